This is an optimization exercise on Yosys and OpenROAD, whose aim is small area and a short achievable clock period, not a production implementation.
Function was checked by simulation only, so behaviour that the tests miss may differ from the original.
The runs stand in the order in which they began. Some may have run side by side, so a run need not build on the results above it, and the first need not be the original design.
The series may have gaps, and a smaller design here may also do less where the tests do not look.

==> flow/design.v <==
module EdgeGray(
	ig00,
	ig01,
	ig02,
	ig10,
	ig11,
	ig12,
	ig20,
	ig21,
	ig22,
	oEdgeGray
);
input		[7:0] ig00;
input		[7:0]	ig01; 
input		[7:0]	ig02; 
input		[7:0]	ig10; 
input		[7:0]	ig11;
input		[7:0]	ig12;
input		[7:0]	ig20;
input		[7:0]	ig21; 
input		[7:0]	ig22; 
output 	[7:0]	oEdgeGray;
wire 		[7:0]	t0,t1,t2,t3,t4,t5,t6,t7;
wire 		[10:0]	otmp;
assign t0 = (ig11>ig00) ? (ig11-ig00) : (ig00-ig11);
assign t1 = (ig11>ig01) ? (ig11-ig01) : (ig01-ig11);
assign t2 = (ig11>ig02) ? (ig11-ig02) : (ig02-ig11);
assign t3 = (ig11>ig10) ? (ig11-ig10) : (ig10-ig11);
assign t4 = (ig11>ig12) ? (ig11-ig12) : (ig12-ig11);
assign t5 = (ig11>ig20) ? (ig11-ig20) : (ig20-ig11);
assign t6 = (ig11>ig21) ? (ig11-ig21) : (ig21-ig11);
assign t7 = (ig11>ig22) ? (ig11-ig22) : (ig22-ig11);
assign otmp = (t0 + t1 + t2 + t3 + t4 + t5 + t6 + t7) >> 1 ;
assign oEdgeGray = (otmp > 90) ? 255 : (otmp < 27) ? 0 : (otmp[7:0]-27)*4;
endmodule 
module SobelEdgeGray(
	ig00,
	ig01,
	ig02,
	ig10,
	ig11,
	ig12,
	ig20,
	ig21,
	ig22,
	oEdgeGray
);
input		[7:0]	ig00;
input		[7:0]	ig01;
input		[7:0]	ig02;
input		[7:0]	ig10;
input		[7:0]	ig11;
input		[7:0]	ig12;
input		[7:0]	ig20;
input		[7:0]	ig21;
input		[7:0]	ig22;
output 	[7:0]	oEdgeGray;
wire 		[10:0]	t1;
wire		[10:0]	t2;
wire 		[10:0]	t3;
wire		[10:0]	t4;
wire 		[10:0]	Tx;
wire		[10:0]	Ty;
wire 		[10:0]	otmp;
assign t1 =  ig02 + 2 * ig12 + ig22;
assign t2 =  ig00 + 2 * ig10 + ig20;
assign Tx =  (t1 >= t2) ? t1 - t2 : t2 - t1;
assign t3 =  ig20 + 2 * ig21 + ig22;
assign t4 =  ig00 + 2 * ig01 + ig02;
assign Ty =  (t3 >= t4) ? t3 - t4 : t4 - t3;
assign otmp = ( Tx + Ty ) >> 1;
assign oEdgeGray =  ( otmp > 255 ) ? 255 : otmp[7:0];
endmodule
module GAUSSIAN(
	ig00,
	ig01,
	ig02,
	ig10,
	ig11,
	ig12,
	ig20,
	ig21,
	ig22,
	oGrey
);
input		[7:0]	ig00;
input		[7:0]	ig01;
input		[7:0]	ig02;
input		[7:0]	ig10;
input		[7:0]	ig11;
input		[7:0]	ig12;
input		[7:0]	ig20;
input		[7:0]	ig21;
input		[7:0]	ig22;
output      [7:0]   oGrey;
wire 		[11:0] 	sum;
assign sum = ig00 + (2*ig01) + ig02 + (2*ig10) + (4*ig11) + (2*ig12) + ig20 + (2*ig21) + ig22;
assign oGrey = sum[11:4];
endmodule 
module RGB2HSI(
	iR,
	iG,
	iB,
	Hue,
	Saturation,
	Intensity
);
input		[7:0]	iR;
input		[7:0]	iG;
input		[7:0]	iB;
output  reg    [8:0]   Hue;
output      [7:0]   Saturation;
output      [7:0]   Intensity;
reg [7:0] min;
wire [9:0] sum;
assign sum = iR + iG + iB;
assign Saturation = (sum==0) ? 0 : (255 - ((765*min)/sum));
assign Intensity = sum/3;
always @(*) begin 
	if (iR <= iG && iR <= iB) begin 
		min = iR;
	end 
	else if (iG < iR && iG <= iB) begin
		min = iG;
	end
	else begin
		min = iB;
	end 
	if (iR==iG && iR==iB) begin
		Hue = 0;
	end 
	else if (min==iB) begin
		Hue = 120*(iG-iB)/(iR+iG-iB-iB);
	end 
	else if (min==iR) begin 
		Hue = 120*(iB-iR)/(iB+iG-iR-iR)+120;
	end 
	else begin
		Hue = 120*(iR-iG)/(iB+iR-iG-iG)+240;
	end 
end 
endmodule  
module HSI2HSI_ALL(
	iH,
	iS,
	iI,
	sw_H,
	sw_H1,
	sw_H2,
	sw_H3,
	sw_S,
	sw_S1,
	sw_S2,
	sw_S3,
	sw_I,
	sw_I1,
	sw_I2,
	sw_I3,
	oH,
	oS,
	oI
);
input		[8:0]	iH;
input		[7:0]	iS;
input		[7:0]	iI;
input               sw_H;
input               sw_H1;
input               sw_H2;
input               sw_H3;
input               sw_S;
input               sw_S1;
input               sw_S2;
input               sw_S3;
input               sw_I;
input               sw_I1;
input               sw_I2;
input               sw_I3;
output      [8:0]   oH;
output      [7:0]   oS;
output      [7:0]   oI;
reg [9:0] oH_w;
reg [8:0] oS_w;
reg [8:0] oI_w;
localparam H_LEVEL1 = 10;
localparam H_LEVEL2 = 20;
localparam H_LEVEL3 = 30;
localparam H_LEVEL4 = 40;
assign oH = (oH_w > 360) ? 360 : oH_w[8:0]; 
assign oS = (oS_w > 255) ? 255 : oS_w[7:0];
assign oI = (oI_w > 255) ? 255 : oI_w[7:0];
always @(*) begin
	if(sw_H)begin
		if({sw_H1,sw_H2,sw_H3} == 3'b000)begin
			if(iH > 60 && iH <=240)begin
				oH_w = (iH>(240-H_LEVEL4)) ? 240 : (iH + H_LEVEL4);
			end  
			else begin
				oH_w = (iH < H_LEVEL4) ? (iH+360-H_LEVEL4) : (iH<(240+H_LEVEL4) && iH > 60) ? 240 : (iH - H_LEVEL4); 
			end  
		end  
		else if({sw_H1,sw_H2,sw_H3} == 3'b001)begin
			if(iH > 60 && iH <=240)begin
				oH_w = (iH>(240-H_LEVEL3)) ? 240 : (iH + H_LEVEL3);
			end  
			else begin
				oH_w = (iH < H_LEVEL3) ? (iH+360-H_LEVEL3) : (iH<(240+H_LEVEL3) && iH > 60) ? 240 : (iH - H_LEVEL3); 
			end  
		end  
		else if({sw_H1,sw_H2,sw_H3} == 3'b010)begin
			if(iH > 60 && iH <=240)begin
				oH_w = (iH>(240-H_LEVEL2)) ? 240 : (iH + H_LEVEL2);
			end  
			else begin
				oH_w = (iH < H_LEVEL2) ? (iH+360-H_LEVEL2) : (iH<(240+H_LEVEL2) && iH > 60) ? 240 : (iH - H_LEVEL2); 
			end  
		end 
		else if({sw_H1,sw_H2,sw_H3} == 3'b011)begin
			if(iH > 60 && iH <=240)begin
				oH_w = (iH>(240-H_LEVEL1)) ? 240 : (iH + H_LEVEL1);
			end  
			else begin
				oH_w = (iH < H_LEVEL1) ? (iH+360-H_LEVEL1) : (iH<(240+H_LEVEL1) && iH > 60) ? 240 : (iH - H_LEVEL1); 
			end  
		end 
		else if({sw_H1,sw_H2,sw_H3} == 3'b100)begin
			if(iH > 60 && iH <=240)begin
				oH_w = (iH<(60+H_LEVEL1))? 60 : (iH - H_LEVEL1) ;
			end  
			else begin
				oH_w = (iH>(360-H_LEVEL1)) ? (iH + H_LEVEL1 - 360) : (iH>(60-H_LEVEL1) && iH < 240) ? 60 : iH + H_LEVEL1; 
			end  
		end 
		else if({sw_H1,sw_H2,sw_H3} == 3'b101)begin
			if(iH > 60 && iH <=240)begin
				oH_w = (iH<(60+H_LEVEL2))? 60 : (iH - H_LEVEL2) ;
			end  
			else begin
				oH_w = (iH>(360-H_LEVEL2)) ? (iH + H_LEVEL2 - 360) : (iH>(60-H_LEVEL2) && iH < 240) ? 60 : iH + H_LEVEL2; 
			end  
		end 
		else if({sw_H1,sw_H2,sw_H3} == 3'b110)begin
			if(iH > 60 && iH <=240)begin
				oH_w = (iH<(60+H_LEVEL3))? 60 : (iH - H_LEVEL3) ;
			end  
			else begin
				oH_w = (iH>(360-H_LEVEL3)) ? (iH + H_LEVEL3 - 360) : (iH>(60-H_LEVEL3) && iH < 240) ? 60 : iH + H_LEVEL3; 
			end  
		end 
		else begin
			if(iH > 60 && iH <=240)begin
				oH_w = (iH<(60+H_LEVEL4))? 60 : (iH - H_LEVEL4) ;
			end  
			else begin
				oH_w = (iH>(360-H_LEVEL4)) ? (iH + H_LEVEL4 - 360) : (iH>(60-H_LEVEL4) && iH < 240) ? 60 : iH + H_LEVEL4; 
			end  
		end  
	end  
	else begin
		oH_w = iH;
	end  
	if(sw_S) begin
		if({sw_S1,sw_S2,sw_S3}==3'b000)begin
			oS_w = (iS<128) ? (iS >> 1) : (iS + (iS >> 1) - 128);
		end 
		else if({sw_S1,sw_S2,sw_S3}==3'b001)begin
			oS_w = (iS<128) ? (iS - (iS>>2) - (iS>>3)) : (iS + (iS >> 2) + (iS >> 3) - 96);
		end  
		else if({sw_S1,sw_S2,sw_S3}==3'b010)begin
			oS_w = (iS<128) ? (iS - (iS >> 2)) : (iS + (iS >> 2) - 64);
		end
		else if({sw_S1,sw_S2,sw_S3}==3'b011)begin
			oS_w = (iS<128) ? (iS - (iS >> 3)) : (iS + (iS >> 3) - 32);
		end  
		else if({sw_S1,sw_S2,sw_S3}==3'b100)begin
			oS_w = (iS>32 && iS<=128)?(iS + (iS >> 3) - 4) : (iS>128 && iS<224) ? (iS - (iS >> 3) + 28) : iS;
		end  
		else if({sw_S1,sw_S2,sw_S3}==3'b101)begin
			oS_w = (iS>32 && iS<=128)?(iS + (iS >> 2) - 8) : (iS>128 && iS<224) ? (iS - (iS >> 2) + 56) : iS;
		end  
		else if({sw_S1,sw_S2,sw_S3}==3'b110)begin
			oS_w = (iS>32 && iS<=128)?(iS + (iS >> 2) + (iS >> 3) - 12) : (iS>128 && iS<224) ? (iS - (iS >> 2) - (iS >> 3) + 84) : iS;
		end  
		else begin
			oS_w = (iS>32 && iS<=128)?(iS + (iS >> 1) - 16) : (iS>128 && iS<224) ? (iS - (iS >> 1) + 112) : iS;
		end  
	end  
	else begin
		oS_w = iS;
	end  
	if(sw_I) begin
		if({sw_I1,sw_I2,sw_I3}==3'b000)begin
			oI_w = (iI<64)?(iI+(iI>>1)):(iI>=64 && iI < 192)?((iI>>1)+64):(iI+(iI>>1)-128);
		end
		else if({sw_I1,sw_I2,sw_I3}==3'b001)begin
			oI_w = (iI<64)?(iI+(iI>>2)+(iI>>3)):(iI>=64 && iI < 192)?(iI-(iI>>2)-(iI>>3)+48):(iI+(iI>>2)+(iI>>3)-96);
		end
		else if({sw_I1,sw_I2,sw_I3}==3'b010)begin
			oI_w = (iI<64)?(iI+(iI>>2)):(iI>=64 && iI < 192)?(iI-(iI>>2)+32):(iI+(iI>>2)-64);
		end 
		else if({sw_I1,sw_I2,sw_I3}==3'b011)begin
			oI_w = (iI<64)?(iI+(iI>>3)):(iI>=64 && iI < 192)?(iI-(iI>>3)+16):(iI+(iI>>3)-32);
		end
		else if({sw_I1,sw_I2,sw_I3}==3'b100)begin
			oI_w = (iI<64)?(iI-(iI>>3)):(iI>=64 && iI < 192)?(iI+(iI>>3)-16):(iI-(iI>>3)+32);
		end
		else if({sw_I1,sw_I2,sw_I3}==3'b101)begin
			oI_w = (iI<64)?(iI-(iI>>2)):(iI>=64 && iI < 192)?(iI+(iI>>2)-32):(iI-(iI>>2)+64);
		end 
		else if({sw_I1,sw_I2,sw_I3}==3'b110)begin
			oI_w = (iI<64)?(iI-(iI>>2)-(iI>>3)):(iI>=64 && iI < 192)?(iI+(iI>>2)+(iI>>3)-48):(iI-(iI>>2)-(iI>>3)+96);
		end
		else begin
			oI_w = (iI<64)?((iI>>1)):(iI>=64 && iI < 192)?(iI+(iI>>1)-64):((iI>>1)+128);
		end  
	end  
	else begin
		oI_w = iI;
	end  
end
endmodule  
module HSI2RGB(
	iH,
	iS,
	iI,
	Red,
	Green,
	Blue
);
input		[8:0]	iH;
input		[7:0]	iS;
input		[7:0]	iI;
output      [7:0]   Red;
output      [7:0]   Green;
output      [7:0]   Blue;
wire [7:0] min;
wire [7:0] temp1;
wire [7:0] temp2;
wire [15:0] IS;
wire [15:0] IS2;
wire [24:0] HSI;
wire [8:0] red2,green2,blue2;
assign IS  = iI*iS;
assign IS2 = (IS*3)/255;
assign HSI = (IS*iH)/10200;
assign min = iI - (IS/255);	
assign red2   = (iH<120) ? (min+IS2-HSI) 	: (iH>=120&&iH<240) ? min 						: (min + HSI - 2*IS2);
assign green2 = (iH<120) ? (min+HSI) 		: (iH>=120&&iH<240) ? (min + 2*IS2 - HSI) : min;
assign blue2  = (iH<120) ? min 				: (iH>=120&&iH<240) ? (min + HSI - IS2) 	: (min + 3*IS2 - HSI);
assign Red = (red2>255)?255:red2;
assign Green = (green2>255)?255:green2;
assign Blue = (blue2>255)?255:blue2;
endmodule  
module GAU_RGB(
	iR,
	iG,
	iB,
	gray,
	oR,
	oG,
	oB
);
input		[7:0]	iR;
input		[7:0]	iG;
input		[7:0]	iB;
input 		[7:0]	gray;
output reg  [7:0]   oR;
output reg  [7:0]   oG;
output reg  [7:0]   oB;
wire		[9:0]	sum;
wire		[9:0]	diff;
wire		[9:0]	sum_g;
wire		[8:0]	diff_3;
wire      [7:0]   tmpR;
wire      [7:0]   tmpG;
wire      [7:0]   tmpB;
assign sum = iR+iG+iB;
assign sum_g = gray+gray+gray;
assign diff = (sum>sum_g)?(sum-sum_g):(sum_g-sum);
assign diff_3 = diff/3;
assign tmpR = (sum>sum_g)? ((iR>diff_3) ? (iR-diff_3) : 0) : ((iR+diff_3>255) ? 255 : (iR+diff_3)); 
assign tmpG = (sum>sum_g)? ((iG>diff_3) ? (iG-diff_3) : 0) : ((iG+diff_3>255) ? 255 : (iG+diff_3)); 
assign tmpB = (sum>sum_g)? ((iB>diff_3) ? (iB-diff_3) : 0) : ((iB+diff_3>255) ? 255 : (iB+diff_3)); 
always @(*) begin
	if(tmpR>127)begin
		oR = (tmpR > 235) ? 255 : (tmpR+20);
	end  
	else begin
		oR = (tmpR < 20) ? 0 : (tmpR-20);
	end  
	if(tmpG>127)begin
		oG = (tmpG > 235) ? 255 : (tmpG+20);
	end  
	else begin
		oG = (tmpG < 20) ? 0 : (tmpG-20);
	end  
	if(tmpB>127)begin
		oB = (tmpB > 235) ? 255 : (tmpB+20);
	end  
	else begin
		oB = (tmpB < 20) ? 0 : (tmpB-20);
	end  
end
endmodule 
module Blend(
	iR,
	iG,
	iB,
	iGray,
	oR,
	oG,
	oB
);
input		[7:0]	iR;
input		[7:0]	iG;
input		[7:0]	iB;
input  		[7:0]	iGray;
output reg  [7:0]   oR;
output reg  [7:0]   oG;
output reg  [7:0]   oB;
wire [9:0] sum;
assign sum = iR + iG + iB;
always @(*) begin
	if(sum < 384)begin
		oR = (iGray==255) ? (iR >> 1) : iR; 
		oG = (iGray==255) ? (iG >> 1) : iG;
		oB = (iGray==255) ? (iB >> 1) : iB; 
	end  
	else begin
		oR = (iGray==255) ? (iR + ((255-iR) >> 1)) : iR; 
		oG = (iGray==255) ? (iG + ((255-iG) >> 1)) : iG;
		oB = (iGray==255) ? (iB + ((255-iB) >> 1)) : iB;
	end  
end
endmodule  
module COLOR_QUAN(
	iR,
	iG,
	iB,
	oR,
	oG,
	oB
);
input		[7:0]	iR;
input		[7:0]	iG;
input		[7:0]	iB;
output      [7:0]   oR;
output      [7:0]   oG;
output      [7:0]   oB;
reg 		[7:0] 	tmpR, tmpG, tmpB;
localparam Q1 = 32;
localparam Q2 = 64;
localparam Q3 = 96;
localparam Q4 = 128;
localparam Q5 = 160;
localparam Q6 = 192;
localparam Q7 = 224;
always @(*) begin
		if(iR < Q1)begin
			tmpR = Q1;
		end  
		else if(iR>=Q1 && iR<Q2)begin
			tmpR = Q2;
		end  
		else if(iR>=Q2 && iR<Q3)begin
			tmpR = Q3;
		end  
		else if(iR>=Q3 && iR<Q4)begin
			tmpR = Q4;
		end  
		else if(iR>=Q4 && iR<Q5)begin
			tmpR = Q5;
		end  
		else if(iR>=Q5 && iR<Q6)begin
			tmpR = Q6;
		end  
		else if(iR>=Q6 && iR<Q7)begin
			tmpR = Q7;
		end  
		else begin
			tmpR = 255;
		end  
		if(iG < Q1)begin
			tmpG = Q1;
		end  
		else if(iG>=Q1 && iG<Q2)begin
			tmpG = Q2;
		end  
		else if(iG>=Q2 && iG<Q3)begin
			tmpG = Q3;
		end  
		else if(iG>=Q3 && iG<Q4)begin
			tmpG = Q4;
		end  
		else if(iG>=Q4 && iG<Q5)begin
			tmpG = Q5;
		end  
		else if(iG>=Q5 && iG<Q6)begin
			tmpG = Q6;
		end  
		else if(iG>=Q6 && iG<Q7)begin
			tmpG = Q7;
		end  
		else begin
			tmpG = 255;
		end  
		if(iB < Q1)begin
			tmpB = Q1;
		end  
		else if(iB>=Q1 && iB<Q2)begin
			tmpB = Q2;
		end  
		else if(iB>=Q2 && iB<Q3)begin
			tmpB = Q3;
		end  
		else if(iB>=Q3 && iB<Q4)begin
			tmpB = Q4;
		end  
		else if(iB>=Q4 && iB<Q5)begin
			tmpB = Q5;
		end  
		else if(iB>=Q5 && iB<Q6)begin
			tmpB = Q6;
		end  
		else if(iB>=Q6 && iB<Q7)begin
			tmpB = Q7;
		end  
		else begin
			tmpB = 255;
		end  
end
assign oR = tmpR; 
assign oG = tmpG;
assign oB = tmpB;
endmodule 
module Gray_Level(iRed, iGreen, iBlue, ogray);
    input  [7:0] iRed;
    input  [7:0] iGreen;
    input  [7:0] iBlue;
    output [7:0] ogray;
    wire   [9:0] tmpgray;
    assign tmpgray = ({2'd0, iRed} + {2'd0, iGreen} + {2'd0, iBlue}) / 3;
    assign ogray = tmpgray[7:0];
endmodule  
module Negative(
	iR,
	iG,
	iB,
	oR,
	oG,
	oB
);
input		[7:0]	iR;
input		[7:0]	iG;
input		[7:0]	iB;
output      [7:0]   oR;
output      [7:0]   oG;
output      [7:0]   oB;
assign oR = ((iR ^ 8'b1111_1111)); 
assign oG = ((iG ^ 8'b1111_1111)); 
assign oB = ((iB ^ 8'b1111_1111)); 
endmodule  
module RGB2RGB_TEMP(
	iR,
	iG,
	iB,
	sw_T,
	sw_T1,
	sw_T2,
	sw_T3,
	oR,
	oG,
	oB
);
input		[7:0]	iR;
input		[7:0]	iG;
input		[7:0]	iB;
input 				sw_T;
input 				sw_T1;
input 				sw_T2;
input 				sw_T3;
output      [7:0]   oR;
output      [7:0]   oG;
output      [7:0]   oB;
reg 		[7:0] 	tmpR, tmpG, tmpB;
localparam TEMP1 = 8'd3;
localparam TEMP2 = 8'd6;
localparam TEMP3 = 8'd9;
localparam TEMP4 = 8'd12;
always @(*) begin
	if(sw_T) begin
		case({sw_T1,sw_T2,sw_T3})
			3'b000:begin
				tmpB = (iB<(8'd255-(TEMP4<<1))) ? (iB + (TEMP4<<1)) : 8'd255;
				tmpG = (iG>TEMP4) ? (iG - TEMP4) : 8'd0;
				tmpR = (iR>TEMP4) ? (iR - TEMP4) : 8'd0;
			end  
			3'b001:begin
				tmpB = (iB<(8'd255-(TEMP3<<1))) ? (iB + (TEMP3<<1)) : 8'd255;
				tmpG = (iG>TEMP3) ? (iG - TEMP3) : 8'd0;
				tmpR = (iR>TEMP3) ? (iR - TEMP3) : 8'd0;
			end  
			3'b010:begin
				tmpB = (iB<(8'd255-(TEMP2<<1))) ? (iB + (TEMP2<<1)) : 8'd255;
				tmpG = (iG>TEMP2) ? (iG - TEMP2) : 8'd0;
				tmpR = (iR>TEMP2) ? (iR - TEMP2) : 8'd0;
			end  
			3'b011:begin
				tmpB = (iB<(8'd255-(TEMP1<<1))) ? (iB + (TEMP1<<1)) : 8'd255;
				tmpG = (iG>TEMP1) ? (iG - TEMP1) : 8'd0;
				tmpR = (iR>TEMP1) ? (iR - TEMP1) : 8'd0;
			end  
			3'b100:begin
				tmpB = (iB>(TEMP1<<1)) ? (iB - (TEMP1<<1)) : 8'd0;
				tmpG = (iG<(255-TEMP1)) ? (iG + TEMP1) : 8'd255;
				tmpR = (iR<(255-TEMP1)) ? (iR + TEMP1) : 8'd255;
			end  
			3'b101:begin
				tmpB = (iB>(TEMP2<<1)) ? (iB - (TEMP2<<1)) : 8'd0;
				tmpG = (iG<(8'd255-TEMP2)) ? (iG + TEMP2) : 8'd255;
				tmpR = (iR<(8'd255-TEMP2)) ? (iR + TEMP2) : 8'd255;
			end  
			3'b110:begin
				tmpB = (iB>(TEMP3<<1)) ? (iB - (TEMP3<<1)) : 8'd0;
				tmpG = (iG<(8'd255-TEMP3)) ? (iG + TEMP3) : 8'd255;
				tmpR = (iR<(8'd255-TEMP3)) ? (iR + TEMP3) : 8'd255;
			end  
			3'b111:begin
				tmpB = (iB>(TEMP4<<1)) ? (iB - (TEMP4<<1)) : 8'd0;
				tmpG = (iG<(8'd255-TEMP4)) ? (iG + TEMP4) : 8'd255;
				tmpR = (iR<(8'd255-TEMP4)) ? (iR + TEMP4) : 8'd255;
			end  
		endcase  
	end  
	else begin
		tmpR = iR;
		tmpG = iG;
		tmpB = iB;
	end  
end
assign oR = tmpR; 
assign oG = tmpG;
assign oB = tmpB;
endmodule 
module EDGE_STR(
	iR,
	iG,
	iB,
	edg,
	oR,
	oG,
	oB
);
input		[7:0]	iR;
input		[7:0]	iG;
input		[7:0]	iB;
input		[7:0]	edg;
output      [7:0]   oR;
output      [7:0]   oG;
output      [7:0]   oB;
assign oR = (edg==255)? ((iR<128) ? (iR >> 2) : (255 - ((255-iR) >> 2))) : iR; 
assign oG = (edg==255)? ((iG<128) ? (iG >> 2) : (255 - ((255-iG) >> 2))) : iG; 
assign oB = (edg==255)? ((iB<128) ? (iB >> 2) : (255 - ((255-iB) >> 2))) : iB; 
endmodule 
module vga_style_pipe(
	iCLK,
	iRST_N,
	iR,
	iG,
	iB,
	iW0,
	iW1,
	iW2,
	iW3,
	iW4,
	iW5,
	iW6,
	iW7,
	iW8,
	iSTYLE,
	iH_CTRL,
	iS_CTRL,
	iI_CTRL,
	iT_CTRL,
	iEdge,
	iPic,
	ikeypxl,
	ikey_valid,
	oR,
	oG,
	oB
);
input				iCLK;
input				iRST_N;
input		[7:0]	iR;
input		[7:0]	iG;
input		[7:0]	iB;
input		[7:0]	iW0;
input		[7:0]	iW1;
input		[7:0]	iW2;
input		[7:0]	iW3;
input		[7:0]	iW4;
input		[7:0]	iW5;
input		[7:0]	iW6;
input		[7:0]	iW7;
input		[7:0]	iW8;
input       [2:0]   iSTYLE;
input       [3:0]   iH_CTRL;
input       [3:0]   iS_CTRL;
input       [3:0]   iI_CTRL;
input       [3:0]   iT_CTRL;
input               iEdge;
input               iPic;
input       [7:0]   ikeypxl;
input               ikey_valid;
output	reg	[7:0]	oR;
output	reg	[7:0]	oG;
output	reg	[7:0]	oB;
reg     [7:0]       oVGA_R_w;
reg     [7:0]       oVGA_G_w;
reg     [7:0]       oVGA_B_w;
wire		[8:0]	rgb2hsi_H_w;
wire		[7:0]	rgb2hsi_S_w;
wire		[7:0]	rgb2hsi_I_w;
reg 		[8:0]	rgb2hsi_H_r;
reg 		[7:0]	rgb2hsi_S_r;
reg 		[7:0]	rgb2hsi_I_r;
wire        [8:0]   h2h_H_w;
wire        [7:0]   h2h_S_w;
wire        [7:0]   h2h_I_w;
reg         [8:0]   h2h_H_r;
reg         [7:0]   h2h_S_r;
reg         [7:0]   h2h_I_r;
wire        [7:0]   hsi2rgb_R_w;
wire        [7:0]   hsi2rgb_G_w;
wire        [7:0]   hsi2rgb_B_w;
reg         [7:0]   hsi2rgb_R_r;
reg         [7:0]   hsi2rgb_G_r;
reg         [7:0]   hsi2rgb_B_r;
reg         [23:0] pipe0;
reg         [23:0] pipe1;
reg         [23:0] pipe2;
reg         [23:0] pipe3;
wire        [23:0] pipe4_w;
reg         [23:0] pipe4;
reg         [23:0] pipe5;
reg         [23:0] pipe6;
reg         [8:0]  Keyin_0;
reg         [8:0]  Keyin_1;
reg         [8:0]  Keyin_2;
reg         [8:0]  Keyin_3;
reg         [8:0]  Keyin_4;
reg         [8:0]  Keyin_5;
reg         [8:0]  Keyin_6;
wire        [7:0] feat_0_w;
reg         [7:0] feat_0;
reg         [7:0] feat_1;
reg         [7:0] feat_2;
reg         [7:0] feat_3;
reg         [7:0] feat_4;
reg         [7:0] feat_5;
reg         [7:0] feat1_0;
reg         [7:0] feat1_1;
reg         [7:0] feat1_2;
reg         [7:0] feat1_3;
wire        [7:0] gaus_0_w;
reg         [7:0] gaus_0;
reg         [7:0] gaus_1;
reg         [7:0] gaus_2;
reg         [23:0] gaus_3;
reg         [23:0] gaus_4;
reg         [23:0] gaus_5;
reg                OutCtrl_p0;
reg                OutCtrl_p1;
reg                OutCtrl_p2;
reg                OutCtrl_p3;
reg         [5:0]  PostCtrl_p0;
reg         [5:0]  PostCtrl_p1;
reg         [5:0]  PostCtrl_p2;
reg         [5:0]  PostCtrl_p3;
reg         [5:0]  PostCtrl_p4;
reg         [5:0]  PostCtrl_p5;
reg         [11:0]  HSICtrl0;
reg         [11:0]  HSICtrl1;
wire    [23:0]      i_sharpen;
wire    [23:0]      o_sharpen;
wire    [7:0]      o_gray;
reg     [7:0]      gray_r;
wire    [23:0]      o_neg;
reg     [23:0]      neg_r;
wire    [23:0]      o_temp;
reg     [23:0]      temp_r;
reg     [3:0]       temp_0;
reg     [3:0]       temp_1;
reg     [3:0]       temp_2;
reg     [3:0]       temp_3;
reg     [3:0]       temp_4;
wire    [7:0]       gaus_r;
wire    [7:0]       gaus_g;
wire    [7:0]       gaus_b;
wire    [7:0]       quant_r;
wire    [7:0]       quant_g;
wire    [7:0]       quant_b;
wire    [7:0]       pic_edge_r;
wire    [7:0]       pic_edge_g;
wire    [7:0]       pic_edge_b;
wire    [7:0]       final_out_R;
wire    [7:0]       final_out_G;
wire    [7:0]       final_out_B;
wire [7:0] feat_0_w1;
wire [7:0] feat_0_w2;
wire [8:0] feat_0_temp;
EdgeGray  edge_gray(.ig00(iW0), .ig01(iW1), .ig02(iW2), .ig10(iW3), .ig11(iW4),
        .ig12(iW5), .ig20(iW6), .ig21(iW7), .ig22(iW8), .oEdgeGray(feat_0_w1));
SobelEdgeGray sobel_edge_gray(.ig00(iW0), .ig01(iW1), .ig02(iW2), .ig10(iW3), .ig11(iW4),
        .ig12(iW5), .ig20(iW6), .ig21(iW7), .ig22(iW8), .oEdgeGray(feat_0_w2));
assign feat_0_temp = (feat_0_w1 + feat_0_w2);
assign feat_0_w = (feat_0_temp > 255) ? 255 : (feat_0_temp[7:0]);
GAUSSIAN gaus(.ig00(iW0),.ig01(iW1),.ig02(iW2),.ig10(iW3),.ig11(iW4),.ig12(iW5),
	.ig20(iW6),.ig21(iW7),.ig22(iW8),.oGrey(gaus_0_w));
RGB2HSI rgb2hsi(pipe0[7:0], pipe0[15:8], pipe0[23:16], rgb2hsi_H_w, rgb2hsi_S_w, rgb2hsi_I_w);
HSI2HSI_ALL hsh(rgb2hsi_H_r, rgb2hsi_S_r, rgb2hsi_I_r, HSICtrl1[0], HSICtrl1[1], HSICtrl1[2],
	HSICtrl1[3], HSICtrl1[4], HSICtrl1[5], HSICtrl1[6], HSICtrl1[7], HSICtrl1[8], HSICtrl1[9],
	HSICtrl1[10], HSICtrl1[11], h2h_H_w, h2h_S_w, h2h_I_w);
HSI2RGB hsi2rgb(h2h_H_r, h2h_S_r, h2h_I_r, hsi2rgb_R_w, hsi2rgb_G_w, hsi2rgb_B_w);
GAU_RGB gaus_rgb( .iR(pipe2[7:0]), .iG(pipe2[15:8]), .iB(pipe2[23:16]), .gray(gaus_2), .oR(gaus_r), .oG(gaus_g), .oB(gaus_b));
Blend   sharpener( .iR(i_sharpen[7:0]),.iG(i_sharpen[15:8]),.iB(i_sharpen[23:16]),.iGray(feat1_3),
	.oR(o_sharpen[7:0]),.oG(o_sharpen[15:8]),.oB(o_sharpen[23:16]));
COLOR_QUAN color_quant(.iR(gaus_3[7:0]),.iG(gaus_3[15:8]),.iB(gaus_3[23:16]),.oR(quant_r),.oG(quant_g),.oB(quant_b));
Gray_Level gray_level(.iRed(pipe4[7:0]), .iGreen(pipe4[15:8]), .iBlue(pipe4[23:16]), .ogray(o_gray));
Negative   negative(.iR(pipe4[7:0]),.iG(pipe4[15:8]),.iB(pipe4[23:16]),
	.oR(o_neg[7:0]),.oG(o_neg[15:8]),.oB(o_neg[23:16]));
RGB2RGB_TEMP rgb_temp(.iR(pipe4[7:0]),.iG(pipe4[15:8]),.iB(pipe4[23:16]),.sw_T(temp_4[0]),.sw_T1(temp_4[1]),
				.sw_T2(temp_4[2]),.sw_T3(temp_4[3]),.oR(o_temp[7:0]),.oG(o_temp[15:8]),.oB(o_temp[23:16]));
EDGE_STR  edge_str(.iR(gaus_4[7:0]),.iG(gaus_4[15:8]),.iB(gaus_4[23:16]),.edg(feat_4),.oR(pic_edge_r),.oG(pic_edge_g),.oB(pic_edge_b));
assign final_out_R = (Keyin_6[8]==1) ? Keyin_6[7:0] : pipe6[7:0];
assign final_out_G = (Keyin_6[8]==1) ? Keyin_6[7:0] : pipe6[15:8];
assign final_out_B = (Keyin_6[8]==1) ? Keyin_6[7:0] : pipe6[23:16];
always@(posedge iCLK or negedge iRST_N) begin
	if(!iRST_N) begin
		pipe0 <= 0;
		feat_0 <= 0;
		gaus_0 <= 0;
		feat1_0<=0;
		Keyin_0 <= 0;
		rgb2hsi_H_r <= 0;
		rgb2hsi_S_r <= 0;
		rgb2hsi_I_r <= 0;
		pipe1 <= 0;
		feat_1 <= 0;
		gaus_1 <= 0;
		Keyin_1 <= 0;
		feat1_1 <= 0;
		h2h_H_r <= 0;
		h2h_S_r <= 0;
		h2h_I_r <= 0;
		pipe2 <= 0;
		feat_2 <= 0;
		gaus_2 <= 0;
		Keyin_2 <= 0;
		feat1_2 <= 0;
		hsi2rgb_R_r <= 0;
		hsi2rgb_G_r <= 0;
		hsi2rgb_B_r <= 0;
		pipe3 <= 0;
		feat_3 <= 0;
		gaus_3 <= 0;
		Keyin_3 <= 0;
		feat1_3 <= 0;
		pipe4 <= 0;
		feat_4 <= 0;
		gaus_4 <= 0;
		Keyin_4 <= 0;
		pipe5 <= 0;
		gray_r <= 0;
		neg_r <= 0;
		temp_r <= 0;
		feat_5 <= 0;
		gaus_5 <= 0;
		Keyin_5 <= 0;
		pipe6 <= 0;
		Keyin_6 <= 0;
	end
	else begin
		pipe0 <= {iB, iG, iR};
		feat_0 <= feat_0_w;
		gaus_0 <= gaus_0_w;
		feat1_0 <= feat_0_w1;
		Keyin_0 <= {ikey_valid, ikeypxl};
		rgb2hsi_H_r <= rgb2hsi_H_w;
		rgb2hsi_S_r <= rgb2hsi_S_w;
		rgb2hsi_I_r <= rgb2hsi_I_w;
		pipe1 <= pipe0;
		feat_1 <= feat_0;
		gaus_1 <= gaus_0;
		Keyin_1 <= Keyin_0;
		feat1_1 <= feat1_0;
		h2h_H_r <= h2h_H_w;
		h2h_S_r <= h2h_S_w;
		h2h_I_r <= h2h_I_w;
		pipe2 <= pipe1;
		feat_2 <= feat_1;
		gaus_2 <= gaus_1;
		Keyin_2 <= Keyin_1;
		feat1_2 <= feat1_1;
		hsi2rgb_R_r <= hsi2rgb_R_w;
		hsi2rgb_G_r <= hsi2rgb_G_w;
		hsi2rgb_B_r <= hsi2rgb_B_w;
		pipe3 <= pipe2;
		feat_3 <= feat_2;
		gaus_3 <= {gaus_b, gaus_g, gaus_r};
		Keyin_3 <= Keyin_2;
		feat1_3 <= feat1_2;
		pipe4 <= pipe4_w;
		feat_4 <= feat_3;
		gaus_4 <= {quant_b, quant_g, quant_r};
		Keyin_4 <= Keyin_3;
		pipe5 <= pipe4;
		gray_r <= o_gray;
		neg_r <= o_neg;
		temp_r <= o_temp;
		feat_5 <= 8'd255^feat_4;
		gaus_5 <= {pic_edge_b, pic_edge_g, pic_edge_r};
		Keyin_5 <= Keyin_4;
		pipe6 <= {oVGA_B_w ,oVGA_G_w ,oVGA_R_w};
		Keyin_6 <= Keyin_5;
	end
end
always@(posedge  iCLK or negedge iRST_N) begin
	if(!iRST_N) begin
		OutCtrl_p0  <= 0;
		OutCtrl_p1  <= 0;
		OutCtrl_p2  <= 0;
		OutCtrl_p3  <= 0;
		HSICtrl0    <= 0;
		HSICtrl1    <= 0;
		PostCtrl_p0 <= 0;
		PostCtrl_p1 <= 0;
		PostCtrl_p2 <= 0;
		PostCtrl_p3 <= 0;
		PostCtrl_p4 <= 0;
		PostCtrl_p5 <= 0;
		temp_0 <= 0;
		temp_1 <= 0;
		temp_2 <= 0;
		temp_3 <= 0;
		temp_4 <= 0;
	end
	else begin
		OutCtrl_p0  <= (iH_CTRL[0]|iS_CTRL[0]|iI_CTRL[0]);
		OutCtrl_p1  <= OutCtrl_p0;
		OutCtrl_p2  <= OutCtrl_p1;
		OutCtrl_p3  <= OutCtrl_p2;
		HSICtrl0    <= {iI_CTRL, iS_CTRL, iH_CTRL};
		HSICtrl1    <= HSICtrl0;
		PostCtrl_p0 <= {iT_CTRL[0], iPic, iEdge, iSTYLE};
		PostCtrl_p1 <= PostCtrl_p0;
		PostCtrl_p2 <= PostCtrl_p1;
		PostCtrl_p3 <= PostCtrl_p2;
		PostCtrl_p4 <= PostCtrl_p3;
		PostCtrl_p5 <= PostCtrl_p4;
		temp_0 <= iT_CTRL;
		temp_1 <= temp_0;
		temp_2 <= temp_1;
		temp_3 <= temp_2;
		temp_4 <= temp_3;
	end
end
assign i_sharpen = (OutCtrl_p3==1) ? {hsi2rgb_B_r, hsi2rgb_G_r ,hsi2rgb_R_r} : pipe3;
assign pipe4_w   = (PostCtrl_p3[2]==1) ? o_sharpen : i_sharpen;
always@(*) begin
	case({PostCtrl_p5[5:3], PostCtrl_p5[1:0]})
		5'b00000: begin
			oVGA_R_w = pipe5[7:0];
			oVGA_G_w = pipe5[15:8];
			oVGA_B_w = pipe5[23:16];
		end
		5'b00001: begin
			oVGA_R_w = gray_r;
			oVGA_G_w = gray_r;
			oVGA_B_w = gray_r;
		end
		5'b00010: begin
			oVGA_R_w = neg_r[7:0];
			oVGA_G_w = neg_r[15:8];
			oVGA_B_w = neg_r[23:16];
		end
		5'b00100: begin
			oVGA_R_w = feat_5;
			oVGA_G_w = feat_5;
			oVGA_B_w = feat_5;
		end
		5'b01000: begin
			oVGA_R_w = gaus_5[7:0];
			oVGA_G_w = gaus_5[15:8];
			oVGA_B_w = gaus_5[23:16];
		end
		5'b10000: begin
			oVGA_R_w = temp_r[7:0];
			oVGA_G_w = temp_r[15:8];
			oVGA_B_w = temp_r[23:16];
		end
		default: begin
			oVGA_R_w = pipe5[7:0];
			oVGA_G_w = pipe5[15:8];
			oVGA_B_w = pipe5[23:16];
		end
	endcase
end
always@(posedge iCLK or negedge iRST_N) begin
	if(!iRST_N) begin
		oR <= 0;
		oG <= 0;
		oB <= 0;
	end
	else begin
		oR <= final_out_R;
		oG <= final_out_G;
		oB <= final_out_B;
	end
end
endmodule
==> flow/run.sh <==
#!/bin/bash
# synth_recipe.tcl (not shown) runs the flow's synth.tcl, then flattens the netlist and writes it again
# the make line also repeats each setting of config.mk as NAME=value (left out here)
make -C /OpenROAD-flow-scripts/flow DESIGN_CONFIG=/design/flow/config.mk WORK_HOME=/design/flow/orfs CLKGATE_MAP_FILE= SYNTH_SCRIPT=/design/flow/synth_recipe.tcl finish
==> flow/config.mk <==
export PLATFORM = sky130hd
export DESIGN_NAME = vga_style_pipe
export DESIGN_NICKNAME = vga_style_pipe
export VERILOG_FILES = /design/flow/design.v
export SDC_FILE = /design/flow/constraint.sdc
export NUM_CORES = 4
export LEC_CHECK = 0
export CAP_MARGIN = 20
export CORE_MARGIN = 2
export CORE_UTILIZATION = 40
export PLACE_DENSITY = 0.6
export SLEW_MARGIN = 20
==> flow/constraint.sdc <==
create_clock -name core_clock -period 180.0 [get_ports {iCLK}]
set_input_delay 36.0000 -clock core_clock [delete_from_list [all_inputs] [get_ports {iCLK}]]
set_output_delay 36.0000 -clock core_clock [all_outputs]
set_load 0.01 [all_outputs]
==> flow_summary_export.csv, run 1 <==
group,metric,value,unit
run_status,run_status,"timing/DRC/antenna clean",
clock_network,clk_latency,0.70,ns
clock_network,cts_buffers,70,
logic_synthesis,synth_xor_area_share,8.181,%
clock_network,cts.sink_count,601,
setup_path,worstSetupStartpoint,"pipe0[1]",
logic_synthesis,synth_seq_area_share,8.874,%
setup_path,path_buf_inv,27,
drt,first_pass_iters,11,
timing,finalHoldViolations,0,
clock_network,cts.reportedPaths.clkPinSlew,0.07,ns
final_layout,sequential_cell_area,15040,um^2
setup_path,timing.reg2reg.setup_slack,56.78,ns
logic_synthesis,synthDominantAreaCellType,"ha_1",
timing,final.setup_skew,0.06275,ns
hold_path,timing.hold.worst.class,"flip-flop to flip-flop",
timing,worst_slew_pin_slew,1.306,ns
final_layout,synthToLayoutAreaGrowth,6.606,%
timing,max_clock_freq,8.116,MHz
clock_network,cts_max_path_buffers,3,
logic_synthesis,synthArstFlopShare,100.0,%
timing,final_setup_violations,0,
logic_synthesis,synthesized_area,169500,um^2
setup_path,r2r_end,"rgb2hsi_H_r[0]",
drt,viasPerCell,5.799,
setup_path,critical_path_peak_fanout,56,
floorplan,floorplan.die_area,428900,um^2
clock_network,htree_depth,3,
setup_path,cpMaxStageDelayCell,"xor2_1",
logic_synthesis,synth_area_per_cell,7.485,um^2
setup_path,critical_path.endpoint,"rgb2hsi_H_r[0]",
timing,final_min_period_over_clock_period,68.46,%
hold_path,worst_hold_path.num_cells,0,
logic_synthesis,synth_top_cells_by_area,"ha_1 21%, dfrtp_1 8.9%, a21oi_1 5.7%",
drt,dr.first_iter.drc_count,11550,
grt,grt_start_max_net_pins,80,
timing,rsz0062_at_grt,"no",
floorplan,chipHeight,654.9,um
setup_path,timing.critical_path.required,180.57,ns
floorplan,core,422800,um^2
drt,wl_per_cell,18.89,um
drt,num_vias,164000,
setup_path,critical_setup_path_class,"flip-flop to flip-flop",
timing,timing.slew.headroom,12.29,%
logic_synthesis,synth.area.mux_share,3.673,%
final_layout,fillCellCount,43160,
floorplan,initial_core_util,40.08,%
setup_path,worstSetupPathDepth,635,
grt,grt_pass1_wl,843.8,mm
setup_path,cp_data_arrival_time,123.79,ns
drt,detail_route.drc_violations,0,
grt,busiest_layer,"met2",
setup_path,start_kind,"flip-flop",
floorplan,core.rowCount,239,
grt,via_count_of_the_first_global_routing_pass,154800,
clock_network,postCtsSetupBuffers,0,
setup_path,timing.reg2reg.worst_path_depth,635,
clock_network,tritoncts,"yes",
logic_synthesis,synthDistinctLibCells,181,
logic_synthesis,synth_fa_ha_area_share,25.63,%
logic_synthesis,ys_ff_latch,601,
hold_path,hold_ep,"feat1_3[1]",
clock_network,post_cts.resized_instances,0,
grt,grt_use_met2,40.05,%
final_layout,multi_input_comb_area,146200,um^2
logic_synthesis,synthSimpleGateAreaFrac,20.73,%
clock_network,hold_buf_count_cts,0,
setup_path,worst_path_most_repeated_cell,"o21a_1",
logic_synthesis,ys_dominant_reg_cell,"dfrtp_1",
timing,totalNegativeSetupSlack,0,ns
logic_synthesis,synth_compound_gate_area_share,27.64,%
hold_path,worst_hold_startpoint,"feat1_2[1]",
setup_path,cp_slowest_stage_delay,0.85,ns
place,port-buffer-count,151,
setup_path,cp-end-kind,"flip-flop",
grt,grt_util_met1,32.64,%
grt,grt_use_met3,2.408,%
logic_synthesis,synth.yosys.warnings,7,
logic_synthesis,synthesis.instances,22640,
place,globalplace.congestion,0.9463,
grt,grt_use_total,24.00,%
floorplan,die_width,654.9,um
final_layout,num-nets-final,25850,
logic_synthesis,combinational_family_with_the_most_area_after_synthesis,"compound AO/OA/AOI/OAI gates",
floorplan,io_pins,152,
setup_path,cp_top_family,"compound AO/OA/AOI/OAI gates",
clock_network,clockRootBuffer,"clkbuf_16",
drt,antenna_violating_nets_post_route,0,
grt,global_route.overflow_total,0,
logic_synthesis,synth-edff-count,0,
grt,antenna_found_initial,34,
timing,period_needed,123.22,ns
setup_path,reg2reg_from,"pipe0[1]",
place,hpwlAfterDp,425.2,mm
final_layout,drive_gt1_share,6.291,%
logic_synthesis,synth_top_cell_area_share,20.91,%
drt,routed_wl,534.3,mm
flow_run,cap_viol_max_count,0,
timing,final_max_slew_viol_count,0,
[kinds of logic after synthesis]
family                     count (synthesis)
and+or+nand+nor                         7319
AOI/OAI and AO/OA                       7131
adders and majority gates               3242
buffers and inverters                   2214
xor gates and xnor gates                1570
DFF                                      601
muxes                                    565
other                                      1
[cell usage after synthesis (28+ instances only)]
cell type and instances:
nand2b_1 309, xnor2_1 1022, fa_1 389, dfrtp_1 601
nor4_1 101, clkbuf_1 528, or2_2 202, mux2i_1 205
o21a_1 1148, o221ai_1 36, and4_1 28, buf_1 62
a22oi_1 50, o31ai_1 710, a21oi_1 1917, o21ai_0 1131
nand4_1 288, o211ai_1 119, a221oi_1 67, nand3b_1 30
nor3_1 1193, xor2_1 535, and3_1 89, nand3_1 256
a211oi_1 154, or3_1 121, o22ai_1 67, a21o_1 585
inv_1 1522, clkbuf_8 44, a221o_1 36, mux2_2 343
nor3b_1 33, o21bai_1 373, and2_1 254, ha_1 2833
a31oi_1 157, o21ai_1 80, a222oi_1 28, nor2_1 1903
nor2b_1 283, a211o_1 35, nand2_1 1987
[metal layers]
| metal | vias up | share of wire (%) | routed length [um] |
|---|---|---|---|
| li1 | 82030 | - | - |
| met1 | 77370 | 46 | 248400 |
| met2 | 3938 | 45 | 241300 |
| met3 | 678 | 5.3 | 28200 |
| met4 | 24 | 3.0 | 16220 |
| met5 | - | 0.031 | 165 |
[sequential cells by signal (all words and copies together), names as in the netlist, 18 cells and up]
name	cells
gaus_5	18
neg_r	24
pipe0	24
pipe1	24
pipe2	24
pipe3	24
pipe4	24
pipe5	24
pipe6	24
temp_r	24
[cell usage in the layout, fill, tap and decap left out, types with 254 or more instances in the layout]
| cell | count |
|---|---|
| a21o_1 | 574 |
| a21oi_1 | 1902 |
| and2_1 | 254 |
| buf_4 | 297 |
| dfrtp_1 | 599 |
| fa_1 | 386 |
| ha_1 | 2827 |
| inv_1 | 1517 |
| mux2_2 | 343 |
| nand2_1 | 1983 |
| nand2b_1 | 308 |
| nand3_1 | 256 |
| nand4_1 | 288 |
| nor2_1 | 1894 |
| nor2b_1 | 282 |
| nor3_1 | 1192 |
| o21a_1 | 1148 |
| o21ai_0 | 1117 |
| o21bai_1 | 372 |
| o31ai_1 | 710 |
| xnor2_1 | 1010 |
| xor2_1 | 530 |
[area by class of cell]
type / instances / area share [%]
clock buffers: 87 / 1.055
diodes: 70 / 0.09695
inverters: 1536 / 3.191
multi-input cells: 19840 / 80.91
well taps: 5663 / 3.922
repair buffers: 451 / 2.092
clock inverters: 40 / 0.4037
flip-flops and latches: 601 / 8.325
[stage by stage]
stage / area [um^2] / hold slack, ns / worst slack [ns] / cells / util (%)
after floorplan: 169500 / 0.3312 / 61.85 / 22660 / -
after global placement: 177800 / 0.3314 / 59.68 / 28090 / 42.05
after detailed placement: 177800 / 0.3347 / 58.15 / 28090 / 42.05
after CTS: 180500 / 0.3169 / 57.47 / 28220 / 42.68
after global routing: 180600 / 0.3270 / 46.51 / 28270 / 42.72
final: 180700 / 0.3112 / 56.78 / 28290 / 42.73
Power of run 1 is not shown: the default activity estimate is doubtful for this run.
==> inputs of run 2 (changes only) <==
==> flow/design.v (replaced) <==
module EdgeGray(
	input  [7:0] ig00, ig01, ig02, ig10, ig11, ig12, ig20, ig21, ig22,
	output [7:0] oEdgeGray
);
wire [7:0] t0 = (ig11>ig00) ? (ig11-ig00) : (ig00-ig11);
wire [7:0] t1 = (ig11>ig01) ? (ig11-ig01) : (ig01-ig11);
wire [7:0] t2 = (ig11>ig02) ? (ig11-ig02) : (ig02-ig11);
wire [7:0] t3 = (ig11>ig10) ? (ig11-ig10) : (ig10-ig11);
wire [7:0] t4 = (ig11>ig12) ? (ig11-ig12) : (ig12-ig11);
wire [7:0] t5 = (ig11>ig20) ? (ig11-ig20) : (ig20-ig11);
wire [7:0] t6 = (ig11>ig21) ? (ig11-ig21) : (ig21-ig11);
wire [7:0] t7 = (ig11>ig22) ? (ig11-ig22) : (ig22-ig11);
wire [10:0] sum = t0 + t1 + t2 + t3 + t4 + t5 + t6 + t7;
wire [9:0]  otmp = sum[10:1];
wire [7:0]  mid = otmp[7:0] - 8'd27;
assign oEdgeGray = (otmp > 10'd90) ? 8'd255 : (otmp < 10'd27) ? 8'd0 : {mid[5:0], 2'b00};
endmodule
module SobelEdgeGray(
	input  [7:0] ig00, ig01, ig02, ig10, ig11, ig12, ig20, ig21, ig22,
	output [7:0] oEdgeGray
);
wire [9:0]  t1 = ig02 + {ig12, 1'b0} + ig22;
wire [9:0]  t2 = ig00 + {ig10, 1'b0} + ig20;
wire [9:0]  t3 = ig20 + {ig21, 1'b0} + ig22;
wire [9:0]  t4 = ig00 + {ig01, 1'b0} + ig02;
wire [9:0]  Tx = (t1 >= t2) ? t1 - t2 : t2 - t1;
wire [9:0]  Ty = (t3 >= t4) ? t3 - t4 : t4 - t3;
wire [10:0] s  = Tx + Ty;
assign oEdgeGray = s[10:9] != 2'b00 ? 8'd255 : s[8:1];
endmodule
module GAUSSIAN(
	input  [7:0] ig00, ig01, ig02, ig10, ig11, ig12, ig20, ig21, ig22,
	output [7:0] oGrey
);
wire [9:0]  c = ig00 + ig02 + ig20 + ig22;
wire [9:0]  e = ig01 + ig10 + ig12 + ig21;
wire [11:0] sum = c + {e, 1'b0} + {ig11, 2'b00};
assign oGrey = sum[11:4];
endmodule
module RGB2HSI(
	input  [7:0] iR,
	input  [7:0] iG,
	input  [7:0] iB,
	output [8:0] Hue,
	output [7:0] Saturation,
	output [7:0] Intensity
);
wire [9:0] sum = iR + iG + iB;
assign Intensity = sum / 2'd3;
wire r_min = (iR <= iG) && (iR <= iB);
wire g_min = !r_min && (iG < iR) && (iG <= iB);
wire [7:0] mn = r_min ? iR : g_min ? iG : iB;
wire b_sel = (mn == iB);
wire r_sel = !b_sel && (mn == iR);
wire [7:0] a = b_sel ? iG : r_sel ? iB : iR;
wire [7:0] b = b_sel ? iR : r_sel ? iG : iB;
wire [7:0] dn = a - mn;
wire [8:0] den = {1'b0, a - mn} + {1'b0, b - mn};
wire [14:0] num = {dn, 7'd0} - {dn, 3'd0};
reg [9:0] hr;
reg [6:0] hq;
integer k;
always @(*) begin
	hr = {2'b00, num[14:7]};
	for (k = 6; k >= 0; k = k - 1) begin
		hr = {hr[8:0], num[k]};
		if (hr >= {1'b0, den}) begin
			hr = hr - {1'b0, den};
			hq[k] = 1'b1;
		end else
			hq[k] = 1'b0;
	end
end
wire all_eq = (iR == iG) && (iR == iB);
assign Hue = all_eq ? 9'd0 : {2'b00, hq} + (b_sel ? 9'd0 : r_sel ? 9'd120 : 9'd240);
wire [17:0] sn = mn * 10'd765;
reg [10:0] sr;
reg [7:0]  sq;
always @(*) begin
	sr = {1'b0, sn[17:8]};
	for (k = 7; k >= 0; k = k - 1) begin
		sr = {sr[9:0], sn[k]};
		if (sr >= {1'b0, sum}) begin
			sr = sr - {1'b0, sum};
			sq[k] = 1'b1;
		end else
			sq[k] = 1'b0;
	end
end
assign Saturation = (sum == 10'd0) ? 8'd0 : ~sq;
endmodule
module HSI2HSI_ALL(
	iH,
	iS,
	iI,
	sw_H,
	sw_H1,
	sw_H2,
	sw_H3,
	sw_S,
	sw_S1,
	sw_S2,
	sw_S3,
	sw_I,
	sw_I1,
	sw_I2,
	sw_I3,
	oH,
	oS,
	oI
);
input		[8:0]	iH;
input		[7:0]	iS;
input		[7:0]	iI;
input               sw_H;
input               sw_H1;
input               sw_H2;
input               sw_H3;
input               sw_S;
input               sw_S1;
input               sw_S2;
input               sw_S3;
input               sw_I;
input               sw_I1;
input               sw_I2;
input               sw_I3;
output      [8:0]   oH;
output      [7:0]   oS;
output      [7:0]   oI;
reg [9:0] oH_w;
reg [8:0] oS_w;
reg [8:0] oI_w;
localparam H_LEVEL1 = 10;
localparam H_LEVEL2 = 20;
localparam H_LEVEL3 = 30;
localparam H_LEVEL4 = 40;
assign oH = (oH_w > 360) ? 360 : oH_w[8:0]; 
assign oS = (oS_w > 255) ? 255 : oS_w[7:0];
assign oI = (oI_w > 255) ? 255 : oI_w[7:0];
wire [1:0]  hc = {sw_H2, sw_H3};
wire [5:0]  L  = sw_H1 ? (6'd10 + {hc, 3'b000} + {hc, 1'b0}) : (6'd40 - {hc, 3'b000} - {hc, 1'b0});
wire [10:0] t1 = {2'b00, iH} + {5'd0, L};
wire [10:0] t2 = {2'b00, iH} - {5'd0, L};
wire        t2n = t2[10];
wire        mid = (iH > 9'd60) && (iH <= 9'd240);
reg  [10:0] h_adj;
always @(*) begin
	if (!sw_H1) begin
		if (mid)            h_adj = (t1 > 11'd240) ? 11'd240 : t1;
		else if (t2n)       h_adj = t2 + 11'd360;
		else if ((iH > 9'd60) && (t2 < 11'd240)) h_adj = 11'd240;
		else                h_adj = t2;
	end else begin
		if (mid)            h_adj = (t2n || t2 < 11'd60) ? 11'd60 : t2;
		else if (t1 > 11'd360) h_adj = t1 - 11'd360;
		else if ((t1 > 11'd60) && (iH < 9'd240)) h_adj = 11'd60;
		else                h_adj = t1;
	end
end
always @(*) oH_w = sw_H ? h_adj[9:0] : {1'b0, iH};
always @(*) begin
	if(sw_S) begin
		if({sw_S1,sw_S2,sw_S3}==3'b000)begin
			oS_w = (iS<128) ? (iS >> 1) : (iS + (iS >> 1) - 128);
		end 
		else if({sw_S1,sw_S2,sw_S3}==3'b001)begin
			oS_w = (iS<128) ? (iS - (iS>>2) - (iS>>3)) : (iS + (iS >> 2) + (iS >> 3) - 96);
		end  
		else if({sw_S1,sw_S2,sw_S3}==3'b010)begin
			oS_w = (iS<128) ? (iS - (iS >> 2)) : (iS + (iS >> 2) - 64);
		end
		else if({sw_S1,sw_S2,sw_S3}==3'b011)begin
			oS_w = (iS<128) ? (iS - (iS >> 3)) : (iS + (iS >> 3) - 32);
		end  
		else if({sw_S1,sw_S2,sw_S3}==3'b100)begin
			oS_w = (iS>32 && iS<=128)?(iS + (iS >> 3) - 4) : (iS>128 && iS<224) ? (iS - (iS >> 3) + 28) : iS;
		end  
		else if({sw_S1,sw_S2,sw_S3}==3'b101)begin
			oS_w = (iS>32 && iS<=128)?(iS + (iS >> 2) - 8) : (iS>128 && iS<224) ? (iS - (iS >> 2) + 56) : iS;
		end  
		else if({sw_S1,sw_S2,sw_S3}==3'b110)begin
			oS_w = (iS>32 && iS<=128)?(iS + (iS >> 2) + (iS >> 3) - 12) : (iS>128 && iS<224) ? (iS - (iS >> 2) - (iS >> 3) + 84) : iS;
		end  
		else begin
			oS_w = (iS>32 && iS<=128)?(iS + (iS >> 1) - 16) : (iS>128 && iS<224) ? (iS - (iS >> 1) + 112) : iS;
		end  
	end  
	else begin
		oS_w = iS;
	end  
	if(sw_I) begin
		if({sw_I1,sw_I2,sw_I3}==3'b000)begin
			oI_w = (iI<64)?(iI+(iI>>1)):(iI>=64 && iI < 192)?((iI>>1)+64):(iI+(iI>>1)-128);
		end
		else if({sw_I1,sw_I2,sw_I3}==3'b001)begin
			oI_w = (iI<64)?(iI+(iI>>2)+(iI>>3)):(iI>=64 && iI < 192)?(iI-(iI>>2)-(iI>>3)+48):(iI+(iI>>2)+(iI>>3)-96);
		end
		else if({sw_I1,sw_I2,sw_I3}==3'b010)begin
			oI_w = (iI<64)?(iI+(iI>>2)):(iI>=64 && iI < 192)?(iI-(iI>>2)+32):(iI+(iI>>2)-64);
		end 
		else if({sw_I1,sw_I2,sw_I3}==3'b011)begin
			oI_w = (iI<64)?(iI+(iI>>3)):(iI>=64 && iI < 192)?(iI-(iI>>3)+16):(iI+(iI>>3)-32);
		end
		else if({sw_I1,sw_I2,sw_I3}==3'b100)begin
			oI_w = (iI<64)?(iI-(iI>>3)):(iI>=64 && iI < 192)?(iI+(iI>>3)-16):(iI-(iI>>3)+32);
		end
		else if({sw_I1,sw_I2,sw_I3}==3'b101)begin
			oI_w = (iI<64)?(iI-(iI>>2)):(iI>=64 && iI < 192)?(iI+(iI>>2)-32):(iI-(iI>>2)+64);
		end 
		else if({sw_I1,sw_I2,sw_I3}==3'b110)begin
			oI_w = (iI<64)?(iI-(iI>>2)-(iI>>3)):(iI>=64 && iI < 192)?(iI+(iI>>2)+(iI>>3)-48):(iI-(iI>>2)-(iI>>3)+96);
		end
		else begin
			oI_w = (iI<64)?((iI>>1)):(iI>=64 && iI < 192)?(iI+(iI>>1)-64):((iI>>1)+128);
		end  
	end  
	else begin
		oI_w = iI;
	end  
end
endmodule  
module HSI2RGB_A(
	input  [8:0]  iH,
	input  [7:0]  iS,
	input  [7:0]  iI,
	output [21:0] oP,      
	output [7:0]  oMin,
	output [8:0]  oIS2,    
	output [1:0]  oReg     
);
wire [15:0] IS = iI * iS;
wire [24:0] P  = IS * iH;
assign oP = P[24:3];
wire [15:0] q255 = (IS + {8'd0, IS[15:8]} + 16'd1) >> 8;
assign oMin = iI - q255[7:0];
wire [9:0] q85 = IS / 7'd85;
assign oIS2 = q85[8:0];
assign oReg = (iH < 9'd120) ? 2'd0 : (iH < 9'd240) ? 2'd1 : 2'd2;
endmodule
module HSI2RGB(
	input  [21:0] iP,
	input  [7:0]  iMin,
	input  [8:0]  iIS2,
	input  [1:0]  iReg,
	output [7:0]  Red,
	output [7:0]  Green,
	output [7:0]  Blue
);
reg [11:0] r;
reg [8:0]  q;
integer k;
always @(*) begin
	r = {2'b00, iP[21:12]};
	for (k = 11; k >= 0; k = k - 1) begin
		r = {r[10:0], iP[k]};
		if (r >= 12'd1275) begin
			r = r - 12'd1275;
			if (k < 9) q[k] = 1'b1;
		end else
			if (k < 9) q[k] = 1'b0;
	end
end
wire [8:0] m  = {1'b0, iMin};
wire [8:0] i2 = {iIS2[7:0], 1'b0};
wire [8:0] i3 = i2 + iIS2;
reg  [8:0] r2, g2, b2;
always @(*) begin
	case (iReg)
		2'd0: begin r2 = m + iIS2 - q; g2 = m + q;       b2 = m;            end
		2'd1: begin r2 = m;            g2 = m + i2 - q;  b2 = m + q - iIS2; end
		default: begin r2 = m + q - i2; g2 = m;          b2 = m + i3 - q;   end
	endcase
end
assign Red   = r2[8] ? 8'd255 : r2[7:0];
assign Green = g2[8] ? 8'd255 : g2[7:0];
assign Blue  = b2[8] ? 8'd255 : b2[7:0];
endmodule
module GAU_RGB(
	input  [7:0] iR, iG, iB,
	input  [7:0] gray,
	input        edg,
	output [7:0] oR, oG, oB
);
wire [9:0] sum   = iR + iG + iB;
wire [9:0] sum_g = gray + {gray, 1'b0};
wire       dn    = sum > sum_g;
wire [9:0] diff  = dn ? sum - sum_g : sum_g - sum;
wire [7:0] d     = diff / 2'd3;
wire [2:0] qR, qG, qB;
GAU_Q qr(.c(iR), .d(d), .dn(dn), .q(qR));
GAU_Q qg(.c(iG), .d(d), .dn(dn), .q(qG));
GAU_Q qb(.c(iB), .d(d), .dn(dn), .q(qB));
COLOR_QUAN cq(.qR(qR), .qG(qG), .qB(qB), .edg(edg), .oR(oR), .oG(oG), .oB(oB));
endmodule
module GAU_Q(
	input  [7:0] c,
	input  [7:0] d,
	input        dn,
	output [2:0] q
);
wire [9:0] t = dn ? {2'b00, c} - {2'b00, d} : {2'b00, c} + {2'b00, d};
wire       neg = t[9];
wire [8:0] u = t[8:0];
assign q = (!neg && u >= 9'd52) + (!neg && u >= 9'd84) + (!neg && u >= 9'd116) +
           (!neg && u >= 9'd128) + (!neg && u >= 9'd140) + (!neg && u >= 9'd172) +
           (!neg && u >= 9'd204);
endmodule
module Blend(
	input  [7:0] iR, iG, iB,
	input        iEdge,      
	output [7:0] oR, oG, oB
);
wire [9:0] sum = iR + iG + iB;
wire dark = sum < 10'd384;
function [7:0] bl(input [7:0] c, input e, input dk);
	bl = !e ? c : dk ? {1'b0, c[7:1]} : ({1'b0, c} + 9'd255) >> 1;
endfunction
assign oR = bl(iR, iEdge, dark);
assign oG = bl(iG, iEdge, dark);
assign oB = bl(iB, iEdge, dark);
endmodule
module COLOR_QUAN(
	input  [2:0] qR, qG, qB,
	input        edg,
	output [7:0] oR, oG, oB
);
function [7:0] lvl(input [2:0] q, input e);
	case ({e, q})
		4'b0000: lvl = 8'd32;  4'b0001: lvl = 8'd64;  4'b0010: lvl = 8'd96;  4'b0011: lvl = 8'd128;
		4'b0100: lvl = 8'd160; 4'b0101: lvl = 8'd192; 4'b0110: lvl = 8'd224; 4'b0111: lvl = 8'd255;
		4'b1000: lvl = 8'd8;   4'b1001: lvl = 8'd16;  4'b1010: lvl = 8'd24;  4'b1011: lvl = 8'd224;
		4'b1100: lvl = 8'd232; 4'b1101: lvl = 8'd240; 4'b1110: lvl = 8'd248; default: lvl = 8'd255;
	endcase
endfunction
assign oR = lvl(qR, edg);
assign oG = lvl(qG, edg);
assign oB = lvl(qB, edg);
endmodule
module Gray_Level(iRed, iGreen, iBlue, ogray);
    input  [7:0] iRed;
    input  [7:0] iGreen;
    input  [7:0] iBlue;
    output [7:0] ogray;
    wire   [9:0] s = iRed + iGreen + iBlue;
    wire   [9:0] q = s / 2'd3;
    assign ogray = q[7:0];
endmodule
module RGB2RGB_TEMP(
	input  [7:0] iR, iG, iB,
	input        sw_T, sw_T1, sw_T2, sw_T3,
	output [7:0] oR, oG, oB
);
wire [1:0] c = {sw_T2, sw_T3};
wire [2:0] n = sw_T1 ? {1'b0, c} + 3'd1 : 3'd4 - {1'b0, c};
wire [4:0] L = {2'b00, n} + {1'b0, n, 1'b0};
wire [5:0] L2 = {L, 1'b0};
function [7:0] sat_add(input [7:0] x, input [5:0] d);
	reg [8:0] s;
	begin s = {1'b0, x} + {3'b000, d}; sat_add = s[8] ? 8'd255 : s[7:0]; end
endfunction
function [7:0] sat_sub(input [7:0] x, input [5:0] d);
	reg [8:0] s;
	begin s = {1'b0, x} - {3'b000, d}; sat_sub = s[8] ? 8'd0 : s[7:0]; end
endfunction
assign oR = !sw_T ? iR : sw_T1 ? sat_add(iR, {1'b0, L}) : sat_sub(iR, {1'b0, L});
assign oG = !sw_T ? iG : sw_T1 ? sat_add(iG, {1'b0, L}) : sat_sub(iG, {1'b0, L});
assign oB = !sw_T ? iB : sw_T1 ? sat_sub(iB, L2) : sat_add(iB, L2);
endmodule
module vga_style_pipe(
	input             iCLK,
	input             iRST_N,
	input      [7:0]  iR,
	input      [7:0]  iG,
	input      [7:0]  iB,
	input      [7:0]  iW0,
	input      [7:0]  iW1,
	input      [7:0]  iW2,
	input      [7:0]  iW3,
	input      [7:0]  iW4,
	input      [7:0]  iW5,
	input      [7:0]  iW6,
	input      [7:0]  iW7,
	input      [7:0]  iW8,
	input      [2:0]  iSTYLE,
	input      [3:0]  iH_CTRL,
	input      [3:0]  iS_CTRL,
	input      [3:0]  iI_CTRL,
	input      [3:0]  iT_CTRL,
	input             iEdge,
	input             iPic,
	input      [7:0]  ikeypxl,
	input             ikey_valid,
	output reg [7:0]  oR,
	output reg [7:0]  oG,
	output reg [7:0]  oB
);
reg [7:0] p0_r, p0_g, p0_b;
reg [7:0] w0, w1, w2, w3, w4, w5, w6, w7, w8;
reg [2:0] sty0;
reg [3:0] hc0, sc0, ic0, tc0;
reg       edge0, pic0, kv0;
reg [7:0] kp0;
always @(posedge iCLK) begin
	p0_r <= iR; p0_g <= iG; p0_b <= iB;
	w0 <= iW0; w1 <= iW1; w2 <= iW2; w3 <= iW3; w4 <= iW4;
	w5 <= iW5; w6 <= iW6; w7 <= iW7; w8 <= iW8;
	sty0 <= iSTYLE; hc0 <= iH_CTRL; sc0 <= iS_CTRL; ic0 <= iI_CTRL; tc0 <= iT_CTRL;
	edge0 <= iEdge; pic0 <= iPic; kv0 <= ikey_valid; kp0 <= ikeypxl;
end
reg [6:0] vld;
always @(posedge iCLK or negedge iRST_N) begin
	if (!iRST_N) vld <= 7'd0;
	else         vld <= {vld[5:0], 1'b1};
end
wire [7:0] e1, e2, gau;
EdgeGray      edge_gray(.ig00(w0), .ig01(w1), .ig02(w2), .ig10(w3), .ig11(w4),
	.ig12(w5), .ig20(w6), .ig21(w7), .ig22(w8), .oEdgeGray(e1));
SobelEdgeGray sobel_edge_gray(.ig00(w0), .ig01(w1), .ig02(w2), .ig10(w3), .ig11(w4),
	.ig12(w5), .ig20(w6), .ig21(w7), .ig22(w8), .oEdgeGray(e2));
GAUSSIAN      gaus(.ig00(w0), .ig01(w1), .ig02(w2), .ig10(w3), .ig11(w4), .ig12(w5),
	.ig20(w6), .ig21(w7), .ig22(w8), .oGrey(gau));
wire [8:0] fsum = e1 + e2;
wire [7:0] feat = fsum[8] ? 8'd255 : fsum[7:0];
wire       feat_sat = fsum >= 9'd255;
wire [7:0] pic_r, pic_g, pic_b;
GAU_RGB gaus_rgb(.iR(p0_r), .iG(p0_g), .iB(p0_b), .gray(gau), .edg(feat_sat),
	.oR(pic_r), .oG(pic_g), .oB(pic_b));
wire [8:0] h_w;
wire [7:0] s_w, i_w;
RGB2HSI rgb2hsi(.iR(p0_r), .iG(p0_g), .iB(p0_b), .Hue(h_w), .Saturation(s_w), .Intensity(i_w));
wire [4:0] sel = {tc0[0], pic0, edge0, sty0[1:0]};
wire is_edge = (sel == 5'b00100);
wire is_pic  = (sel == 5'b01000);
wire fin_w   = kv0 | is_edge | is_pic;
wire hsi_w   = hc0[0] | sc0[0] | ic0[0];
wire [23:0] fin_val = kv0 ? {kp0, kp0, kp0} : is_edge ? ~{feat, feat, feat} : {pic_b, pic_g, pic_r};
wire [1:0] post_w = (sel == 5'b00001) ? 2'd1 : (sel == 5'b00010) ? 2'd2 :
                    (sel == 5'b10000) ? 2'd3 : 2'd0;
reg        fin1, hsi1, blend1;
reg [24:0] d1;
reg [3:0]  hc1, sc1, ic1;
reg [1:0]  post1;
reg [2:0]  tc1;
always @(posedge iCLK) begin
	fin1   <= fin_w;
	hsi1   <= hsi_w;
	d1     <= fin_w ? {1'b0, fin_val} : hsi_w ? {h_w, s_w, i_w} : {1'b0, p0_b, p0_g, p0_r};
	hc1    <= hc0; sc1 <= sc0; ic1 <= ic0;
	blend1 <= sty0[2] & (e1 == 8'd255);
	post1  <= post_w;
	tc1    <= tc0[3:1];
end
wire [8:0] h2;
wire [7:0] s2, i2;
HSI2HSI_ALL hsh(d1[24:16], d1[15:8], d1[7:0], hc1[0], hc1[1], hc1[2], hc1[3],
	sc1[0], sc1[1], sc1[2], sc1[3], ic1[0], ic1[1], ic1[2], ic1[3], h2, s2, i2);
wire [21:0] pp;
wire [7:0]  pmin;
wire [8:0]  pis2;
wire [1:0]  preg;
HSI2RGB_A hsi2rgb_a(.iH(h2), .iS(s2), .iI(i2), .oP(pp), .oMin(pmin), .oIS2(pis2), .oReg(preg));
reg        fin2, hsi2, blend2;
reg [40:0] d2;
reg [1:0]  post2;
reg [2:0]  tc2;
always @(posedge iCLK) begin
	fin2   <= fin1;
	hsi2   <= hsi1 & ~fin1;
	d2     <= (hsi1 & ~fin1) ? {pp, pmin, pis2, preg} : {17'd0, d1[23:0]};
	blend2 <= blend1;
	post2  <= post1;
	tc2    <= tc1;
end
wire [7:0] x_r, x_g, x_b;
HSI2RGB hsi2rgb(.iP(d2[40:19]), .iMin(d2[18:11]), .iIS2(d2[10:2]), .iReg(d2[1:0]),
	.Red(x_r), .Green(x_g), .Blue(x_b));
reg        fin3, blend3;
reg [23:0] d3;
reg [1:0]  post3;
reg [2:0]  tc3;
always @(posedge iCLK) begin
	fin3   <= fin2;
	d3     <= hsi2 ? {x_b, x_g, x_r} : d2[23:0];
	blend3 <= blend2;
	post3  <= post2;
	tc3    <= tc2;
end
wire [7:0] y_r, y_g, y_b;
Blend sharpener(.iR(d3[7:0]), .iG(d3[15:8]), .iB(d3[23:16]), .iEdge(blend3),
	.oR(y_r), .oG(y_g), .oB(y_b));
wire [7:0] gray;
Gray_Level gray_level(.iRed(y_r), .iGreen(y_g), .iBlue(y_b), .ogray(gray));
wire [7:0] t_r, t_g, t_b;
RGB2RGB_TEMP rgb_temp(.iR(y_r), .iG(y_g), .iB(y_b), .sw_T(1'b1), .sw_T1(tc3[0]),
	.sw_T2(tc3[1]), .sw_T3(tc3[2]), .oR(t_r), .oG(t_g), .oB(t_b));
reg [23:0] z;
always @(*) begin
	if (fin3)              z = d3;
	else case (post3)
		2'd1:    z = {gray, gray, gray};
		2'd2:    z = ~{y_b, y_g, y_r};
		2'd3:    z = {t_b, t_g, t_r};
		default: z = {y_b, y_g, y_r};
	endcase
end
reg [23:0] d4, d5, d6;
always @(posedge iCLK) begin
	d4 <= z;
	d5 <= d4;
	d6 <= d5;
end
always @(posedge iCLK or negedge iRST_N) begin
	if (!iRST_N) begin
		oR <= 8'd0;
		oG <= 8'd0;
		oB <= 8'd0;
	end else begin
		oR <= vld[6] ? d6[7:0]   : 8'd0;
		oG <= vld[6] ? d6[15:8]  : 8'd0;
		oB <= vld[6] ? d6[23:16] : 8'd0;
	end
end
endmodule
==> run 2 against run 1 <==
  * Still clean
  * Utilization is 0.83 points higher
  * Wire length is 62% lower
  * Count of clock-buffer cells in the layout decreased by 32
  * Register-to-register slack better by 95 ns
  * Critical path depth fell by 634
  * Global-route usage down 1.0 points
  * Sequential cell count decreased by 247
  * Cell area fell by 59%
  * Area after synthesis down 60%
  * Non-clock buffer count shrank 198
==> flow_summary_export.csv, run 2 <==
group,metric,value,unit
grt,grt_start_max_net_pins,57,
final_layout,synthToLayoutAreaGrowth,8.171,%
final_layout,multi_input_comb_area,56440,um^2
logic_synthesis,synthArstFlopShare,8.757,%
clock_network,cts.sink_count,354,
timing,max_clock_freq,26.66,MHz
clock_network,cts_buffers,44,
setup_path,start_kind,"flip-flop",
run_status,run_status,"timing/DRC/antenna clean",
final_layout,layout_common_cells,"991 x ha_1, 918 x inv_1, 777 x nor2_1, 758 x a21oi_1, 621 x nand2_1",
place,port-buffer-count,151,
setup_path,cpMaxStageDelayCell,"clkdlybuf4s50_1",
clock_network,hold_buf_count_cts,0,
hold_path,timing.hold.worst.class,"flip-flop to flip-flop",
hold_path,hold_ep,"d6[14]",
clock_network,cts_max_path_buffers,3,
hold_path,worst_hold_path.num_cells,0,
timing,final_max_slew_viol_count,0,
setup_path,timing.critical_path.required,144.00,ns
grt,antenna_found_initial,1,
logic_synthesis,synth_top_cell_area_share,18.17,%
setup_path,r2r_end,"d1[8]",
place,post_dp_cell_area,72250,um^2
floorplan,io_pins,152,
final_layout,max_ffs_per_register,41,
floorplan,initial_core_util,40.27,%
setup_path,cp_slowest_stage_delay,0.53,ns
logic_synthesis,synth.yosys.warnings,7,
setup_path,timing.reg2reg.setup_slack,151.82,ns
flow_run,cap_viol_max_count,0,
logic_synthesis,ys_dominant_reg_cell,"dfxtp_1",
drt,routed_wl,204.2,mm
final_layout,reg.largest.list,"d2 x41, d1 x25",
drt,dr.first_iter.drc_count,4508,
logic_synthesis,ys_ff_latch,354,
final_layout,n_antenna_cell,0,
floorplan,chipHeight,417.1,um
logic_synthesis,synth_top_cells_by_count,"991 x ha_1, 918 x inv_1, 777 x nor2_1",
clock_network,clockRootBuffer,"clkbuf_16",
floorplan,floorplan.die_area,173900,um^2
drt,first_pass_iters,8,
hold_path,worst_hold_startpoint,"d5[14]",
place,globalplace.congestion,0.9287,
final_layout,layout.cells.most_common,"ha_1",
final_layout,utilization,43.56,%
place,hpwlAfterDp,166.0,mm
timing,final.setup_skew,0.09637,ns
timing,period_needed,37.50,ns
drt,num_vias,61870,
timing,final_min_period_over_clock_period,20.84,%
final_layout,design_area,73830,um^2
floorplan,core,169500,um^2
setup_path,cp_data_arrival_time,1.50,ns
logic_synthesis,synth_seq_area_share,10.61,%
setup_path,timing.reg2reg.worst_path_depth,131,
final_layout,drive_gt1_share,4.836,%
logic_synthesis,synthesized_area,68250,um^2
floorplan,core.rowCount,151,
drt,wl_per_cell,18.56,um
final_layout,fillCellCount,17020,
setup_path,worstSetupPathDepth,1,
final_layout,sequential_cell_area,7243,um^2
logic_synthesis,synthDominantAreaCellType,"ha_1",
clock_network,postCtsSetupBuffers,0,
timing,timing.slew.headroom,18.29,%
final_layout,reg_with_most_ffs,"d2",
logic_synthesis,top_count_cell_post_synth,"ha_1",
logic_synthesis,synth_area_per_cell,7.813,um^2
timing,totalNegativeSetupSlack,0,ns
grt,grt_use_total,23.00,%
timing,finalHoldViolations,0,
setup_path,critical_setup_path_class,"flip-flop to primary output",
grt,global_route.overflow_total,0,
clock_network,tritoncts,"yes",
grt,grt_pass1_wl,326.7,mm
drt,detail_route.drc_violations,0,
logic_synthesis,synthesis.instances,8736,
grt,via_count_of_the_first_global_routing_pass,60470,
setup_path,path_buf_inv,1,
timing,hold_slack,0.3228,ns
final_layout,num-nets-final,10260,
timing,rsz0062_at_grt,"no",
setup_path,worstPathCellList,"clkdlybuf4s50_1",
drt,viasPerCell,5.621,
logic_synthesis,synth-edff-count,0,
drt,antenna_violating_nets_post_route,0,
clock_network,post_cts.resized_instances,0,
logic_synthesis,synthDistinctLibCells,135,
setup_path,reg2reg_from,"p0_b[1]",
timing,worst_slew_pin_slew,1.215,ns
setup_path,cp_top_family,"buffers and inverters",
clock_network,clk_latency,0.71,ns
clock_network,cts.reportedPaths.clkPinSlew,0.06,ns
setup_path,critical_path_peak_fanout,1,
clock_network,htree_depth,2,
setup_path,cp-end-kind,"primary output",
timing,final_setup_violations,0,
logic_synthesis,synth_top_cells_by_area,"ha_1 18%, fa_1 11%, dfxtp_1 9.5%",
floorplan,die_width,417.1,um
## run 2: area by class of cell
type | instances | area share (%)
sequential | 354 | 9.811
clock inverter | 27 | 0.5203
clock buffer | 55 | 1.617
timing repair buffer | 253 | 3.084
tap | 2218 | 3.759
multi-input combinational | 7164 | 76.45
inverter | 936 | 4.759
## run 2: how the worst max path moves through the flow
stage               startpoint     to  slack [ns]
floorplan                oB[0]  oB[0]      143.62
global placement         oB[5]  oB[5]      143.17
detailed placement       oR[3]  oR[3]      143.15
CTS                      oR[3]  oR[3]      142.42
global route             oR[3]  oR[3]      142.41
finish                   oB[7]  oB[7]      142.50
## run 2: kinds of logic after synthesis
kind of cell    count (synthesis)  share of synthesized area, %
mux                           227                         3.610
fa+ha+maj                    1383                         29.58
buf+inv                      1218                         6.805
xor+xnor                      730                         9.423
other cells                     1                      0.005494
compound gates               2572                         24.52
simple gates                 2251                         15.45
flops                         354                         10.61
## run 2: metrics by stage
step | cells | setup slack, ns
floorplan | 8736 | 143.62
global placement | 10930 | 143.17
detailed placement | 10930 | 143.15
CTS | 11010 | 142.42
global route | 11010 | 142.41
finish | 11010 | 142.50
## run 2: metal layers
metal | share of wire [%] | GRT usage, % | up-vias | wire [um]
li1 | - | - | 30600 | -
met1 | 44 | 29.37 | 29480 | 89650
met2 | 48 | 40.37 | 1514 | 99000
met3 | 4.1 | 2.054 | 282 | 8358
met4 | 3.5 | 7.928 | 0 | 7228
met5 | 0 | 0 | - | 0
Power of run 2 is left out: the tool's default activity adds up to more than one toggle a clock period on the data nets, which glitch-free logic cannot reach.
==> inputs of run 3 (changes only) <==
==> flow/design.v (replaced) <==
module EdgeGray(
	input  [7:0] ig00, ig01, ig02, ig10, ig11, ig12, ig20, ig21, ig22,
	output [7:0] oEdgeGray
);
wire [63:0] w = {ig22, ig21, ig20, ig12, ig10, ig02, ig01, ig00};
wire [7:0]  ad [0:7];
wire [7:0]  sg;
genvar i;
generate for (i = 0; i < 8; i = i + 1) begin : g
	wire [7:0] d;
	wire       ge;
	SUBR #(8) sub(.a(ig11), .b(w[8*i+7:8*i]), .d(d), .ge(ge));
	assign sg[i] = ~ge;
	assign ad[i] = d ^ {8{~ge}};
end endgenerate
wire [8:0]  s01, s23, s45, s67;
wire [9:0]  s03, s47;
wire [10:0] s07, t;
RCA #(8)  a01(.a(ad[0]), .b(ad[1]), .ci(sg[0]), .s(s01[7:0]), .co(s01[8]));
RCA #(8)  a23(.a(ad[2]), .b(ad[3]), .ci(sg[1]), .s(s23[7:0]), .co(s23[8]));
RCA #(8)  a45(.a(ad[4]), .b(ad[5]), .ci(sg[2]), .s(s45[7:0]), .co(s45[8]));
RCA #(8)  a67(.a(ad[6]), .b(ad[7]), .ci(sg[3]), .s(s67[7:0]), .co(s67[8]));
RCA #(9)  a03(.a(s01), .b(s23), .ci(sg[4]), .s(s03[8:0]), .co(s03[9]));
RCA #(9)  a47(.a(s45), .b(s67), .ci(sg[5]), .s(s47[8:0]), .co(s47[9]));
RCA #(10) a07(.a(s03), .b(s47), .ci(sg[6]), .s(s07[9:0]), .co(s07[10]));
RCA #(11) fin(.a(s07), .b(11'd0), .ci(sg[7]), .s(t), .co());
wire [9:0] otmp = t[10:1];
wire [7:0] mid = otmp[7:0] - 8'd27;
assign oEdgeGray = (otmp > 10'd90) ? 8'd255 : (otmp < 10'd27) ? 8'd0 : {mid[5:0], 2'b00};
endmodule
module SobelEdgeGray(
	input  [7:0] ig00, ig01, ig02, ig10, ig11, ig12, ig20, ig21, ig22,
	output [7:0] oEdgeGray,
	output [7:0] oGauss
);
wire [8:0] s28, s06, s02, s68;
RCA #(8) u28(.a(ig02), .b(ig22), .ci(1'b0), .s(s28[7:0]), .co(s28[8]));
RCA #(8) u06(.a(ig00), .b(ig20), .ci(1'b0), .s(s06[7:0]), .co(s06[8]));
RCA #(8) u02(.a(ig00), .b(ig02), .ci(1'b0), .s(s02[7:0]), .co(s02[8]));
RCA #(8) u68(.a(ig20), .b(ig22), .ci(1'b0), .s(s68[7:0]), .co(s68[8]));
wire [9:0] t1, t2, t3, t4;
assign t1[0] = s28[0]; RCA #(8) u1(.a(s28[8:1]), .b(ig12), .ci(1'b0), .s(t1[8:1]), .co(t1[9]));
assign t2[0] = s06[0]; RCA #(8) u2(.a(s06[8:1]), .b(ig10), .ci(1'b0), .s(t2[8:1]), .co(t2[9]));
assign t3[0] = s68[0]; RCA #(8) u3(.a(s68[8:1]), .b(ig21), .ci(1'b0), .s(t3[8:1]), .co(t3[9]));
assign t4[0] = s02[0]; RCA #(8) u4(.a(s02[8:1]), .b(ig01), .ci(1'b0), .s(t4[8:1]), .co(t4[9]));
wire [9:0] gx, gy;
wire       px, py;
SUBR #(10) ux(.a(t1), .b(t2), .d(gx), .ge(px));
SUBR #(10) uy(.a(t3), .b(t4), .d(gy), .ge(py));
wire [10:0] s0, s;
RCA #(10) ua(.a(gx ^ {10{~px}}), .b(gy ^ {10{~py}}), .ci(~px), .s(s0[9:0]), .co(s0[10]));
RCA #(11) ub(.a(s0), .b(11'd0), .ci(~py), .s(s), .co());
assign oEdgeGray = s[10:9] != 2'b00 ? 8'd255 : s[8:1];
wire [10:0] g1;
RCA #(10) ug1(.a(t3), .b(t4), .ci(1'b0), .s(g1[9:0]), .co(g1[10]));
wire [8:0] e35;
RCA #(8) ug2(.a(ig10), .b(ig12), .ci(1'b0), .s(e35[7:0]), .co(e35[8]));
wire [10:0] g2;
RCA #(10) ug3(.a(g1[10:1]), .b({1'b0, e35}), .ci(1'b0), .s(g2[9:0]), .co(g2[10]));
wire [9:0] g3;
RCA #(10) ug4(.a(g2[10:1]), .b({2'b00, ig11}), .ci(1'b0), .s(g3), .co());
assign oGauss = g3[9:2];
endmodule
module RGB2HSI(
	input  [7:0] iR,
	input  [7:0] iG,
	input  [7:0] iB,
	input  [9:0] iSum,
	output [8:0] Hue,
	output [7:0] Saturation,
	output [7:0] Intensity
);
wire [9:0] i3;
DIV3 #(10) dv(.x(iSum), .q(i3));
assign Intensity = i3[7:0];
wire [7:0] unused0, unused1, unused2, unused3;
wire b_le_r, b_le_g, r_le_g, r_le_b;
SUBR #(8) c0(.a(iR), .b(iB), .d(unused0), .ge(b_le_r));
SUBR #(8) c1(.a(iG), .b(iB), .d(unused1), .ge(b_le_g));
SUBR #(8) c2(.a(iG), .b(iR), .d(unused2), .ge(r_le_g));
SUBR #(8) c3(.a(iB), .b(iR), .d(unused3), .ge(r_le_b));
wire b_sel = b_le_r & b_le_g;
wire r_sel = !b_sel & r_le_g & r_le_b;
wire [7:0] mn = b_sel ? iB : r_sel ? iR : iG;
wire [7:0] a  = b_sel ? iG : r_sel ? iB : iR;
wire [7:0] dn;
wire       unused4;
SUBR #(8) c4(.a(a), .b(mn), .d(dn), .ge(unused4));
wire [9:0] mn3;
assign mn3[0] = mn[0];
RCA #(8) m3(.a(mn), .b({1'b0, mn[7:1]}), .ci(1'b0), .s(mn3[8:1]), .co(mn3[9]));
wire [9:0] den;
wire       unused5;
SUBR #(10) c5(.a(iSum), .b(mn3), .d(den), .ge(unused5));
wire [14:0] num;
wire        unused6;
assign num[2:0] = 3'd0;
SUBR #(12) c6(.a({dn, 4'd0}), .b({4'd0, dn}), .d(num[14:3]), .ge(unused6));
wire [6:0] hq;
wire [8:0] hr;
DIVR #(15, 9, 7) hdiv(.x(num), .d(den[8:0]), .q(hq), .r(hr));
wire all_eq = (den == 10'd0);
wire [8:0] hoff = b_sel ? 9'd0 : r_sel ? 9'd120 : 9'd240;
wire [8:0] hsum;
RCA #(9) ho(.a({2'b00, hq}), .b(hoff), .ci(1'b0), .s(hsum), .co());
assign Hue = all_eq ? 9'd0 : hsum;
wire [17:0] sn;
wire        unused7;
SUBR #(18) c7(.a({mn3, 8'd0}), .b({8'd0, mn3}), .d(sn), .ge(unused7));
wire [7:0] sq;
wire [9:0] sr;
DIVR #(18, 10, 8) sdiv(.x(sn), .d(iSum), .q(sq), .r(sr));
assign Saturation = (iSum == 10'd0) ? 8'd0 : ~sq;
endmodule
module HSI2HSI_ALL(
	input  [8:0] iH,
	input  [7:0] iS,
	input  [7:0] iI,
	input        sw_H, sw_H1, sw_H2, sw_H3,
	input        sw_S, sw_S1, sw_S2, sw_S3,
	input        sw_I, sw_I1, sw_I2, sw_I3,
	output [8:0] oH,
	output [7:0] oS,
	output [7:0] oI
);
wire [1:0]  hc = {sw_H2, sw_H3};
wire [5:0]  L  = sw_H1 ? (6'd10 + {hc, 3'b000} + {hc, 1'b0}) : (6'd40 - {hc, 3'b000} - {hc, 1'b0});
wire [10:0] t1, t2;
RCA  #(11) ut1(.a({2'b00, iH}), .b({5'd0, L}), .ci(1'b0), .s(t1), .co());
wire unused0;
SUBR #(11) ut2(.a({2'b00, iH}), .b({5'd0, L}), .d(t2), .ge(unused0));
wire        t2n = t2[10];
wire        mid = (iH > 9'd60) && (iH <= 9'd240);
reg  [10:0] h_adj;
always @(*) begin
	if (!sw_H1) begin
		if (mid)            h_adj = (t1 > 11'd240) ? 11'd240 : t1;
		else if (t2n)       h_adj = t2 + 11'd360;
		else if ((iH > 9'd60) && (t2 < 11'd240)) h_adj = 11'd240;
		else                h_adj = t2;
	end else begin
		if (mid)            h_adj = (t2n || t2 < 11'd60) ? 11'd60 : t2;
		else if (t1 > 11'd360) h_adj = t1 - 11'd360;
		else if ((t1 > 11'd60) && (iH < 9'd240)) h_adj = 11'd60;
		else                h_adj = t1;
	end
end
wire [9:0] oH_w = sw_H ? h_adj[9:0] : {1'b0, iH};
assign oH = (oH_w > 10'd360) ? 9'd360 : oH_w[8:0];
function [7:0] pick_m(input [7:0] x, input [1:0] idx, input [6:0] s23);
	case (idx)
		2'd0: pick_m = {1'b0, x[7:1]};
		2'd1: pick_m = {1'b0, s23};
		2'd2: pick_m = {2'b00, x[7:2]};
		default: pick_m = {3'b000, x[7:3]};
	endcase
endfunction
wire [2:0] sc  = {sw_S1, sw_S2, sw_S3};
wire [1:0] sid = sc[2] ? ~sc[1:0] : sc[1:0];
wire [2:0] sn  = 3'd4 - {1'b0, sid};           
wire [6:0] s_s23;
RCA #(6) us23(.a(iS[7:2]), .b({1'b0, iS[7:3]}), .ci(1'b0), .s(s_s23[5:0]), .co(s_s23[6]));
wire [7:0] s_m = pick_m(iS, sid, s_s23);
wire s_lo  = ~iS[7];                               
wire s_A   = (iS > 8'd32) && (iS <= 8'd128);
wire s_B   = (iS > 8'd128) && (iS < 8'd224);
reg        s_plus, s_zero, s_keep;
reg [8:0]  s_k;
always @(*) begin
	s_zero = 1'b0; s_keep = 1'b0; s_plus = 1'b0; s_k = 9'd0;
	if (!sc[2]) begin
		if (s_lo) begin
			s_plus = (sc == 3'd0); s_zero = (sc == 3'd0);
		end else begin
			s_plus = 1'b1; s_k = -{1'b0, sn, 5'd0};       
		end
	end else begin
		if (s_A)      begin s_plus = 1'b1; s_k = -{4'd0, sn, 2'd0}; end     
		else if (s_B) begin s_plus = 1'b0; s_k = {4'd0, sn, 2'd0} * 9'd7; end  
		else          s_keep = 1'b1;
	end
end
wire [8:0] s_base = s_zero ? 9'd0 : {1'b0, iS};
wire [8:0] s_t, s_u;
RCA #(9) us1(.a(s_base), .b({1'b0, s_m} ^ {9{~s_plus}}), .ci(~s_plus), .s(s_t), .co());
RCA #(9) us2(.a(s_t), .b(s_k), .ci(1'b0), .s(s_u), .co());
wire [7:0] s_adj = s_keep ? iS : s_u[8] ? 8'd255 : s_u[7:0];
assign oS = sw_S ? s_adj : iS;
wire [2:0] ic  = {sw_I1, sw_I2, sw_I3};
wire [1:0] iid = ic[2] ? ~ic[1:0] : ic[1:0];
wire [2:0] inn = 3'd4 - {1'b0, iid};
wire [6:0] i_s23;
RCA #(6) ui23(.a(iI[7:2]), .b({1'b0, iI[7:3]}), .ci(1'b0), .s(i_s23[5:0]), .co(i_s23[6]));
wire [7:0] i_m = pick_m(iI, iid, i_s23);
wire i_lo  = (iI < 8'd64);
wire i_mid = !i_lo && (iI < 8'd192);
wire i_hi  = !i_lo && !i_mid;
wire i_zero = (ic == 3'd0 && i_mid) || (ic == 3'd7 && !i_mid);
wire i_plus = i_zero | (ic[2] ? i_mid : !i_mid);
wire [8:0] i_k16 = {2'b00, inn, 4'd0};
wire [8:0] i_k32 = {1'b0, inn, 5'd0};
wire [8:0] i_k = i_lo ? 9'd0 : i_mid ? (ic[2] ? -i_k16 : i_k16) : (ic[2] ? i_k32 : -i_k32);
wire [8:0] i_base = i_zero ? 9'd0 : {1'b0, iI};
wire [8:0] i_t, i_u;
RCA #(9) ui1(.a(i_base), .b({1'b0, i_m} ^ {9{~i_plus}}), .ci(~i_plus), .s(i_t), .co());
RCA #(9) ui2(.a(i_t), .b(i_k), .ci(1'b0), .s(i_u), .co());
wire [7:0] i_adj = i_u[8] ? 8'd255 : i_u[7:0];
assign oI = sw_I ? i_adj : iI;
endmodule
module HSI2RGB_A(
	input  [8:0]  iH,
	input  [7:0]  iS,
	input  [7:0]  iI,
	output [19:0] oY,      
	output [7:0]  oMin,
	output [8:0]  oA,      
	output [1:0]  oReg     
);
wire [15:0] IS;
MULU #(8, 8) m1(.a(iS), .b(iI), .p(IS));
wire [15:0] t255;
RCA #(16) d1(.a(IS), .b({8'd0, IS[15:8]}), .ci(1'b1), .s(t255), .co());
wire [7:0] q255 = t255[15:8];
wire unused0;
SUBR #(8) mn(.a(iI), .b(q255), .d(oMin), .ge(unused0));
wire [7:0] r;
RCA #(8) rr(.a(IS[7:0]), .b(q255), .ci(1'b0), .s(r), .co());
wire r85 = (r >= 8'd85), r170 = (r >= 8'd170);
RCA #(9) aa(.a({1'b0, q255}), .b({q255, r170}), .ci(r85), .s(oA), .co());
wire [7:0] b;
wire unused1;
SUBR #(8) bb(.a(r), .b(r170 ? 8'd170 : r85 ? 8'd85 : 8'd0), .d(b), .ge(unused1));
wire k1 = (iH >= 9'd120), k2 = (iH >= 9'd240);
assign oReg = {k2, k1 & ~k2};
wire [8:0] hh;
wire unused2;
SUBR #(9) hs(.a(iH), .b(k2 ? 9'd240 : k1 ? 9'd120 : 9'd0), .d(hh), .ge(unused2));
wire [22:0] ISh;
MULU #(16, 7) m2(.a(IS), .b(hh[6:0]), .p(ISh));
wire [7:0] kb = k2 ? {b[6:0], 1'b0} : k1 ? b : 8'd0;
wire [11:0] z;
wire unused3;
SUBR #(12) zz(.a({kb, 4'd0}), .b({4'd0, kb}), .d(z), .ge(unused3));
RCA #(20) yy(.a(ISh[22:3]), .b({8'd0, z}), .ci(1'b0), .s(oY), .co());
endmodule
module HSI2RGB(
	input  [19:0] iY,
	input  [7:0]  iMin,
	input  [8:0]  iA,
	input  [1:0]  iReg,
	output [7:0]  Red,
	output [7:0]  Green,
	output [7:0]  Blue
);
wire [9:0]  q;
wire [10:0] rm;
DIVR #(20, 11, 10) dq(.x(iY), .d(11'd1275), .q(q), .r(rm));
wire [8:0] m = {1'b0, iMin};
wire [8:0] ma, u, v;
RCA  #(9) u1(.a(m), .b(iA), .ci(1'b0), .s(ma), .co());
wire unused0;
SUBR #(9) u2(.a(ma), .b(q[8:0]), .d(u), .ge(unused0));
RCA  #(9) u3(.a(m), .b(q[8:0]), .ci(1'b0), .s(v), .co());
wire [7:0] uc = u[8] ? 8'd255 : u[7:0];
wire [7:0] vc = v[8] ? 8'd255 : v[7:0];
assign Red   = iReg[1] ? vc    : iReg[0] ? iMin : uc;
assign Green = iReg[1] ? iMin  : iReg[0] ? uc   : vc;
assign Blue  = iReg[1] ? uc    : iReg[0] ? vc   : iMin;
endmodule
module GAU_RGB(
	input  [7:0] iR, iG, iB,
	input  [9:0] iSum,
	input  [7:0] gray,
	input        edg,
	output [7:0] oR, oG, oB
);
wire [9:0] sum_g;
assign sum_g[0] = gray[0];
RCA #(8) u3(.a(gray), .b({1'b0, gray[7:1]}), .ci(1'b0), .s(sum_g[8:1]), .co(sum_g[9]));
wire [9:0] df;
wire       ge;    
SUBR #(10) us(.a(iSum), .b(sum_g), .d(df), .ge(ge));
wire [9:0] diff0 = df ^ {10{~ge}};
wire [9:0] diff;
RCA #(10) un(.a(diff0), .b(10'd0), .ci(~ge), .s(diff), .co());
wire [9:0] d3;
DIV3 #(10) dv(.x(diff), .q(d3));
wire       dn = ge & (df != 10'd0);    
wire [2:0] qR, qG, qB;
GAU_Q qr(.c(iR), .d(d3[7:0]), .dn(dn), .q(qR));
GAU_Q qg(.c(iG), .d(d3[7:0]), .dn(dn), .q(qG));
GAU_Q qb(.c(iB), .d(d3[7:0]), .dn(dn), .q(qB));
COLOR_QUAN cq(.qR(qR), .qG(qG), .qB(qB), .edg(edg), .oR(oR), .oG(oG), .oB(oB));
endmodule
module GAU_Q(
	input  [7:0] c,
	input  [7:0] d,
	input        dn,
	output [2:0] q
);
wire [7:0] s;
wire       co;
RCA #(8) u(.a(c), .b(d ^ {8{dn}}), .ci(dn), .s(s), .co(co));
wire neg = dn & ~co;
wire [8:0] u9 = {co & ~dn, s};
assign q = (!neg && u9 >= 9'd52) + (!neg && u9 >= 9'd84) + (!neg && u9 >= 9'd116) +
           (!neg && u9 >= 9'd128) + (!neg && u9 >= 9'd140) + (!neg && u9 >= 9'd172) +
           (!neg && u9 >= 9'd204);
endmodule
module Blend(
	input  [7:0] iR, iG, iB,
	input        iEdge,      
	output [7:0] oR, oG, oB
);
wire [8:0] s1;
wire [9:0] sum;
RCA #(8) a1(.a(iR), .b(iG), .ci(1'b0), .s(s1[7:0]), .co(s1[8]));
RCA #(9) a2(.a(s1), .b({1'b0, iB}), .ci(1'b0), .s(sum[8:0]), .co(sum[9]));
wire dark = (sum < 10'd384);
wire [7:0] ur, ug, ub;
wire cr, cg, cb;
RCA #(8) br(.a(iR), .b(8'hFF), .ci(1'b0), .s(ur), .co(cr));
RCA #(8) bg(.a(iG), .b(8'hFF), .ci(1'b0), .s(ug), .co(cg));
RCA #(8) bb(.a(iB), .b(8'hFF), .ci(1'b0), .s(ub), .co(cb));
assign oR = !iEdge ? iR : dark ? {1'b0, iR[7:1]} : {cr, ur[7:1]};
assign oG = !iEdge ? iG : dark ? {1'b0, iG[7:1]} : {cg, ug[7:1]};
assign oB = !iEdge ? iB : dark ? {1'b0, iB[7:1]} : {cb, ub[7:1]};
endmodule
module COLOR_QUAN(
	input  [2:0] qR, qG, qB,
	input        edg,
	output [7:0] oR, oG, oB
);
function [7:0] lvl(input [2:0] q, input e);
	case ({e, q})
		4'b0000: lvl = 8'd32;  4'b0001: lvl = 8'd64;  4'b0010: lvl = 8'd96;  4'b0011: lvl = 8'd128;
		4'b0100: lvl = 8'd160; 4'b0101: lvl = 8'd192; 4'b0110: lvl = 8'd224; 4'b0111: lvl = 8'd255;
		4'b1000: lvl = 8'd8;   4'b1001: lvl = 8'd16;  4'b1010: lvl = 8'd24;  4'b1011: lvl = 8'd224;
		4'b1100: lvl = 8'd232; 4'b1101: lvl = 8'd240; 4'b1110: lvl = 8'd248; default: lvl = 8'd255;
	endcase
endfunction
assign oR = lvl(qR, edg);
assign oG = lvl(qG, edg);
assign oB = lvl(qB, edg);
endmodule
module Gray_Level(iRed, iGreen, iBlue, ogray);
    input  [7:0] iRed;
    input  [7:0] iGreen;
    input  [7:0] iBlue;
    output [7:0] ogray;
    wire   [8:0] s1;
    wire   [9:0] s, q;
    RCA #(8) a1(.a(iRed), .b(iGreen), .ci(1'b0), .s(s1[7:0]), .co(s1[8]));
    RCA #(9) a2(.a(s1), .b({1'b0, iBlue}), .ci(1'b0), .s(s[8:0]), .co(s[9]));
    DIV3 #(10) d(.x(s), .q(q));
    assign ogray = q[7:0];
endmodule
module RCA #(parameter N = 8) (
	input  [N-1:0] a,
	input  [N-1:0] b,
	input          ci,
	output [N-1:0] s,
	output         co
);
wire [N:0] c;
assign c[0] = ci;
genvar i;
generate for (i = 0; i < N; i = i + 1) begin : bit_
	assign s[i]   = a[i] ^ b[i] ^ c[i];
	assign c[i+1] = (a[i] & b[i]) | (a[i] & c[i]) | (b[i] & c[i]);
end endgenerate
assign co = c[N];
endmodule
module SUBR #(parameter N = 8) (
	input  [N-1:0] a,
	input  [N-1:0] b,
	output [N-1:0] d,
	output         ge
);
RCA #(N) u(.a(a), .b(~b), .ci(1'b1), .s(d), .co(ge));
endmodule
module DIVR #(parameter NN = 16, parameter ND = 8, parameter NQ = 8) (
	input  [NN-1:0] x,
	input  [ND-1:0] d,
	output [NQ-1:0] q,
	output [ND-1:0] r
);
wire [ND-1:0] rem [0:NQ];
assign rem[NQ] = x[NN-1:NQ];
genvar j;
generate for (j = NQ - 1; j >= 0; j = j - 1) begin : st
	wire [ND:0] t = {rem[j+1], x[j]};
	wire [ND:0] df;
	wire        ge;
	SUBR #(ND + 1) s(.a(t), .b({1'b0, d}), .d(df), .ge(ge));
	assign q[j]   = ge;
	assign rem[j] = ge ? df[ND-1:0] : t[ND-1:0];
end endgenerate
assign r = rem[0];
endmodule
module DIV3 #(parameter N = 10) (
	input  [N-1:0] x,
	output [N-1:0] q
);
wire [1:0] r [0:N];
assign r[N] = 2'd0;
genvar j;
generate for (j = N - 1; j >= 0; j = j - 1) begin : st
	wire [2:0] t = {r[j+1], x[j]};
	assign q[j]   = (t >= 3'd3);
	assign r[j]   = (t >= 3'd3) ? t[1:0] - 2'd3 : t[1:0];
end endgenerate
endmodule
module MULU #(parameter NA = 8, parameter NB = 8) (
	input  [NA-1:0]    a,
	input  [NB-1:0]    b,
	output [NA+NB-1:0] p
);
wire [NA-1:0] acc [0:NB-1];
wire          cy  [0:NB-1];
assign acc[0] = a & {NA{b[0]}};
assign cy[0]  = 1'b0;
assign p[0]   = acc[0][0];
genvar i;
generate for (i = 1; i < NB; i = i + 1) begin : row
	wire [NA-1:0] s;
	wire          co;
	RCA #(NA) u(.a({cy[i-1], acc[i-1][NA-1:1]}), .b(a & {NA{b[i]}}), .ci(1'b0), .s(s), .co(co));
	assign acc[i] = s;
	assign cy[i]  = co;
	assign p[i]   = s[0];
end endgenerate
assign p[NA+NB-1:NB] = {cy[NB-1], acc[NB-1][NA-1:1]};
endmodule
module RGB2RGB_TEMP(
	input  [7:0] iR, iG, iB,
	input        sw_T, sw_T1, sw_T2, sw_T3,
	output [7:0] oR, oG, oB
);
wire [1:0] c = {sw_T2, sw_T3};
wire [2:0] n = sw_T1 ? {1'b0, c} + 3'd1 : 3'd4 - {1'b0, c};
wire [4:0] L = {2'b00, n} + {1'b0, n, 1'b0};
wire [7:0] rg_d = {3'b000, L};
wire [7:0] b_d  = {2'b00, L, 1'b0};
wire rg_add = sw_T1, b_add = ~sw_T1;
wire [7:0] sr, sg, sb;
wire cr, cg, cb;
RCA #(8) ar(.a(iR), .b(rg_d ^ {8{~rg_add}}), .ci(~rg_add), .s(sr), .co(cr));
RCA #(8) ag(.a(iG), .b(rg_d ^ {8{~rg_add}}), .ci(~rg_add), .s(sg), .co(cg));
RCA #(8) ab(.a(iB), .b(b_d ^ {8{~b_add}}),   .ci(~b_add),  .s(sb), .co(cb));
function [7:0] sat(input [7:0] s, input co, input add);
	sat = add ? (co ? 8'd255 : s) : (co ? s : 8'd0);
endfunction
assign oR = !sw_T ? iR : sat(sr, cr, rg_add);
assign oG = !sw_T ? iG : sat(sg, cg, rg_add);
assign oB = !sw_T ? iB : sat(sb, cb, b_add);
endmodule
module vga_style_pipe(
	input             iCLK,
	input             iRST_N,
	input      [7:0]  iR,
	input      [7:0]  iG,
	input      [7:0]  iB,
	input      [7:0]  iW0,
	input      [7:0]  iW1,
	input      [7:0]  iW2,
	input      [7:0]  iW3,
	input      [7:0]  iW4,
	input      [7:0]  iW5,
	input      [7:0]  iW6,
	input      [7:0]  iW7,
	input      [7:0]  iW8,
	input      [2:0]  iSTYLE,
	input      [3:0]  iH_CTRL,
	input      [3:0]  iS_CTRL,
	input      [3:0]  iI_CTRL,
	input      [3:0]  iT_CTRL,
	input             iEdge,
	input             iPic,
	input      [7:0]  ikeypxl,
	input             ikey_valid,
	output reg [7:0]  oR,
	output reg [7:0]  oG,
	output reg [7:0]  oB
);
reg [7:0] p0_r, p0_g, p0_b;
reg [7:0] w0, w1, w2, w3, w4, w5, w6, w7, w8;
reg [2:0] sty0;
reg [3:0] hc0, sc0, ic0, tc0;
reg       edge0, pic0, kv0;
reg [7:0] kp0;
always @(posedge iCLK) begin
	p0_r <= iR; p0_g <= iG; p0_b <= iB;
	w0 <= iW0; w1 <= iW1; w2 <= iW2; w3 <= iW3; w4 <= iW4;
	w5 <= iW5; w6 <= iW6; w7 <= iW7; w8 <= iW8;
	sty0 <= iSTYLE; hc0 <= iH_CTRL; sc0 <= iS_CTRL; ic0 <= iI_CTRL; tc0 <= iT_CTRL;
	edge0 <= iEdge; pic0 <= iPic; kv0 <= ikey_valid; kp0 <= ikeypxl;
end
reg [6:0] vld;
always @(posedge iCLK or negedge iRST_N) begin
	if (!iRST_N) vld <= 7'd0;
	else         vld <= {vld[5:0], 1'b1};
end
wire [7:0] e1, e2, gau;
EdgeGray      edge_gray(.ig00(w0), .ig01(w1), .ig02(w2), .ig10(w3), .ig11(w4),
	.ig12(w5), .ig20(w6), .ig21(w7), .ig22(w8), .oEdgeGray(e1));
SobelEdgeGray sobel_edge_gray(.ig00(w0), .ig01(w1), .ig02(w2), .ig10(w3), .ig11(w4),
	.ig12(w5), .ig20(w6), .ig21(w7), .ig22(w8), .oEdgeGray(e2), .oGauss(gau));
wire [8:0] fsum;
RCA #(8) fadd(.a(e1), .b(e2), .ci(1'b0), .s(fsum[7:0]), .co(fsum[8]));
wire [7:0] feat = fsum[8] ? 8'd255 : fsum[7:0];
wire       feat_sat = fsum[8] | (&fsum[7:0]);
wire [8:0] rg;
wire [9:0] rgb_sum;
RCA #(8) sadd1(.a(p0_r), .b(p0_g), .ci(1'b0), .s(rg[7:0]), .co(rg[8]));
RCA #(9) sadd2(.a(rg), .b({1'b0, p0_b}), .ci(1'b0), .s(rgb_sum[8:0]), .co(rgb_sum[9]));
wire [7:0] pic_r, pic_g, pic_b;
GAU_RGB gaus_rgb(.iR(p0_r), .iG(p0_g), .iB(p0_b), .iSum(rgb_sum), .gray(gau), .edg(feat_sat),
	.oR(pic_r), .oG(pic_g), .oB(pic_b));
wire [8:0] h_w;
wire [7:0] s_w, i_w;
RGB2HSI rgb2hsi(.iR(p0_r), .iG(p0_g), .iB(p0_b), .iSum(rgb_sum), .Hue(h_w), .Saturation(s_w), .Intensity(i_w));
wire [4:0] sel = {tc0[0], pic0, edge0, sty0[1:0]};
wire is_edge = (sel == 5'b00100);
wire is_pic  = (sel == 5'b01000);
wire fin_w   = kv0 | is_edge | is_pic;
wire hsi_w   = hc0[0] | sc0[0] | ic0[0];
wire [23:0] fin_val = kv0 ? {kp0, kp0, kp0} : is_edge ? ~{feat, feat, feat} : {pic_b, pic_g, pic_r};
wire [1:0] post_w = (sel == 5'b00001) ? 2'd1 : (sel == 5'b00010) ? 2'd2 :
                    (sel == 5'b10000) ? 2'd3 : 2'd0;
reg        fin1, hsi1, blend1;
reg [24:0] d1;
reg [3:0]  hc1, sc1, ic1;
reg [1:0]  post1;
reg [2:0]  tc1;
always @(posedge iCLK) begin
	fin1   <= fin_w;
	hsi1   <= hsi_w;
	d1     <= fin_w ? {1'b0, fin_val} : hsi_w ? {h_w, s_w, i_w} : {1'b0, p0_b, p0_g, p0_r};
	hc1    <= hc0; sc1 <= sc0; ic1 <= ic0;
	blend1 <= sty0[2] & (e1 == 8'd255);
	post1  <= post_w;
	tc1    <= tc0[3:1];
end
wire [8:0] h2;
wire [7:0] s2, i2;
HSI2HSI_ALL hsh(d1[24:16], d1[15:8], d1[7:0], hc1[0], hc1[1], hc1[2], hc1[3],
	sc1[0], sc1[1], sc1[2], sc1[3], ic1[0], ic1[1], ic1[2], ic1[3], h2, s2, i2);
wire [19:0] pp;
wire [7:0]  pmin;
wire [8:0]  pis2;
wire [1:0]  preg;
HSI2RGB_A hsi2rgb_a(.iH(h2), .iS(s2), .iI(i2), .oY(pp), .oMin(pmin), .oA(pis2), .oReg(preg));
reg        fin2, hsi2, blend2;
reg [38:0] d2;
reg [1:0]  post2;
reg [2:0]  tc2;
always @(posedge iCLK) begin
	fin2   <= fin1;
	hsi2   <= hsi1 & ~fin1;
	d2     <= (hsi1 & ~fin1) ? {pp, pmin, pis2, preg} : {15'd0, d1[23:0]};
	blend2 <= blend1;
	post2  <= post1;
	tc2    <= tc1;
end
wire [7:0] x_r, x_g, x_b;
HSI2RGB hsi2rgb(.iY(d2[38:19]), .iMin(d2[18:11]), .iA(d2[10:2]), .iReg(d2[1:0]),
	.Red(x_r), .Green(x_g), .Blue(x_b));
reg        fin3, blend3;
reg [23:0] d3;
reg [1:0]  post3;
reg [2:0]  tc3;
always @(posedge iCLK) begin
	fin3   <= fin2;
	d3     <= hsi2 ? {x_b, x_g, x_r} : d2[23:0];
	blend3 <= blend2;
	post3  <= post2;
	tc3    <= tc2;
end
wire [7:0] y_r, y_g, y_b;
Blend sharpener(.iR(d3[7:0]), .iG(d3[15:8]), .iB(d3[23:16]), .iEdge(blend3),
	.oR(y_r), .oG(y_g), .oB(y_b));
wire [7:0] gray;
Gray_Level gray_level(.iRed(y_r), .iGreen(y_g), .iBlue(y_b), .ogray(gray));
wire [7:0] t_r, t_g, t_b;
RGB2RGB_TEMP rgb_temp(.iR(y_r), .iG(y_g), .iB(y_b), .sw_T(1'b1), .sw_T1(tc3[0]),
	.sw_T2(tc3[1]), .sw_T3(tc3[2]), .oR(t_r), .oG(t_g), .oB(t_b));
reg [23:0] z;
always @(*) begin
	if (fin3)              z = d3;
	else case (post3)
		2'd1:    z = {gray, gray, gray};
		2'd2:    z = ~{y_b, y_g, y_r};
		2'd3:    z = {t_b, t_g, t_r};
		default: z = {y_b, y_g, y_r};
	endcase
end
reg [23:0] d4, d5, d6;
always @(posedge iCLK) begin
	d4 <= z;
	d5 <= d4;
	d6 <= d5;
end
always @(posedge iCLK or negedge iRST_N) begin
	if (!iRST_N) begin
		oR <= 8'd0;
		oG <= 8'd0;
		oB <= 8'd0;
	end else begin
		oR <= vld[6] ? d6[7:0]   : 8'd0;
		oG <= vld[6] ? d6[15:8]  : 8'd0;
		oB <= vld[6] ? d6[23:16] : 8'd0;
	end
end
endmodule
==> run 3 against run 2 <==
  * Sequential cell count decreased by 2
  * Non-clock buffer count decreased by 60
  * Register-to-register slack got worse by 10 ns
  * Die area decreased by 38%
  * Wire length decreased by 51%
  * Utilization increased by 1.2 points
  * Critical endpoint is now d1[8]
  * Critical path depth increased by 114
  * Sequential share of layout area increased by 5.7 points
  * Highest routed layer is now met5
==> flow_summary_export.csv, run 3 <==
group,metric,value,unit
run_status,run_status,"timing/DRC/antenna clean",
clock_network,postCtsSetupBuffers,0,
timing,finalHoldViolations,0,
final_layout,reg_with_most_ffs,"d2",
hold_path,timing.hold.worst.class,"flip-flop to flip-flop",
clock_network,clockRootBuffer,"clkbuf_16",
grt,global_route.overflow_total,0,
final_layout,fillCellCount,10090,
logic_synthesis,synthDominantAreaCellType,"fa_1",
grt,grt_pass1_wl,162.7,mm
timing,timing.slew.headroom,33.48,%
clock_network,hold_buf_count_cts,0,
logic_synthesis,synth_top_cell_area_share,34.06,%
grt,antenna_found_initial,7,
setup_path,critical_path_peak_fanout,20,
timing,totalNegativeSetupSlack,0,ns
clock_network,cts.reportedPaths.clkPinSlew,0.06,ns
final_layout,drive_gt1_share,6.538,%
timing,final.setup_skew,0.02153,ns
floorplan,core,103600,um^2
logic_synthesis,synthesized_area,41850,um^2
setup_path,cpMaxStageDelayCell,"fa_1",
final_layout,layout.cells.most_common,"fa_1",
setup_path,worst_path_most_repeated_cell,"fa_1",
setup_path,critical_setup_path_class,"flip-flop to flip-flop",
clock_network,htree_depth,2,
logic_synthesis,ys_ff_latch,352,
logic_synthesis,combinational_family_with_the_most_area_after_synthesis,"adder cells",
drt,antenna_violating_nets_post_route,0,
clock_network,tritoncts,"yes",
logic_synthesis,synth_top_cells_by_area,"fa_1 34%, dfxtp_1 15%, ha_1 10%",
timing,final_setup_violations,0,
logic_synthesis,top_count_cell_post_synth,"fa_1",
final_layout,layout_common_cells,"712 x fa_1, 661 x inv_1, 336 x ha_1, 320 x dfxtp_1, 284 x nand2_1",
logic_synthesis,ys_dominant_reg_cell,"dfxtp_1",
setup_path,cp_top_family,"adder cells",
place,hpwlAfterDp,85.00,mm
grt,via_count_of_the_first_global_routing_pass,29950,
drt,dr.first_iter.drc_count,1716,
clock_network,cts_buffers,44,
floorplan,initial_core_util,40.37,%
floorplan,die_width,327.4,um
grt,grt_use_total,19.11,%
logic_synthesis,synthesis.instances,4264,
final_layout,design_area,46380,um^2
floorplan,io_pins,152,
timing,final_min_period_over_clock_period,21.43,%
clock_network,cts_max_path_buffers,3,
place,globalplace.congestion,0.8979,
final_layout,max_ffs_per_register,39,
logic_synthesis,synth_area_per_cell,9.814,um^2
logic_synthesis,synthSimpleGateAreaFrac,10.18,%
final_layout,reg.largest.list,"d2 x39, d1 x25",
final_layout,synthToLayoutAreaGrowth,10.85,%
logic_synthesis,synthArstFlopShare,8.807,%
setup_path,timing.reg2reg.setup_slack,141.43,ns
logic_synthesis,synth.area.mux_share,5.062,%
clock_network,clk_latency,0.62,ns
drt,detail_route.drc_violations,0,
floorplan,floorplan.die_area,107200,um^2
drt,routed_wl,100.2,mm
timing,worst_slew_pin_slew,0.9874,ns
logic_synthesis,synth_top_cells_by_count,"712 x fa_1, 661 x inv_1, 336 x ha_1",
setup_path,path_buf_inv,6,
drt,num_vias,29120,
place,port-buffer-count,151,
setup_path,cp_data_arrival_time,39.09,ns
logic_synthesis,synth_fa_ha_area_share,44.64,%
drt,viasPerCell,5.046,
timing,max_clock_freq,25.92,MHz
logic_synthesis,synth_xor_area_share,4.617,%
drt,first_pass_iters,5,
final_layout,multi_input_comb_area,31560,um^2
floorplan,core.rowCount,118,
setup_path,cp-end-kind,"flip-flop",
logic_synthesis,synth_compound_gate_area_share,10.84,%
final_layout,sequential_cell_area,7203,um^2
floorplan,chipHeight,327.4,um
logic_synthesis,synth.yosys.warnings,11,
clock_network,post_cts.resized_instances,0,
final_layout,num-nets-final,5531,
clock_network,cts.sink_count,352,
timing,rsz0062_at_grt,"no",
logic_synthesis,synth_seq_area_share,17.21,%
flow_run,cap_viol_max_count,0,
timing,final_max_slew_viol_count,0,
grt,grt_start_max_net_pins,56,
setup_path,timing.critical_path.required,180.52,ns
logic_synthesis,synthDistinctLibCells,101,
setup_path,start_kind,"flip-flop",
place,post_dp_cell_area,44820,um^2
logic_synthesis,synth-edff-count,0,
drt,wl_per_cell,17.37,um
timing,period_needed,38.57,ns
final_layout,utilization,44.75,%
setup_path,cp_slowest_stage_delay,0.61,ns
==> run 3: cell types whose count changed in the layout (fill, tap and decap cells not counted), sizes merged, moves of 87 or more <==
cell	before	now
xor2	209	104
o21ai	560	249
a21oi	766	179
ha	991	336
xnor2	521	114
a211oi	163	28
fa	386	712
inv	936	673
nor2b	132	45
o21bai	168	14
a21o	240	21
nand2	623	285
nor2	783	250
nor3	136	31
==> run 3: path summary, 6_finish.rpt <==
check,to,startpoint,cells past startpoint
max,d1[8],p0_r[2],115
min,tc3[1],tc2[1],0
max reg2reg,d1[8],p0_r[2],115
min reg2reg,tc3[1],tc2[1],0
max in group asynchronous,oG[2],iRST_N,2
min in group asynchronous,oB[7],iRST_N,2
==> run 3: cells by family after synthesis <==
family	count (synthesis)
adders and majority gates	1070
and+or+nand+nor	894
buffers and inverters	815
AOI/OAI and AO/OA	720
DFF	352
xor gates and xnor gates	219
muxes	193
other	1
==> run 3: area by class of cell <==
type	instances	share of cell area, %
timing repair buffer	193	3.938
multi-input combinational	3097	68.04
tap	1380	3.722
clock buffer	50	2.487
inverter	667	5.398
sequential	352	15.53
clock inverter	31	0.8821
antenna	1	0.005395
==> run 3: stage by stage <==
stage	hold slack [ns]	setup WS, ns	cells
6_report	0.3210	141.43	5771
5_1_grt	0.3250	139.73	5770
4_1_cts	0.3254	141.59	5770
2_1_floorplan	0.3096	143.62	4264
3_5_place_dp	0.3121	141.62	5689
3_3_place_gp	0.3100	142.51	5689
==> run 3: layer usage <==
layer	up-vias	wire (um)	GRT usage, %
li1	14030	-	-
met1	14360	44720	25.63
met2	594	48980	32.76
met3	131	4284	2.295
met4	2	2255	4.807
met5	-	13	0
Power of run 3 is left out for the same reason.
==> inputs of run 4 (changes only) <==
--- a/flow/design.v
+++ b/flow/design.v
@@ -9,7 +9,7 @@
 generate for (i = 0; i < 8; i = i + 1) begin : g
 	wire [7:0] d;
 	wire       ge;
-	SUBR #(8) sub(.a(ig11), .b(w[8*i+7:8*i]), .d(d), .ge(ge));
+	SUBR #(8) sub(.a(w[8*i+7:8*i]), .b(ig11), .d(d), .ge(ge));
 	assign sg[i] = ~ge;
 	assign ad[i] = d ^ {8{~ge}};
 end endgenerate
@@ -252,9 +252,14 @@
 	output [7:0]  Green,
 	output [7:0]  Blue
 );
-wire [9:0]  q;
-wire [10:0] rm;
-DIVR #(20, 11, 10) dq(.x(iY), .d(11'd1275), .q(q), .r(rm));
+wire [20:0] t;
+RCA #(20) q1(.a(iY), .b({8'd0, iY[19:8]}), .ci(1'b0), .s(t[19:0]), .co(t[20]));
+wire [20:0] u255;
+RCA #(21) q2(.a(t), .b({16'd0, t[20:16]}), .ci(1'b1), .s(u255), .co());
+wire [11:0] y255 = u255[19:8];
+wire [11:0] q12;
+DIV5 #(12) q3(.x(y255), .q(q12));
+wire [9:0] q = q12[9:0];
 wire [8:0] m = {1'b0, iMin};
 wire [8:0] ma, u, v;
 RCA  #(9) u1(.a(m), .b(iA), .ci(1'b0), .s(ma), .co());
@@ -402,13 +407,27 @@
 	input  [N-1:0] x,
 	output [N-1:0] q
 );
-wire [1:0] r [0:N];
-assign r[N] = 2'd0;
+wire [N:0] r1, r0;
+assign r1[N] = 1'b0;
+assign r0[N] = 1'b0;
 genvar j;
 generate for (j = N - 1; j >= 0; j = j - 1) begin : st
-	wire [2:0] t = {r[j+1], x[j]};
-	assign q[j]   = (t >= 3'd3);
-	assign r[j]   = (t >= 3'd3) ? t[1:0] - 2'd3 : t[1:0];
+	assign q[j]  = r1[j+1] | (r0[j+1] & x[j]);
+	assign r1[j] = x[j] ? r1[j+1] : r0[j+1];
+	assign r0[j] = x[j] ? ~(r1[j+1] | r0[j+1]) : r1[j+1];
+end endgenerate
+endmodule
+module DIV5 #(parameter N = 12) (
+	input  [N-1:0] x,
+	output [N-1:0] q
+);
+wire [2:0] r [0:N];
+assign r[N] = 3'd0;
+genvar j;
+generate for (j = N - 1; j >= 0; j = j - 1) begin : st
+	wire [3:0] t = {r[j+1], x[j]};     
+	assign q[j] = (t >= 4'd5);
+	assign r[j] = (t >= 4'd5) ? t[2:0] - 3'd5 : t[2:0];
 end endgenerate
 endmodule
 module MULU #(parameter NA = 8, parameter NB = 8) (
--- a/flow/config.mk
+++ b/flow/config.mk
@@ -5,6 +5,7 @@
 export SDC_FILE = /design/flow/constraint.sdc
 export NUM_CORES = 4
 export LEC_CHECK = 0
+export ABC_AREA = 1
 export CAP_MARGIN = 20
 export CORE_MARGIN = 2
 export CORE_UTILIZATION = 40
==> run 4 against run 3 <==
  * Via count grew 0.52%
  * Cell area shrank 4.0%
  * Wire length shrank 2.5%
  * Sequential cell count is the same
  * Fmax grew 2.9%
  * Die area shrank 4.0%
  * Critical path type is now flip-flop to primary output
  * Largest cell class unchanged
==> flow_summary_export.csv, run 4 <==
group,metric,value,unit
floorplan,chipHeight,320.8,um
grt,grt_use_total,19.57,%
grt,grt_util_met1,25.77,%
timing,final_max_slew_viol_count,0,
grt,grt_use_met2,33.97,%
setup_path,critical_setup_path_class,"flip-flop to primary output",
setup_path,worstSetupStartpoint,"oB[1]",
setup_path,path_buf_inv,1,
final_layout,synthToLayoutAreaGrowth,10.91,%
clock_network,tritoncts,"yes",
clock_network,cts.sink_count,352,
floorplan,io_pins,152,
clock_network,cts.reportedPaths.clkPinSlew,0.06,ns
clock_network,clockRootBuffer,"clkbuf_16",
final_layout,max_ffs_per_register,39,
setup_path,cp_slowest_stage_delay,0.53,ns
grt,global_route.overflow_total,0,
timing,totalNegativeSetupSlack,0,ns
clock_network,cts_max_path_buffers,3,
clock_network,post_cts.resized_instances,0,
hold_path,timing.hold.worst.class,"flip-flop to flip-flop",
floorplan,core,99860,um^2
setup_path,start_kind,"flip-flop",
drt,num_vias,29270,
logic_synthesis,synthesized_area,40140,um^2
place,hpwlAfterDp,83.50,mm
setup_path,cpMaxStageDelayCell,"clkdlybuf4s50_1",
clock_network,cts_buffers,42,
logic_synthesis,synth_top_cell_area_share,35.96,%
logic_synthesis,synthArstFlopShare,8.807,%
final_layout,fillCellCount,9813,
run_status,run_status,"timing/DRC/antenna clean",
flow_run,cap_viol_max_count,0,
drt,dr.first_iter.drc_count,1590,
drt,antenna_violating_nets_post_route,0,
logic_synthesis,synth_top_cells_by_area,"fa_1 36%, dfxtp_1 16%, inv_1 8.8%",
final_layout,num-nets-final,5787,
timing,final_setup_violations,0,
final_layout,drive_gt1_share,4.767,%
logic_synthesis,synth_seq_area_share,17.94,%
timing,max_clock_freq,26.68,MHz
timing,timing.slew.headroom,27.19,%
floorplan,core.rowCount,116,
logic_synthesis,top_count_cell_post_synth,"inv_1",
place,port-buffer-count,151,
clock_network,hold_buf_count_cts,0,
logic_synthesis,synth_area_per_cell,8.813,um^2
setup_path,worstPathCellList,"clkdlybuf4s50_1",
final_layout,final-instance-count-excl-fill,5997,
setup_path,reg2reg_from,"p0_r[1]",
grt,grt_use_met3,1.958,%
clock_network,postCtsSetupBuffers,0,
final_layout,reg_with_most_ffs,"d2",
logic_synthesis,synth_top_cells_by_count,"945 x inv_1, 734 x nand2_1, 721 x fa_1",
drt,wl_per_cell,16.30,um
timing,rsz0062_at_grt,"no",
setup_path,cp_data_arrival_time,1.48,ns
place,globalplace.congestion,0.9229,
drt,first_pass_iters,6,
final_layout,n_antenna_cell,0,
timing,final_min_period_over_clock_period,20.82,%
final_layout,multi_input_comb_area,28890,um^2
final_layout,layout_common_cells,"944 x inv_1, 734 x nand2_1, 721 x fa_1, 321 x dfxtp_1, 316 x nor2_1",
setup_path,critical_path_peak_fanout,1,
final_layout,reg.largest.list,"d2 x39, d1 x25",
logic_synthesis,synthDominantAreaCellType,"fa_1",
logic_synthesis,ys_dominant_reg_cell,"dfxtp_1",
logic_synthesis,synthesis.instances,4555,
grt,grt_pass1_wl,159.9,mm
clock_network,htree_depth,2,
clock_network,clk_latency,0.63,ns
logic_synthesis,synth-edff-count,0,
drt,routed_wl,97.75,mm
timing,worst_slew_pin_slew,1.088,ns
final_layout,layout.cells.most_common,"inv_1",
floorplan,die_width,320.8,um
floorplan,floorplan.die_area,102900,um^2
drt,viasPerCell,4.881,
grt,antenna_found_initial,1,
grt,via_count_of_the_first_global_routing_pass,30070,
logic_synthesis,ys_ff_latch,352,
hold_path,worst_hold_startpoint,"post1[1]",
grt,grt_start_max_net_pins,49,
grt,busiest_layer,"met2",
logic_synthesis,synth.yosys.warnings,10,
place,dp.cells,5921,
timing,finalHoldViolations,0,
setup_path,cp_top_family,"buffers and inverters",
setup_path,timing.critical_path.required,144.00,ns
final_layout,sequential_cell_area,7202,um^2
floorplan,initial_core_util,40.20,%
setup_path,cp-end-kind,"primary output",
timing,final.setup_skew,0.05792,ns
final_layout,utilization,44.58,%
timing,period_needed,37.48,ns
logic_synthesis,synthDistinctLibCells,73,
drt,detail_route.drc_violations,0,
## run 4: changes by cell type in the layout (fill, tap and decap cells not counted), sizes merged, moves of 58 or more
cell / delta
nand3: +71
mux2i: -89
mux2: -94
o21ai: +58
nand2: +486
nor2: +72
and2: -109
ha: -65
inv: +293
## run 4: per-stage QoR
step | hold WS (ns) | cell area [um^2] | worst slack (ns)
after detailed placement | 0.3121 | 42990 | 143.16
final | 0.3224 | 44520 | 142.52
after floorplan | 0.3096 | 40140 | 143.62
after global placement | 0.3097 | 42990 | 143.17
after global routing | 0.3192 | 44520 | 140.99
after CTS | 0.2991 | 44520 | 142.45
## run 4: cells by family after synthesis
kind of cell	Yosys count	synth area share (%)
AND/OR/NAND/NOR	1297	13.60
buffers and inverters	1068	10.09
adder cells (fa/ha/maj)	995	44.48
AO/OA/AOI/OAI	669	10.08
flip-flops	352	17.94
XOR/XNOR	168	3.666
multiplexers	5	0.1309
other	1	0.009342
## run 4: routing by layer
metal	wire (um)	share of wire [%]
met5	0	0
met4	3070	3.1
met2	48200	49
met3	3843	3.9
met1	42640	44
## run 4: final cells by class
type / instances / share of cell area (%)
inverters: 972 / 8.212
well taps: 1298 / 3.648
multi-input cells: 3135 / 64.90
clock buffers: 48 / 2.479
flip-flops and latches: 352 / 16.18
repair buffers: 164 / 3.614
clock inverters: 28 / 0.9696
## run 4: path summary, 6_finish.rpt
| path | cells after the start | to | slack, ns |
|---|---|---|---|
| worst max-delay path | 1 | oB[1] | 142.52 |
| worst min-delay path | 0 | post2[1] | 0.32 |
| worst max register to register | 129 | d1[8] | 143.31 |
| worst min register to register | 0 | post2[1] | 0.32 |
| max in group asynchronous | 2 | oR[2] | 143.96 |
| min in group asynchronous | 2 | oG[6] | 35.76 |
Power of run 4 is left out for the same reason.
==> inputs of run 5 (changes only) <==
--- a/flow/design.v
+++ b/flow/design.v
@@ -67,8 +67,10 @@
 	input  [7:0] iB,
 	input  [9:0] iSum,
 	output [8:0] Hue,
-	output [7:0] Saturation,
-	output [7:0] Intensity
+	output [7:0] Intensity,
+	output [3:0] oSq,
+	output [9:0] oSr,
+	output [3:0] oSn
 );
 wire [9:0] i3;
 DIV3 #(10) dv(.x(iSum), .q(i3));
@@ -107,10 +109,20 @@
 wire [17:0] sn;
 wire        unused7;
 SUBR #(18) c7(.a({mn3, 8'd0}), .b({8'd0, mn3}), .d(sn), .ge(unused7));
-wire [7:0] sq;
-wire [9:0] sr;
-DIVR #(18, 10, 8) sdiv(.x(sn), .d(iSum), .q(sq), .r(sr));
-assign Saturation = (iSum == 10'd0) ? 8'd0 : ~sq;
+DIVR #(14, 10, 4) sdiv(.x(sn[17:4]), .d(iSum), .q(oSq), .r(oSr));
+assign oSn = sn[3:0];
+endmodule
+module RGB2HSI_S(
+	input  [9:0] iSum,
+	input  [3:0] iSq,
+	input  [9:0] iSr,
+	input  [3:0] iSn,
+	output [7:0] Saturation
+);
+wire [3:0] ql;
+wire [9:0] r;
+DIVR #(14, 10, 4) sdiv(.x({iSr, iSn}), .d(iSum), .q(ql), .r(r));
+assign Saturation = (iSum == 10'd0) ? 8'd0 : ~{iSq, ql};
 endmodule
 module HSI2HSI_ALL(
 	input  [8:0] iH,
@@ -515,10 +527,10 @@
 	sty0 <= iSTYLE; hc0 <= iH_CTRL; sc0 <= iS_CTRL; ic0 <= iI_CTRL; tc0 <= iT_CTRL;
 	edge0 <= iEdge; pic0 <= iPic; kv0 <= ikey_valid; kp0 <= ikeypxl;
 end
-reg [6:0] vld;
+reg [2:0] vcnt;
 always @(posedge iCLK or negedge iRST_N) begin
-	if (!iRST_N) vld <= 7'd0;
-	else         vld <= {vld[5:0], 1'b1};
+	if (!iRST_N)              vcnt <= 3'd0;
+	else if (vcnt != 3'd7)    vcnt <= vcnt + 3'd1;
 end
 wire [7:0] e1, e2, gau;
 EdgeGray      edge_gray(.ig00(w0), .ig01(w1), .ig02(w2), .ig10(w3), .ig11(w4),
@@ -537,8 +549,15 @@
 GAU_RGB gaus_rgb(.iR(p0_r), .iG(p0_g), .iB(p0_b), .iSum(rgb_sum), .gray(gau), .edg(feat_sat),
 	.oR(pic_r), .oG(pic_g), .oB(pic_b));
 wire [8:0] h_w;
-wire [7:0] s_w, i_w;
-RGB2HSI rgb2hsi(.iR(p0_r), .iG(p0_g), .iB(p0_b), .iSum(rgb_sum), .Hue(h_w), .Saturation(s_w), .Intensity(i_w));
+wire [7:0] i_w;
+wire [3:0] sq_w, sn_w;
+wire [9:0] sr_w;
+RGB2HSI rgb2hsi(.iR(p0_r), .iG(p0_g), .iB(p0_b), .iSum(rgb_sum), .Hue(h_w), .Intensity(i_w),
+	.oSq(sq_w), .oSr(sr_w), .oSn(sn_w));
+wire [8:0] h_x;
+wire [7:0] s_x, ia_w;
+HSI2HSI_ALL hsi_i(h_w, 8'd0, i_w, 1'b0, 1'b0, 1'b0, 1'b0, 1'b0, 1'b0, 1'b0, 1'b0,
+	ic0[0], ic0[1], ic0[2], ic0[3], h_x, s_x, ia_w);
 wire [4:0] sel = {tc0[0], pic0, edge0, sty0[1:0]};
 wire is_edge = (sel == 5'b00100);
 wire is_pic  = (sel == 5'b01000);
@@ -548,76 +567,90 @@
 wire [1:0] post_w = (sel == 5'b00001) ? 2'd1 : (sel == 5'b00010) ? 2'd2 :
                     (sel == 5'b10000) ? 2'd3 : 2'd0;
 reg        fin1, hsi1, blend1;
-reg [24:0] d1;
-reg [3:0]  hc1, sc1, ic1;
+reg [44:0] d1;
+reg [3:0]  hc1, sc1;
 reg [1:0]  post1;
 reg [2:0]  tc1;
 always @(posedge iCLK) begin
 	fin1   <= fin_w;
-	hsi1   <= hsi_w;
-	d1     <= fin_w ? {1'b0, fin_val} : hsi_w ? {h_w, s_w, i_w} : {1'b0, p0_b, p0_g, p0_r};
-	hc1    <= hc0; sc1 <= sc0; ic1 <= ic0;
+	hsi1   <= hsi_w & ~fin_w;
+	d1     <= (hsi_w & ~fin_w) ? {h_w, ia_w, sq_w, sr_w, sn_w, rgb_sum}
+	                           : {21'd0, fin_w ? fin_val : {p0_b, p0_g, p0_r}};
+	hc1    <= hc0; sc1 <= sc0;
 	blend1 <= sty0[2] & (e1 == 8'd255);
 	post1  <= post_w;
 	tc1    <= tc0[3:1];
 end
+wire [7:0] s_w;
+RGB2HSI_S rgb2hsi_s(.iSum(d1[9:0]), .iSq(d1[27:24]), .iSr(d1[23:14]), .iSn(d1[13:10]), .Saturation(s_w));
 wire [8:0] h2;
 wire [7:0] s2, i2;
-HSI2HSI_ALL hsh(d1[24:16], d1[15:8], d1[7:0], hc1[0], hc1[1], hc1[2], hc1[3],
-	sc1[0], sc1[1], sc1[2], sc1[3], ic1[0], ic1[1], ic1[2], ic1[3], h2, s2, i2);
-wire [19:0] pp;
-wire [7:0]  pmin;
-wire [8:0]  pis2;
-wire [1:0]  preg;
-HSI2RGB_A hsi2rgb_a(.iH(h2), .iS(s2), .iI(i2), .oY(pp), .oMin(pmin), .oA(pis2), .oReg(preg));
+HSI2HSI_ALL hsh(d1[44:36], s_w, d1[35:28], hc1[0], hc1[1], hc1[2], hc1[3],
+	sc1[0], sc1[1], sc1[2], sc1[3], 1'b0, 1'b0, 1'b0, 1'b0, h2, s2, i2);
 reg        fin2, hsi2, blend2;
-reg [38:0] d2;
+reg [24:0] d2;
 reg [1:0]  post2;
 reg [2:0]  tc2;
 always @(posedge iCLK) begin
 	fin2   <= fin1;
-	hsi2   <= hsi1 & ~fin1;
-	d2     <= (hsi1 & ~fin1) ? {pp, pmin, pis2, preg} : {15'd0, d1[23:0]};
+	hsi2   <= hsi1;
+	d2     <= hsi1 ? {h2, s2, i2} : {1'b0, d1[23:0]};
 	blend2 <= blend1;
 	post2  <= post1;
 	tc2    <= tc1;
 end
-wire [7:0] x_r, x_g, x_b;
-HSI2RGB hsi2rgb(.iY(d2[38:19]), .iMin(d2[18:11]), .iA(d2[10:2]), .iReg(d2[1:0]),
-	.Red(x_r), .Green(x_g), .Blue(x_b));
-reg        fin3, blend3;
-reg [23:0] d3;
+wire [19:0] pp;
+wire [7:0]  pmin;
+wire [8:0]  pis2;
+wire [1:0]  preg;
+HSI2RGB_A hsi2rgb_a(.iH(d2[24:16]), .iS(d2[15:8]), .iI(d2[7:0]), .oY(pp), .oMin(pmin), .oA(pis2), .oReg(preg));
+reg        fin3, hsi3, blend3;
+reg [38:0] d3;
 reg [1:0]  post3;
 reg [2:0]  tc3;
 always @(posedge iCLK) begin
 	fin3   <= fin2;
-	d3     <= hsi2 ? {x_b, x_g, x_r} : d2[23:0];
+	hsi3   <= hsi2;
+	d3     <= hsi2 ? {pp, pmin, pis2, preg} : {15'd0, d2[23:0]};
 	blend3 <= blend2;
 	post3  <= post2;
 	tc3    <= tc2;
 end
+wire [7:0] x_r, x_g, x_b;
+HSI2RGB hsi2rgb(.iY(d3[38:19]), .iMin(d3[18:11]), .iA(d3[10:2]), .iReg(d3[1:0]),
+	.Red(x_r), .Green(x_g), .Blue(x_b));
+reg        fin4, blend4;
+reg [23:0] d4;
+reg [1:0]  post4;
+reg [2:0]  tc4;
+always @(posedge iCLK) begin
+	fin4   <= fin3;
+	d4     <= hsi3 ? {x_b, x_g, x_r} : d3[23:0];
+	blend4 <= blend3;
+	post4  <= post3;
+	tc4    <= tc3;
+end
 wire [7:0] y_r, y_g, y_b;
-Blend sharpener(.iR(d3[7:0]), .iG(d3[15:8]), .iB(d3[23:16]), .iEdge(blend3),
+Blend sharpener(.iR(d4[7:0]), .iG(d4[15:8]), .iB(d4[23:16]), .iEdge(blend4),
 	.oR(y_r), .oG(y_g), .oB(y_b));
 wire [7:0] gray;
 Gray_Level gray_level(.iRed(y_r), .iGreen(y_g), .iBlue(y_b), .ogray(gray));
 wire [7:0] t_r, t_g, t_b;
-RGB2RGB_TEMP rgb_temp(.iR(y_r), .iG(y_g), .iB(y_b), .sw_T(1'b1), .sw_T1(tc3[0]),
-	.sw_T2(tc3[1]), .sw_T3(tc3[2]), .oR(t_r), .oG(t_g), .oB(t_b));
+RGB2RGB_TEMP rgb_temp(.iR(y_r), .iG(y_g), .iB(y_b), .sw_T(1'b1), .sw_T1(tc4[0]),
+	.sw_T2(tc4[1]), .sw_T3(tc4[2]), .oR(t_r), .oG(t_g), .oB(t_b));
 reg [23:0] z;
 always @(*) begin
-	if (fin3)              z = d3;
-	else case (post3)
+	if (fin4)              z = d4;
+	else case (post4)
 		2'd1:    z = {gray, gray, gray};
 		2'd2:    z = ~{y_b, y_g, y_r};
 		2'd3:    z = {t_b, t_g, t_r};
 		default: z = {y_b, y_g, y_r};
 	endcase
 end
-reg [23:0] d4, d5, d6;
+reg [23:0] d5, d6;
 always @(posedge iCLK) begin
-	d4 <= z;
-	d5 <= d4;
+	d5 <= z;
 	d6 <= d5;
 end
 always @(posedge iCLK or negedge iRST_N) begin
@@ -626,9 +659,9 @@
 		oG <= 8'd0;
 		oB <= 8'd0;
 	end else begin
-		oR <= vld[6] ? d6[7:0]   : 8'd0;
-		oG <= vld[6] ? d6[15:8]  : 8'd0;
-		oB <= vld[6] ? d6[23:16] : 8'd0;
+		oR <= (vcnt == 3'd7) ? d6[7:0]   : 8'd0;
+		oG <= (vcnt == 3'd7) ? d6[15:8]  : 8'd0;
+		oB <= (vcnt == 3'd7) ? d6[23:16] : 8'd0;
 	end
 end
 endmodule
==> run 5 against run 4 <==
  * Wire length increased by 4.0%
  * Register-to-register slack improved by 9.2 ns
  * Area after synthesis increased by 2.3%
  * Critical path depth unchanged
  * Critical endpoint is now oG[0]
  * Sequential cell count increased by 21
  * Fmax about the same
  * Utilization increased by 0.23 points
==> flow_summary_export.csv, run 5 <==
group,metric,value,unit
clock_network,htree_depth,2,
timing,period_needed,37.46,ns
drt,detail_route.drc_violations,0,
final_layout,multi_input_comb_area,29160,um^2
setup_path,cpMaxStageDelayCell,"clkdlybuf4s50_1",
logic_synthesis,synthesized_area,41080,um^2
clock_network,cts.reportedPaths.clkPinSlew,0.06,ns
logic_synthesis,synth_top_cells_by_count,"1000 x inv_1, 895 x nand2_1, 718 x fa_1",
run_status,run_status,"timing/DRC/antenna clean",
setup_path,worstSetupPathDepth,1,
logic_synthesis,ys_dominant_reg_cell,"dfxtp_1",
timing,max_clock_freq,26.70,MHz
grt,grt_start_max_net_pins,49,
final_layout,layout_common_cells,"1000 x inv_1, 895 x nand2_1, 718 x fa_1, 346 x dfxtp_1, 326 x o21ai_0",
logic_synthesis,synthesis.instances,4769,
clock_network,clk_latency,0.64,ns
logic_synthesis,top_count_cell_post_synth,"inv_1",
floorplan,die_width,324.5,um
logic_synthesis,synth_fa_ha_area_share,43.29,%
clock_network,cts_max_path_buffers,3,
grt,grt_pass1_wl,165.6,mm
logic_synthesis,synth_top_cell_area_share,34.99,%
clock_network,hold_buf_count_cts,0,
logic_synthesis,synth.area.mux_share,0.3259,%
clock_network,tritoncts,"yes",
timing,totalNegativeSetupSlack,0,ns
logic_synthesis,synthDominantAreaCellType,"fa_1",
final_layout,max_ffs_per_register,45,
logic_synthesis,synth_compound_gate_area_share,9.844,%
drt,viasPerCell,4.841,
floorplan,core,101900,um^2
logic_synthesis,synthSimpleGateAreaFrac,13.90,%
floorplan,initial_core_util,40.32,%
setup_path,timing.reg2reg.worst_path_depth,115,
drt,dr.first_iter.drc_count,1706,
logic_synthesis,synth_area_per_cell,8.614,um^2
setup_path,start_kind,"flip-flop",
hold_path,timing.hold.worst.class,"flip-flop to flip-flop",
clock_network,cts_buffers,46,
timing,rsz0062_at_grt,"no",
drt,first_pass_iters,6,
final_layout,reg.largest.list,"d1 x45, d3 x39, d2 x25",
timing,worst_slew_pin_slew,1.056,ns
final_layout,synthToLayoutAreaGrowth,11.14,%
clock_network,clockRootBuffer,"clkbuf_16",
logic_synthesis,synth_seq_area_share,18.51,%
place,port-buffer-count,151,
clock_network,post_cts.resized_instances,0,
place,globalplace.congestion,0.9217,
timing,final_min_period_over_clock_period,20.81,%
logic_synthesis,synth_top_cells_by_area,"fa_1 35%, dfxtp_1 17%, inv_1 9.1%",
final_layout,sequential_cell_area,7602,um^2
drt,routed_wl,101.6,mm
logic_synthesis,synth-edff-count,0,
timing,final.setup_skew,0.03491,ns
logic_synthesis,synthArstFlopShare,7.239,%
final_layout,layout.cells.most_common,"inv_1",
final_layout,fillCellCount,10030,
setup_path,path_buf_inv,1,
timing,timing.slew.headroom,29.31,%
setup_path,worstPathCellList,"clkdlybuf4s50_1",
final_layout,drive_gt1_share,4.056,%
logic_synthesis,synthDistinctLibCells,62,
setup_path,cp-end-kind,"primary output",
setup_path,cp_top_family,"buffers and inverters",
final_layout,num-nets-final,5984,
grt,global_route.overflow_total,0,
setup_path,cp_slowest_stage_delay,0.52,ns
hold_path,worst_hold_path.num_cells,0,
final_layout,reg_with_most_ffs,"d1",
setup_path,timing.critical_path.required,144.00,ns
floorplan,floorplan.die_area,105300,um^2
logic_synthesis,synth_xor_area_share,3.603,%
timing,final_setup_violations,0,
logic_synthesis,synth.yosys.warnings,10,
floorplan,io_pins,152,
timing,final_max_slew_viol_count,0,
setup_path,cp_data_arrival_time,1.46,ns
drt,num_vias,30370,
place,hpwlAfterDp,87.37,mm
clock_network,postCtsSetupBuffers,0,
final_layout,n_antenna_cell,0,
drt,antenna_violating_nets_post_route,0,
logic_synthesis,ys_ff_latch,373,
grt,antenna_found_initial,2,
timing,finalHoldViolations,0,
setup_path,critical_setup_path_class,"flip-flop to primary output",
drt,wl_per_cell,16.20,um
floorplan,chipHeight,324.5,um
logic_synthesis,combinational_family_with_the_most_area_after_synthesis,"adder cells",
flow_run,cap_viol_max_count,0,
clock_network,cts.sink_count,373,
setup_path,critical_path_peak_fanout,1,
floorplan,core.rowCount,117,
grt,grt_use_total,19.69,%
grt,via_count_of_the_first_global_routing_pass,30810,
run 5: layer usage:
layer	vias to the layer above	GRT usage (%)	wire length, um
met2	686	35.01	51120
met4	0	5.284	2506
met5	-	0	0
li1	14840	-	-
met3	139	1.997	4732
met1	14710	25.48	43270
run 5: cell families after synthesis:
| kind of cell | count (synthesis) |
|---|---|
| AO/OA/AOI/OAI | 688 |
| AND/OR/NAND/NOR | 1394 |
| flip-flops | 373 |
| XOR/XNOR | 169 |
| multiplexers | 13 |
| adder cells (fa/ha/maj) | 991 |
| buffers and inverters | 1141 |
run 5: per-stage QoR:
step / area (um^2) / setup slack, ns / std cells / util, % / hold WS (ns)
6_report: 45660 / 142.54 / 6274 / 44.81 / 0.3244
5_1_grt: 45660 / 142.45 / 6274 / 44.81 / 0.3306
4_1_cts: 45660 / 142.48 / 6274 / 44.81 / 0.3253
3_5_place_dp: 43960 / 143.17 / 6188 / 43.15 / 0.3121
3_3_place_gp: 43970 / 142.63 / 6188 / 43.15 / 0.3111
2_1_floorplan: 41080 / 143.62 / 4769 / - / 0.3096
run 5: cell type report:
| class | count | area share [%] |
|---|---|---|
| multi-input cells | 3255 | 63.88 |
| flip-flops and latches | 373 | 16.65 |
| inverters | 1024 | 8.435 |
| well taps | 1368 | 3.749 |
| repair buffers | 168 | 3.579 |
| clock buffers | 60 | 2.951 |
| clock inverters | 26 | 0.7564 |
run 5: final timing paths:
path	startpoint	end	slack, ns
max reg2reg	p0_g[0]	d1[36]	152.52
min reg2reg	tc2[0]	tc3[0]	0.32
min in group asynchronous	iRST_N	oR[2]	35.38
min	tc2[0]	tc3[0]	0.32
max in group asynchronous	iRST_N	vcnt[0]	144.24
max	oG[0]	oG[0]	142.54
Power of run 5 is left out for the same reason.
==> inputs of run 6 (changes only) <==
--- a/flow/design.v
+++ b/flow/design.v
@@ -66,15 +66,14 @@
 	input  [7:0] iG,
 	input  [7:0] iB,
 	input  [9:0] iSum,
+	input  [9:0] iSum3,
 	output [8:0] Hue,
 	output [7:0] Intensity,
 	output [3:0] oSq,
 	output [9:0] oSr,
 	output [3:0] oSn
 );
-wire [9:0] i3;
-DIV3 #(10) dv(.x(iSum), .q(i3));
-assign Intensity = i3[7:0];
+assign Intensity = iSum3[7:0];
 wire [7:0] unused0, unused1, unused2, unused3;
 wire b_le_r, b_le_g, r_le_g, r_le_b;
 SUBR #(8) c0(.a(iR), .b(iB), .d(unused0), .ge(b_le_r));
@@ -188,7 +187,12 @@
 		end
 	end else begin
 		if (s_A)      begin s_plus = 1'b1; s_k = -{4'd0, sn, 2'd0}; end     
-		else if (s_B) begin s_plus = 1'b0; s_k = {4'd0, sn, 2'd0} * 9'd7; end  
+		else if (s_B) begin
+			s_plus = 1'b0;                                                       
+			case (sid)
+				2'd0: s_k = 9'd112; 2'd1: s_k = 9'd84; 2'd2: s_k = 9'd56; default: s_k = 9'd28;
+			endcase
+		end
 		else          s_keep = 1'b1;
 	end
 end
@@ -289,6 +293,8 @@
 	input  [9:0] iSum,
 	input  [7:0] gray,
 	input        edg,
+	output [9:0] oDiff,
+	input  [9:0] iD3,
 	output [7:0] oR, oG, oB
 );
 wire [9:0] sum_g;
@@ -300,8 +306,8 @@
 wire [9:0] diff0 = df ^ {10{~ge}};
 wire [9:0] diff;
 RCA #(10) un(.a(diff0), .b(10'd0), .ci(~ge), .s(diff), .co());
-wire [9:0] d3;
-DIV3 #(10) dv(.x(diff), .q(d3));
+assign oDiff = diff;
+wire [9:0] d3 = iD3;
 wire       dn = ge & (df != 10'd0);    
 wire [2:0] qR, qG, qB;
 GAU_Q qr(.c(iR), .d(d3[7:0]), .dn(dn), .q(qR));
@@ -320,9 +326,14 @@
 RCA #(8) u(.a(c), .b(d ^ {8{dn}}), .ci(dn), .s(s), .co(co));
 wire neg = dn & ~co;
 wire [8:0] u9 = {co & ~dn, s};
-assign q = (!neg && u9 >= 9'd52) + (!neg && u9 >= 9'd84) + (!neg && u9 >= 9'd116) +
-           (!neg && u9 >= 9'd128) + (!neg && u9 >= 9'd140) + (!neg && u9 >= 9'd172) +
-           (!neg && u9 >= 9'd204);
+assign q = neg             ? 3'd0 :
+           (u9 >= 9'd204)  ? 3'd7 :
+           (u9 >= 9'd172)  ? 3'd6 :
+           (u9 >= 9'd140)  ? 3'd5 :
+           (u9 >= 9'd128)  ? 3'd4 :
+           (u9 >= 9'd116)  ? 3'd3 :
+           (u9 >= 9'd84)   ? 3'd2 :
+           (u9 >= 9'd52)   ? 3'd1 : 3'd0;
 endmodule
 module Blend(
 	input  [7:0] iR, iG, iB,
@@ -532,6 +543,9 @@
 	if (!iRST_N)              vcnt <= 3'd0;
 	else if (vcnt != 3'd7)    vcnt <= vcnt + 3'd1;
 end
+wire [4:0] sel = {tc0[0], pic0, edge0, sty0[1:0]};
+wire is_edge = (sel == 5'b00100);
+wire is_pic  = (sel == 5'b01000);
 wire [7:0] e1, e2, gau;
 EdgeGray      edge_gray(.ig00(w0), .ig01(w1), .ig02(w2), .ig10(w3), .ig11(w4),
 	.ig12(w5), .ig20(w6), .ig21(w7), .ig22(w8), .oEdgeGray(e1));
@@ -545,41 +559,38 @@
 wire [9:0] rgb_sum;
 RCA #(8) sadd1(.a(p0_r), .b(p0_g), .ci(1'b0), .s(rg[7:0]), .co(rg[8]));
 RCA #(9) sadd2(.a(rg), .b({1'b0, p0_b}), .ci(1'b0), .s(rgb_sum[8:0]), .co(rgb_sum[9]));
+wire [9:0] pic_diff, div3_in, div3_q;
+assign div3_in = is_pic ? pic_diff : rgb_sum;
+DIV3 #(10) div3(.x(div3_in), .q(div3_q));
 wire [7:0] pic_r, pic_g, pic_b;
 GAU_RGB gaus_rgb(.iR(p0_r), .iG(p0_g), .iB(p0_b), .iSum(rgb_sum), .gray(gau), .edg(feat_sat),
-	.oR(pic_r), .oG(pic_g), .oB(pic_b));
+	.oDiff(pic_diff), .iD3(div3_q), .oR(pic_r), .oG(pic_g), .oB(pic_b));
 wire [8:0] h_w;
 wire [7:0] i_w;
 wire [3:0] sq_w, sn_w;
 wire [9:0] sr_w;
-RGB2HSI rgb2hsi(.iR(p0_r), .iG(p0_g), .iB(p0_b), .iSum(rgb_sum), .Hue(h_w), .Intensity(i_w),
+RGB2HSI rgb2hsi(.iR(p0_r), .iG(p0_g), .iB(p0_b), .iSum(rgb_sum), .iSum3(div3_q), .Hue(h_w), .Intensity(i_w),
 	.oSq(sq_w), .oSr(sr_w), .oSn(sn_w));
 wire [8:0] h_x;
 wire [7:0] s_x, ia_w;
 HSI2HSI_ALL hsi_i(h_w, 8'd0, i_w, 1'b0, 1'b0, 1'b0, 1'b0, 1'b0, 1'b0, 1'b0, 1'b0,
 	ic0[0], ic0[1], ic0[2], ic0[3], h_x, s_x, ia_w);
-wire [4:0] sel = {tc0[0], pic0, edge0, sty0[1:0]};
-wire is_edge = (sel == 5'b00100);
-wire is_pic  = (sel == 5'b01000);
 wire fin_w   = kv0 | is_edge | is_pic;
 wire hsi_w   = hc0[0] | sc0[0] | ic0[0];
 wire [23:0] fin_val = kv0 ? {kp0, kp0, kp0} : is_edge ? ~{feat, feat, feat} : {pic_b, pic_g, pic_r};
-wire [1:0] post_w = (sel == 5'b00001) ? 2'd1 : (sel == 5'b00010) ? 2'd2 :
-                    (sel == 5'b10000) ? 2'd3 : 2'd0;
-reg        fin1, hsi1, blend1;
+wire [3:0] post_w = fin_w ? 4'b0000 : (sel == 5'b00001) ? 4'b0001 : (sel == 5'b00010) ? 4'b0010 :
+                    (sel == 5'b10000) ? {1'b1, tc0[3:1]} : 4'b0000;
+reg        hsi1, blend1;
 reg [44:0] d1;
 reg [3:0]  hc1, sc1;
-reg [1:0]  post1;
-reg [2:0]  tc1;
+reg [3:0]  post1;
 always @(posedge iCLK) begin
-	fin1   <= fin_w;
 	hsi1   <= hsi_w & ~fin_w;
 	d1     <= (hsi_w & ~fin_w) ? {h_w, ia_w, sq_w, sr_w, sn_w, rgb_sum}
 	                           : {21'd0, fin_w ? fin_val : {p0_b, p0_g, p0_r}};
 	hc1    <= hc0; sc1 <= sc0;
-	blend1 <= sty0[2] & (e1 == 8'd255);
+	blend1 <= sty0[2] & (e1 == 8'd255) & ~fin_w;
 	post1  <= post_w;
-	tc1    <= tc0[3:1];
 end
 wire [7:0] s_w;
 RGB2HSI_S rgb2hsi_s(.iSum(d1[9:0]), .iSq(d1[27:24]), .iSr(d1[23:14]), .iSn(d1[13:10]), .Saturation(s_w));
@@ -587,48 +598,39 @@
 wire [7:0] s2, i2;
 HSI2HSI_ALL hsh(d1[44:36], s_w, d1[35:28], hc1[0], hc1[1], hc1[2], hc1[3],
 	sc1[0], sc1[1], sc1[2], sc1[3], 1'b0, 1'b0, 1'b0, 1'b0, h2, s2, i2);
-reg        fin2, hsi2, blend2;
+reg        hsi2, blend2;
 reg [24:0] d2;
-reg [1:0]  post2;
-reg [2:0]  tc2;
+reg [3:0]  post2;
 always @(posedge iCLK) begin
-	fin2   <= fin1;
 	hsi2   <= hsi1;
 	d2     <= hsi1 ? {h2, s2, i2} : {1'b0, d1[23:0]};
 	blend2 <= blend1;
 	post2  <= post1;
-	tc2    <= tc1;
 end
 wire [19:0] pp;
 wire [7:0]  pmin;
 wire [8:0]  pis2;
 wire [1:0]  preg;
 HSI2RGB_A hsi2rgb_a(.iH(d2[24:16]), .iS(d2[15:8]), .iI(d2[7:0]), .oY(pp), .oMin(pmin), .oA(pis2), .oReg(preg));
-reg        fin3, hsi3, blend3;
+reg        hsi3, blend3;
 reg [38:0] d3;
-reg [1:0]  post3;
-reg [2:0]  tc3;
+reg [3:0]  post3;
 always @(posedge iCLK) begin
-	fin3   <= fin2;
 	hsi3   <= hsi2;
 	d3     <= hsi2 ? {pp, pmin, pis2, preg} : {15'd0, d2[23:0]};
 	blend3 <= blend2;
 	post3  <= post2;
-	tc3    <= tc2;
 end
 wire [7:0] x_r, x_g, x_b;
 HSI2RGB hsi2rgb(.iY(d3[38:19]), .iMin(d3[18:11]), .iA(d3[10:2]), .iReg(d3[1:0]),
 	.Red(x_r), .Green(x_g), .Blue(x_b));
-reg        fin4, blend4;
+reg        blend4;
 reg [23:0] d4;
-reg [1:0]  post4;
-reg [2:0]  tc4;
+reg [3:0]  post4;
 always @(posedge iCLK) begin
-	fin4   <= fin3;
 	d4     <= hsi3 ? {x_b, x_g, x_r} : d3[23:0];
 	blend4 <= blend3;
 	post4  <= post3;
-	tc4    <= tc3;
 end
 wire [7:0] y_r, y_g, y_b;
 Blend sharpener(.iR(d4[7:0]), .iG(d4[15:8]), .iB(d4[23:16]), .iEdge(blend4),
@@ -636,17 +638,14 @@
 wire [7:0] gray;
 Gray_Level gray_level(.iRed(y_r), .iGreen(y_g), .iBlue(y_b), .ogray(gray));
 wire [7:0] t_r, t_g, t_b;
-RGB2RGB_TEMP rgb_temp(.iR(y_r), .iG(y_g), .iB(y_b), .sw_T(1'b1), .sw_T1(tc4[0]),
-	.sw_T2(tc4[1]), .sw_T3(tc4[2]), .oR(t_r), .oG(t_g), .oB(t_b));
+RGB2RGB_TEMP rgb_temp(.iR(y_r), .iG(y_g), .iB(y_b), .sw_T(1'b1), .sw_T1(post4[0]),
+	.sw_T2(post4[1]), .sw_T3(post4[2]), .oR(t_r), .oG(t_g), .oB(t_b));
 reg [23:0] z;
 always @(*) begin
-	if (fin4)              z = d4;
-	else case (post4)
-		2'd1:    z = {gray, gray, gray};
-		2'd2:    z = ~{y_b, y_g, y_r};
-		2'd3:    z = {t_b, t_g, t_r};
-		default: z = {y_b, y_g, y_r};
-	endcase
+	if (post4[3])          z = {t_b, t_g, t_r};
+	else if (post4[0])     z = {gray, gray, gray};
+	else if (post4[1])     z = ~{y_b, y_g, y_r};
+	else                   z = {y_b, y_g, y_r};
 end
 reg [23:0] d5, d6;
 always @(posedge iCLK) begin
==> run 6 against run 5 <==
  * Cell area down 1.8%
  * Synthesized cell count down 2.0%
  * Area after synthesis down 1.4%
  * Register-to-register slack worse by 0.04 ns
  * Worst hold slack about the same
  * Wire length down 5.9%
  * Critical path depth unchanged
  * Die area down 1.4%
  * Via count down 3.4%
==> flow_summary_export.csv, run 6 <==
group,metric,value,unit
run_status,run_status,"timing/DRC/antenna clean",
logic_synthesis,synthesized_area,40500,um^2
drt,antenna_violating_nets_post_route,0,
final_layout,synthToLayoutAreaGrowth,10.68,%
timing,final.setup_skew,0.01488,ns
clock_network,clockRootBuffer,"clkbuf_16",
clock_network,hold_buf_count_cts,0,
clock_network,cts.reportedPaths.clkPinSlew,0.06,ns
clock_network,clk_latency,0.60,ns
grt,antenna_found_initial,1,
clock_network,post_cts.resized_instances,0,
floorplan,core,100300,um^2
drt,num_vias,29350,
setup_path,worstSetupStartpoint,"oG[7]",
timing,period_needed,37.46,ns
timing,worst_slew_pin_slew,1.086,ns
logic_synthesis,synth-edff-count,0,
grt,grt_pass1_wl,158.1,mm
logic_synthesis,synth_top_cell_area_share,34.90,%
grt,grt_start_max_net_pins,50,
final_layout,reg.largest.list,"d1 x45, d3 x39, d2 x25",
setup_path,worstPathCellList,"clkdlybuf4s50_1",
logic_synthesis,synthDistinctLibCells,70,
grt,global_route.overflow_total,0,
setup_path,cpMaxStageDelayCell,"clkdlybuf4s50_1",
drt,routed_wl,95.61,mm
floorplan,chipHeight,322.2,um
clock_network,postCtsSetupBuffers,0,
timing,timing.slew.headroom,26.99,%
logic_synthesis,synth_seq_area_share,18.38,%
logic_synthesis,synth_top_cells_by_area,"fa_1 35%, dfxtp_1 17%, inv_1 9.4%",
timing,final_min_period_over_clock_period,20.81,%
setup_path,cp-end-kind,"primary output",
logic_synthesis,synthesis.instances,4672,
floorplan,floorplan.die_area,103800,um^2
setup_path,timing.critical_path.required,144.00,ns
setup_path,critical_setup_path_class,"flip-flop to primary output",
drt,dr.first_iter.drc_count,1563,
place,dp.cells,6079,
timing,finalHoldViolations,0,
place,port-buffer-count,151,
final_layout,layout.cells.most_common,"inv_1",
timing,final_max_slew_viol_count,0,
final_layout,reg_with_most_ffs,"d1",
grt,via_count_of_the_first_global_routing_pass,30280,
logic_synthesis,synthArstFlopShare,7.397,%
final_layout,final-instance-count-excl-fill,6156,
place,globalplace.congestion,0.9143,
timing,totalNegativeSetupSlack,0,ns
setup_path,reg2reg_from,"p0_b[0]",
hold_path,timing.hold.worst.class,"flip-flop to flip-flop",
drt,detail_route.drc_violations,0,
floorplan,core.rowCount,116,
place,hpwlAfterDp,82.04,mm
hold_path,worst_hold_startpoint,"post3[0]",
timing,rsz0062_at_grt,"no",
clock_network,tritoncts,"yes",
logic_synthesis,synthDominantAreaCellType,"fa_1",
timing,max_clock_freq,26.70,MHz
logic_synthesis,ys_dominant_reg_cell,"dfxtp_1",
final_layout,design_area,44820,um^2
drt,viasPerCell,4.767,
setup_path,cp_data_arrival_time,1.46,ns
clock_network,cts.sink_count,365,
setup_path,cp_top_family,"buffers and inverters",
setup_path,cp_slowest_stage_delay,0.54,ns
timing,hold_slack,0.3240,ns
final_layout,n_antenna_cell,0,
setup_path,start_kind,"flip-flop",
drt,wl_per_cell,15.53,um
setup_path,critical_path_peak_fanout,1,
final_layout,drive_gt1_share,4.376,%
final_layout,layout_common_cells,"1015 x inv_1, 837 x nand2_1, 706 x fa_1, 338 x dfxtp_1, 277 x nor2_1",
grt,grt_use_total,19.13,%
clock_network,cts_max_path_buffers,3,
logic_synthesis,synth_area_per_cell,8.668,um^2
clock_network,htree_depth,2,
logic_synthesis,ys_ff_latch,365,
place,post_dp_cell_area,43380,um^2
final_layout,fillCellCount,9876,
logic_synthesis,synth_top_cells_by_count,"1015 x inv_1, 837 x nand2_1, 706 x fa_1",
floorplan,io_pins,152,
clock_network,cts_buffers,43,
drt,first_pass_iters,6,
logic_synthesis,synth.yosys.warnings,10,
flow_run,cap_viol_max_count,0,
logic_synthesis,top_count_cell_post_synth,"inv_1",
final_layout,max_ffs_per_register,45,
floorplan,die_width,322.2,um
timing,final_setup_violations,0,
setup_path,path_buf_inv,1,
final_layout,num-nets-final,5872,
floorplan,initial_core_util,40.38,%
[run 6: kinds of logic after synthesis]
| logic type | count (synthesis) | synth area share [%] |
|---|---|---|
| and+or+nand+nor | 1336 | 13.74 |
| buffers and inverters | 1157 | 10.84 |
| adders and majority gates | 980 | 43.35 |
| AOI/OAI and AO/OA | 661 | 9.915 |
| DFF | 365 | 18.38 |
| xor gates and xnor gates | 165 | 3.569 |
| muxes | 8 | 0.2070 |
[run 6: final timing paths]
kind / endpoint / slack [ns] / cells after the start
worst min-delay path: post4[0] / 0.32 / 0
worst max register to register: d1[36] / 152.48 / 108
worst min register to register: post4[0] / 0.32 / 0
worst max-delay path: oG[7] / 142.54 / 1
min in group asynchronous: oG[3] / 35.80 / 2
max in group asynchronous: oG[1] / 143.93 / 2
[run 6: cell type report]
type                            instances  area [um^2]  area share [%]
Clock buffer                           57         1210           2.700
Clock inverter                         20        226.5          0.5053
Multi-Input combinational cell       3150        28690           64.02
Tap cell                             1357         1698           3.788
Sequential cell                       365         7442           16.60
Timing Repair Buffer                  170         1654           3.691
Inverter                             1037         3897           8.696
[run 6: metrics by stage]
step,worst slack (ns),utilization (%)
floorplan,143.62,-
global placement,143.17,43.26
detailed placement,143.14,43.26
CTS,142.48,44.69
global route,142.47,44.69
finish,142.54,44.69
[run 6: layer usage]
| metal | up-vias | share of wire (%) | wire length [um] | global-route usage [%] |
|---|---|---|---|---|
| met5 | - | 0.013 | 12 | 0 |
| met4 | 2 | 2.5 | 2383 | 4.901 |
| met3 | 122 | 4.7 | 4509 | 3.102 |
| met2 | 619 | 49 | 46390 | 33.14 |
| met1 | 14090 | 44 | 42310 | 24.85 |
| li1 | 14510 | - | - | - |
Power of run 6 is left out for the same reason.
==> inputs of run 7 (changes only) <==
--- a/flow/design.v
+++ b/flow/design.v
@@ -68,10 +68,8 @@
 	input  [9:0] iSum,
 	input  [9:0] iSum3,
 	output [8:0] Hue,
-	output [7:0] Intensity,
-	output [3:0] oSq,
-	output [9:0] oSr,
-	output [3:0] oSn
+	output [7:0] Saturation,
+	output [7:0] Intensity
 );
 assign Intensity = iSum3[7:0];
 wire [7:0] unused0, unused1, unused2, unused3;
@@ -108,20 +106,10 @@
 wire [17:0] sn;
 wire        unused7;
 SUBR #(18) c7(.a({mn3, 8'd0}), .b({8'd0, mn3}), .d(sn), .ge(unused7));
-DIVR #(14, 10, 4) sdiv(.x(sn[17:4]), .d(iSum), .q(oSq), .r(oSr));
-assign oSn = sn[3:0];
-endmodule
-module RGB2HSI_S(
-	input  [9:0] iSum,
-	input  [3:0] iSq,
-	input  [9:0] iSr,
-	input  [3:0] iSn,
-	output [7:0] Saturation
-);
-wire [3:0] ql;
-wire [9:0] r;
-DIVR #(14, 10, 4) sdiv(.x({iSr, iSn}), .d(iSum), .q(ql), .r(r));
-assign Saturation = (iSum == 10'd0) ? 8'd0 : ~{iSq, ql};
+wire [7:0] sq;
+wire [9:0] sr;
+DIVR #(18, 10, 8) sdiv(.x(sn), .d(iSum), .q(sq), .r(sr));
+assign Saturation = (iSum == 10'd0) ? 8'd0 : ~sq;
 endmodule
 module HSI2HSI_ALL(
 	input  [8:0] iH,
@@ -566,90 +554,73 @@
 GAU_RGB gaus_rgb(.iR(p0_r), .iG(p0_g), .iB(p0_b), .iSum(rgb_sum), .gray(gau), .edg(feat_sat),
 	.oDiff(pic_diff), .iD3(div3_q), .oR(pic_r), .oG(pic_g), .oB(pic_b));
 wire [8:0] h_w;
-wire [7:0] i_w;
-wire [3:0] sq_w, sn_w;
-wire [9:0] sr_w;
-RGB2HSI rgb2hsi(.iR(p0_r), .iG(p0_g), .iB(p0_b), .iSum(rgb_sum), .iSum3(div3_q), .Hue(h_w), .Intensity(i_w),
-	.oSq(sq_w), .oSr(sr_w), .oSn(sn_w));
-wire [8:0] h_x;
-wire [7:0] s_x, ia_w;
-HSI2HSI_ALL hsi_i(h_w, 8'd0, i_w, 1'b0, 1'b0, 1'b0, 1'b0, 1'b0, 1'b0, 1'b0, 1'b0,
-	ic0[0], ic0[1], ic0[2], ic0[3], h_x, s_x, ia_w);
+wire [7:0] s_w, i_w;
+RGB2HSI rgb2hsi(.iR(p0_r), .iG(p0_g), .iB(p0_b), .iSum(rgb_sum), .iSum3(div3_q), .Hue(h_w),
+	.Saturation(s_w), .Intensity(i_w));
 wire fin_w   = kv0 | is_edge | is_pic;
 wire hsi_w   = hc0[0] | sc0[0] | ic0[0];
 wire [23:0] fin_val = kv0 ? {kp0, kp0, kp0} : is_edge ? ~{feat, feat, feat} : {pic_b, pic_g, pic_r};
 wire [3:0] post_w = fin_w ? 4'b0000 : (sel == 5'b00001) ? 4'b0001 : (sel == 5'b00010) ? 4'b0010 :
                     (sel == 5'b10000) ? {1'b1, tc0[3:1]} : 4'b0000;
 reg        hsi1, blend1;
-reg [44:0] d1;
-reg [3:0]  hc1, sc1;
+reg [24:0] d1;
+reg [3:0]  hc1, sc1, ic1;
 reg [3:0]  post1;
 always @(posedge iCLK) begin
 	hsi1   <= hsi_w & ~fin_w;
-	d1     <= (hsi_w & ~fin_w) ? {h_w, ia_w, sq_w, sr_w, sn_w, rgb_sum}
-	                           : {21'd0, fin_w ? fin_val : {p0_b, p0_g, p0_r}};
-	hc1    <= hc0; sc1 <= sc0;
+	d1     <= (hsi_w & ~fin_w) ? {h_w, s_w, i_w} : {1'b0, fin_w ? fin_val : {p0_b, p0_g, p0_r}};
+	hc1    <= hc0; sc1 <= sc0; ic1 <= ic0;
 	blend1 <= sty0[2] & (e1 == 8'd255) & ~fin_w;
 	post1  <= post_w;
 end
-wire [7:0] s_w;
-RGB2HSI_S rgb2hsi_s(.iSum(d1[9:0]), .iSq(d1[27:24]), .iSr(d1[23:14]), .iSn(d1[13:10]), .Saturation(s_w));
 wire [8:0] h2;
 wire [7:0] s2, i2;
-HSI2HSI_ALL hsh(d1[44:36], s_w, d1[35:28], hc1[0], hc1[1], hc1[2], hc1[3],
-	sc1[0], sc1[1], sc1[2], sc1[3], 1'b0, 1'b0, 1'b0, 1'b0, h2, s2, i2);
+HSI2HSI_ALL hsh(d1[24:16], d1[15:8], d1[7:0], hc1[0], hc1[1], hc1[2], hc1[3],
+	sc1[0], sc1[1], sc1[2], sc1[3], ic1[0], ic1[1], ic1[2], ic1[3], h2, s2, i2);
+wire [19:0] pp;
+wire [7:0]  pmin;
+wire [8:0]  pis2;
+wire [1:0]  preg;
+HSI2RGB_A hsi2rgb_a(.iH(h2), .iS(s2), .iI(i2), .oY(pp), .oMin(pmin), .oA(pis2), .oReg(preg));
 reg        hsi2, blend2;
-reg [24:0] d2;
+reg [38:0] d2;
 reg [3:0]  post2;
 always @(posedge iCLK) begin
 	hsi2   <= hsi1;
-	d2     <= hsi1 ? {h2, s2, i2} : {1'b0, d1[23:0]};
+	d2     <= hsi1 ? {pp, pmin, pis2, preg} : {15'd0, d1[23:0]};
 	blend2 <= blend1;
 	post2  <= post1;
 end
-wire [19:0] pp;
-wire [7:0]  pmin;
-wire [8:0]  pis2;
-wire [1:0]  preg;
-HSI2RGB_A hsi2rgb_a(.iH(d2[24:16]), .iS(d2[15:8]), .iI(d2[7:0]), .oY(pp), .oMin(pmin), .oA(pis2), .oReg(preg));
-reg        hsi3, blend3;
-reg [38:0] d3;
+wire [7:0] x_r, x_g, x_b;
+HSI2RGB hsi2rgb(.iY(d2[38:19]), .iMin(d2[18:11]), .iA(d2[10:2]), .iReg(d2[1:0]),
+	.Red(x_r), .Green(x_g), .Blue(x_b));
+reg        blend3;
+reg [23:0] d3;
 reg [3:0]  post3;
 always @(posedge iCLK) begin
-	hsi3   <= hsi2;
-	d3     <= hsi2 ? {pp, pmin, pis2, preg} : {15'd0, d2[23:0]};
+	d3     <= hsi2 ? {x_b, x_g, x_r} : d2[23:0];
 	blend3 <= blend2;
 	post3  <= post2;
 end
-wire [7:0] x_r, x_g, x_b;
-HSI2RGB hsi2rgb(.iY(d3[38:19]), .iMin(d3[18:11]), .iA(d3[10:2]), .iReg(d3[1:0]),
-	.Red(x_r), .Green(x_g), .Blue(x_b));
-reg        blend4;
-reg [23:0] d4;
-reg [3:0]  post4;
-always @(posedge iCLK) begin
-	d4     <= hsi3 ? {x_b, x_g, x_r} : d3[23:0];
-	blend4 <= blend3;
-	post4  <= post3;
-end
 wire [7:0] y_r, y_g, y_b;
-Blend sharpener(.iR(d4[7:0]), .iG(d4[15:8]), .iB(d4[23:16]), .iEdge(blend4),
+Blend sharpener(.iR(d3[7:0]), .iG(d3[15:8]), .iB(d3[23:16]), .iEdge(blend3),
 	.oR(y_r), .oG(y_g), .oB(y_b));
 wire [7:0] gray;
 Gray_Level gray_level(.iRed(y_r), .iGreen(y_g), .iBlue(y_b), .ogray(gray));
 wire [7:0] t_r, t_g, t_b;
-RGB2RGB_TEMP rgb_temp(.iR(y_r), .iG(y_g), .iB(y_b), .sw_T(1'b1), .sw_T1(post4[0]),
-	.sw_T2(post4[1]), .sw_T3(post4[2]), .oR(t_r), .oG(t_g), .oB(t_b));
+RGB2RGB_TEMP rgb_temp(.iR(y_r), .iG(y_g), .iB(y_b), .sw_T(1'b1), .sw_T1(post3[0]),
+	.sw_T2(post3[1]), .sw_T3(post3[2]), .oR(t_r), .oG(t_g), .oB(t_b));
 reg [23:0] z;
 always @(*) begin
-	if (post4[3])          z = {t_b, t_g, t_r};
-	else if (post4[0])     z = {gray, gray, gray};
-	else if (post4[1])     z = ~{y_b, y_g, y_r};
+	if (post3[3])          z = {t_b, t_g, t_r};
+	else if (post3[0])     z = {gray, gray, gray};
+	else if (post3[1])     z = ~{y_b, y_g, y_r};
 	else                   z = {y_b, y_g, y_r};
 end
-reg [23:0] d5, d6;
+reg [23:0] d4, d5, d6;
 always @(posedge iCLK) begin
-	d5 <= z;
+	d4 <= z;
+	d5 <= d4;
 	d6 <= d5;
 end
 always @(posedge iCLK or negedge iRST_N) begin
==> run 7 against run 6 <==
  * Die area shrank 2.5%
  * Cell area shrank 2.5%
  * Critical path depth is the same
  * Worst setup slack lost 0.020 ns
  * Still clean on timing, DRC and antenna
==> flow_summary_export.csv, run 7 <==
group,metric,value,unit
run_status,run_status,"timing/DRC/antenna clean",
place,hpwlAfterDp,82.85,mm
place,globalplace.congestion,0.9272,
timing,period_needed,37.48,ns
drt,dr.first_iter.drc_count,1698,
logic_synthesis,ys_dominant_reg_cell,"dfxtp_1",
drt,detail_route.drc_violations,0,
final_layout,layout.cells.most_common,"inv_1",
final_layout,n_antenna_cell,0,
floorplan,die_width,318.1,um
final_layout,sequential_cell_area,6982,um^2
setup_path,critical_path_peak_fanout,1,
flow_run,cap_viol_max_count,0,
clock_network,tritoncts,"yes",
setup_path,cpMaxStageDelayCell,"clkdlybuf4s50_1",
final_layout,multi_input_comb_area,28540,um^2
timing,hold_slack,0.3205,ns
setup_path,cp-end-kind,"primary output",
timing,final_setup_violations,0,
logic_synthesis,synth_top_cells_by_area,"fa_1 36%, dfxtp_1 16%, ha_1 8.7%",
timing,final.setup_skew,0.03510,ns
clock_network,clk_latency,0.62,ns
timing,totalNegativeSetupSlack,0,ns
clock_network,cts_max_path_buffers,3,
hold_path,timing.hold.worst.class,"flip-flop to flip-flop",
clock_network,post_cts.resized_instances,0,
floorplan,io_pins,152,
final_layout,max_ffs_per_register,39,
timing,worst_slew_pin_slew,1.012,ns
setup_path,timing.critical_path.required,144.00,ns
logic_synthesis,synth_area_per_cell,8.738,um^2
setup_path,start_kind,"flip-flop",
clock_network,cts_buffers,39,
setup_path,worstPathCellList,"clkdlybuf4s50_1",
drt,wl_per_cell,16.23,um
drt,viasPerCell,4.875,
clock_network,hold_buf_count_cts,0,
setup_path,worstSetupStartpoint,"oR[4]",
clock_network,postCtsSetupBuffers,0,
floorplan,floorplan.die_area,101200,um^2
logic_synthesis,synthDistinctLibCells,64,
timing,finalWorstSetupSlack,142.52,ns
timing,finalHoldViolations,0,
logic_synthesis,synth_top_cell_area_share,35.96,%
clock_network,cts.reportedPaths.clkPinSlew,0.06,ns
place,detailedPlace.worstSlack,143.10,ns
setup_path,cp_data_arrival_time,1.48,ns
logic_synthesis,synth_top_cells_by_count,"910 x inv_1, 814 x nand2_1, 709 x fa_1",
logic_synthesis,synthArstFlopShare,7.895,%
timing,final_min_period_over_clock_period,20.82,%
drt,antenna_violating_nets_post_route,0,
final_layout,num-nets-final,5732,
drt,num_vias,28950,
final_layout,reg.largest.list,"d2 x39, d1 x25",
grt,grt_use_total,19.60,%
timing,timing.slew.headroom,31.61,%
setup_path,timing.reg2reg.worst_path_depth,132,
final_layout,fillCellCount,9785,
drt,first_pass_iters,5,
setup_path,worstSetupPathDepth,1,
setup_path,critical_path.endpoint,"oR[4]",
grt,grt_start_max_net_pins,49,
grt,grt_pass1_wl,158.3,mm
logic_synthesis,ys_ff_latch,342,
drt,routed_wl,96.38,mm
floorplan,initial_core_util,40.22,%
setup_path,cp_top_family,"buffers and inverters",
logic_synthesis,synthesis.instances,4517,
logic_synthesis,synth-edff-count,0,
final_layout,reg_with_most_ffs,"d2",
clock_network,htree_depth,2,
logic_synthesis,synth_seq_area_share,17.69,%
grt,global_route.overflow_total,0,
timing,max_clock_freq,26.68,MHz
clock_network,cts.sink_count,342,
floorplan,chipHeight,318.1,um
timing,final_max_slew_viol_count,0,
logic_synthesis,synth.yosys.warnings,10,
final_layout,synthToLayoutAreaGrowth,10.67,%
floorplan,core.rowCount,115,
timing,rsz0062_at_grt,"no",
setup_path,timing.reg2reg.setup_slack,142.90,ns
floorplan,core,98130,um^2
place,port-buffer-count,151,
final_layout,drive_gt1_share,4.837,%
setup_path,cp_slowest_stage_delay,0.53,ns
logic_synthesis,top_count_cell_post_synth,"inv_1",
setup_path,path_buf_inv,1,
setup_path,r2r_end,"d1[8]",
logic_synthesis,synthesized_area,39470,um^2
clock_network,clockRootBuffer,"clkbuf_16",
final_layout,utilization,44.51,%
final_layout,layout_common_cells,"910 x inv_1, 814 x nand2_1, 709 x fa_1, 315 x dfxtp_1, 279 x o21ai_0",
grt,via_count_of_the_first_global_routing_pass,29590,
logic_synthesis,synthDominantAreaCellType,"fa_1",
grt,antenna_found_initial,2,
setup_path,critical_setup_path_class,"flip-flop to primary output",
setup_path,reg2reg_from,"p0_b[1]",
[run 7: changes by cell type after synthesis, sizes merged, moves of 9 or more]
| cell | previous run | this run |
|---|---|---|
| nand2 | 865 | 843 |
| inv | 1030 | 931 |
| o211ai | 48 | 39 |
| or2 | 27 | 51 |
| dfxtp | 338 | 315 |
| o21ai | 294 | 333 |
| o221ai | 32 | 15 |
| clkbuf | 108 | 85 |
[run 7: layout make-up]
| cell class | instances | area share, % |
|---|---|---|
| Clock inverter | 21 | 0.7877 |
| Multi-Input combinational cell | 3134 | 65.33 |
| Sequential cell | 342 | 15.98 |
| Clock buffer | 51 | 2.406 |
| Tap cell | 1287 | 3.687 |
| Timing Repair Buffer | 168 | 3.753 |
| Inverter | 936 | 8.049 |
[run 7: worst min-delay path by stage]
stage | cells past startpoint | slack [ns] | to | startpoint
after floorplan | 0 | 0.31 | blend2 | blend1
after global placement | 0 | 0.31 | ic1[2] | ic0[2]
after detailed placement | 0 | 0.31 | d5[3] | d4[3]
after CTS | 0 | 0.32 | d6[15] | d5[15]
after global routing | 0 | 0.33 | d5[10] | d4[10]
final | 0 | 0.32 | d6[15] | d5[15]
[run 7: cell families after synthesis]
kind of cell / after synthesis / share of synthesized area, %
AO/OA/AOI/OAI: 657 / 9.840
adder cells (fa/ha/maj): 986 / 44.72
XOR/XNOR: 166 / 3.684
flip-flops: 342 / 17.69
buffers and inverters: 1041 / 10.03
multiplexers: 4 / 0.1078
AND/OR/NAND/NOR: 1321 / 13.93
[run 7: stage by stage]
stage / cell area (um^2) / instances
3_3_place_gp: 42280 / 5867
2_1_floorplan: 39470 / 4517
5_1_grt: 43680 / 5939
6_report: 43680 / 5939
3_5_place_dp: 42280 / 5867
4_1_cts: 43680 / 5939
[run 7: layer usage]
layer  global-route usage [%]  part of all wire, %
met4                    5.487                  2.7
met2                    33.14                   48
met3                    2.385                  4.7
met5                        0                0.013
met1                    26.51                   45
Power of run 7 is left out for the same reason.
==> inputs of run 8 (changes only) <==
--- a/flow/design.v
+++ b/flow/design.v
@@ -557,6 +557,10 @@
 wire [7:0] s_w, i_w;
 RGB2HSI rgb2hsi(.iR(p0_r), .iG(p0_g), .iB(p0_b), .iSum(rgb_sum), .iSum3(div3_q), .Hue(h_w),
 	.Saturation(s_w), .Intensity(i_w));
+wire [8:0] h_x;
+wire [7:0] s_x, ia_w;
+HSI2HSI_ALL hsi_i(h_w, 8'd0, i_w, 1'b0, 1'b0, 1'b0, 1'b0, 1'b0, 1'b0, 1'b0, 1'b0,
+	ic0[0], ic0[1], ic0[2], ic0[3], h_x, s_x, ia_w);
 wire fin_w   = kv0 | is_edge | is_pic;
 wire hsi_w   = hc0[0] | sc0[0] | ic0[0];
 wire [23:0] fin_val = kv0 ? {kp0, kp0, kp0} : is_edge ? ~{feat, feat, feat} : {pic_b, pic_g, pic_r};
@@ -564,19 +568,19 @@
                     (sel == 5'b10000) ? {1'b1, tc0[3:1]} : 4'b0000;
 reg        hsi1, blend1;
 reg [24:0] d1;
-reg [3:0]  hc1, sc1, ic1;
+reg [3:0]  hc1, sc1;
 reg [3:0]  post1;
 always @(posedge iCLK) begin
 	hsi1   <= hsi_w & ~fin_w;
-	d1     <= (hsi_w & ~fin_w) ? {h_w, s_w, i_w} : {1'b0, fin_w ? fin_val : {p0_b, p0_g, p0_r}};
-	hc1    <= hc0; sc1 <= sc0; ic1 <= ic0;
+	d1     <= (hsi_w & ~fin_w) ? {h_w, s_w, ia_w} : {1'b0, fin_w ? fin_val : {p0_b, p0_g, p0_r}};
+	hc1    <= hc0; sc1 <= sc0;
 	blend1 <= sty0[2] & (e1 == 8'd255) & ~fin_w;
 	post1  <= post_w;
 end
 wire [8:0] h2;
 wire [7:0] s2, i2;
 HSI2HSI_ALL hsh(d1[24:16], d1[15:8], d1[7:0], hc1[0], hc1[1], hc1[2], hc1[3],
-	sc1[0], sc1[1], sc1[2], sc1[3], ic1[0], ic1[1], ic1[2], ic1[3], h2, s2, i2);
+	sc1[0], sc1[1], sc1[2], sc1[3], 1'b0, 1'b0, 1'b0, 1'b0, h2, s2, i2);
 wire [19:0] pp;
 wire [7:0]  pmin;
 wire [8:0]  pis2;
@@ -594,32 +598,26 @@
 wire [7:0] x_r, x_g, x_b;
 HSI2RGB hsi2rgb(.iY(d2[38:19]), .iMin(d2[18:11]), .iA(d2[10:2]), .iReg(d2[1:0]),
 	.Red(x_r), .Green(x_g), .Blue(x_b));
-reg        blend3;
-reg [23:0] d3;
-reg [3:0]  post3;
-always @(posedge iCLK) begin
-	d3     <= hsi2 ? {x_b, x_g, x_r} : d2[23:0];
-	blend3 <= blend2;
-	post3  <= post2;
-end
+wire [23:0] x3 = hsi2 ? {x_b, x_g, x_r} : d2[23:0];
 wire [7:0] y_r, y_g, y_b;
-Blend sharpener(.iR(d3[7:0]), .iG(d3[15:8]), .iB(d3[23:16]), .iEdge(blend3),
+Blend sharpener(.iR(x3[7:0]), .iG(x3[15:8]), .iB(x3[23:16]), .iEdge(blend2),
 	.oR(y_r), .oG(y_g), .oB(y_b));
 wire [7:0] gray;
 Gray_Level gray_level(.iRed(y_r), .iGreen(y_g), .iBlue(y_b), .ogray(gray));
 wire [7:0] t_r, t_g, t_b;
-RGB2RGB_TEMP rgb_temp(.iR(y_r), .iG(y_g), .iB(y_b), .sw_T(1'b1), .sw_T1(post3[0]),
-	.sw_T2(post3[1]), .sw_T3(post3[2]), .oR(t_r), .oG(t_g), .oB(t_b));
+RGB2RGB_TEMP rgb_temp(.iR(y_r), .iG(y_g), .iB(y_b), .sw_T(1'b1), .sw_T1(post2[0]),
+	.sw_T2(post2[1]), .sw_T3(post2[2]), .oR(t_r), .oG(t_g), .oB(t_b));
 reg [23:0] z;
 always @(*) begin
-	if (post3[3])          z = {t_b, t_g, t_r};
-	else if (post3[0])     z = {gray, gray, gray};
-	else if (post3[1])     z = ~{y_b, y_g, y_r};
+	if (post2[3])          z = {t_b, t_g, t_r};
+	else if (post2[0])     z = {gray, gray, gray};
+	else if (post2[1])     z = ~{y_b, y_g, y_r};
 	else                   z = {y_b, y_g, y_r};
 end
-reg [23:0] d4, d5, d6;
+reg [23:0] d3, d4, d5, d6;
 always @(posedge iCLK) begin
-	d4 <= z;
+	d3 <= z;
+	d4 <= d3;
 	d5 <= d4;
 	d6 <= d5;
 end
==> run 8 against run 7 <==
  * Synthesized cell count fell by 1.3%
  * Still clean
  * Global-route usage rose by 0.16 points
  * Fmax barely moved
  * Utilization rose by 0.11 points
  * First-iteration DRC count rose by 15%
  * Via count fell by 1.5%
==> flow_summary_export.csv, run 8 <==
group,metric,value,unit
logic_synthesis,synthDistinctLibCells,69,
setup_path,reg2reg_from,"p0_g[1]",
clock_network,post_cts.resized_instances,0,
floorplan,core,96990,um^2
clock_network,cts_buffers,38,
final_layout,final-instance-count-excl-fill,5873,
setup_path,worstSetupStartpoint,"oG[7]",
timing,finalWorstSetupSlack,142.55,ns
place,port-buffer-count,151,
logic_synthesis,ys_ff_latch,333,
setup_path,timing.critical_path.required,144.00,ns
logic_synthesis,ys_dominant_reg_cell,"dfxtp_1",
logic_synthesis,synth_fa_ha_area_share,45.13,%
grt,grt_start_max_net_pins,57,
logic_synthesis,synth_top_cell_area_share,36.24,%
run_status,run_status,"timing/DRC/antenna clean",
final_layout,synthToLayoutAreaGrowth,10.36,%
logic_synthesis,combinational_family_with_the_most_area_after_synthesis,"adder cells",
final_layout,layout_common_cells,"902 x inv_1, 817 x nand2_1, 710 x fa_1, 305 x dfxtp_1, 276 x ha_1",
clock_network,cts.reportedPaths.clkPinSlew,0.06,ns
logic_synthesis,synth.yosys.warnings,10,
grt,global_route.overflow_total,0,
logic_synthesis,synth_area_per_cell,8.797,um^2
setup_path,cp-end-kind,"primary output",
logic_synthesis,synth_top_cells_by_count,"902 x inv_1, 817 x nand2_1, 710 x fa_1",
timing,final_max_slew_viol_count,0,
setup_path,worstPathCellList,"clkdlybuf4s50_1",
drt,detail_route.drc_violations,0,
logic_synthesis,synth_xor_area_share,3.797,%
logic_synthesis,top_count_cell_post_synth,"inv_1",
clock_network,tritoncts,"yes",
clock_network,clk_latency,0.60,ns
setup_path,path_buf_inv,1,
grt,grt_pass1_wl,156.7,mm
drt,viasPerCell,4.853,
floorplan,chipHeight,317.1,um
final_layout,reg.largest.list,"d2 x39, d1 x25",
drt,wl_per_cell,16.10,um
hold_path,timing.hold.worst.class,"flip-flop to flip-flop",
drt,antenna_violating_nets_post_route,0,
place,globalplace.congestion,0.9002,
setup_path,cp_slowest_stage_delay,0.54,ns
clock_network,clockRootBuffer,"clkbuf_16",
setup_path,critical_setup_path_class,"flip-flop to primary output",
final_layout,n_antenna_cell,0,
grt,antenna_found_initial,1,
timing,final_min_period_over_clock_period,20.80,%
drt,first_pass_iters,5,
grt,via_count_of_the_first_global_routing_pass,29410,
place,detailedPlace.worstSlack,143.15,ns
logic_synthesis,synthesis.instances,4458,
grt,grt_use_total,19.75,%
floorplan,initial_core_util,40.43,%
logic_synthesis,synthesized_area,39220,um^2
hold_path,worst_hold_startpoint,"d3[14]",
floorplan,core.rowCount,114,
timing,final.setup_skew,0.02243,ns
flow_run,cap_viol_max_count,0,
clock_network,hold_buf_count_cts,0,
setup_path,start_kind,"flip-flop",
final_layout,layout.cells.most_common,"inv_1",
clock_network,htree_depth,2,
timing,max_clock_freq,26.70,MHz
drt,routed_wl,94.58,mm
drt,num_vias,28500,
logic_synthesis,synth_top_cells_by_area,"fa_1 36%, dfxtp_1 16%, ha_1 8.8%",
timing,worst_slew_pin_slew,0.9892,ns
final_layout,max_ffs_per_register,39,
clock_network,postCtsSetupBuffers,0,
logic_synthesis,synth_seq_area_share,17.34,%
timing,period_needed,37.45,ns
setup_path,cp_data_arrival_time,1.45,ns
timing,totalNegativeSetupSlack,0,ns
logic_synthesis,synthDominantAreaCellType,"fa_1",
place,dp.cells,5805,
logic_synthesis,synthSimpleGateAreaFrac,13.85,%
setup_path,critical_path_peak_fanout,1,
clock_network,cts.sink_count,333,
logic_synthesis,synth-edff-count,0,
logic_synthesis,synth_compound_gate_area_share,9.757,%
timing,timing.slew.headroom,34.05,%
timing,rsz0062_at_grt,"no",
drt,dr.first_iter.drc_count,1949,
clock_network,cts_max_path_buffers,3,
final_layout,drive_gt1_share,4.655,%
place,hpwlAfterDp,80.97,mm
timing,finalHoldViolations,0,
setup_path,cpMaxStageDelayCell,"clkdlybuf4s50_1",
final_layout,num-nets-final,5683,
place,post_dp_cell_area,42060,um^2
floorplan,io_pins,152,
logic_synthesis,synthArstFlopShare,8.108,%
floorplan,die_width,317.1,um
logic_synthesis,synth.area.mux_share,0.1085,%
final_layout,design_area,43280,um^2
floorplan,floorplan.die_area,100600,um^2
final_layout,reg_with_most_ffs,"d2",
setup_path,cp_top_family,"buffers and inverters",
timing,final_setup_violations,0,
==> run 8: cell types whose count changed after synthesis, sizes merged, moves of 8 or more <==
cell / delta
clkbuf: -8
or2: -17
o21ai: -56
o22ai: -17
dfxtp: -9
o221ai: +11
nand3: -17
==> run 8: metrics by stage <==
| step | utilization (%) | hold WS, ns |
|---|---|---|
| after global placement | 43.36 | 0.3099 |
| final | 44.62 | 0.3191 |
| after floorplan | - | 0.3096 |
| after CTS | 44.61 | 0.3194 |
| after global routing | 44.62 | 0.3193 |
| after detailed placement | 43.36 | 0.3121 |
==> run 8: final cells by class <==
cell class | instances | area [um^2]
repair buffers | 169 | 1647
fillers | 9517 | 53710
multi-input cells | 3092 | 28510
well taps | 1276 | 1597
clock inverters | 18 | 197.7
clock buffers | 50 | 1016
inverters | 935 | 3512
flip-flops and latches | 333 | 6803
==> run 8: path summary, 6_finish.rpt <==
path                       endpoint  slack, ns  cells after the start
max in group asynchronous   vcnt[0]     143.95                      2
max reg2reg                   d1[8]     143.08                    128
min reg2reg                  d4[14]       0.32                      0
max                           oG[7]     142.55                      1
min in group asynchronous     oR[6]      35.79                      2
min                          d4[14]       0.32                      0
==> run 8: layer usage <==
layer	track usage [%]	share of wire, %	vias up
met4	6.167	3.2	0
met3	2.628	4.5	158
met2	33.59	48	620
li1	-	-	13940
met5	0	0	-
met1	26.16	44	13780
==> run 8: kinds of logic (layout without fill, tap and decap cells) <==
logic type      count (synthesis)  count (layout)
compound gates                625             625
xor+xnor                      170             170
fa+ha+maj                     989             989
buf+inv                      1033            1172
flops                         333             333
mux                             4               4
simple gates                 1304            1304
Power of run 8 is left out for the same reason.
==> inputs of run 9 (changes only) <==
--- a/flow/config.mk
+++ b/flow/config.mk
@@ -9,5 +9,8 @@
 export CAP_MARGIN = 20
 export CORE_MARGIN = 2
 export CORE_UTILIZATION = 40
+export CTS_BUF_LIST = sky130_fd_sc_hd__clkbuf_8
+export CTS_CLUSTER_DIAMETER = 60
+export CTS_CLUSTER_SIZE = 18
 export PLACE_DENSITY = 0.6
 export SLEW_MARGIN = 20
==> run 9 against run 8 <==
  * Clock skew increased by 0.059 ns
  * Via count is 0.21% lower
  * Still clean
  * Cell count fell by 0.10%
  * Area after synthesis unchanged
==> flow_summary_export.csv, run 9 <==
group,metric,value,unit
run_status,run_status,"timing/DRC/antenna clean",
timing,final.setup_skew,0.08190,ns
timing,totalNegativeSetupSlack,0,ns
logic_synthesis,synthSimpleGateAreaFrac,13.85,%
final_layout,reg.largest.list,"d2 x39, d1 x25",
clock_network,htree_depth,2,
place,hpwlAfterDp,80.97,mm
grt,antenna_found_initial,2,
logic_synthesis,synth_top_cell_area_share,36.24,%
clock_network,post_cts.resized_instances,0,
grt,via_count_of_the_first_global_routing_pass,29250,
drt,num_vias,28440,
clock_network,postCtsSetupBuffers,0,
drt,detail_route.drc_violations,0,
clock_network,cts_buffers,35,
setup_path,critical_setup_path_class,"flip-flop to primary output",
timing,finalWorstSetupSlack,142.43,ns
grt,grt_pass1_wl,156.0,mm
setup_path,worstPathCellList,"clkdlybuf4s50_1",
timing,timing.slew.headroom,31.10,%
drt,dr.first_iter.drc_count,1946,
logic_synthesis,synth_xor_area_share,3.797,%
setup_path,timing.critical_path.required,144.00,ns
place,globalplace.congestion,0.9002,
clock_network,hold_buf_count_cts,0,
setup_path,start_kind,"flip-flop",
timing,final_setup_violations,0,
final_layout,layout.cells.most_common,"inv_1",
logic_synthesis,combinational_family_with_the_most_area_after_synthesis,"adder cells",
floorplan,io_pins,152,
setup_path,critical_path.endpoint,"oG[7]",
timing,final_max_slew_viol_count,0,
setup_path,worstSetupStartpoint,"oG[7]",
logic_synthesis,ys_ff_latch,333,
final_layout,drive_gt1_share,4.619,%
final_layout,synthToLayoutAreaGrowth,9.227,%
final_layout,max_ffs_per_register,39,
setup_path,cp_slowest_stage_delay,0.55,ns
logic_synthesis,synth_compound_gate_area_share,9.757,%
timing,final_min_period_over_clock_period,20.87,%
logic_synthesis,synth-edff-count,0,
logic_synthesis,synth_fa_ha_area_share,45.13,%
grt,global_route.overflow_total,0,
logic_synthesis,synthesized_area,39220,um^2
flow_run,cap_viol_max_count,0,
floorplan,core,96990,um^2
final_layout,utilization,44.16,%
clock_network,clockRootBuffer,"clkbuf_8",
setup_path,path_buf_inv,1,
logic_synthesis,synth_top_cells_by_area,"fa_1 36%, dfxtp_1 16%, ha_1 8.8%",
timing,rsz0062_at_grt,"no",
setup_path,cp-end-kind,"primary output",
timing,hold_slack,0.3145,ns
drt,antenna_violating_nets_post_route,0,
logic_synthesis,synth.area.mux_share,0.1085,%
logic_synthesis,synth_seq_area_share,17.34,%
setup_path,cpMaxStageDelayCell,"clkdlybuf4s50_1",
logic_synthesis,synth.yosys.warnings,10,
drt,wl_per_cell,16.04,um
floorplan,core.rowCount,114,
logic_synthesis,top_count_cell_post_synth,"inv_1",
hold_path,timing.hold.worst.class,"flip-flop to flip-flop",
place,detailedPlace.worstSlack,143.15,ns
setup_path,r2r_end,"d1[8]",
grt,grt_use_total,19.67,%
drt,routed_wl,94.12,mm
logic_synthesis,synth_area_per_cell,8.797,um^2
setup_path,worstSetupPathDepth,1,
timing,finalHoldViolations,0,
setup_path,timing.reg2reg.setup_slack,143.12,ns
drt,viasPerCell,4.848,
clock_network,clk_latency,0.71,ns
setup_path,critical_path_peak_fanout,1,
logic_synthesis,synthDominantAreaCellType,"fa_1",
setup_path,cp_data_arrival_time,1.57,ns
floorplan,die_width,317.1,um
logic_synthesis,synthesis.instances,4458,
place,port-buffer-count,151,
setup_path,reg2reg_from,"p0_g[1]",
floorplan,floorplan.die_area,100600,um^2
floorplan,initial_core_util,40.43,%
logic_synthesis,synthArstFlopShare,8.108,%
drt,first_pass_iters,6,
clock_network,cts.sink_count,333,
timing,period_needed,37.57,ns
timing,worst_slew_pin_slew,1.027,ns
clock_network,tritoncts,"yes",
grt,grt_start_max_net_pins,57,
logic_synthesis,synth_top_cells_by_count,"902 x inv_1, 817 x nand2_1, 710 x fa_1",
final_layout,num-nets-final,5680,
setup_path,timing.reg2reg.worst_path_depth,128,
floorplan,chipHeight,317.1,um
clock_network,cts_max_path_buffers,3,
final_layout,reg_with_most_ffs,"d2",
logic_synthesis,synthDistinctLibCells,69,
setup_path,cp_top_family,"buffers and inverters",
clock_network,cts.reportedPaths.clkPinSlew,0.10,ns
final_layout,layout_common_cells,"907 x inv_1, 817 x nand2_1, 710 x fa_1, 305 x dfxtp_1, 276 x ha_1",
logic_synthesis,ys_dominant_reg_cell,"dfxtp_1",
timing,max_clock_freq,26.62,MHz
==> run 9: changes by cell type in the layout (fill, tap and decap cells not counted), sizes merged <==
cell	before	now
bufinv	1	0
clkbuf	50	36
clkinvlp	4	2
diode	0	1
inv	935	945
==> run 9: how the worst min path moves through the flow <==
| stage | from | end | slack, ns | depth (start not counted) |
|---|---|---|---|---|
| floorplan | blend1 | blend2 | 0.31 | 0 |
| global placement | d3[11] | d4[11] | 0.31 | 0 |
| detailed placement | d3[11] | d4[11] | 0.31 | 0 |
| CTS | d4[3] | d5[3] | 0.31 | 0 |
| global route | d4[3] | d5[3] | 0.32 | 0 |
| finish | d4[3] | d5[3] | 0.31 | 0 |
==> run 9: kinds of logic (layout without fill, tap and decap cells) <==
kind of cell / Yosys count / in the layout
AO/OA/AOI/OAI: 625 / 625
XOR/XNOR: 170 / 170
adder cells (fa/ha/maj): 989 / 989
buffers and inverters: 1033 / 1165
flip-flops: 333 / 333
multiplexers: 4 / 4
other: 0 / 1
AND/OR/NAND/NOR: 1304 / 1304
==> run 9: through the flow <==
stage          cell area [um^2]  instances
2_1_floorplan             39220       4458
4_1_cts                   42820       5866
5_1_grt                   42830       5867
3_3_place_gp              42060       5805
6_report                  42830       5867
3_5_place_dp              42060       5805
==> run 9: final cells by class <==
cell class | instances | area, um^2
Inverter | 935 | 3512
Clock inverter | 25 | 271.5
Multi-Input combinational cell | 3092 | 28510
Sequential cell | 333 | 6803
Timing Repair Buffer | 169 | 1647
Antenna cell | 1 | 2.502
Fill cell | 9547 | 54160
Clock buffer | 36 | 495.5
Tap cell | 1276 | 1597
==> run 9: per-layer routing <==
layer	track usage [%]	share of wire, %
met2	33.60	48
met4	5.783	3.0
met5	0	0
met1	25.98	44
met3	2.726	4.9
Power of run 9 is left out for the same reason.
==> inputs of run 10 (changes only) <==
--- a/flow/config.mk
+++ b/flow/config.mk
@@ -9,8 +9,8 @@
 export CAP_MARGIN = 20
 export CORE_MARGIN = 2
 export CORE_UTILIZATION = 40
-export CTS_BUF_LIST = sky130_fd_sc_hd__clkbuf_8
-export CTS_CLUSTER_DIAMETER = 60
-export CTS_CLUSTER_SIZE = 18
+export CTS_BUF_LIST = sky130_fd_sc_hd__clkbuf_16
+export CTS_CLUSTER_DIAMETER = 100
+export CTS_CLUSTER_SIZE = 30
 export PLACE_DENSITY = 0.6
 export SLEW_MARGIN = 20
==> run 10 against run 9 <==
  * Utilization shrank 0.075 points
  * Critical path type unchanged
  * Register-to-register slack lost 0.05 ns
  * Clock skew shrank 0.044 ns
  * Sequential share of layout area is essentially flat
  * Cell area shrank 0.17%
  * Global-route usage shrank 0.19 points
  * Still clean
  * Die area is the same
==> flow_summary_export.csv, run 10 <==
group,metric,value,unit
final_layout,synthToLayoutAreaGrowth,9.042,%
drt,viasPerCell,4.842,
timing,totalNegativeSetupSlack,0,ns
logic_synthesis,top_count_cell_post_synth,"inv_1",
setup_path,critical_setup_path_class,"flip-flop to primary output",
place,port-buffer-count,151,
logic_synthesis,synthesized_area,39220,um^2
timing,final_min_period_over_clock_period,20.82,%
floorplan,core.rowCount,114,
setup_path,critical_path_peak_fanout,1,
logic_synthesis,synthesis.instances,4458,
timing,final_setup_violations,0,
drt,routed_wl,93.57,mm
logic_synthesis,ys_dominant_reg_cell,"dfxtp_1",
drt,wl_per_cell,16.02,um
final_layout,layout.cells.most_common,"inv_1",
floorplan,chipHeight,317.1,um
logic_synthesis,synth_top_cell_area_share,36.24,%
floorplan,floorplan.die_area,100600,um^2
final_layout,multi_input_comb_area,28510,um^2
floorplan,core,96990,um^2
grt,antenna_found_initial,2,
timing,worst_slew_pin_slew,0.9886,ns
grt,via_count_of_the_first_global_routing_pass,29110,
clock_network,post_cts.resized_instances,0,
grt,grt_start_max_net_pins,57,
final_layout,fillCellCount,9550,
final_layout,max_ffs_per_register,39,
timing,rsz0062_at_grt,"no",
floorplan,io_pins,152,
clock_network,cts_buffers,19,
final_layout,design_area,42760,um^2
logic_synthesis,synthDominantAreaCellType,"fa_1",
logic_synthesis,synthDistinctLibCells,69,
logic_synthesis,synth.yosys.warnings,10,
clock_network,cts.reportedPaths.clkPinSlew,0.10,ns
hold_path,timing.hold.worst.class,"flip-flop to flip-flop",
logic_synthesis,synth_seq_area_share,17.34,%
clock_network,hold_buf_count_cts,0,
logic_synthesis,synth-edff-count,0,
clock_network,clk_latency,0.59,ns
grt,global_route.overflow_total,0,
drt,dr.first_iter.drc_count,1920,
timing,period_needed,37.47,ns
setup_path,start_kind,"flip-flop",
final_layout,num-nets-final,5664,
clock_network,htree_depth,1,
grt,grt_use_total,19.48,%
final_layout,sequential_cell_area,6803,um^2
setup_path,cp-end-kind,"primary output",
place,post_dp_cell_area,42060,um^2
final_layout,final-instance-count-excl-fill,5839,
timing,timing.slew.headroom,34.09,%
setup_path,cp_data_arrival_time,1.47,ns
clock_network,postCtsSetupBuffers,0,
drt,first_pass_iters,6,
run_status,run_status,"timing/DRC/antenna clean",
flow_run,cap_viol_max_count,0,
setup_path,cp_slowest_stage_delay,0.54,ns
final_layout,reg.largest.list,"d2 x39, d1 x25",
drt,num_vias,28270,
setup_path,worstPathCellList,"clkdlybuf4s50_1",
final_layout,n_antenna_cell,0,
grt,grt_pass1_wl,155.5,mm
setup_path,path_buf_inv,1,
drt,detail_route.drc_violations,0,
floorplan,die_width,317.1,um
clock_network,cts_max_path_buffers,3,
setup_path,cp_top_family,"buffers and inverters",
logic_synthesis,synth_area_per_cell,8.797,um^2
timing,final_max_slew_viol_count,0,
timing,max_clock_freq,26.69,MHz
final_layout,reg_with_most_ffs,"d2",
place,detailedPlace.worstSlack,143.15,ns
timing,final.setup_skew,0.03815,ns
clock_network,tritoncts,"yes",
logic_synthesis,ys_ff_latch,333,
place,globalplace.congestion,0.9002,
logic_synthesis,synthArstFlopShare,8.108,%
clock_network,cts.sink_count,333,
setup_path,cpMaxStageDelayCell,"clkdlybuf4s50_1",
drt,antenna_violating_nets_post_route,0,
clock_network,clockRootBuffer,"clkbuf_16",
place,hpwlAfterDp,80.97,mm
timing,finalWorstSetupSlack,142.53,ns
final_layout,drive_gt1_share,4.098,%
setup_path,timing.critical_path.required,144.00,ns
final_layout,layout_common_cells,"905 x inv_1, 817 x nand2_1, 710 x fa_1, 305 x dfxtp_1, 276 x ha_1",
timing,finalHoldViolations,0,
floorplan,initial_core_util,40.43,%
place,dp.cells,5805,
logic_synthesis,synth_top_cells_by_count,"902 x inv_1, 817 x nand2_1, 710 x fa_1",
logic_synthesis,synth_top_cells_by_area,"fa_1 36%, dfxtp_1 16%, ha_1 8.8%",
-- run 10: worst paths after layout --
kind,start,endpoint,slack [ns],cells past startpoint
worst max-delay path,oG[7],oG[7],142.53,1
worst min-delay path,d5[5],d6[5],0.33,0
worst max register to register,p0_r[0],d1[8],143.07,133
worst min register to register,d5[5],d6[5],0.33,0
max in group asynchronous,iRST_N,vcnt[1],143.97,2
min in group asynchronous,iRST_N,oR[6],35.77,2
-- run 10: logic make-up after synthesis --
| group | Yosys count | share of synthesized area, % |
|---|---|---|
| multiplexers | 4 | 0.1085 |
| flip-flops | 333 | 17.34 |
| AO/OA/AOI/OAI | 625 | 9.757 |
| AND/OR/NAND/NOR | 1304 | 13.85 |
| XOR/XNOR | 170 | 3.797 |
| buffers and inverters | 1033 | 10.02 |
| adder cells (fa/ha/maj) | 989 | 45.13 |
-- run 10: final cells by class --
type / instances / share of cell area [%]
multi-input combinational: 3092 / 66.66
sequential: 333 / 15.91
inverter: 935 / 8.213
timing repair buffer: 169 / 3.851
tap: 1276 / 3.733
clock buffer: 19 / 1.112
clock inverter: 15 / 0.5179
-- run 10: routing by layer --
metal	share of wire, %	global-route usage, %	vias to the layer above
met5	0.014	0	-
met4	2.6	4.972	2
met2	48	33.55	637
met1	45	26.07	13620
met3	4.3	2.296	127
li1	-	-	13880
-- run 10: metrics by stage --
| stage | utilization (%) | hold WS, ns |
|---|---|---|
| 6_report | 44.09 | 0.3266 |
| 4_1_cts | 44.08 | 0.3291 |
| 2_1_floorplan | - | 0.3096 |
| 3_3_place_gp | 43.36 | 0.3099 |
| 5_1_grt | 44.09 | 0.3350 |
| 3_5_place_dp | 43.36 | 0.3121 |
Power of run 10 is left out for the same reason.
==> inputs of run 11 (changes only) <==
--- a/flow/design.v
+++ b/flow/design.v
@@ -124,28 +124,30 @@
 );
 wire [1:0]  hc = {sw_H2, sw_H3};
 wire [5:0]  L  = sw_H1 ? (6'd10 + {hc, 3'b000} + {hc, 1'b0}) : (6'd40 - {hc, 3'b000} - {hc, 1'b0});
-wire [10:0] t1, t2;
-RCA  #(11) ut1(.a({2'b00, iH}), .b({5'd0, L}), .ci(1'b0), .s(t1), .co());
+wire [9:0]  t1, t2;
+RCA  #(10) ut1(.a({1'b0, iH}), .b({4'd0, L}), .ci(1'b0), .s(t1), .co());
 wire unused0;
-SUBR #(11) ut2(.a({2'b00, iH}), .b({5'd0, L}), .d(t2), .ge(unused0));
-wire        t2n = t2[10];
+SUBR #(10) ut2(.a({1'b0, iH}), .b({4'd0, L}), .d(t2), .ge(unused0));
+wire        t2n = t2[9];
+wire [8:0]  w_up, w_dn;
+RCA  #(9) uw1(.a(t2[8:0]), .b(9'd360), .ci(1'b0), .s(w_up), .co());
+RCA  #(9) uw2(.a(t1[8:0]), .b(9'd152), .ci(1'b0), .s(w_dn), .co());
 wire        mid = (iH > 9'd60) && (iH <= 9'd240);
-reg  [10:0] h_adj;
+reg  [8:0]  h_adj;
 always @(*) begin
 	if (!sw_H1) begin
-		if (mid)            h_adj = (t1 > 11'd240) ? 11'd240 : t1;
-		else if (t2n)       h_adj = t2 + 11'd360;
-		else if ((iH > 9'd60) && (t2 < 11'd240)) h_adj = 11'd240;
-		else                h_adj = t2;
+		if (mid)            h_adj = (t1 > 10'd240) ? 9'd240 : t1[8:0];
+		else if (t2n)       h_adj = w_up;
+		else if ((iH > 9'd60) && (t2 < 10'd240)) h_adj = 9'd240;
+		else                h_adj = t2[8:0];
 	end else begin
-		if (mid)            h_adj = (t2n || t2 < 11'd60) ? 11'd60 : t2;
-		else if (t1 > 11'd360) h_adj = t1 - 11'd360;
-		else if ((t1 > 11'd60) && (iH < 9'd240)) h_adj = 11'd60;
-		else                h_adj = t1;
+		if (mid)            h_adj = (t2n || t2 < 10'd60) ? 9'd60 : t2[8:0];
+		else if (t1 > 10'd360) h_adj = w_dn;
+		else if ((t1 > 10'd60) && (iH < 9'd240)) h_adj = 9'd60;
+		else                h_adj = t1[8:0];
 	end
 end
-wire [9:0] oH_w = sw_H ? h_adj[9:0] : {1'b0, iH};
-assign oH = (oH_w > 10'd360) ? 9'd360 : oH_w[8:0];
+assign oH = sw_H ? h_adj : iH;
 function [7:0] pick_m(input [7:0] x, input [1:0] idx, input [6:0] s23);
 	case (idx)
 		2'd0: pick_m = {1'b0, x[7:1]};
==> run 11 against run 10 <==
  * Sequential share of layout area about the same
  * Count of clock-buffer cells in the layout increased by 2
  * Non-clock buffer count up 5
  * Sequential cell count unchanged
  * Fmax hardly changed
  * Clock skew increased by 0.0010 ns
  * Cell count fell by 0.34%
  * Die area decreased by 0.53%
  * First-iteration DRC count down 6.5%
  * Critical path depth stayed put
  * Worst hold slack worse by 0.014 ns
  * Critical path type unchanged
  * Highest routed layer is now met4
==> flow_summary_export.csv, run 11 <==
group,metric,value,unit
logic_synthesis,top_count_cell_post_synth,"inv_1",
timing,rsz0062_at_grt,"no",
clock_network,clk_latency,0.62,ns
place,dp.cells,5781,
timing,final_min_period_over_clock_period,20.83,%
logic_synthesis,synthDistinctLibCells,67,
logic_synthesis,synthArstFlopShare,8.108,%
hold_path,timing.hold.worst.class,"flip-flop to flip-flop",
floorplan,floorplan.die_area,100000,um^2
logic_synthesis,synthesized_area,39010,um^2
grt,via_count_of_the_first_global_routing_pass,29020,
final_layout,fillCellCount,9659,
final_layout,final-instance-count-excl-fill,5819,
drt,viasPerCell,4.866,
logic_synthesis,synth-edff-count,0,
final_layout,layout_common_cells,"920 x inv_1, 791 x nand2_1, 709 x fa_1, 304 x dfxtp_1, 279 x ha_1",
drt,routed_wl,94.83,mm
grt,grt_pass1_wl,156.3,mm
setup_path,cp_slowest_stage_delay,0.53,ns
floorplan,io_pins,152,
timing,hold_slack,0.3128,ns
final_layout,max_ffs_per_register,39,
timing,final_max_slew_viol_count,0,
logic_synthesis,ys_ff_latch,333,
floorplan,core,96710,um^2
setup_path,critical_path_peak_fanout,1,
floorplan,chipHeight,316.3,um
place,globalplace.congestion,0.9071,
logic_synthesis,synth_top_cells_by_count,"917 x inv_1, 791 x nand2_1, 709 x fa_1",
final_layout,num-nets-final,5644,
logic_synthesis,synth_area_per_cell,8.805,um^2
floorplan,die_width,316.3,um
clock_network,clockRootBuffer,"clkbuf_16",
final_layout,drive_gt1_share,4.072,%
floorplan,core.rowCount,114,
final_layout,reg_with_most_ffs,"d2",
drt,antenna_violating_nets_post_route,0,
final_layout,n_antenna_cell,0,
timing,totalNegativeSetupSlack,0,ns
timing,timing.slew.headroom,33.65,%
clock_network,tritoncts,"yes",
logic_synthesis,ys_dominant_reg_cell,"dfxtp_1",
setup_path,path_buf_inv,1,
timing,max_clock_freq,26.67,MHz
timing,finalWorstSetupSlack,142.51,ns
clock_network,postCtsSetupBuffers,0,
timing,final_setup_violations,0,
clock_network,cts.sink_count,333,
timing,period_needed,37.49,ns
floorplan,initial_core_util,40.34,%
final_layout,reg.largest.list,"d2 x39, d1 x25",
logic_synthesis,synthDominantAreaCellType,"fa_1",
logic_synthesis,synth_seq_area_share,17.44,%
final_layout,synthToLayoutAreaGrowth,9.495,%
clock_network,cts_buffers,21,
setup_path,start_kind,"flip-flop",
logic_synthesis,synthesis.instances,4430,
place,port-buffer-count,151,
grt,grt_start_max_net_pins,56,
flow_run,cap_viol_max_count,0,
setup_path,cp-end-kind,"primary output",
setup_path,cp_data_arrival_time,1.49,ns
drt,num_vias,28310,
run_status,run_status,"timing/DRC/antenna clean",
clock_network,cts_max_path_buffers,3,
final_layout,layout.cells.most_common,"inv_1",
logic_synthesis,synth_top_cells_by_area,"fa_1 36%, dfxtp_1 16%, ha_1 8.9%",
setup_path,critical_setup_path_class,"flip-flop to primary output",
setup_path,worstPathCellList,"clkdlybuf4s50_1",
grt,grt_use_total,19.76,%
drt,detail_route.drc_violations,0,
clock_network,hold_buf_count_cts,0,
place,detailedPlace.worstSlack,143.15,ns
logic_synthesis,synth.yosys.warnings,10,
logic_synthesis,synth_top_cell_area_share,36.39,%
drt,first_pass_iters,6,
timing,finalHoldViolations,0,
clock_network,cts.reportedPaths.clkPinSlew,0.11,ns
grt,antenna_found_initial,3,
clock_network,post_cts.resized_instances,0,
setup_path,cpMaxStageDelayCell,"clkdlybuf4s50_1",
setup_path,timing.critical_path.required,144.00,ns
setup_path,cp_top_family,"buffers and inverters",
clock_network,htree_depth,1,
timing,final.setup_skew,0.03915,ns
timing,worst_slew_pin_slew,0.9893,ns
place,hpwlAfterDp,81.97,mm
drt,wl_per_cell,16.30,um
drt,dr.first_iter.drc_count,1795,
grt,global_route.overflow_total,0,
run 11: changes by cell type after synthesis, moves of 5 or more:
cell and change:
clkbuf_1 +8, inv_1 +15, o21ai_0 +7, nand2_1 -26
o21ai_2 -6, a21oi_1 +9, a221oi_1 +6, buf_4 -5
nand3_1 -7, o211ai_1 -6
run 11: worst paths after layout:
| path | from | endpoint | slack (ns) | cells past startpoint |
|---|---|---|---|---|
| worst max-delay path | oR[0] | oR[0] | 142.51 | 1 |
| worst min-delay path | d4[4] | d5[4] | 0.31 | 0 |
| worst max register to register | p0_b[2] | d1[8] | 143.25 | 129 |
| worst min register to register | d4[4] | d5[4] | 0.31 | 0 |
| max in group asynchronous | iRST_N | oR[2] | 143.99 | 2 |
| min in group asynchronous | iRST_N | vcnt[1] | 35.74 | 2 |
run 11: cell type report:
cell class | instances | area (um^2) | share of cell area [%]
clock buffer | 21 | 525.5 | 1.230
clock inverter | 17 | 280.3 | 0.6562
inverter | 951 | 3575 | 8.369
multi-input combinational | 3047 | 28250 | 66.13
sequential | 333 | 6804 | 15.93
tap | 1276 | 1597 | 3.738
timing repair buffer | 174 | 1684 | 3.943
run 11: cell families (layout without fill, tap and decap cells):
kind of cell / Yosys count / after routing / synth area share (%)
and+or+nand+nor: 1257 / 1257 / 13.35
buffers and inverters: 1050 / 1163 / 10.20
adders and majority gates: 991 / 991 / 45.41
AOI/OAI and AO/OA: 624 / 624 / 9.642
DFF: 333 / 333 / 17.44
xor gates and xnor gates: 170 / 170 / 3.817
muxes: 5 / 5 / 0.1379
run 11: metrics by stage:
step | utilization [%] | cell area [um^2]
final | 44.17 | 42710
after global routing | 44.17 | 42710
after CTS | 44.17 | 42710
after detailed placement | 43.33 | 41910
after global placement | 43.32 | 41890
after floorplan | - | 39010
run 11: per-layer routing:
layer	track usage [%]	routed length, um
met5	0	0
met4	4.642	2253
met3	2.008	4470
met2	35.20	47470
met1	25.84	40630
Power of run 11 is left out for the same reason.
==> inputs of run 12 (changes only) <==
--- a/flow/config.mk
+++ b/flow/config.mk
@@ -10,7 +10,7 @@
 export CORE_MARGIN = 2
 export CORE_UTILIZATION = 40
 export CTS_BUF_LIST = sky130_fd_sc_hd__clkbuf_16
-export CTS_CLUSTER_DIAMETER = 100
-export CTS_CLUSTER_SIZE = 30
+export CTS_CLUSTER_DIAMETER = 90
+export CTS_CLUSTER_SIZE = 35
 export PLACE_DENSITY = 0.6
 export SLEW_MARGIN = 20
==> run 12 against run 11 <==
  * Highest routed layer unchanged
  * Count of clock-buffer cells in the layout increased by 2
  * Via count is essentially flat
  * Non-clock buffer count did not move
  * Still clean
  * Largest cell class unchanged
  * Die area unchanged
  * First-iteration DRC count decreased by 0.95%
==> flow_summary_export.csv, run 12 <==
group,metric,value,unit
logic_synthesis,synth_area_per_cell,8.805,um^2
setup_path,critical_setup_path_class,"flip-flop to primary output",
logic_synthesis,ys_dominant_reg_cell,"dfxtp_1",
clock_network,htree_depth,1,
grt,grt_use_total,19.74,%
logic_synthesis,synthSimpleGateAreaFrac,13.35,%
setup_path,timing.reg2reg.worst_path_depth,129,
timing,worst_slew_pin_slew,0.9693,ns
setup_path,timing.critical_path.required,144.00,ns
logic_synthesis,synth_compound_gate_area_share,9.642,%
logic_synthesis,synthesized_area,39010,um^2
hold_path,worst_hold_path.num_cells,0,
logic_synthesis,synth.yosys.warnings,10,
timing,final.setup_skew,0.03793,ns
logic_synthesis,synth-edff-count,0,
logic_synthesis,synthDominantAreaCellType,"fa_1",
setup_path,cpMaxStageDelayCell,"clkdlybuf4s50_1",
hold_path,hold_ep,"d6[11]",
logic_synthesis,synth_seq_area_share,17.44,%
logic_synthesis,synthDistinctLibCells,67,
drt,wl_per_cell,16.29,um
setup_path,timing.reg2reg.setup_slack,143.26,ns
drt,detail_route.drc_violations,0,
flow_run,cap_viol_max_count,0,
hold_path,timing.hold.worst.class,"flip-flop to flip-flop",
timing,final_min_period_over_clock_period,20.84,%
setup_path,worstPathCellList,"clkdlybuf4s50_1",
timing,finalHoldViolations,0,
grt,via_count_of_the_first_global_routing_pass,29080,
logic_synthesis,synth_top_cell_area_share,36.39,%
floorplan,core,96710,um^2
floorplan,die_width,316.3,um
floorplan,floorplan.die_area,100000,um^2
clock_network,clockRootBuffer,"clkbuf_16",
grt,grt_pass1_wl,156.3,mm
grt,antenna_found_initial,2,
timing,final_max_slew_viol_count,0,
floorplan,io_pins,152,
clock_network,cts_max_path_buffers,3,
final_layout,num-nets-final,5646,
clock_network,cts_buffers,23,
final_layout,n_antenna_cell,0,
drt,dr.first_iter.drc_count,1778,
timing,max_clock_freq,26.66,MHz
place,port-buffer-count,151,
final_layout,reg.largest.list,"d2 x39, d1 x25",
timing,rsz0062_at_grt,"no",
clock_network,hold_buf_count_cts,0,
logic_synthesis,top_count_cell_post_synth,"inv_1",
place,post_dp_cell_area,41910,um^2
drt,num_vias,28310,
floorplan,core.rowCount,114,
setup_path,path_buf_inv,1,
setup_path,cp_top_family,"buffers and inverters",
run_status,run_status,"timing/DRC/antenna clean",
floorplan,initial_core_util,40.34,%
final_layout,layout.cells.most_common,"inv_1",
setup_path,r2r_end,"d1[8]",
drt,routed_wl,94.84,mm
drt,viasPerCell,4.861,
logic_synthesis,synth_xor_area_share,3.817,%
hold_path,worst_hold_startpoint,"d5[11]",
setup_path,critical_path_peak_fanout,1,
final_layout,fillCellCount,9633,
setup_path,start_kind,"flip-flop",
drt,antenna_violating_nets_post_route,0,
clock_network,cts.sink_count,333,
logic_synthesis,ys_ff_latch,333,
clock_network,postCtsSetupBuffers,0,
clock_network,post_cts.resized_instances,0,
final_layout,synthToLayoutAreaGrowth,9.966,%
place,hpwlAfterDp,81.97,mm
timing,timing.slew.headroom,34.99,%
setup_path,reg2reg_from,"p0_b[2]",
logic_synthesis,synthArstFlopShare,8.108,%
floorplan,chipHeight,316.3,um
logic_synthesis,synth_top_cells_by_area,"fa_1 36%, dfxtp_1 16%, ha_1 8.9%",
setup_path,cp_data_arrival_time,1.51,ns
timing,final_setup_violations,0,
place,globalplace.congestion,0.9071,
setup_path,cp_slowest_stage_delay,0.53,ns
clock_network,clk_latency,0.63,ns
setup_path,cp-end-kind,"primary output",
final_layout,layout_common_cells,"918 x inv_1, 791 x nand2_1, 709 x fa_1, 304 x dfxtp_1, 279 x ha_1",
grt,global_route.overflow_total,0,
logic_synthesis,combinational_family_with_the_most_area_after_synthesis,"adder cells",
logic_synthesis,synth.area.mux_share,0.1379,%
final_layout,design_area,42890,um^2
drt,first_pass_iters,5,
grt,grt_start_max_net_pins,56,
clock_network,tritoncts,"yes",
timing,totalNegativeSetupSlack,0,ns
final_layout,reg_with_most_ffs,"d2",
final_layout,max_ffs_per_register,39,
logic_synthesis,synthesis.instances,4430,
logic_synthesis,synth_fa_ha_area_share,45.41,%
final_layout,drive_gt1_share,4.201,%
clock_network,cts.reportedPaths.clkPinSlew,0.11,ns
timing,period_needed,37.51,ns
logic_synthesis,synth_top_cells_by_count,"917 x inv_1, 791 x nand2_1, 709 x fa_1",
-- run 12: cell count changes in the layout (fill, tap and decap cells not counted), moves of 2 or more --
cell and delta:
clkbuf_16 +2, inv_6 -3, clkinv_16 +4, inv_12 +5
inv_1 -2
-- run 12: worst max path at each step --
stage,to,slack [ns],cells after the start,start
2_1_floorplan,oB[0],143.62,0,oB[0]
3_3_place_gp,oB[4],143.16,1,oB[4]
3_5_place_dp,oR[0],143.15,1,oR[0]
4_1_cts,oB[2],142.43,1,oB[2]
5_1_grt,d1[8],141.43,134,p0_g[0]
6_report,oB[2],142.49,1,oB[2]
-- run 12: logic make-up after synthesis --
family / after synthesis
AND/OR/NAND/NOR: 1257
buffers and inverters: 1050
multiplexers: 5
flip-flops: 333
AO/OA/AOI/OAI: 624
adder cells (fa/ha/maj): 991
XOR/XNOR: 170
-- run 12: layer usage --
layer	share of wire [%]	routed length [um]	GRT usage, %	vias up
met5	0	0	0	-
met4	2.3	2223	4.460	0
met3	3.8	3595	1.910	96
met2	50	47590	35.23	582
met1	44	41440	25.89	13850
li1	-	-	-	13780
-- run 12: layout make-up --
cell class | instances | area [um^2] | area share, %
clock inverter | 19 | 414.1 | 0.9655
sequential | 333 | 6804 | 15.86
multi-input combinational | 3047 | 28250 | 65.85
inverter | 951 | 3575 | 8.334
timing repair buffer | 174 | 1684 | 3.926
clock buffer | 23 | 575.6 | 1.342
tap | 1276 | 1597 | 3.722
-- run 12: per-stage QoR --
step                      setup slack (ns)  util (%)  hold slack, ns  cells
final                               142.49     44.36          0.3321   5823
after global routing                141.43     44.36          0.3377   5823
after CTS                           142.43     44.36          0.3333   5823
after detailed placement            143.15     43.33          0.3121   5781
after global placement              143.16     43.32          0.3106   5781
after floorplan                     143.62         -          0.3096   4430
Power of run 12 is left out for the same reason.
==> inputs of run 13 (changes only) <==
--- a/flow/config.mk
+++ b/flow/config.mk
@@ -9,8 +9,8 @@
 export CAP_MARGIN = 20
 export CORE_MARGIN = 2
 export CORE_UTILIZATION = 40
-export CTS_BUF_LIST = sky130_fd_sc_hd__clkbuf_16
-export CTS_CLUSTER_DIAMETER = 90
-export CTS_CLUSTER_SIZE = 35
+export CTS_BUF_LIST = sky130_fd_sc_hd__clkbuf_8 sky130_fd_sc_hd__clkbuf_16
+export CTS_CLUSTER_DIAMETER = 100
+export CTS_CLUSTER_SIZE = 30
 export PLACE_DENSITY = 0.6
 export SLEW_MARGIN = 20
==> run 13 against run 12 <==
  * Critical path depth did not move
  * Global-route usage barely moved
  * Largest cell class unchanged
  * Worst setup slack gained 0.014 ns
  * Still clean on timing, DRC and antenna
  * Register-to-register slack is essentially flat
  * Worst hold slack lost 0.019 ns
  * Clock skew up 0.0012 ns
==> flow_summary_export.csv, run 13 <==
group,metric,value,unit
drt,viasPerCell,4.866,
setup_path,cp_top_family,"buffers and inverters",
clock_network,clockRootBuffer,"clkbuf_16",
place,port-buffer-count,151,
final_layout,n_antenna_cell,0,
place,post_dp_cell_area,41910,um^2
grt,grt_pass1_wl,156.3,mm
timing,final.setup_skew,0.03915,ns
place,dp.cells,5781,
grt,global_route.overflow_total,0,
clock_network,cts.reportedPaths.clkPinSlew,0.11,ns
drt,antenna_violating_nets_post_route,0,
drt,dr.first_iter.drc_count,1795,
final_layout,drive_gt1_share,4.072,%
logic_synthesis,synth-edff-count,0,
final_layout,sequential_cell_area,6804,um^2
clock_network,cts_max_path_buffers,3,
final_layout,reg_with_most_ffs,"d2",
floorplan,io_pins,152,
logic_synthesis,synth_top_cells_by_count,"917 x inv_1, 791 x nand2_1, 709 x fa_1",
place,hpwlAfterDp,81.97,mm
floorplan,chipHeight,316.3,um
grt,grt_start_max_net_pins,56,
setup_path,path_buf_inv,1,
grt,grt_use_met3,2.008,%
run_status,run_status,"timing/DRC/antenna clean",
timing,rsz0062_at_grt,"no",
logic_synthesis,synth_seq_area_share,17.44,%
setup_path,cp_slowest_stage_delay,0.53,ns
grt,grt_use_total,19.76,%
logic_synthesis,synthesized_area,39010,um^2
setup_path,cpMaxStageDelayCell,"clkdlybuf4s50_1",
logic_synthesis,synthDominantAreaCellType,"fa_1",
place,globalplace.congestion,0.9071,
logic_synthesis,synthArstFlopShare,8.108,%
setup_path,timing.critical_path.required,144.00,ns
clock_network,tritoncts,"yes",
final_layout,num-nets-final,5644,
final_layout,fillCellCount,9659,
logic_synthesis,synth.yosys.warnings,10,
drt,routed_wl,94.83,mm
logic_synthesis,synthDistinctLibCells,67,
setup_path,cp-end-kind,"primary output",
timing,final_min_period_over_clock_period,20.83,%
setup_path,critical_setup_path_class,"flip-flop to primary output",
final_layout,reg.largest.list,"d2 x39, d1 x25",
logic_synthesis,top_count_cell_post_synth,"inv_1",
timing,final_max_slew_viol_count,0,
drt,num_vias,28310,
floorplan,core,96710,um^2
grt,busiest_layer,"met2",
final_layout,layout_common_cells,"920 x inv_1, 791 x nand2_1, 709 x fa_1, 304 x dfxtp_1, 279 x ha_1",
drt,wl_per_cell,16.30,um
clock_network,htree_depth,1,
timing,max_clock_freq,26.67,MHz
final_layout,design_area,42710,um^2
grt,antenna_found_initial,3,
setup_path,critical_path_peak_fanout,1,
clock_network,clk_latency,0.62,ns
clock_network,cts_buffers,21,
timing,timing.slew.headroom,33.65,%
logic_synthesis,synthesis.instances,4430,
timing,finalHoldViolations,0,
floorplan,initial_core_util,40.34,%
final_layout,max_ffs_per_register,39,
setup_path,timing.reg2reg.setup_slack,143.25,ns
logic_synthesis,synth_top_cell_area_share,36.39,%
setup_path,cp_data_arrival_time,1.49,ns
final_layout,multi_input_comb_area,28250,um^2
floorplan,floorplan.die_area,100000,um^2
drt,detail_route.drc_violations,0,
clock_network,postCtsSetupBuffers,0,
setup_path,start_kind,"flip-flop",
logic_synthesis,synth_top_cells_by_area,"fa_1 36%, dfxtp_1 16%, ha_1 8.9%",
grt,via_count_of_the_first_global_routing_pass,29020,
drt,first_pass_iters,6,
flow_run,cap_viol_max_count,0,
final_layout,synthToLayoutAreaGrowth,9.495,%
logic_synthesis,synth_area_per_cell,8.805,um^2
floorplan,die_width,316.3,um
floorplan,core.rowCount,114,
final_layout,layout.cells.most_common,"inv_1",
timing,totalNegativeSetupSlack,0,ns
clock_network,hold_buf_count_cts,0,
timing,worst_slew_pin_slew,0.9893,ns
clock_network,post_cts.resized_instances,0,
logic_synthesis,ys_ff_latch,333,
setup_path,worstPathCellList,"clkdlybuf4s50_1",
grt,grt_use_met2,35.20,%
final_layout,final-instance-count-excl-fill,5819,
clock_network,cts.sink_count,333,
logic_synthesis,ys_dominant_reg_cell,"dfxtp_1",
hold_path,timing.hold.worst.class,"flip-flop to flip-flop",
timing,period_needed,37.49,ns
grt,grt_util_met1,25.84,%
timing,final_setup_violations,0,
## run 13: changes by cell type in the layout (fill, tap and decap cells not counted)
cell       change
inv_12         -5
clkinv_16      -4
inv_6          +3
clkbuf_16      -2
inv_1          +2
clkinv_4       +1
clkinv_8       +1
inv_16         +1
inv_8          -1
## run 13: per-layer routing
metal | wire [um] | vias to the layer above
li1 | - | 13780
met1 | 40630 | 13800
met2 | 47470 | 634
met3 | 4470 | 105
met4 | 2253 | 0
met5 | 0 | -
## run 13: cells by family after synthesis
family                   count (synthesis)  share of synthesized area [%]
adder cells (fa/ha/maj)                991                          45.41
AO/OA/AOI/OAI                          624                          9.642
flip-flops                             333                          17.44
buffers and inverters                 1050                          10.20
AND/OR/NAND/NOR                       1257                          13.35
multiplexers                             5                         0.1379
XOR/XNOR                               170                          3.817
## run 13: path summary, 6_finish.rpt
path                               from  endpoint  cells past startpoint
max in group asynchronous        iRST_N     oR[2]                      2
worst max register to register  p0_b[2]     d1[8]                    129
worst max-delay path              oR[0]     oR[0]                      1
worst min register to register    d4[4]     d5[4]                      0
worst min-delay path              d4[4]     d5[4]                      0
min in group asynchronous        iRST_N   vcnt[1]                      2
## run 13: final cells by class
type                            count  share of cell area [%]
Clock buffer                       21                   1.230
Clock inverter                     17                  0.6562
Inverter                          951                   8.369
Multi-Input combinational cell   3047                   66.13
Sequential cell                   333                   15.93
Tap cell                         1276                   3.738
Timing Repair Buffer              174                   3.943
## run 13: per-stage QoR
step / setup slack, ns / utilization, % / hold WS, ns
3_5_place_dp: 143.15 / 43.33 / 0.3121
5_1_grt: 141.44 / 44.17 / 0.3137
6_report: 142.51 / 44.17 / 0.3128
2_1_floorplan: 143.62 / - / 0.3096
3_3_place_gp: 143.16 / 43.32 / 0.3106
4_1_cts: 142.44 / 44.17 / 0.3156
Power of run 13 is left out for the same reason.

[port drivers added, routing unchanged]
In the flow no input, the clock included, has a driving cell. The finished layouts below were timed again as built, in two steps.
Step 1, drivers: a clkbuf_16 drives iCLK and a buf_2 each remaining input, both assumed.
Step 2 adds t to the input delays and takes it off the output delays; t is the mean of the earliest and latest rising clock arrival at the registers after step 1. Input paths then give back, and output paths get back, about the clock's delay inside the block.
Three values: no drivers, after step 1, after step 2; two values: the first two.
run | shift t [ns] | setup slack, ns | worst data-port slew with drivers (ns) | cell pins on the clock port's net
run 1 | 0.745 | 56.779 / 56.779 / 56.779 | 0.23 | 1
run 2 | 0.745 | 142.495 / 142.411 / 143.156 | 0.04 | 1
run 3 | 0.680 | 141.425 / 141.425 / 141.425 | 0.11 | 1
run 4 | 0.671 | 142.519 / 142.452 / 143.123 | 0.04 | 1
run 5 | 0.688 | 142.540 / 142.475 / 143.163 | 0.05 | 1
run 6 | 0.654 | 142.542 / 142.476 / 143.130 | 0.04 | 1
run 7 | 0.671 | 142.522 / 142.455 / 142.899 | 0.04 | 1
run 8 | 0.660 | 142.553 / 142.487 / 143.078 | 0.04 | 1
run 9 | 0.732 | 142.432 / 142.365 / 143.097 | 0.04 | 1
run 10 | 0.645 | 142.528 / 142.460 / 143.074 | 0.04 | 1
run 11 | 0.674 | 142.507 / 142.439 / 143.113 | 0.05 | 1
run 12 | 0.675 | 142.493 / 142.426 / 143.102 | 0.05 | 1
run 13 | 0.674 | 142.507 / 142.439 / 143.113 | 0.05 | 1
After both steps every run listed still meets setup and hold.
